What follows belongs to an exercise in optimizing a design on an open flow for small area; a production flow would make more cautious choices. RTL that was checked went through simulation tests only; none was proved equivalent to the original. Order is by start time. A run may have started before the one above it ended, and the first run may already hold edits. Not every run is shown, and edits may drop behaviour that the tests do not exercise. No functional check of the RTL was part of run 3. In runs 5 to 9, 11 and 13 to 15 the design's own scripts or RTL, not TritonCTS, make the clock network. The flow treats the clock pin as an ideal source. Dropping or thinning the clock tree relies on that and would not hold on a real chip. Power figures rest on the tool's default switching activity, not on a simulated workload.

==> design.v <==
`timescale 1ns / 1ps
module vending_machine(
input			CLK,
input			RESET,
input			RELOAD,
input			CARD_IN,
input	[2:0]	ITEM_CODE,
input			KEY_PRESS,
input			VALID_TRN,
output	reg		VEND,
output	reg		INVALID_SEL,
output	reg[2:0]	COST,
output	reg		FALID_TRAN
);
parameter IDEL = 4'b0000,
		RELOADING = 4'b0001,
		AWAIT_KEY1 = 4'B0010,	
		AWAIT_KEY2 = 4'b0011, 
		INVALID_SELECTION = 4'b0100,
		AWAIT_VALID_TRAN = 4'b0101,
		FAILURE = 4'b0110,
		VENDING = 4'b0111;
reg [3:0] current_state;
reg [3:0] code1;
reg [3:0] code2;
reg	[2:0]	time_cnt;
reg	[3:0]	stored_10_left;
reg	[3:0]	stored_11_left;
reg	[3:0]	stored_12_left;
reg	[3:0]	stored_13_left;
reg	[3:0]	stored_14_left;
reg	[3:0]	stored_20_left;
reg	[3:0]	stored_21_left;
reg	[3:0]	stored_22_left;
reg	[3:0]	stored_23_left;
reg	[3:0]	stored_24_left;
always@(posedge CLK)
	begin
		if(RESET)
			begin
				stored_10_left <=0;
				stored_11_left <=0;
				stored_12_left <=0;
				stored_13_left <=0;
				stored_14_left <=0;
				stored_20_left <=0;
				stored_21_left <=0;
				stored_22_left <=0;
				stored_23_left <=0;
				stored_24_left <=0;
				code1 <=0;
				code2 <=0;
				VEND <= 0;
				INVALID_SEL<=0;
				COST <= 0;
				FALID_TRAN <=0;
				time_cnt <= 0;
				current_state <= IDEL;
			end
else
case(current_state)
	IDEL :
		begin
			code1 <=0;
			code2 <=0;
			VEND <= 0;
			INVALID_SEL<=0;
			COST <= 0;
			FALID_TRAN <=0;
			time_cnt <= 0;
			if(CARD_IN)
				current_state <= AWAIT_KEY1;
			else if(RELOAD)
				begin
					current_state <= RELOADING;
				end
		end
	 RELOADING:
		begin
			current_state <= IDEL;
			stored_10_left <=10;
			stored_11_left <=10;
			stored_12_left <=10;
			stored_13_left <=10;
			stored_14_left <=10;
			stored_20_left <=10;
			stored_21_left <=10;
			stored_22_left <=10;
			stored_23_left <=10;
			stored_24_left <=10;
		end
	AWAIT_KEY1:
		begin
			if(time_cnt == 4)
				begin
					time_cnt <=0;
					current_state <= IDEL;
				end
			else if(KEY_PRESS)
				begin
					time_cnt <=0;
					code1 <= ITEM_CODE;
					current_state <= AWAIT_KEY2;
				end
			else
				time_cnt <= time_cnt + 1'b1;
		end
	AWAIT_KEY2:
		begin
		if(time_cnt == 4)
			begin
				time_cnt <=0;
				current_state <= IDEL;
				INVALID_SEL <=1;
			end
		else if(KEY_PRESS)
			begin
			time_cnt <=0;
			if(code1==4'd1 && ITEM_CODE == 4'd0 && (stored_10_left > 0))
				begin
					code2 <=ITEM_CODE;
					COST <= 2;
					current_state <= AWAIT_VALID_TRAN;
				end
			else if(code1==4'd1 && ITEM_CODE == 4'd1 && (stored_11_left > 0))
				begin
					code2 <=ITEM_CODE;
					COST <= 2;
					current_state <= AWAIT_VALID_TRAN;
				end
			else if(code1==4'd1 && ITEM_CODE == 4'd2 && (stored_12_left > 0))
				begin
					code2 <=ITEM_CODE;
					COST <= 2;
					current_state <= AWAIT_VALID_TRAN;
				end
			else if(code1==4'd1 && ITEM_CODE == 4'd3 && (stored_13_left > 0))
				begin
					code2 <=ITEM_CODE;
					COST <= 2;
					current_state <= AWAIT_VALID_TRAN;
				end
			else if(code1==4'd1 && ITEM_CODE == 4'd4 && (stored_14_left > 0))
				begin
					code2 <=ITEM_CODE;
					COST <= 2;
					current_state <= AWAIT_VALID_TRAN;
				end
			else if(code1==4'd2 && ITEM_CODE == 4'd0 && (stored_20_left > 0))
				begin
					code2 <=ITEM_CODE;
					COST <= 5;
					current_state <= AWAIT_VALID_TRAN;
				end
			else if(code1==4'd2 && ITEM_CODE == 4'd1 && (stored_21_left > 0))
				begin
					code2 <=ITEM_CODE;
					COST <= 5;
					current_state <= AWAIT_VALID_TRAN;
				end
			else if(code1==4'd2 && ITEM_CODE == 4'd2 && (stored_22_left > 0))
				begin
					code2 <=ITEM_CODE;
					COST <= 5;
					current_state <= AWAIT_VALID_TRAN;
				end
			else if(code1==4'd2 && ITEM_CODE == 4'd3 && (stored_23_left > 0))
				begin
					code2 <=ITEM_CODE;
					COST <= 5;
					current_state <= AWAIT_VALID_TRAN;
				end
			else if(code1==4'd2 && ITEM_CODE == 4'd4 && (stored_24_left > 0))
				begin
					code2 <=ITEM_CODE;
					COST <= 5;
					current_state <= AWAIT_VALID_TRAN;
				end
			else
				begin
				INVALID_SEL <=1;
				current_state <= INVALID_SELECTION;
				end
			end
		else
			time_cnt <= time_cnt + 1'b1;
		end
	INVALID_SELECTION:
		begin
			INVALID_SEL <=0;
			current_state <= IDEL;	
		end
	AWAIT_VALID_TRAN:
		begin
			if(time_cnt == 4)
				begin
					time_cnt <=0;
					current_state <= FAILURE;
					FALID_TRAN <=1;
				end
			else if(VALID_TRN)
				begin
					time_cnt <=0;
					current_state <= VENDING;
					VEND <= 1;
				end
			else
				time_cnt <= time_cnt + 1'b1;
		end
	FAILURE:
		begin
			FALID_TRAN <=0;
			current_state <= IDEL;
		end
	VENDING:
		begin
			VEND <= 0;
			current_state <= IDEL;
			if(code1==4'd1 && code2 == 4'd0 && (stored_10_left > 0))
				begin
					stored_10_left <= stored_10_left -1'b1;
				end
			else if(code1==4'd1 && code2 == 4'd1 && (stored_11_left > 0))
				begin
					stored_11_left <= stored_11_left -1'b1;
				end
			else if(code1==4'd1 && code2 == 4'd2 && (stored_12_left > 0))
				begin
					stored_12_left <= stored_12_left -1'b1;
				end
			else if(code1==4'd1 && code2 == 4'd3 && (stored_13_left > 0))
				begin
					stored_13_left <= stored_13_left -1'b1;
				end
			else if(code1==4'd1 && code2 == 4'd4 && (stored_14_left > 0))
				begin
					stored_14_left <= stored_14_left -1'b1;
				end
			else if(code1==4'd2 && code2 == 4'd0 && (stored_20_left > 0))
				begin
					stored_20_left <= stored_20_left -1'b1;
				end
			else if(code1==4'd2 && code2 == 4'd1 && (stored_21_left > 0))
				begin
					stored_21_left <= stored_21_left -1'b1;
				end
			else if(code1==4'd2 && code2 == 4'd2 && (stored_22_left > 0))
				begin
					stored_22_left <= stored_22_left -1'b1;
				end
			else if(code1==4'd2 && code2 == 4'd3 && (stored_23_left > 0))
				begin
					stored_23_left <= stored_23_left -1'b1;
				end
			else if(code1==4'd2 && code2 == 4'd4 && (stored_24_left > 0))
				begin
					stored_24_left <= stored_24_left -1'b1;
				end
		end
endcase
end	 
endmodule
==> config.mk <==
export PLATFORM = sky130hd
export DESIGN_NAME = vending_machine
export DESIGN_NICKNAME = vending_machine
export VERILOG_FILES = /design/flow/design.v
export SDC_FILE = /design/flow/constraint.sdc
export NUM_CORES = 4
export LEC_CHECK = 0
export CAP_MARGIN = 20
export CORE_MARGIN = 2
export CORE_UTILIZATION = 40
export SLEW_MARGIN = 20
==> run.sh <==
#!/bin/bash
# synth_recipe.tcl (not shown) runs the flow's synth.tcl, then flattens the netlist and writes it again
# the make line also repeats each setting of config.mk as NAME=value (left out here)
make -C /OpenROAD-flow-scripts/flow DESIGN_CONFIG=/design/flow/config.mk WORK_HOME=/design/flow/orfs CLKGATE_MAP_FILE= SYNTH_SCRIPT=/design/flow/synth_recipe.tcl finish
==> constraint.sdc <==
create_clock -name core_clock -period 8.0 [get_ports {CLK}]
set_input_delay 1.6000 -clock core_clock [delete_from_list [all_inputs] [get_ports {CLK}]]
set_output_delay 1.6000 -clock core_clock [all_outputs]
set_load 0.01 [all_outputs]
==> results.cfg, run 1 <==
[run_status]
status = finished clean

[timing]
period_needed_ps = 3420
hold_viol = 0
setup_tns_ps = 0
clock_skew_ps = 7.75
tightest_slew_ps = 841
setup_viol = 0
maxSlewViolCount = 0
worst_slew_margin_rel_pct = 43.8
hold_slack_ps = 458
finalCritPeriodShare_pct = 42.7
rsz0062_at_grt = no
fmax_mhz = 293

[setup_path]
crit_path_cell_trace = clkdlybuf4s50_1 > nand2b_1 > nor3b_1 > o31ai_1 > a31oi_1 > a211oi_1
crit_type = primary input to flop
arrival_ps = 3670
critPathRequiredTime_ps = 8250
max_stage_delay_ps = 710
worst_setup_path_start_kind = primary input
cp_max_fo = 9
end_kind = flop
rr_worst_depth = 5
rr_startpoint = current_state[1]$_SDFFE_PP0P_
crit_slowest_cell = o31ai_1
r2r-end = stored_13_left[2]$_SDFFE_PP0P_
reg2reg_slack_ps = 5300

[job]
drv_cap = 0

[cts]
root_buffer = clkbuf_8
cts_resized = 0
clk_latency_ps = 340
cts-buffers-inserted = 9
postCtsSetupRepairBufs = 0
cts_tree = done
ctsHoldBuffers = 0
clock_path_buffers = 2
cts.reportedPaths.clkPinSlew_ps = 70
htreeDepth = 3
clock_sinks = 57

[synth]
synth_top_family_by_area = simple AND/OR/NAND/NOR gates
synth_compound_area_share_pct = 21.7
syn_area_um2 = 3450
avgSynthCellArea_um2 = 8.29
synth_area_leaders = dfxtp_1 (33%), ha_1 (8.0%), nor2_1 (4.8%)
yosysTopAreaCellShare_pct = 33.1
ys_types = 57
synth-xor-area-share_pct = 3.05
ys.flop_type = dfxtp_1
synthTopCellsByCount = dfxtp_1 (57), nor2_1 (44), nand2_1 (30), inv_1 (25)
synth_top_cell_by_area = dfxtp_1
ys.warnings.count = 1
yosysMostFrequentCell = dfxtp_1
synthMuxAreaShare_pct = 1.45
synth_simple_gate_area_share_pct = 26.9
syn-instance-count = 416
synth_edf_count = 0
ys_ff_latch = 57
synth_fp_nets = 447
yosysSeqAreaShare_pct = 33.1
synthAdderAreaFrac_pct = 7.98
synthArstFlopShare_pct = 0

[floorplanning]
die_w_um = 96.9
io_pins = 15
die_area_um2 = 9380
die_y_um = 96.9
rows = 33
start_util_pct = 41.5
core_um2 = 8300

[routing]
vias = 3116
wire_per_inst_um = 16.0
ant_nets = 0
drc = 0
first_pass_iters = 5
drtIter0Drc = 169
routed_wl_um = 8480
via_per_inst = 5.88

[global_route]
grt_max_degree = 44
grt_usage_pct = 18.2
grt_first_pass_wirelength_um = 13900
globalRouteOverflowTotal = 0
grt_pass1_vias = 2837
grt_antenna_before_repair = 0

[finish]
antennaDiodeCount = 0
finish.instance_area_um2 = 3860
stdcell_count = 530
layout-drive-gt1-share_pct = 8.94
fin_nets = 451
syn_to_final_growth_pct = 12.0

[pwr]
peakVddDrop_mv = 0.0952
p_leak_nw = 1.40
p_per_area_nw_per_um2 = 248

[worst_hold_path]
hold_path_depth = 2
hold_path_class = flop to flop
min_to = COST[1]$_SDFFE_PP0P_
hold_start = COST[1]$_SDFFE_PP0P_

[placement]
dp_hpwl_um = 5770
portBuffers = 14
dpl.cell_count = 514
routabilityCongestion = 0.772
place_area_um2 = 3630
## state kept, by name, summed over array words and instances, names as in the netlist, 4 cells and up
signal / cells
stored_24_left: 4
stored_12_left: 4
stored_14_left: 4
stored_22_left: 4
stored_21_left: 4
stored_20_left: 4
stored_11_left: 4
stored_23_left: 4
stored_13_left: 4
stored_10_left: 4
## where the power goes
part	internal, mW	total, mW	switching (mW)
clock network	0.191	0.312	0.121
logic	0.116	0.272	0.156
registers	0.330	0.376	0.0456
total	0.637	0.960	0.323
## worst max-delay path by stage
stage / from / slack (ps) / endpoint
floorplan: ITEM_CODE[2] / 4890 / INVALID_SEL$_SDFFE_PP0P_
global placement: ITEM_CODE[2] / 4360 / COST[0]$_SDFFE_PP0P_
detailed placement: ITEM_CODE[2] / 4270 / INVALID_SEL$_SDFFE_PP0P_
CTS: ITEM_CODE[2] / 4620 / INVALID_SEL$_SDFFE_PP0P_
global route: ITEM_CODE[2] / 4480 / current_state[0]$_SDFFE_PP0P_
finish: ITEM_CODE[2] / 4580 / INVALID_SEL$_SDFFE_PP0P_
## worst max-delay path, delay by kind of cell
family	cells	cell delay, ps
simple gates	2	280
buf+inv	1	660
compound gates	3	1120
## cells in the final DEF (no fill, tap or decap), drive strengths merged, types with 3 or more instances in the layout
cell type / n
o31ai: 9
nor3: 13
a21oi: 23
dfxtp: 57
a31o: 7
buf: 3
a22oi: 4
or3: 5
o21ai: 11
xor2: 9
nand2: 30
or3b: 7
or4: 7
clkdlybuf4s50: 14
a311oi: 8
nor2b: 3
clkbuf: 11
nand4: 11
nor3b: 10
xnor2: 3
inv: 25
nand2b: 11
nor4: 4
nand3: 9
nand3b: 3
a221oi: 3
o21a: 3
a211oi: 5
mux2i: 5
nor2: 45
a2111oi: 3
a31oi: 15
ha: 22
## kinds of logic after synthesis
family | Yosys count
muxes | 5
xor gates and xnor gates | 12
buffers and inverters | 49
AOI/OAI and AO/OA | 103
DFF | 57
adders and majority gates | 22
and+or+nand+nor | 168
## layer usage
metal / vias up / wire, um / GRT usage (%)
met4: 0 / 94 / 5.31
met2: 60 / 3930 / 29.3
met3: 12 / 294 / 3.83
li1: 1536 / - / -
met5: - / 0 / 0
met1: 1508 / 4160 / 24.6
## area by class of cell
cell class,instances,area (um2)
fillers,825,4440
well taps,105,131
flip-flops and latches,57,1140
inverters,25,93.8
repair buffers,17,163
clock inverters,5,77.6
clock buffers,11,151
multi-input cells,310,2110
## per-stage QoR
stage          setup slack (ps)  power, mW  util (%)
6_report                   4580      0.960      46.6
3_5_place_dp               4270      0.651      43.8
2_1_floorplan              4890      0.586         -
4_1_cts                    4620      0.967      46.6
3_3_place_gp               4360      0.645      43.8
5_1_grt                    4480       1.03      46.6
==> run 2, diff against run 1 <==
==> design.v (replaced) <==
module vending_machine(
input			CLK,
input			RESET,
input			RELOAD,
input			CARD_IN,
input	[2:0]	ITEM_CODE,
input			KEY_PRESS,
input			VALID_TRN,
output	reg		VEND,
output	reg		INVALID_SEL,
output	[2:0]	COST,
output	reg		FALID_TRAN
);
reg [1:0] s;
reg [2:0] t;
reg [2:0] x;
reg cost2, cost5;
reg [3:0] stock [0:9];
assign COST = {cost5, cost2, cost5};
wire st_idle = (s == 2'b00);
wire idle_act = st_idle & ~t[0];
wire key1 = (s == 2'b01);
wire key2 = (s == 2'b11);
wire pay  = (s == 2'b10);
wire t4 = t[2] & ~t[0];
wire [2:0] t_step = {t[1], t[0], ~t[2]};
wire load = idle_act & ~CARD_IN & RELOAD;
wire c1 = (x == 3'd1);
wire c2 = (x == 3'd2);
wire [9:0] nz;
genvar gi;
generate for (gi = 0; gi < 10; gi = gi + 1) begin : g_nz
	assign nz[gi] = stock[gi][0] | stock[gi][3];
end endgenerate
reg avail;
always @* begin
	case (ITEM_CODE)
		3'd0: avail = c1 ? nz[0] : nz[5];
		3'd1: avail = c1 ? nz[1] : nz[6];
		3'd2: avail = c1 ? nz[2] : nz[7];
		3'd3: avail = c1 ? nz[3] : nz[8];
		3'd4: avail = c1 ? nz[4] : nz[9];
		default: avail = 1'b0;
	endcase
end
wire valid = (c1 | c2) & avail;
wire key2_go = key2 & ~t4 & KEY_PRESS;
always @(posedge CLK) begin
	if (RESET) begin
		s <= 2'b00;
		t <= 3'b000;
		VEND <= 1'b0;
		FALID_TRAN <= 1'b0;
		INVALID_SEL <= 1'b0;
		cost2 <= 1'b0;
		cost5 <= 1'b0;
	end else begin
		VEND <= pay & ~t4 & VALID_TRN;
		FALID_TRAN <= pay & t4;
		INVALID_SEL <= key2 & (t4 | (KEY_PRESS & ~valid));
		cost2 <= (key2_go & valid & c1) | (cost2 & ~idle_act);
		cost5 <= (key2_go & valid & c2) | (cost5 & ~idle_act);
		case (s)
			2'b00: begin
				if (~t[0] & CARD_IN) s <= 2'b01;
				t <= {2'b00, load};
			end
			2'b01: begin
				if (t4) begin s <= 2'b00; t <= 3'b000; end
				else if (KEY_PRESS) begin s <= 2'b11; t <= 3'b000; end
				else t <= t_step;
			end
			2'b11: begin
				if (t4) begin s <= 2'b00; t <= 3'b000; end
				else if (KEY_PRESS) begin
					if (valid) begin s <= 2'b10; t <= 3'b000; end
					else begin s <= 2'b00; t <= 3'b001; end
				end
				else t <= t_step;
			end
			2'b10: begin
				if (t4 | VALID_TRN) begin s <= 2'b00; t <= 3'b001; end
				else t <= t_step;
			end
		endcase
	end
end
always @(posedge CLK)
	if (KEY_PRESS & ~pay)
		x <= ITEM_CODE;
wire dec_any = VEND & ~RESET;
wire lr = load | RESET;
wire load_n = load & ~RESET;
generate for (gi = 0; gi < 10; gi = gi + 1) begin : g_stock
	wire d = dec_any & (cost5 == (gi >= 5)) & (x == (gi % 5));
	wire h = ~(d | lr);
	wire [3:0] q = stock[gi];
	wire n0 = ~(q[0] & q[3]);
	wire [3:0] nx;
	vm_ao22  u0 (.a(h), .b(q[0]), .c(d), .e(n0),   .y(nx[0]));
	vm_ao221 u1 (.a(h), .b(q[1]), .c(d), .e(q[0]), .k(RESET),  .y(nx[1]));
	vm_ao221 u2 (.a(h), .b(q[2]), .c(d), .e(q[1]), .k(RESET),  .y(nx[2]));
	vm_ao221 u3 (.a(h), .b(q[3]), .c(d), .e(q[2]), .k(load_n), .y(nx[3]));
	always @(posedge CLK)
		stock[gi] <= nx;
end endgenerate
endmodule
module vm_ao22(input a, input b, input c, input e, output y);
	assign y = (a & b) | (c & e);
endmodule
module vm_ao221(input a, input b, input c, input e, input k, output y);
	assign y = (a & b) | (c & e) | k;
endmodule
--- a/config.mk
+++ b/config.mk
@@ -10,2 +10,3 @@
 export CORE_UTILIZATION = 40
 export SLEW_MARGIN = 20
+export SYNTH_HIERARCHICAL = 1
==> run 2 against run 1 <==
Global-route usage down 1.7 points. Area after synthesis down 38%. Final cell count down 45%. Power down 40%. Register-to-register slack better by 620 ps. Die area down 37%. Clock skew down 2.4 ps. Via count down 46%. Worst setup slack worse by 300 ps.
==> results.cfg, run 2 <==
[job]
drv_cap = 0

[setup_path]
reg2reg_slack_ps = 5920
arrival_ps = 3910
crit_type = primary input to flop
critPathRequiredTime_ps = 8200
end_kind = flop
worst_setup_path_start_kind = primary input
rr_worst_depth = 4
r2r-end = stock[0][2]$_DFF_P_
cp_max_fo = 36
worstSetupEndpoint = stock[0][2]$_DFF_P_
critical_path.startpoint = RESET
rr_startpoint = VEND$_SDFF_PP0_

[finish]
fin_nets = 236
stdcell_count = 293
syn_to_final_growth_pct = 13.6
largest-register = stock
antennaDiodeCount = 0
final_common_cell = dfxtp_1
fillers = 520
final_cell_mix = dfxtp_1 (50), a221o_1 (31), nor2_1 (29)
layout-drive-gt1-share_pct = 6.28
final_util_pct = 47.2
reg_top3 = stock: 40 flops, t: 3 flops, x: 3 flops
largest_register_ffs = 40

[pwr]
p_total_uw = 577
peakVddDrop_mv = 0.107
p_leak_nw = 0.870
p_per_area_nw_per_um2 = 238

[cts]
cts_resized = 0
cts-buffers-inserted = 5
cts.reportedPaths.clkPinSlew_ps = 90
clk_latency_ps = 310
root_buffer = clkbuf_8
ctsHoldBuffers = 0
clock_sinks = 53
htreeDepth = 2
postCtsSetupRepairBufs = 0
clock_path_buffers = 2
cts_tree = done

[synth]
ys_ff_latch = 53
ys_types = 37
synthTopCellsByCount = dfxtp_1 (50), a221o_1 (31), nor2_1 (29), nand2_1 (16), a22o_1 (10)
syn-instance-count = 207
synth_area_leaders = dfxtp_1 (47%), a221o_1 (15%), nor2_1 (5.1%)
ys.flop_type = dfxtp_1
avgSynthCellArea_um2 = 10.3
yosysSeqAreaShare_pct = 51.1
syn_area_um2 = 2140
ys.warnings.count = 8
synthArstFlopShare_pct = 0
synth_edf_count = 3
synth_top_cell_by_area = dfxtp_1
synth_fp_nets = 220
yosysMostFrequentCell = dfxtp_1
yosysTopAreaCellShare_pct = 46.8

[placement]
dp_hpwl_um = 3090
routabilityCongestion = 0.789
portBuffers = 14
dpl.cell_count = 286

[timing]
rsz0062_at_grt = no
finalCritPeriodShare_pct = 46.4
setup_viol = 0
tightest_slew_ps = 749
clock_skew_ps = 5.36
fmax_mhz = 269
hold_viol = 0
period_needed_ps = 3710
setup_tns_ps = 0
maxSlewViolCount = 0
worst_slew_margin_rel_pct = 49.6

[routing]
drtIter0Drc = 90
ant_nets = 0
vias = 1673
first_pass_iters = 4
wire_per_inst_um = 15.2
drc = 0
routed_wl_um = 4460
via_per_inst = 5.71

[floorplanning]
die_y_um = 77.1
die_w_um = 77.1
rows = 26
io_pins = 15
core_um2 = 5140
start_util_pct = 41.6
die_area_um2 = 5940

[run_status]
status = finished clean

[global_route]
grt_first_pass_wirelength_um = 7710
grt_usage_pct = 16.5
grt_antenna_before_repair = 0
globalRouteOverflowTotal = 0
grt_max_degree = 37
grt_pass1_vias = 1575

[worst_hold_path]
hold_path_class = flop to flop
-- run 2: changes by cell type in the layout (fill, tap and decap cells not counted), sizes merged, moves of 10 or more --
| cell | previous run | this run |
|---|---|---|
| a221o | 0 | 32 |
| a21oi | 23 | 4 |
| ha | 22 | 4 |
| inv | 25 | 7 |
| nor2 | 45 | 29 |
| a31oi | 15 | 0 |
| nand2 | 30 | 16 |
| nand4 | 11 | 0 |
| nor3 | 13 | 2 |
| a22o | 0 | 10 |
| nor3b | 10 | 0 |
-- run 2: worst max-delay path: stages --
cell             delay (ps)
clkdlybuf4s50_1         400
buf_4                   240
or3b_2                  560
nor4_1                  530
nor2_1                  190
a221o_1                 380
-- run 2: kinds of logic (layout without fill, tap and decap cells) --
kind of cell               Yosys count  in the layout  synth area share (%)
AOI/OAI and AO/OA                   68             68                  27.9
buffers and inverters               14             30                  3.34
DFF                                 53             53                  51.1
and+or+nand+nor                     68             68                  15.4
adders and majority gates            4              4                  2.34
-- run 2: worst min path at each step --
stage                    start               to  slack (ps)  cells past startpoint
2_1_floorplan  t[1]$_SDFF_PP0_  t[2]$_SDFF_PP0_         430                      1
3_3_place_gp   t[1]$_SDFF_PP0_  t[2]$_SDFF_PP0_         440                      1
3_5_place_dp   t[1]$_SDFF_PP0_  t[2]$_SDFF_PP0_         440                      1
4_1_cts        t[1]$_SDFF_PP0_  t[2]$_SDFF_PP0_         470                      1
5_1_grt        t[1]$_SDFF_PP0_  t[2]$_SDFF_PP0_         470                      1
6_report       t[1]$_SDFF_PP0_  t[2]$_SDFF_PP0_         460                      1
-- run 2: per-module statistics from Yosys (local to each module, per instance) --
| module | area, um2 | flip-flops and latches |
|---|---|---|
| vending_machine | 1750 | 53 |
| vm_ao22 | 8.76 | 0 |
| vm_ao221 | 10.0 | 0 |
-- run 2: routing by layer --
metal	track usage (%)	vias to the layer above	share of wire, %
met5	0	-	0
met3	3.88	7	3.6
met1	22.7	798	50
met4	7.50	0	1.7
met2	24.4	26	45
li1	-	842	-
-- run 2: cell type report --
| type | count | area (um2) | area share, % |
|---|---|---|---|
| timing repair buffer | 16 | 155 | 6.39 |
| multi-input combinational | 140 | 981 | 40.4 |
| tap | 70 | 87.6 | 3.61 |
| sequential | 53 | 1090 | 44.9 |
| inverter | 7 | 26.3 | 1.08 |
| clock buffer | 7 | 86.3 | 3.56 |
-- run 2: report_power, final --
| part | leakage (nW) | total, mW | internal, mW | switching, mW |
|---|---|---|---|---|
| clock network | 0.0443 | 0.152 | 0.0688 | 0.0827 |
| logic | 0.384 | 0.111 | 0.0474 | 0.0631 |
| registers | 0.441 | 0.315 | 0.295 | 0.0199 |
-- run 2: stage by stage --
| step | worst slack (ps) | hold slack (ps) | cell area, um2 |
|---|---|---|---|
| floorplan | 4800 | 429 | 2140 |
| global placement | 3990 | 438 | 2340 |
| detailed placement | 3960 | 443 | 2340 |
| CTS | 4280 | 466 | 2430 |
| global route | 4070 | 469 | 2430 |
| finish | 4290 | 462 | 2430 |
==> run 3, diff against run 2 <==
==> design.v (replaced) <==
module vending_machine(
input			CLK,
input			RESET,
input			RELOAD,
input			CARD_IN,
input	[2:0]	ITEM_CODE,
input			KEY_PRESS,
input			VALID_TRN,
output	reg		VEND,
output	reg		INVALID_SEL,
output	[2:0]	COST,
output	reg		FALID_TRAN
);
reg k1, k2, pay;
reg [2:0] t;
reg [2:0] x;
reg cost2, cost5;
assign COST = {cost5, cost2, cost5};
wire idle_act = ~(k1 | k2 | pay | t[0]);
wire t4 = t[2] & ~t[0];
wire nt4 = ~t4;
wire load = idle_act & ~CARD_IN & RELOAD;
wire c1 = ~x[2] & ~x[1] & x[0];
wire c2 = ~x[2] & x[1] & ~x[0];
wire [9:0] z;
wire [4:0] a;
genvar gi;
generate for (gi = 0; gi < 5; gi = gi + 1) begin : g_av
	assign a[gi] = (c1 & ~z[gi]) | (c2 & ~z[gi + 5]);
end endgenerate
wire avail = ITEM_CODE[2] ? (~ITEM_CODE[1] & ~ITEM_CODE[0] & a[4]) : a[ITEM_CODE[1:0]];
wire key2_go = k2 & nt4 & KEY_PRESS;
wire sel_ok = key2_go & avail;
wire stay = ~RESET & nt4 & (((k1 | k2) & ~KEY_PRESS) | (pay & ~VALID_TRN));
always @(posedge CLK) begin
	VEND <= ~RESET & pay & nt4 & VALID_TRN;
	FALID_TRAN <= ~RESET & pay & t4;
	INVALID_SEL <= ~RESET & k2 & (t4 | (KEY_PRESS & ~avail));
	cost2 <= ~RESET & ((sel_ok & c1) | (cost2 & ~idle_act));
	cost5 <= ~RESET & ((sel_ok & c2) | (cost5 & ~idle_act));
	k1 <= ~RESET & ((idle_act & CARD_IN) | (k1 & nt4 & ~KEY_PRESS));
	k2 <= ~RESET & ((k1 & nt4 & KEY_PRESS) | (k2 & nt4 & ~KEY_PRESS));
	pay <= ~RESET & (sel_ok | (pay & nt4 & ~VALID_TRN));
	t[2] <= stay & t[1];
	t[1] <= stay & t[0];
	t[0] <= (stay & ~t[2]) | (~RESET & (load | (pay & (t4 | VALID_TRN)) | (key2_go & ~avail)));
end
always @(posedge CLK)
	if (KEY_PRESS & ~pay)
		x <= ITEM_CODE;
wire [4:0] sel;
assign sel[0] = ~x[2] & ~x[1] & ~x[0];
assign sel[1] = ~x[1] & x[0];
assign sel[2] = x[1] & ~x[0];
assign sel[3] = x[1] & x[0];
assign sel[4] = x[2];
wire v_lo = VEND & cost2 & ~RESET;
wire v_hi = VEND & cost5 & ~RESET;
wire lr = load | RESET;
wire load_n = load & ~RESET;
generate for (gi = 0; gi < 10; gi = gi + 1) begin : g_stock
	reg [3:0] q;
	wire d = (gi < 5 ? v_lo : v_hi) & sel[gi % 5];
	wire h = ~(d | lr);
	wire n0 = ~(q[0] & q[3]);
	wire [3:0] nx;
	assign z[gi] = ~(q[0] | q[3]);
	vm_ao22  u0 (.a(h), .b(q[0]), .c(d), .e(n0),   .y(nx[0]));
	vm_ao221 u1 (.a(h), .b(q[1]), .c(d), .e(q[0]), .k(RESET),  .y(nx[1]));
	vm_ao221 u2 (.a(h), .b(q[2]), .c(d), .e(q[1]), .k(RESET),  .y(nx[2]));
	vm_ao221 u3 (.a(h), .b(q[3]), .c(d), .e(q[2]), .k(load_n), .y(nx[3]));
	always @(posedge CLK)
		q <= nx;
end endgenerate
endmodule
module vm_ao22(input a, input b, input c, input e, output y);
	assign y = (a & b) | (c & e);
endmodule
module vm_ao221(input a, input b, input c, input e, input k, output y);
	assign y = (a & b) | (c & e) | k;
endmodule
==> run 3 against run 2 <==
Critical path depth unchanged. Routed wire length is 9.6% lower. Register-to-register slack got worse by 190 ps. Still clean on timing, DRC and antenna. First-iteration DRC count increased by 49%. Clock-buffer cell count fell by 2. Maximum frequency is 5.4% higher. Worst hold slack lost 40 ps.
==> results.cfg, run 3 <==
[floorplanning]
core_um2 = 5040
die_area_um2 = 5740
die_w_um = 75.8
io_pins = 15
start_util_pct = 40.9
rows = 26
die_y_um = 75.8

[pwr]
peakVddDrop_mv = 0.0976
p_switching_uw = 121
p_leak_nw = 0.872
power.internal_uw = 369
power_frac_comb_pct = 8.6
switching_share_pct = 24.8
p_clk_share_pct = 30.9
power.share.sequential_pct = 60.5
p_per_area_nw_per_um2 = 209

[global_route]
globalRouteOverflowTotal = 0
grt_pass1_vias = 1445
grt_usage_pct = 15.8
grt_first_pass_wirelength_um = 6840
grt_antenna_before_repair = 0
grt_max_degree = 34

[synth]
ys.flop_type = dfxtp_1
synth_edf_count = 3
yosysSeqAreaShare_pct = 53.9
syn_area_um2 = 2060
ys_ff_latch = 54
yosysTopAreaCellShare_pct = 49.5
synthArstFlopShare_pct = 0
avgSynthCellArea_um2 = 10.3
synthTopCellsByCount = dfxtp_1 (51), nor2_1 (39), a221o_1 (30), nand2_1 (14), a22o_1 (10)
synth_fp_nets = 210
ys.warnings.count = 7
synth_area_leaders = dfxtp_1 (50%), a221o_1 (15%), nor2_1 (7.1%)
ys_types = 35
syn-instance-count = 201
yosysMostFrequentCell = dfxtp_1
synth_top_cell_by_area = dfxtp_1

[cts]
ctsHoldBuffers = 0
htreeDepth = 2
clock_sinks = 54
postCtsSetupRepairBufs = 0
root_buffer = clkbuf_8
clk_latency_ps = 310
cts_resized = 0
cts.reportedPaths.clkPinSlew_ps = 100
cts_tree = done
cts-buffers-inserted = 5
clock_path_buffers = 2

[setup_path]
worst_setup_path_start_kind = primary input
critPathRequiredTime_ps = 8200
end_kind = flop
cp_max_fo = 33
reg2reg_slack_ps = 5730
r2r-end = g_stock[5].q[3]$_DFF_P_
rr_startpoint = pay$_DFF_P_
rr_worst_depth = 5
worstSetupEndpoint = g_stock[0].q[1]$_DFF_P_
crit_type = primary input to flop
critical_path.startpoint = RESET
arrival_ps = 3730

[timing]
finalCritPeriodShare_pct = 44.0
fmax_mhz = 284
setup_tns_ps = 0
setup_viol = 0
layout_setup_ws_ps = 4480
tightest_slew_ps = 888
maxSlewViolCount = 0
worst_slew_margin_rel_pct = 40.6
clock_skew_ps = 9.62
rsz0062_at_grt = no
hold_viol = 0
period_needed_ps = 3520

[finish]
final_cell_mix = dfxtp_1 (51), nor2_1 (39), a221o_1 (30)
seq_area_um2 = 1110
antennaDiodeCount = 0
multiInputGateArea_um2 = 893
finish.instance_area_um2 = 2340
layout-drive-gt1-share_pct = 4.61
final_common_cell = dfxtp_1
fin_nets = 225
reg_top3 = g_stock.q: 40 flops, t: 3 flops, x: 3 flops
fillers = 485
largest_register_ffs = 40
largest-register = g_stock.q
syn_to_final_growth_pct = 13.7

[placement]
routabilityCongestion = 0.755
dp_hpwl_um = 2840
post-place-ws_ps = 4140
portBuffers = 14
place_area_um2 = 2250

[routing]
routed_wl_um = 4030
ant_nets = 0
first_pass_iters = 4
drc = 0
wire_per_inst_um = 14.0
via_per_inst = 5.49
vias = 1575
drtIter0Drc = 134

[job]
drv_cap = 0

[worst_hold_path]
hold_path_class = flop to flop

[run_status]
status = finished clean
run 3: cell count changes in the layout (fill, tap and decap cells not counted), sizes merged, moves of 3 or more:
cell / previous run / this run
o21ai: 7 / 1
a211oi: 3 / 0
nor2: 29 / 39
o32ai: 4 / 1
a21oi: 4 / 1
ha: 4 / 0
nor3b: 0 / 3
run 3: area by class of cell:
class	instances	area share, %
Clock buffer	5	2.94
Sequential cell	54	47.4
Clock inverter	3	0.854
Timing Repair Buffer	15	6.30
Inverter	4	0.641
Tap cell	70	3.74
Multi-Input combinational cell	136	38.1
run 3: modules after synthesis (local to each module, per instance):
module / area (um2) / cells inside
vm_ao22: 8.76 / 1
vm_ao221: 10.0 / 1
vending_machine: 1670 / 161
run 3: stage by stage:
stage	total power [mW]	hold WS (ps)	util [%]	std cells
6_report	0.490	422	46.5	287
5_1_grt	0.510	451	46.5	287
4_1_cts	0.492	422	46.5	287
3_5_place_dp	0.345	409	44.7	279
3_3_place_gp	0.345	409	44.7	279
2_1_floorplan	0.329	395	-	201
run 3: worst max-delay path: stages:
cell and delay, ps:
clkdlybuf4s50_1 390, buf_4 240, nand3b_1 290, nor4_1 590, nor2_1 210, a221o_1 390
run 3: worst min-delay path by stage:
stage                  from      endpoint  slack, ps  cells after the start
6_report       t[1]$_DFF_P_  t[2]$_DFF_P_        420                      2
3_5_place_dp   t[1]$_DFF_P_  t[2]$_DFF_P_        410                      2
3_3_place_gp   t[1]$_DFF_P_  t[2]$_DFF_P_        410                      2
4_1_cts        t[1]$_DFF_P_  t[2]$_DFF_P_        420                      2
5_1_grt        t[1]$_DFF_P_  t[2]$_DFF_P_        450                      2
2_1_floorplan  t[1]$_DFF_P_  t[2]$_DFF_P_        400                      2
run 3: logic make-up after synthesis:
group	synth area share, %
multiplexers	0.486
AND/OR/NAND/NOR	18.3
flip-flops	53.9
buffers and inverters	2.73
AO/OA/AOI/OAI	24.5
run 3: metal layers:
layer / vias up / GRT usage, % / part of all wire, %
met4: 0 / 4.68 / 1.2
met3: 7 / 4.37 / 3.6
met1: 750 / 21.4 / 51
met2: 20 / 24.7 / 44
li1: 798 / - / -
met5: - / 0 / 0
run 3: power by group through the flow:
stage / Sequential [mW] / Combinational, mW / Clock (mW)
4_1_cts: 0.297 / 0.0425 / 0.153
5_1_grt: 0.299 / 0.0470 / 0.164
6_report: 0.297 / 0.0421 / 0.151
3_5_place_dp: 0.303 / 0.0424 / 0
3_3_place_gp: 0.303 / 0.0424 / 0
2_1_floorplan: 0.300 / 0.0292 / 0
==> run 4, diff against run 3 <==
==> design.v (replaced) <==
module vending_machine(
input			CLK,
input			RESET,
input			RELOAD,
input			CARD_IN,
input	[2:0]	ITEM_CODE,
input			KEY_PRESS,
input			VALID_TRN,
output			VEND,
output			INVALID_SEL,
output	[2:0]	COST,
output			FALID_TRAN
);
reg k1, k2, pay;
reg [2:0] t;
reg [2:0] x;
reg cost2, cost5;
assign COST = {cost5, cost2, cost5};
wire k1_d, k2_d, pay_d, cost2_d, cost5_d, x_en;
wire [2:0] t_d;
wire [9:0] z;             
wire nc1, nc2;            
wire [4:0] a;             
wire m4, p4, navail;
vm_or3b  u_nc1 (.a(x[2]), .b(x[1]), .cn(x[0]), .y(nc1));
vm_or3b  u_nc2 (.a(x[2]), .b(x[0]), .cn(x[1]), .y(nc2));
genvar gi;
generate for (gi = 0; gi < 5; gi = gi + 1) begin : g_av
	vm_o22ai u_a (.a1(nc1), .a2(z[gi]), .b1(nc2), .b2(z[gi + 5]), .y(a[gi]));
end endgenerate
vm_mux4  u_m4 (.a0(a[0]), .a1(a[1]), .a2(a[2]), .a3(a[3]), .s0(ITEM_CODE[0]), .s1(ITEM_CODE[1]), .y(m4));
vm_nor3b u_p4 (.a(ITEM_CODE[1]), .b(ITEM_CODE[0]), .cn(a[4]), .y(p4));
vm_mux2i u_na (.a0(m4), .a1(p4), .s(ITEM_CODE[2]), .y(navail));
wire w, idle_act, nr, t4, g, ev, ge, gn, stay;
vm_or3   u_w   (.a(k1), .b(k2), .c(pay), .y(w));
vm_nor2  u_ia  (.a(w), .b(t[0]), .y(idle_act));
vm_inv   u_nr  (.a(RESET), .y(nr));
vm_and2b u_t4  (.an(t[0]), .b(t[2]), .y(t4));
vm_nor2  u_g   (.a(RESET), .b(t4), .y(g));
vm_mux2  u_ev  (.a0(KEY_PRESS), .a1(VALID_TRN), .s(pay), .y(ev));
vm_and2  u_ge  (.a(g), .b(ev), .y(ge));
vm_nor2b u_gn  (.a(ev), .bn(g), .y(gn));
vm_and2  u_st  (.a(gn), .b(w), .y(stay));
vm_a32o  u_k1  (.a1(nr), .a2(idle_act), .a3(CARD_IN), .b1(gn), .b2(k1), .y(k1_d));
vm_a22o  u_k2  (.a(ge), .b(k1), .c(gn), .e(k2), .y(k2_d));
wire sel_n, pay_h_n;
vm_nand3b u_sel (.an(navail), .b(ge), .c(k2), .y(sel_n));
vm_nand2 u_ph  (.a(gn), .b(pay), .y(pay_h_n));
vm_nand2 u_pay (.a(pay_h_n), .b(sel_n), .y(pay_d));
wire to2, q_ev, evd, fe, st2n, load, load_n, lr;
vm_and3  u_to2 (.a(nr), .b(k2), .c(t4), .y(to2));
vm_a21o  u_qev (.a1(k2), .a2(navail), .b(pay), .y(q_ev));
vm_and2  u_evd (.a(ge), .b(q_ev), .y(evd));
vm_a211o u_t2  (.a1(stay), .a2(t[1]), .b(to2), .c(evd), .y(t_d[2]));
vm_and2  u_t1  (.a(stay), .b(t[0]), .y(t_d[1]));
vm_and3  u_fe  (.a(nr), .b(pay), .c(t4), .y(fe));
vm_and2b u_s2n (.an(t[2]), .b(stay), .y(st2n));
vm_or4   u_t0  (.a(st2n), .b(load_n), .c(fe), .d(evd), .y(t_d[0]));
vm_and3b u_ld  (.an(CARD_IN), .b(idle_act), .c(RELOAD), .y(load));
vm_or2   u_lr  (.a(load), .b(RESET), .y(lr));
vm_and2  u_ldn (.a(load), .b(nr), .y(load_n));
wire keep;
vm_nor2  u_kp  (.a(RESET), .b(idle_act), .y(keep));
vm_a2bb2o u_c2 (.a1n(sel_n), .a2n(nc1), .b1(keep), .b2(cost2), .y(cost2_d));
vm_a2bb2o u_c5 (.a1n(sel_n), .a2n(nc2), .b1(keep), .b2(cost5), .y(cost5_d));
wire p;
vm_or2   u_p   (.a(cost2), .b(cost5), .y(p));
vm_and4b u_vend (.an(w), .b(t[0]), .c(t[2]), .d(p), .y(VEND));
vm_and4bb u_fail (.an(w), .bn(t[2]), .c(t[0]), .d(p), .y(FALID_TRAN));
vm_nor3b u_inv (.a(w), .b(p), .cn(t[2]), .y(INVALID_SEL));
vm_nor2b u_xen (.a(pay), .bn(KEY_PRESS), .y(x_en));
always @(posedge CLK) begin
	k1 <= k1_d;
	k2 <= k2_d;
	pay <= pay_d;
	t <= t_d;
	cost2 <= cost2_d;
	cost5 <= cost5_d;
end
always @(posedge CLK)
	if (x_en)
		x <= ITEM_CODE;
wire vlo_n, vhi_n;
wire [4:0] sel_x_n;       
vm_nand3 u_vlo (.a(VEND), .b(cost2), .c(nr), .y(vlo_n));
vm_nand3 u_vhi (.a(VEND), .b(cost5), .c(nr), .y(vhi_n));
vm_or3   u_s0  (.a(x[2]), .b(x[1]), .c(x[0]), .y(sel_x_n[0]));
vm_nand2b u_s1 (.an(x[1]), .b(x[0]), .y(sel_x_n[1]));
vm_nand2b u_s2 (.an(x[0]), .b(x[1]), .y(sel_x_n[2]));
vm_nand2 u_s3  (.a(x[1]), .b(x[0]), .y(sel_x_n[3]));
vm_inv   u_s4  (.a(x[2]), .y(sel_x_n[4]));
generate for (gi = 0; gi < 10; gi = gi + 1) begin : g_stock
	reg [3:0] q;
	wire [3:0] nx;
	wire d, h, n0;
	vm_nor2  u_d  (.a(gi < 5 ? vlo_n : vhi_n), .b(sel_x_n[gi % 5]), .y(d));
	vm_nor2  u_h  (.a(d), .b(lr), .y(h));
	vm_nand2 u_n0 (.a(q[0]), .b(q[3]), .y(n0));
	vm_nor2  u_z  (.a(q[0]), .b(q[3]), .y(z[gi]));
	vm_a22o  u0 (.a(h), .b(q[0]), .c(d), .e(n0),   .y(nx[0]));
	vm_a221o u1 (.a(h), .b(q[1]), .c(d), .e(q[0]), .k(RESET),  .y(nx[1]));
	vm_a221o u2 (.a(h), .b(q[2]), .c(d), .e(q[1]), .k(RESET),  .y(nx[2]));
	vm_a221o u3 (.a(h), .b(q[3]), .c(d), .e(q[2]), .k(load_n), .y(nx[3]));
	always @(posedge CLK)
		q <= nx;
end endgenerate
endmodule
module vm_inv(input a, output y); assign y = ~a; endmodule
module vm_nor2(input a, input b, output y); assign y = ~(a | b); endmodule
module vm_nand2(input a, input b, output y); assign y = ~(a & b); endmodule
module vm_and2(input a, input b, output y); assign y = a & b; endmodule
module vm_or2(input a, input b, output y); assign y = a | b; endmodule
module vm_and2b(input an, input b, output y); assign y = ~an & b; endmodule
module vm_nor2b(input a, input bn, output y); assign y = ~a & bn; endmodule
module vm_nand2b(input an, input b, output y); assign y = an | ~b; endmodule
module vm_and3(input a, input b, input c, output y); assign y = a & b & c; endmodule
module vm_nand3(input a, input b, input c, output y); assign y = ~(a & b & c); endmodule
module vm_or3(input a, input b, input c, output y); assign y = a | b | c; endmodule
module vm_or3b(input a, input b, input cn, output y); assign y = a | b | ~cn; endmodule
module vm_nor3b(input a, input b, input cn, output y); assign y = ~a & ~b & cn; endmodule
module vm_and3b(input an, input b, input c, output y); assign y = ~an & b & c; endmodule
module vm_nand3b(input an, input b, input c, output y); assign y = an | ~b | ~c; endmodule
module vm_or4(input a, input b, input c, input d, output y); assign y = a | b | c | d; endmodule
module vm_and4b(input an, input b, input c, input d, output y); assign y = ~an & b & c & d; endmodule
module vm_and4bb(input an, input bn, input c, input d, output y); assign y = ~an & ~bn & c & d; endmodule
module vm_a21o(input a1, input a2, input b, output y); assign y = (a1 & a2) | b; endmodule
module vm_a22o(input a, input b, input c, input e, output y); assign y = (a & b) | (c & e); endmodule
module vm_a221o(input a, input b, input c, input e, input k, output y); assign y = (a & b) | (c & e) | k; endmodule
module vm_a32o(input a1, input a2, input a3, input b1, input b2, output y); assign y = (a1 & a2 & a3) | (b1 & b2); endmodule
module vm_a211o(input a1, input a2, input b, input c, output y); assign y = (a1 & a2) | b | c; endmodule
module vm_a2bb2o(input a1n, input a2n, input b1, input b2, output y); assign y = (~a1n & ~a2n) | (b1 & b2); endmodule
module vm_o22ai(input a1, input a2, input b1, input b2, output y); assign y = ~((a1 | a2) & (b1 | b2)); endmodule
module vm_mux2(input a0, input a1, input s, output y); assign y = s ? a1 : a0; endmodule
module vm_mux2i(input a0, input a1, input s, output y); assign y = ~(s ? a1 : a0); endmodule
module vm_mux4(input a0, input a1, input a2, input a3, input s0, input s1, output y);
	assign y = s1 ? (s0 ? a3 : a2) : (s0 ? a1 : a0);
endmodule
==> run 4 against run 3 <==
Still clean. Worst hold slack better by 19 ps. Core utilization up 1.7 points. Clock power down 5%. Synthesized cell count down 8.5%. Non-clock buffer count down 1. Critical path depth unchanged. Worst setup slack worse by 230 ps. Clock-buffer cell count unchanged. Register-to-register slack worse by 230 ps. Global-route usage up 1.5 points. Die area down 1.8%. Critical path type unchanged. Largest cell class unchanged. Highest routed layer unchanged.
==> results.cfg, run 4 <==
[run_status]
status = finished clean

[timing]
finalCritPeriodShare_pct = 46.9
setup_tns_ps = 0
worst_slew_margin_rel_pct = 39.1
rsz0062_at_grt = no
period_needed_ps = 3750
fmax_mhz = 266
maxSlewViolCount = 0
setup_viol = 0
layout_setup_ws_ps = 4250
hold_viol = 0
clock_skew_ps = 7.76
tightest_slew_ps = 911

[cts]
cts_tree = done
cts_resized = 0
clock_sinks = 51
htreeDepth = 2
cts-buffers-inserted = 5
clock_path_buffers = 2
cts.reportedPaths.clkPinSlew_ps = 90
root_buffer = clkbuf_8
ctsHoldBuffers = 0
postCtsSetupRepairBufs = 0
clk_latency_ps = 310

[pwr]
peakVddDrop_mv = 0.109
p_leak_nw = 0.872
p_per_area_nw_per_um2 = 206

[finish]
antennaDiodeCount = 0
fillers = 436
fin_nets = 211
final_util_pct = 48.2
largest_register_ffs = 40
seq_area_um2 = 1050
final_cell_mix = dfxtp_1 (48), nor2_1 (33), a221o_1 (30)
reg_top3 = g_stock.q: 40 flops, t: 3 flops, x: 3 flops
multiInputGateArea_um2 = 940
layout-drive-gt1-share_pct = 8.37
syn_to_final_growth_pct = 14.1
largest-register = g_stock.q
final_common_cell = dfxtp_1

[routing]
wire_per_inst_um = 16.0
ant_nets = 0
first_pass_iters = 4
routed_wl_um = 4330
drc = 0
drtIter0Drc = 150
via_per_inst = 5.71
vias = 1542

[synth]
synth_area_leaders = dfxtp_1 (48%), a221o_1 (15%), nor2_1 (6.1%)
yosysMostFrequentCell = dfxtp_1
syn_area_um2 = 2020
synthArstFlopShare_pct = 0
avgSynthCellArea_um2 = 11.0
synthTopCellsByCount = dfxtp_1 (48), nor2_1 (33), a221o_1 (30), nand2_1 (13), a22o_1 (11)
synth_fp_nets = 193
syn-instance-count = 184
ys_types = 30
ys.flop_type = dfxtp_1
synth_edf_count = 3
ys_ff_latch = 51
ys.warnings.count = 7
synth_top_cell_by_area = dfxtp_1
yosysTopAreaCellShare_pct = 47.6
yosysSeqAreaShare_pct = 52.0

[worst_hold_path]
hold_path_class = flop to flop

[setup_path]
worst_setup_path_start_kind = primary input
cp_max_fo = 24
arrival_ps = 3950
end_kind = flop
critPathRequiredTime_ps = 8190
crit_type = primary input to flop

[floorplanning]
die_w_um = 75.1
rows = 25
start_util_pct = 42.2
io_pins = 15
core_um2 = 4790
die_area_um2 = 5640
die_y_um = 75.1

[placement]
post-place-ws_ps = 3930
dp_hpwl_um = 3070
portBuffers = 14
routabilityCongestion = 0.797

[job]
drv_cap = 0

[global_route]
globalRouteOverflowTotal = 0
grt_pass1_vias = 1454
grt_antenna_before_repair = 0
grt_max_degree = 25
grt_usage_pct = 17.3
grt_first_pass_wirelength_um = 7150
==> run 4: cell types whose count changed in the layout (fill, tap and decap cells not counted), moves of 3 or more <==
cell	delta
nor2_1	-6
and2_1	+4
nor2b_4	+4
nor3_1	-4
dfxtp_1	-3
nor3b_1	-3
nor4_1	-3
==> run 4: critical path: stages <==
cell and delay (ps):
clkdlybuf4s50_1 870, inv_1 350, nand3_1 230, nor2_1 360, nor2_1 150, a221o_1 390
==> run 4: logic make-up (layout without fill, tap and decap cells) <==
family                 Yosys count  after routing  synth area share, %
AOI/OAI and AO/OA               51             51                 24.0
buffers and inverters            5             24                 1.49
DFF                             51             51                 52.0
muxes                            3              3                 2.35
and+or+nand+nor                 74             74                 20.2
==> run 4: area by class of cell <==
type	instances	share of cell area [%]
Clock buffer	5	2.98
Clock inverter	3	0.651
Inverter	2	0.326
Multi-Input combinational cell	128	40.7
Sequential cell	51	45.6
Tap cell	67	3.64
Timing Repair Buffer	14	6.08
==> run 4: where the power goes <==
part / internal, mW / switching, mW / total [mW]
registers: 0.273 / 0.0120 / 0.285
clock network: 0.0596 / 0.0846 / 0.144
logic: 0.0234 / 0.0227 / 0.0462
total: 0.356 / 0.119 / 0.475
==> run 4: path summary, 6_finish.rpt <==
kind	startpoint	end	slack [ps]	cells past startpoint
hold reg to reg	t[1]$_DFF_P_	t[2]$_DFF_P_	440	1
setup / recovery	RESET	g_stock[2].q[1]$_DFF_P_	4250	6
hold / removal	t[1]$_DFF_P_	t[2]$_DFF_P_	440	1
setup reg to reg	x[1]$_DFFE_PP_	t[0]$_DFF_P_	5500	7
==> run 4: layer usage <==
metal / share of wire, % / GRT usage [%] / routed length [um]
met2: 48 / 28.5 / 2080
met3: 5.8 / 3.08 / 252
met5: 0 / 0 / 0
met4: 1.8 / 10.5 / 80
met1: 44 / 21.0 / 1910
==> run 4: per-stage QoR <==
stage / power, mW / hold WS (ps) / std cells / area, um2
finish: 0.475 / 441 / 270 / 2310
global route: 0.495 / 461 / 270 / 2310
CTS: 0.478 / 446 / 270 / 2310
detailed placement: 0.336 / 425 / 262 / 2220
global placement: 0.332 / 422 / 262 / 2220
floorplan: 0.318 / 412 / 184 / 2020
==> run 4: modules after synthesis (local to each module, per instance), excerpt <==
module	cell area, um2	cells
vm_mux4	22.5	1
vm_nand3	5.00	1
vm_mux2i	10.0	1
vm_and2	6.26	1
vm_a32o	10.0	1
vm_or3b	8.76	1
vm_a22o	8.76	1
vm_and4bb	12.5	1
vm_inv	3.75	1
vm_a211o	8.76	1
vm_nand2b	6.26	1
vm_o22ai	6.26	1
vm_nor2b	13.8	1
vm_and2b	13.8	1
vm_mux2	15.0	1
vm_a221o	10.0	1
==> run 5, diff against run 4 <==
==> flow/run.sh (new file) <==
#!/bin/bash
# The standard ORFS layout (standard.sh, unchanged synthesis) with:
#  - the smallest buffer (buf_1) on every input and output port;
#  - combinational cells downsized to their smallest drive strength after
#    floorplanning (flow/downsize.tcl); later repairs upsize where needed;
#  - a clock tree of VM_CLK_GROUPS buffers, each driving the register clock
#    pins of one placement cluster (flow/cts.tcl), in place of TritonCTS.
set -euo pipefail
here=$(pwd)
export BUFFER_PORTS_ARGS="-buffer_cell sky130_fd_sc_hd__buf_1"
export POST_FLOORPLAN_TCL=$here/flow/downsize.tcl
export PRE_CTS_TCL=$here/flow/cts.tcl
export VM_CLK_GROUPS=3
export VM_CLK_BUF=sky130_fd_sc_hd__clkbuf_8
bash standard.sh > standard.log 2>&1
==> flow/cts.tcl (new file) <==
# Sourced by ORFS's cts.tcl before clock_tree_synthesis: in place of the tree
# TritonCTS would build, split the register clock pins into VM_CLK_GROUPS
# groups by placement (k-means) and drive each group from one clock buffer
# placed at its centre; the clock port drives only those buffers. Every
# register is one buffer away from the clock port.
rename clock_tree_synthesis __tritoncts
proc clock_tree_synthesis { args } {
  set k 3
  if { [info exists ::env(VM_CLK_GROUPS)] } { set k $::env(VM_CLK_GROUPS) }
  set bufcell sky130_fd_sc_hd__clkbuf_8
  if { [info exists ::env(VM_CLK_BUF)] } { set bufcell $::env(VM_CLK_BUF) }
  set block [ord::get_db_block]
  set dbu [$block getDbUnitsPerMicron]
  set pins {}
  set xs {}
  set ys {}
  foreach pin [get_pins -of_objects [get_nets CLK]] {
    set it [sta::sta_to_db_pin $pin]
    set bb [[$it getInst] getBBox]
    lappend pins $pin
    lappend xs [expr { ([$bb xMin] + [$bb xMax]) / 2.0 / $dbu }]
    lappend ys [expr { ([$bb yMin] + [$bb yMax]) / 2.0 / $dbu }]
  }
  set n [llength $pins]
  # initial centres: points spread along the sorted x coordinate
  set order [lsort -real -indices $xs]
  set cx {}
  set cy {}
  for { set c 0 } { $c < $k } { incr c } {
    set i [lindex $order [expr { int(($c + 0.5) * $n / $k) }]]
    lappend cx [lindex $xs $i]
    lappend cy [lindex $ys $i]
  }
  for { set iter 0 } { $iter < 50 } { incr iter } {
    set assign {}
    for { set i 0 } { $i < $n } { incr i } {
      set best 0
      set bd 1e30
      for { set c 0 } { $c < $k } { incr c } {
        set dx [expr { [lindex $xs $i] - [lindex $cx $c] }]
        set dy [expr { [lindex $ys $i] - [lindex $cy $c] }]
        set d [expr { $dx * $dx + $dy * $dy }]
        if { $d < $bd } { set bd $d; set best $c }
      }
      lappend assign $best
    }
    set ncx {}
    set ncy {}
    for { set c 0 } { $c < $k } { incr c } {
      set sx 0.0
      set sy 0.0
      set m 0
      for { set i 0 } { $i < $n } { incr i } {
        if { [lindex $assign $i] == $c } {
          set sx [expr { $sx + [lindex $xs $i] }]
          set sy [expr { $sy + [lindex $ys $i] }]
          incr m
        }
      }
      if { $m > 0 } {
        lappend ncx [expr { $sx / $m }]
        lappend ncy [expr { $sy / $m }]
      } else {
        lappend ncx [lindex $cx $c]
        lappend ncy [lindex $cy $c]
      }
    }
    set cx $ncx
    set cy $ncy
  }
  for { set c 0 } { $c < $k } { incr c } {
    set group {}
    for { set i 0 } { $i < $n } { incr i } {
      if { [lindex $assign $i] == $c } { lappend group [lindex $pins $i] }
    }
    if { [llength $group] == 0 } { continue }
    puts "clock group $c: [llength $group] pins, buffer at ([lindex $cx $c], [lindex $cy $c])"
    insert_buffer -net CLK -load_pins $group -buffer_cell $bufcell \
      -location [list [lindex $cx $c] [lindex $cy $c]] \
      -buffer_name clkbuf_$c -net_name clknet_$c
  }
  set_propagated_clock [all_clocks]
}
==> flow/downsize.tcl (new file) <==
# Downsize every combinational cell that synthesis gave a drive strength
# above the smallest to the smallest-area cell of the same function (same
# cell family, other drive strength). Registers keep their cells; later
# repair steps upsize again wherever slew, capacitance or timing need it.
proc vm_downsize { } {
  set dont_use [list]
  if { [info exists ::env(DONT_USE_CELLS)] } { set dont_use $::env(DONT_USE_CELLS) }
  set n 0
  foreach inst [get_cells *] {
    set lc [get_lib_cells -of_objects $inst]
    set name [get_name $lc]
    if { ![regexp {^(sky130_fd_sc_hd__[a-z0-9]+)_([0-9]+)$} $name -> base sz] } { continue }
    if { [regexp {__(df|edf|sdf|dl|clk|buf|inv|tap|fill|decap|conb)} $base] } { continue }
    set best $name
    set best_area [get_property $lc area]
    foreach c [get_lib_cells ${base}_*] {
      set cn [get_name $c]
      if { ![regexp "^${base}_\[0-9\]+\$" $cn] } { continue }
      if { [lsearch -exact $dont_use $cn] >= 0 } { continue }
      set a [get_property $c area]
      if { $a < $best_area } { set best $cn; set best_area $a }
    }
    if { $best ne $name } {
      replace_cell $inst [get_lib_cells $best]
      incr n
    }
  }
  puts "vm_downsize: $n cells downsized"
}
vm_downsize
==> standard.sh (new file) <==
#!/bin/bash
# synth_recipe.tcl (not shown) runs the flow's synth.tcl, then flattens the netlist and writes it again
# the make line also repeats each setting of config.mk as NAME=value (left out here)
make -C /OpenROAD-flow-scripts/flow DESIGN_CONFIG=/design/flow/config.mk WORK_HOME=/design/flow/orfs CLKGATE_MAP_FILE= SYNTH_SCRIPT=/design/flow/synth_recipe.tcl "${@:-finish}"
removed: run.sh
==> run 5 against run 4 <==
Still clean on timing, DRC and antenna. Synthesized cell count stayed put. First-iteration DRC count is 48% lower. Flip-flop and latch count unchanged. Via count shrank 2.8%.
==> results.cfg, run 5 <==
[timing]
setup_tns_ps = 0
setup_viol = 0
worst_slew_margin_rel_pct = 25.1
period_needed_ps = 3610
maxSlewViolCount = 0
hold_slack_ps = 477
finalCritPeriodShare_pct = 45.1
tightest_slew_ps = 1120
clock_skew_ps = 34.4
rsz0062_at_grt = no
fmax_mhz = 277
hold_viol = 0

[floorplanning]
rows = 25
core_um2 = 4790
die_y_um = 75.1
die_area_um2 = 5640
start_util_pct = 42.2
die_w_um = 75.1
io_pins = 15

[finish]
largest-register = g_stock.q
final_common_cell = dfxtp_1
final_util_pct = 44.3
reg_top3 = g_stock.q: 40 flops, t: 3 flops, x: 3 flops
layout-drive-gt1-share_pct = 2.53
finish.instance_area_um2 = 2120
fin_nets = 209
antennaDiodeCount = 0
syn_to_final_growth_pct = 4.89
final_cell_mix = dfxtp_1 (48), nor2_1 (33), a221o_1 (30)
largest_register_ffs = 40

[placement]
portBuffers = 14
place_area_um2 = 2080
dp_hpwl_um = 2840
routabilityCongestion = 0.744

[setup_path]
arrival_ps = 3640
critPathRequiredTime_ps = 8040
r2r-end = t[0]$_DFF_P_
reg2reg_slack_ps = 5510
rr_worst_depth = 7
crit_slowest_cell = buf_1
max_stage_delay_ps = 810
cp_max_fo = 24
rr_startpoint = x[1]$_DFFE_PP_
crit_buf_inv = 2
end_kind = flop
worst_setup_path_start_kind = primary input
crit_family = buffers and inverters
crit_path_cell_trace = buf_1 > inv_1 > and2_1 > or4_1
crit_type = primary input to flop

[cts]
ctsHoldBuffers = 0
clk_latency_ps = 170
postCtsSetupRepairBufs = 0
cts_resized = 0
cts.reportedPaths.clkPinSlew_ps = 100

[pwr]
p_leak_nw = 0.795
power.internal_uw = 327
switching_share_pct = 22.3
power.share.sequential_pct = 67.5
p_per_area_nw_per_um2 = 199
peakVddDrop_mv = 0.115
p_clk_share_pct = 22.8
p_switching_uw = 93.8
power_frac_comb_pct = 9.7

[routing]
drtIter0Drc = 78
route.met2.wl_um = 1860
wire_per_inst_um = 15.0
routed_wl_um = 3970
dr_wl_met3_um = 192
vias = 1499
drc = 0
first_pass_iters = 5
via_per_inst = 5.66
wl_met1_um = 1870
ant_nets = 0
top_layer = met4

[worst_hold_path]
hold_path_class = flop to flop
hold_path_depth = 1
min_to = t[2]$_DFF_P_
hold_start = t[1]$_DFF_P_

[synth]
synth_edf_count = 3
synth_top_cell_by_area = dfxtp_1
synth_area_leaders = dfxtp_1 (48%), a221o_1 (15%), nor2_1 (6.1%)
avgSynthCellArea_um2 = 11.0
ys_ff_latch = 51
ys.flop_type = dfxtp_1
yosysSeqAreaShare_pct = 52.0
synth_fp_nets = 193
syn_area_um2 = 2020
yosysMostFrequentCell = dfxtp_1
synthArstFlopShare_pct = 0
synthTopCellsByCount = dfxtp_1 (48), nor2_1 (33), a221o_1 (30), nand2_1 (13), a22o_1 (11)
ys_types = 30
syn-instance-count = 184
ys.warnings.count = 7
yosysTopAreaCellShare_pct = 47.6

[global_route]
grt_max_degree = 25
grt_first_pass_wirelength_um = 6800
grt_pass1_vias = 1479
grt_usage_pct = 15.0
globalRouteOverflowTotal = 0
grt_antenna_before_repair = 0

[run_status]
status = finished clean

[job]
drv_cap = 0
## run 5: per-stage QoR
step / worst slack, ps / instances / power [mW]
final: 4390 / 265 / 0.421
after global routing: 4320 / 265 / 0.440
after CTS: 4420 / 265 / 0.423
after detailed placement: 4270 / 262 / 0.330
after global placement: 4350 / 262 / 0.327
after floorplan: 5180 / 184 / 0.318
## run 5: power groups by stage
stage          logic, mW  clock network (mW)  registers, mW
6_report          0.0408              0.0959          0.284
4_1_cts           0.0410              0.0981          0.284
2_1_floorplan     0.0319                   0          0.286
3_3_place_gp      0.0391                   0          0.288
5_1_grt           0.0453               0.109          0.286
3_5_place_dp      0.0409                   0          0.289
## run 5: cells by family after synthesis
group / Yosys count / share of synthesized area (%)
and+or+nand+nor: 74 / 20.2
AOI/OAI and AO/OA: 51 / 24.0
DFF: 51 / 52.0
buffers and inverters: 5 / 1.49
muxes: 3 / 2.35
## run 5: layer usage
| metal | up-vias | track usage (%) |
|---|---|---|
| li1 | 741 | - |
| met1 | 721 | 21.6 |
| met2 | 33 | 25.2 |
| met3 | 4 | 1.61 |
| met4 | 0 | 1.59 |
| met5 | - | 0 |
## run 5: how the worst max path moves through the flow
| stage | end | slack, ps | cells after the start | from |
|---|---|---|---|---|
| floorplan | t[0]$_DFF_P_ | 5180 | 5 | ITEM_CODE[0] |
| global placement | t[0]$_DFF_P_ | 4350 | 4 | RESET |
| detailed placement | t[0]$_DFF_P_ | 4270 | 4 | RESET |
| CTS | t[0]$_DFF_P_ | 4420 | 4 | RESET |
| global route | g_stock[1].q[3]$_DFF_P_ | 4320 | 6 | RESET |
| finish | t[0]$_DFF_P_ | 4390 | 4 | RESET |
## run 5: layout make-up, without the clock buffers
cell class	instances	area, um2
repair buffers	14	52.6
fillers	449	2670
flip-flops and latches	51	1050
inverters	2	7.51
well taps	67	83.8
multi-input cells	128	883
## run 5: per-module statistics from Yosys (local to each module, per instance), a selection
module / cells / times used
vending_machine: 54 / 1
vm_a221o: 1 / 30
vm_a32o: 1 / 1
vm_and2: 1 / 5
vm_and4b: 1 / 1
vm_and4bb: 1 / 1
vm_mux2: 1 / 1
vm_mux4: 1 / 1
vm_nand2: 1 / 13
vm_nand2b: 1 / 2
vm_nand3b: 1 / 1
vm_nor3b: 1 / 2
vm_or2: 1 / 2
vm_or3: 1 / 2
vm_or3b: 1 / 2
vm_or4: 1 / 1
==> run 6, diff against run 5 <==
--- a/flow/run.sh
+++ b/flow/run.sh
@@ -11,5 +11,5 @@
 export POST_FLOORPLAN_TCL=$here/flow/downsize.tcl
 export PRE_CTS_TCL=$here/flow/cts.tcl
-export VM_CLK_GROUPS=3
-export VM_CLK_BUF=sky130_fd_sc_hd__clkbuf_8
+export VM_CLK_GROUPS=2
+export VM_CLK_BUF=sky130_fd_sc_hd__clkbuf_16
 bash standard.sh > standard.log 2>&1
==> run 6 against run 5 <==
Core utilization up 0.18 points. Die area unchanged. Combinational power about the same. Sequential share of layout area down 0.20 points. Via count down 1.3%. Global-route usage down 0.14 points. Critical endpoint unchanged. Highest routed layer unchanged.
==> results.cfg, run 6 <==
[setup_path]
crit_type = primary input to flop
critPathRequiredTime_ps = 8040
arrival_ps = 3620
max_stage_delay_ps = 790
r2r-end = t[0]$_DFF_P_
worst_setup_path_start_kind = primary input
crit_slowest_cell = buf_1
rr_worst_depth = 7
crit_path_cell_trace = buf_1 > inv_1 > and2_1 > or4_1
end_kind = flop
crit_buf_inv = 2
rr_startpoint = x[1]$_DFFE_PP_
reg2reg_slack_ps = 5510
crit_family = buffers and inverters
cp_max_fo = 24

[timing]
worst_slew_margin_rel_pct = 26.4
rsz0062_at_grt = no
maxSlewViolCount = 0
finalCritPeriodShare_pct = 44.8
setup_viol = 0
period_needed_ps = 3590
clock_skew_ps = 4.95
fmax_mhz = 279
setup_tns_ps = 0
hold_viol = 0
tightest_slew_ps = 1100

[cts]
postCtsSetupRepairBufs = 0
ctsHoldBuffers = 0
clk_latency_ps = 160
cts_resized = 0
cts.reportedPaths.clkPinSlew_ps = 90

[finish]
final_util_pct = 44.5
reg_top3 = g_stock.q: 40 flops, t: 3 flops, x: 3 flops
layout-drive-gt1-share_pct = 2.03
syn_to_final_growth_pct = 5.33
antennaDiodeCount = 0
final_common_cell = dfxtp_1
fin_nets = 208
final_cell_mix = dfxtp_1 (48), nor2_1 (33), a221o_1 (30)
largest-register = g_stock.q
finish.instance_area_um2 = 2130
largest_register_ffs = 40

[placement]
dp_hpwl_um = 2840
routabilityCongestion = 0.744
place_area_um2 = 2080
portBuffers = 14

[synth]
yosysTopAreaCellShare_pct = 47.6
synthTopCellsByCount = dfxtp_1 (48), nor2_1 (33), a221o_1 (30), nand2_1 (13), a22o_1 (11)
ys_types = 30
synth_area_leaders = dfxtp_1 (48%), a221o_1 (15%), nor2_1 (6.1%)
yosysMostFrequentCell = dfxtp_1
synth_top_cell_by_area = dfxtp_1
ys_ff_latch = 51
ys.warnings.count = 7
synth_edf_count = 3
avgSynthCellArea_um2 = 11.0
syn-instance-count = 184
synth_fp_nets = 193
syn_area_um2 = 2020
yosysSeqAreaShare_pct = 52.0
synthArstFlopShare_pct = 0
ys.flop_type = dfxtp_1

[floorplanning]
start_util_pct = 42.2
io_pins = 15
die_y_um = 75.1
rows = 25
die_w_um = 75.1
die_area_um2 = 5640
core_um2 = 4790

[routing]
vias = 1479
routed_wl_um = 3950
wire_per_inst_um = 15.0
via_per_inst = 5.60
drtIter0Drc = 99
drc = 0
first_pass_iters = 4
ant_nets = 0

[worst_hold_path]
hold_start = t[1]$_DFF_P_
min_to = t[2]$_DFF_P_
hold_path_class = flop to flop
hold_path_depth = 1

[pwr]
p_per_area_nw_per_um2 = 203
p_leak_nw = 0.798
peakVddDrop_mv = 0.107

[job]
drv_cap = 0

[global_route]
grt_antenna_before_repair = 0
grt_usage_pct = 14.9
grt_pass1_vias = 1464
grt_first_pass_wirelength_um = 6740
grt_max_degree = 27
globalRouteOverflowTotal = 0

[run_status]
status = finished clean
## run 6: cell counts after synthesis
Identical to the previous run, type by type.
## run 6: worst max path at each step
stage                 startpoint           end  slack [ps]  cells after the start
detailed placement         RESET  t[0]$_DFF_P_        4270                      4
finish                     RESET  t[0]$_DFF_P_        4410                      4
global route               RESET  t[0]$_DFF_P_        4330                      4
global placement           RESET  t[0]$_DFF_P_        4350                      4
floorplan           ITEM_CODE[0]  t[0]$_DFF_P_        5180                      5
CTS                        RESET  t[0]$_DFF_P_        4420                      4
## run 6: per-stage QoR
step | instances | hold WS [ps] | power (mW) | setup WS (ps)
2_1_floorplan | 184 | 412 | 0.318 | 5180
3_3_place_gp | 262 | 427 | 0.327 | 4350
3_5_place_dp | 262 | 453 | 0.330 | 4270
4_1_cts | 264 | 480 | 0.434 | 4420
5_1_grt | 264 | 491 | 0.452 | 4330
6_report | 264 | 475 | 0.432 | 4410
## run 6: area by class of cell, without the clock buffers
type | instances | area (um2)
Tap cell | 67 | 83.8
Fill cell | 446 | 2660
Sequential cell | 51 | 1050
Timing Repair Buffer | 14 | 52.6
Inverter | 2 | 7.51
Multi-Input combinational cell | 128 | 883
## run 6: layer usage
layer | wire length, um | up-vias | GRT usage, %
met5 | 0 | - | 0
met4 | 33 | 0 | 1.19
met3 | 155 | 4 | 1.20
met2 | 1850 | 30 | 24.9
met1 | 1910 | 704 | 21.9
li1 | - | 741 | -
## run 6: cell families (layout without fill, tap and decap cells)
logic type	count (synthesis)	after routing	synth area share [%]
mux	3	3	2.35
flops	51	51	52.0
simple gates	74	74	20.2
buf+inv	5	18	1.49
compound gates	51	51	24.0
## run 6: worst register-to-register path: cells and delay by family, from the launching register on
kind,cells,cell delay (ps)
AOI/OAI and AO/OA,2,420
DFF,1,450
muxes,2,350
and+or+nand+nor,3,1150
## run 6: power breakdown
| part | switching [mW] | internal, mW | leakage, nW | total (mW) |
|---|---|---|---|---|
| Sequential | 0.0114 | 0.273 | 0.425 | 0.284 |
| Combinational | 0.0214 | 0.0195 | 0.348 | 0.0410 |
| Clock | 0.0610 | 0.0459 | 0.0246 | 0.107 |
## run 6: Yosys stat by module, one instance, submodules excluded, excerpt
module	cells inside	times used
vm_a22o	1	11
vm_nor2b	1	2
vm_mux2	1	1
vm_inv	1	2
vm_a2bb2o	1	2
vm_and4bb	1	1
vm_a221o	1	30
vm_and2b	1	2
vm_a21o	1	1
==> run 7, diff against run 6 <==
--- a/flow/run.sh
+++ b/flow/run.sh
@@ -11,5 +11,5 @@
 export POST_FLOORPLAN_TCL=$here/flow/downsize.tcl
 export PRE_CTS_TCL=$here/flow/cts.tcl
-export VM_CLK_GROUPS=2
-export VM_CLK_BUF=sky130_fd_sc_hd__clkbuf_16
+export VM_CLK_GROUPS=3
+export VM_CLK_BUF=sky130_fd_sc_hd__clkbuf_8
 bash standard.sh > standard.log 2>&1
--- a/config.mk
+++ b/config.mk
@@ -8,5 +8,5 @@
 export CAP_MARGIN = 20
 export CORE_MARGIN = 2
-export CORE_UTILIZATION = 40
+export CORE_UTILIZATION = 65
 export SLEW_MARGIN = 20
 export SYNTH_HIERARCHICAL = 1
==> run 7 against run 6 <==
Still clean on timing, DRC and antenna. First-iteration DRC count increased by 7.1%. Routed wire length decreased by 6.0%. Area after synthesis unchanged. Worst hold slack got worse by 17 ps. Core utilization increased by 25 points. Maximum frequency increased by 1.8%. Critical path depth unchanged. Clock skew increased by 11 ps. Clock power decreased by 12%. Global-route usage increased by 6.8 points. Flip-flop and latch count unchanged. Critical path type unchanged. Highest routed layer unchanged.
==> results.cfg, run 7 <==
[finish]
fin_nets = 209
fillers = 249
largest_register_ffs = 40
antennaDiodeCount = 0
syn_to_final_growth_pct = 2.79
seq_area_um2 = 1050
final_cell_mix = dfxtp_1 (48), nor2_1 (33), a221o_1 (30)
final_common_cell = dfxtp_1
reg_top3 = g_stock.q: 40 flops, t: 3 flops, x: 3 flops
layout-drive-gt1-share_pct = 2.53
largest-register = g_stock.q
multiInputGateArea_um2 = 883
stdcell_count = 231

[timing]
clock_skew_ps = 16.3
finalCritPeriodShare_pct = 44.1
fmax_mhz = 284
rsz0062_at_grt = no
setup_viol = 0
hold_viol = 0
setup_tns_ps = 0
worst_slew_margin_rel_pct = 28.4
tightest_slew_ps = 1070
hold_slack_ps = 458
maxSlewViolCount = 0
period_needed_ps = 3530

[synth]
synth_top_cell_by_area = dfxtp_1
synth_area_leaders = dfxtp_1 (48%), a221o_1 (15%), nor2_1 (6.1%)
yosysTopAreaCellShare_pct = 47.6
ys.warnings.count = 7
avgSynthCellArea_um2 = 11.0
syn-instance-count = 184
synthTopCellsByCount = dfxtp_1 (48), nor2_1 (33), a221o_1 (30), nand2_1 (13), a22o_1 (11)
synth_edf_count = 3
syn_area_um2 = 2020
synth_fp_nets = 193
ys.flop_type = dfxtp_1
yosysSeqAreaShare_pct = 52.0
yosysMostFrequentCell = dfxtp_1
ys_types = 30
synthArstFlopShare_pct = 0
ys_ff_latch = 51

[global_route]
grt_antenna_before_repair = 0
grt_max_degree = 25
grt_first_pass_wirelength_um = 6200
grt_pass1_vias = 1408
globalRouteOverflowTotal = 0
grt_usage_pct = 21.6

[routing]
ant_nets = 0
first_pass_iters = 4
routed_wl_um = 3710
drtIter0Drc = 106
drc = 0
via_per_inst = 6.53
wire_per_inst_um = 16.1
vias = 1508

[floorplanning]
start_util_pct = 67.3
die_y_um = 59.8
die_area_um2 = 3570
core_um2 = 3000
die_w_um = 59.8
io_pins = 15
rows = 20

[job]
drv_cap = 0

[setup_path]
crit_type = primary input to flop
critPathRequiredTime_ps = 8050
end_kind = flop
arrival_ps = 3570
cp_max_fo = 24
worst_setup_path_start_kind = primary input

[pwr]
switching_share_pct = 21.8
p_clk_share_pct = 22.5
p_leak_nw = 0.795
peakVddDrop_mv = 0.152
power.internal_uw = 327
power.share.sequential_pct = 67.9
power_frac_comb_pct = 9.6
p_per_area_nw_per_um2 = 201
p_switching_uw = 91.1

[placement]
portBuffers = 14
routabilityCongestion = 0.798
dpl.cell_count = 228
dp_hpwl_um = 2610

[cts]
clk_latency_ps = 160
cts_resized = 0
postCtsSetupRepairBufs = 0
ctsHoldBuffers = 0
cts.reportedPaths.clkPinSlew_ps = 100

[worst_hold_path]
hold_path_class = flop to flop

[run_status]
status = finished clean
run 7: cell counts after synthesis:
No cell type changed its count.
run 7: layout make-up, without the clock buffers:
class	instances	area share, %
Timing Repair Buffer	14	2.53
Multi-Input combinational cell	128	42.5
Sequential cell	51	50.6
Inverter	2	0.361
Tap cell	33	1.99
run 7: kinds of logic after synthesis:
| kind of cell | synth area share, % |
|---|---|
| AO/OA/AOI/OAI | 24.0 |
| buffers and inverters | 1.49 |
| flip-flops | 52.0 |
| multiplexers | 2.35 |
| AND/OR/NAND/NOR | 20.2 |
run 7: routing by layer:
| metal | vias up | wire [um] | track usage [%] |
|---|---|---|---|
| met4 | 0 | 89 | 5.71 |
| li1 | 744 | - | - |
| met3 | 8 | 156 | 1.52 |
| met5 | - | 0 | 0 |
| met1 | 723 | 1640 | 30.0 |
| met2 | 33 | 1820 | 36.3 |
run 7: final timing paths:
kind,start,to,slack [ps],depth (start not counted)
hold reg to reg,t[1]$_DFF_P_,t[2]$_DFF_P_,460,1
hold / removal,t[1]$_DFF_P_,t[2]$_DFF_P_,460,1
setup reg to reg,x[1]$_DFFE_PP_,t[0]$_DFF_P_,5560,7
setup / recovery,RESET,t[0]$_DFF_P_,4470,4
run 7: power groups by stage:
stage | clock [mW] | sequential, mW | combinational, mW
6_report | 0.0939 | 0.284 | 0.0400
5_1_grt | 0.106 | 0.286 | 0.0450
4_1_cts | 0.0951 | 0.284 | 0.0401
3_5_place_dp | 0 | 0.289 | 0.0401
3_3_place_gp | 0 | 0.288 | 0.0385
2_1_floorplan | 0 | 0.286 | 0.0319
run 7: Yosys stat by module, one instance, submodules excluded, a selection:
module,cell area (um2),cells,copies in the design
vm_and2b,13.8,1,2
vm_nand3b,7.51,1,1
vm_and2,6.26,1,5
vm_a21o,7.51,1,1
vm_mux4,22.5,1,1
vm_nor2,3.75,1,33
vm_nor3b,12.5,1,2
vm_and3b,8.76,1,1
vm_nor2b,13.8,1,2
vm_or3b,8.76,1,2
run 7: critical path, cell delays in order:
cell    delay, ps
buf_1         770
inv_1         270
and2_1        370
or4_1         560
run 7: metrics by stage:
stage,power (mW),area (um2),utilization [%],setup WS [ps]
after detailed placement,0.329,2040,67.8,4300
final,0.418,2080,69.2,4470
after global placement,0.327,2040,67.8,4380
after CTS,0.419,2080,69.2,4480
after floorplan,0.318,2020,-,5180
after global routing,0.438,2080,69.2,4360
==> run 8, diff against run 7 <==
--- a/design.v
+++ b/design.v
@@ -12,10 +12,11 @@
 output			FALID_TRAN
 );
-reg k1, k2, pay;
+reg [1:0] s;
 reg [2:0] t;
 reg [2:0] x;
 reg cost2, cost5;
 assign COST = {cost5, cost2, cost5};
-wire k1_d, k2_d, pay_d, cost2_d, cost5_d, x_en;
+wire [1:0] s_d;
+wire cost2_d, cost5_d, x_en;
 wire [2:0] t_d;
 wire [9:0] z;             
@@ -32,32 +33,32 @@
 vm_nor3b u_p4 (.a(ITEM_CODE[1]), .b(ITEM_CODE[0]), .cn(a[4]), .y(p4));
 vm_mux2i u_na (.a0(m4), .a1(p4), .s(ITEM_CODE[2]), .y(navail));
-wire w, idle_act, nr, t4, g, ev, ge, gn, stay;
-vm_or3   u_w   (.a(k1), .b(k2), .c(pay), .y(w));
+wire w, idle_act, nr, t4, ng, ev, ge, gn, stay;
+vm_or2   u_w   (.a(s[1]), .b(s[0]), .y(w));
 vm_nor2  u_ia  (.a(w), .b(t[0]), .y(idle_act));
 vm_inv   u_nr  (.a(RESET), .y(nr));
 vm_and2b u_t4  (.an(t[0]), .b(t[2]), .y(t4));
-vm_nor2  u_g   (.a(RESET), .b(t4), .y(g));
-vm_mux2  u_ev  (.a0(KEY_PRESS), .a1(VALID_TRN), .s(pay), .y(ev));
-vm_and2  u_ge  (.a(g), .b(ev), .y(ge));
-vm_nor2b u_gn  (.a(ev), .bn(g), .y(gn));
+vm_or2   u_ng  (.a(RESET), .b(t4), .y(ng));
+vm_mux2  u_ev  (.a0(VALID_TRN), .a1(KEY_PRESS), .s(s[0]), .y(ev));
+vm_nor2b u_ge  (.a(ng), .bn(ev), .y(ge));
+vm_nor2  u_gn  (.a(ng), .b(ev), .y(gn));
 vm_and2  u_st  (.a(gn), .b(w), .y(stay));
-vm_a32o  u_k1  (.a1(nr), .a2(idle_act), .a3(CARD_IN), .b1(gn), .b2(k1), .y(k1_d));
-vm_a22o  u_k2  (.a(ge), .b(k1), .c(gn), .e(k2), .y(k2_d));
-wire sel_n, pay_h_n;
-vm_nand3b u_sel (.an(navail), .b(ge), .c(k2), .y(sel_n));
-vm_nand2 u_ph  (.a(gn), .b(pay), .y(pay_h_n));
-vm_nand2 u_pay (.a(pay_h_n), .b(sel_n), .y(pay_d));
-wire to2, q_ev, evd, fe, st2n, load, load_n, lr;
-vm_and3  u_to2 (.a(nr), .b(k2), .c(t4), .y(to2));
-vm_a21o  u_qev (.a1(k2), .a2(navail), .b(pay), .y(q_ev));
-vm_and2  u_evd (.a(ge), .b(q_ev), .y(evd));
+wire h0, y1, sel_n;
+vm_a21oi u_h0  (.a1(ev), .a2(s[1]), .b(ng), .y(h0));
+vm_a32o  u_sd0 (.a1(nr), .a2(idle_act), .a3(CARD_IN), .b1(s[0]), .b2(h0), .y(s_d[0]));
+vm_nand2 u_y1  (.a(s[1]), .b(navail), .y(y1));
+vm_a32o  u_sd1 (.a1(ge), .a2(s[0]), .a3(y1), .b1(gn), .b2(s[1]), .y(s_d[1]));
+vm_nand4b u_sel (.an(navail), .b(ge), .c(s[1]), .d(s[0]), .y(sel_n));
+wire to2, q_ev, evd, fe, st2n, nload, load_n, lr;
+vm_and4  u_to2 (.a(nr), .b(s[1]), .c(s[0]), .d(t4), .y(to2));
+vm_nand2b u_qev (.an(navail), .b(s[0]), .y(q_ev));
+vm_and3  u_evd (.a(ge), .b(s[1]), .c(q_ev), .y(evd));
 vm_a211o u_t2  (.a1(stay), .a2(t[1]), .b(to2), .c(evd), .y(t_d[2]));
-vm_and2  u_t1  (.a(stay), .b(t[0]), .y(t_d[1]));
-vm_and3  u_fe  (.a(nr), .b(pay), .c(t4), .y(fe));
+vm_a21o  u_t1  (.a1(stay), .a2(t[0]), .b(fe), .y(t_d[1]));
+vm_and4b u_fe  (.an(s[0]), .b(nr), .c(s[1]), .d(t4), .y(fe));
 vm_and2b u_s2n (.an(t[2]), .b(stay), .y(st2n));
 vm_or4   u_t0  (.a(st2n), .b(load_n), .c(fe), .d(evd), .y(t_d[0]));
-vm_and3b u_ld  (.an(CARD_IN), .b(idle_act), .c(RELOAD), .y(load));
-vm_or2   u_lr  (.a(load), .b(RESET), .y(lr));
-vm_and2  u_ldn (.a(load), .b(nr), .y(load_n));
+vm_nand3b u_ld (.an(CARD_IN), .b(idle_act), .c(RELOAD), .y(nload));
+vm_nand2b u_lr (.an(RESET), .b(nload), .y(lr));
+vm_nor2  u_ldn (.a(RESET), .b(nload), .y(load_n));
 wire keep;
 vm_nor2  u_kp  (.a(RESET), .b(idle_act), .y(keep));
@@ -66,12 +67,10 @@
 wire p;
 vm_or2   u_p   (.a(cost2), .b(cost5), .y(p));
-vm_and4b u_vend (.an(w), .b(t[0]), .c(t[2]), .d(p), .y(VEND));
-vm_and4bb u_fail (.an(w), .bn(t[2]), .c(t[0]), .d(p), .y(FALID_TRAN));
+vm_and3b u_vend (.an(w), .b(t[2]), .c(p), .y(VEND));
+vm_nor2b u_fail (.a(w), .bn(t[1]), .y(FALID_TRAN));
 vm_nor3b u_inv (.a(w), .b(p), .cn(t[2]), .y(INVALID_SEL));
-vm_nor2b u_xen (.a(pay), .bn(KEY_PRESS), .y(x_en));
+vm_and2  u_xen (.a(KEY_PRESS), .b(s[0]), .y(x_en));
 always @(posedge CLK) begin
-	k1 <= k1_d;
-	k2 <= k2_d;
-	pay <= pay_d;
+	s <= s_d;
 	t <= t_d;
 	cost2 <= cost2_d;
@@ -122,4 +121,7 @@
 module vm_nand3b(input an, input b, input c, output y); assign y = an | ~b | ~c; endmodule
 module vm_or4(input a, input b, input c, input d, output y); assign y = a | b | c | d; endmodule
+module vm_and4(input a, input b, input c, input d, output y); assign y = a & b & c & d; endmodule
+module vm_nand4b(input an, input b, input c, input d, output y); assign y = an | ~b | ~c | ~d; endmodule
+module vm_a21oi(input a1, input a2, input b, output y); assign y = ~((a1 & a2) | b); endmodule
 module vm_and4b(input an, input b, input c, input d, output y); assign y = ~an & b & c & d; endmodule
 module vm_and4bb(input an, input bn, input c, input d, output y); assign y = ~an & ~bn & c & d; endmodule
==> run 8 against run 7 <==
Still clean on timing, DRC and antenna. Worst setup slack improved by 44 ps. Maximum frequency rose by 1.3%. Combinational power up 32%. First-iteration DRC count is 25% higher. Die area fell by 0.80%. Sequential power about the same. Clock skew decreased by 3.8 ps. Final cell count fell by 0.43%. Synthesized cell count fell by 0.54%. Clock power about the same. Highest routed layer is now met3.
==> results.cfg, run 8 <==
[setup_path]
crit_slowest_cell = buf_1
reg2reg_slack_ps = 5530
crit_family = buffers and inverters
end_kind = flop
crit_path_cell_trace = buf_1 > inv_1 > nand3_1 > nor2_1 > nor2_1 > a221o_1
rr_startpoint = x[1]$_DFFE_PP_
arrival_ps = 3590
cp_max_fo = 25
crit_buf_inv = 2
rr_worst_depth = 7
r2r-end = t[0]$_DFF_P_
worst_setup_path_start_kind = primary input
path_common_cell = nor2_1
crit_type = primary input to flop
critPathRequiredTime_ps = 8110
max_stage_delay_ps = 800

[timing]
hold_viol = 0
layout_setup_ws_ps = 4520
clock_skew_ps = 12.5
period_needed_ps = 3480
tightest_slew_ps = 1120
setup_viol = 0
fmax_mhz = 287
finalCritPeriodShare_pct = 43.5
maxSlewViolCount = 0
rsz0062_at_grt = no
setup_tns_ps = 0
worst_slew_margin_rel_pct = 25.3

[worst_hold_path]
min_to = t[2]$_DFF_P_
hold_path_depth = 1
hold_path_class = flop to flop
hold_start = t[1]$_DFF_P_

[finish]
largest-register = g_stock.q
largest_register_ffs = 40
syn_to_final_growth_pct = 2.62
stdcell_count = 230
layout-drive-gt1-share_pct = 2.03
final_cell_mix = dfxtp_1 (47), nor2_1 (34), a221o_1 (30)
final_common_cell = dfxtp_1
reg_top3 = g_stock.q: 40 flops, t: 3 flops, x: 3 flops
fin_nets = 208
antennaDiodeCount = 0

[global_route]
grt_pass1_vias = 1383
globalRouteOverflowTotal = 0
grt_usage_pct = 22.2
grt_antenna_before_repair = 0
grt_max_degree = 26
grt_first_pass_wirelength_um = 6240

[synth]
ys_types = 32
synthTopCellsByCount = dfxtp_1 (47), nor2_1 (34), a221o_1 (30), nand2_1 (12), a22o_1 (10)
synth_area_leaders = dfxtp_1 (47%), a221o_1 (15%), nor2_1 (6.4%)
yosysSeqAreaShare_pct = 51.5
synthArstFlopShare_pct = 0
avgSynthCellArea_um2 = 10.9
synth_top_cell_by_area = dfxtp_1
ys.flop_type = dfxtp_1
syn_area_um2 = 2000
yosysTopAreaCellShare_pct = 47.0
synth_edf_count = 3
synth_fp_nets = 192
ys_ff_latch = 50
syn-instance-count = 183
ys.warnings.count = 7
yosysMostFrequentCell = dfxtp_1

[routing]
via_per_inst = 6.43
first_pass_iters = 4
wire_per_inst_um = 16.4
drc = 0
vias = 1479
drtIter0Drc = 133
routed_wl_um = 3760
ant_nets = 0

[cts]
cts.reportedPaths.clkPinSlew_ps = 100
ctsHoldBuffers = 0
postCtsSetupRepairBufs = 0
cts_resized = 0
clk_latency_ps = 160

[placement]
portBuffers = 14
dpl.cell_count = 227
routabilityCongestion = 0.734
post-place-ws_ps = 4350
dp_hpwl_um = 2700

[pwr]
p_per_area_nw_per_um2 = 211
p_leak_nw = 0.770
peakVddDrop_mv = 0.143
p_total_uw = 434

[floorplanning]
die_w_um = 59.5
io_pins = 15
core_um2 = 3000
rows = 20
start_util_pct = 66.7
die_y_um = 59.5
die_area_um2 = 3540

[run_status]
status = finished clean

[job]
drv_cap = 0
[run 8: kinds of logic (layout without fill, tap and decap cells)]
logic type	count (synthesis)	after routing	share of synthesized area [%]
DFF	50	50	51.5
muxes	3	3	2.37
and+or+nand+nor	73	73	20.0
buffers and inverters	5	19	1.50
AOI/OAI and AO/OA	52	52	24.7
[run 8: how the worst max path moves through the flow]
| stage | cells after the start | end | slack [ps] | from |
|---|---|---|---|---|
| final | 6 | g_stock[7].q[2]$_DFF_P_ | 4520 | RESET |
| after global routing | 6 | g_stock[4].q[2]$_DFF_P_ | 4370 | RESET |
| after CTS | 6 | g_stock[9].q[2]$_DFF_P_ | 4530 | RESET |
| after detailed placement | 6 | t[0]$_DFF_P_ | 4350 | RESET |
| after global placement | 3 | t[0]$_DFF_P_ | 4440 | RESET |
| after floorplan | 5 | t[0]$_DFF_P_ | 5130 | ITEM_CODE[0] |
[run 8: report_power, final]
part / internal, mW / switching [mW] / leakage [nW] / total (mW)
combinational: 0.0252 / 0.0277 / 0.333 / 0.0529
sequential: 0.271 / 0.0153 / 0.415 / 0.287
clock: 0.0348 / 0.0595 / 0.0216 / 0.0942
[run 8: per-layer routing]
layer,global-route usage (%),up-vias,share of wire [%],wire length (um)
met1,31.8,720,47,1780
met3,1.31,0,2.9,109
met5,0,-,0,0
met2,37.7,21,50,1870
li1,-,738,-,-
met4,3.49,0,0,0
[run 8: metrics by stage]
stage               utilization (%)  area, um2  hold WS (ps)
floorplan                         -       2000           436
global placement               67.1       2010           442
detailed placement             67.1       2010           444
CTS                            68.5       2060           469
global route                   68.5       2060           483
finish                         68.5       2060           464
[run 8: final cells by class, without the clock buffers]
| cell class | instances | area, um2 |
|---|---|---|
| timing repair buffer | 14 | 52.6 |
| tap | 33 | 41.3 |
| fill | 259 | 947 |
| inverter | 2 | 7.51 |
| multi-input combinational | 128 | 882 |
| sequential | 50 | 1030 |
[run 8: modules after synthesis (local to each module, per instance), a selection]
module / flip-flops and latches / cells
vm_or3b: 0 / 1
vm_nand4b: 0 / 1
vm_a21oi: 0 / 1
vm_nor3b: 0 / 1
vm_and4: 0 / 1
vm_mux4: 0 / 1
vm_and2: 0 / 1
vm_a32o: 0 / 1
vm_nand3b: 0 / 1
vending_machine: 50 / 53
vm_a22o: 0 / 1
vm_and3: 0 / 1
vm_or4: 0 / 1
==> run 9, diff against run 8 <==
--- a/design.v
+++ b/design.v
@@ -7,8 +7,8 @@
 input			KEY_PRESS,
 input			VALID_TRN,
-output			VEND,
-output			INVALID_SEL,
+output	reg		VEND,
+output	reg		INVALID_SEL,
 output	[2:0]	COST,
-output			FALID_TRAN
+output	reg		FALID_TRAN
 );
 reg [1:0] s;
@@ -53,6 +53,6 @@
 vm_nand2b u_qev (.an(navail), .b(s[0]), .y(q_ev));
 vm_and3  u_evd (.a(ge), .b(s[1]), .c(q_ev), .y(evd));
-vm_a211o u_t2  (.a1(stay), .a2(t[1]), .b(to2), .c(evd), .y(t_d[2]));
-vm_a21o  u_t1  (.a1(stay), .a2(t[0]), .b(fe), .y(t_d[1]));
+vm_and2  u_t2  (.a(stay), .b(t[1]), .y(t_d[2]));
+vm_and2  u_t1  (.a(stay), .b(t[0]), .y(t_d[1]));
 vm_and4b u_fe  (.an(s[0]), .b(nr), .c(s[1]), .d(t4), .y(fe));
 vm_and2b u_s2n (.an(t[2]), .b(stay), .y(st2n));
@@ -65,12 +65,13 @@
 vm_a2bb2o u_c2 (.a1n(sel_n), .a2n(nc1), .b1(keep), .b2(cost2), .y(cost2_d));
 vm_a2bb2o u_c5 (.a1n(sel_n), .a2n(nc2), .b1(keep), .b2(cost5), .y(cost5_d));
-wire p;
-vm_or2   u_p   (.a(cost2), .b(cost5), .y(p));
-vm_and3b u_vend (.an(w), .b(t[2]), .c(p), .y(VEND));
-vm_nor2b u_fail (.a(w), .bn(t[1]), .y(FALID_TRAN));
-vm_nor3b u_inv (.a(w), .b(p), .cn(t[2]), .y(INVALID_SEL));
+wire vend_d, inv_d;
+vm_and3b u_vend (.an(s[0]), .b(ge), .c(s[1]), .y(vend_d));
+vm_a41o  u_inv (.a1(ge), .a2(s[1]), .a3(s[0]), .a4(navail), .b(to2), .y(inv_d));
 vm_and2  u_xen (.a(KEY_PRESS), .b(s[0]), .y(x_en));
 always @(posedge CLK) begin
 	s <= s_d;
+	VEND <= vend_d;
+	FALID_TRAN <= fe;
+	INVALID_SEL <= inv_d;
 	t <= t_d;
 	cost2 <= cost2_d;
@@ -121,4 +122,5 @@
 module vm_nand3b(input an, input b, input c, output y); assign y = an | ~b | ~c; endmodule
 module vm_or4(input a, input b, input c, input d, output y); assign y = a | b | c | d; endmodule
+module vm_a41o(input a1, input a2, input a3, input a4, input b, output y); assign y = (a1 & a2 & a3 & a4) | b; endmodule
 module vm_and4(input a, input b, input c, input d, output y); assign y = a & b & c & d; endmodule
 module vm_nand4b(input an, input b, input c, input d, output y); assign y = an | ~b | ~c | ~d; endmodule
==> run 9 against run 8 <==
Combinational power is 5.3% lower. Core utilization is 1.4 points higher. Clock skew decreased by 6.2 ps. Clock power is 2.8% higher. Worst setup slack gained 77 ps. Power grew 3.3%. Routed wire length increased by 1.0%. Critical endpoint is now g_stock[7].q[1]$_DFF_P_. Largest cell class unchanged. Highest routed layer is now met4.
==> results.cfg, run 9 <==
[setup_path]
arrival_ps = 3510
rr_startpoint = x[1]$_DFFE_PP_
end_kind = flop
reg2reg_slack_ps = 5520
critPathRequiredTime_ps = 8100
worst_setup_path_start_kind = primary input
path_common_cell = nor2_1
critical_path.startpoint = RESET
crit_path_cell_trace = buf_1 > inv_1 > nand3_1 > nor2_1 > nor2_1 > a221o_1
crit_slowest_cell = buf_1
crit_family = buffers and inverters
max_stage_delay_ps = 740
crit_type = primary input to flop
cp_max_fo = 25
crit_buf_inv = 2

[timing]
rsz0062_at_grt = no
worst_slew_margin_rel_pct = 32.1
maxSlewViolCount = 0
period_needed_ps = 3410
tightest_slew_ps = 1020
clock_skew_ps = 6.40
setup_viol = 0
layout_setup_ws_ps = 4590
hold_viol = 0
setup_tns_ps = 0
finalCritPeriodShare_pct = 42.6
fmax_mhz = 294
hold_slack_ps = 455

[pwr]
p_total_uw = 448
p_per_area_nw_per_um2 = 212
peakVddDrop_mv = 0.183
p_leak_nw = 0.780

[cts]
cts.reportedPaths.clkPinSlew_ps = 100
ctsHoldBuffers = 0
postCtsSetupRepairBufs = 0
clk_latency_ps = 160
cts_resized = 0

[floorplanning]
die_area_um2 = 3600
core_um2 = 3030
die_w_um = 60.0
io_pins = 15
rows = 20
die_y_um = 60.0
start_util_pct = 67.3

[synth]
syn_area_um2 = 2040
ys_types = 31
avgSynthCellArea_um2 = 11.1
yosysTopAreaCellShare_pct = 49.1
synth_edf_count = 3
synthTopCellsByCount = dfxtp_1 (50), nor2_1 (34), a221o_1 (30), nand2_1 (12), a22o_1 (10)
syn-instance-count = 184
ys.flop_type = dfxtp_1
ys.warnings.count = 7
ys_ff_latch = 53
synth_area_leaders = dfxtp_1 (49%), a221o_1 (15%), nor2_1 (6.3%)
yosysSeqAreaShare_pct = 53.6
synth_fp_nets = 193
synthArstFlopShare_pct = 0
yosysMostFrequentCell = dfxtp_1
synth_top_cell_by_area = dfxtp_1

[placement]
routabilityCongestion = 0.840
dp_hpwl_um = 2760
portBuffers = 14
post-place-ws_ps = 4400
dpl.cell_count = 239

[worst_hold_path]
hold_path_class = flop to flop
hold_start = t[1]$_DFF_P_

[routing]
routed_wl_um = 3800
route.met2.wl_um = 1900
first_pass_iters = 5
vias = 1541
via_per_inst = 6.37
wl_met1_um = 1640
drtIter0Drc = 140
wire_per_inst_um = 15.7
dr_wl_met3_um = 177
ant_nets = 0
drc = 0
top_layer = met4

[global_route]
grt_first_pass_wirelength_um = 6420
grt_antenna_before_repair = 0
grt_max_degree = 26
globalRouteOverflowTotal = 0
grt_usage_pct = 22.5
grt_pass1_vias = 1452

[finish]
multiInputGateArea_um2 = 868
final_common_cell = dfxtp_1
final_cell_mix = dfxtp_1 (50), nor2_1 (34), a221o_1 (30)
fillers = 236
seq_area_um2 = 1090
antennaDiodeCount = 0
layout-drive-gt1-share_pct = 2.02
largest_register_ffs = 40
reg_top3 = g_stock.q: 40 flops, t: 3 flops, x: 3 flops
stdcell_count = 242
largest-register = g_stock.q
fin_nets = 209
syn_to_final_growth_pct = 3.87

[job]
drv_cap = 0

[run_status]
status = finished clean
-- run 9: cell count changes in the layout (fill, tap and decap cells not counted), sizes merged --
cell,before,now
dfxtp,47,50
or2,3,2
nor3b,2,1
a41o,0,1
nor2b,4,3
a211o,1,0
a21o,1,0
and2,2,4
-- run 9: routing by layer --
layer / global-route usage (%) / vias up
met5: 0 / -
met4: 4.76 / 0
met3: 1.95 / 7
met2: 39.6 / 48
met1: 30.2 / 741
li1: - / 745
-- run 9: kinds of logic after synthesis --
kind of cell | share of synthesized area [%]
and+or+nand+nor | 18.7
DFF | 53.6
muxes | 2.33
AOI/OAI and AO/OA | 24.0
buffers and inverters | 1.47
-- run 9: Yosys stat by module, one instance, submodules excluded, a selection --
| module | flops+latches | copies in the design | cell area [um2] | cells inside |
|---|---|---|---|---|
| vm_and4 | 0 | 1 | 8.76 | 1 |
| vm_inv | 0 | 2 | 3.75 | 1 |
| vm_a41o | 0 | 1 | 10.0 | 1 |
| vm_nand4b | 0 | 1 | 8.76 | 1 |
| vm_and3b | 0 | 1 | 8.76 | 1 |
| vm_and2b | 0 | 2 | 13.8 | 1 |
| vm_a221o | 0 | 30 | 10.0 | 1 |
| vm_a21oi | 0 | 1 | 8.76 | 1 |
-- run 9: final timing paths --
check                                  to  cells past startpoint
setup / recovery  g_stock[7].q[1]$_DFF_P_                      6
setup reg to reg             t[0]$_DFF_P_                      7
hold reg to reg              t[2]$_DFF_P_                      1
hold / removal               t[2]$_DFF_P_                      1
-- run 9: worst register-to-register path, cell delays in order, from the launching register on --
cell,delay (ps)
edfxtp_1,450
or3b_1,510
o22ai_1,210
mux4_2,250
mux2i_1,130
nand2b_1,170
and3_1,180
or4_1,470
-- run 9: stage by stage --
stage	cell area, um2	util, %
floorplan	2040	-
global placement	2070	68.5
detailed placement	2070	68.5
CTS	2120	69.9
global route	2120	69.9
finish	2120	69.9
-- run 9: power by group --
group | total, mW | internal (mW) | switching [mW]
combinational | 0.0501 | 0.0239 | 0.0262
sequential | 0.301 | 0.286 | 0.0154
clock | 0.0968 | 0.0349 | 0.0620
-- run 9: area by class of cell, without the clock buffers --
| class | instances | share of cell area [%] |
|---|---|---|
| Sequential cell | 53 | 51.6 |
| Inverter | 2 | 0.355 |
| Tap cell | 44 | 2.60 |
| Timing Repair Buffer | 14 | 2.48 |
| Multi-Input combinational cell | 126 | 41.0 |
==> run 10, diff against run 9 <==
--- a/design.v
+++ b/design.v
@@ -7,8 +7,8 @@
 input			KEY_PRESS,
 input			VALID_TRN,
-output	reg		VEND,
-output	reg		INVALID_SEL,
+output			VEND,
+output			INVALID_SEL,
 output	[2:0]	COST,
-output	reg		FALID_TRAN
+output			FALID_TRAN
 );
 reg [1:0] s;
@@ -53,6 +53,6 @@
 vm_nand2b u_qev (.an(navail), .b(s[0]), .y(q_ev));
 vm_and3  u_evd (.a(ge), .b(s[1]), .c(q_ev), .y(evd));
-vm_and2  u_t2  (.a(stay), .b(t[1]), .y(t_d[2]));
-vm_and2  u_t1  (.a(stay), .b(t[0]), .y(t_d[1]));
+vm_a211o u_t2  (.a1(stay), .a2(t[1]), .b(to2), .c(evd), .y(t_d[2]));
+vm_a21o  u_t1  (.a1(stay), .a2(t[0]), .b(fe), .y(t_d[1]));
 vm_and4b u_fe  (.an(s[0]), .b(nr), .c(s[1]), .d(t4), .y(fe));
 vm_and2b u_s2n (.an(t[2]), .b(stay), .y(st2n));
@@ -65,13 +65,12 @@
 vm_a2bb2o u_c2 (.a1n(sel_n), .a2n(nc1), .b1(keep), .b2(cost2), .y(cost2_d));
 vm_a2bb2o u_c5 (.a1n(sel_n), .a2n(nc2), .b1(keep), .b2(cost5), .y(cost5_d));
-wire vend_d, inv_d;
-vm_and3b u_vend (.an(s[0]), .b(ge), .c(s[1]), .y(vend_d));
-vm_a41o  u_inv (.a1(ge), .a2(s[1]), .a3(s[0]), .a4(navail), .b(to2), .y(inv_d));
+wire p;
+vm_or2   u_p   (.a(cost2), .b(cost5), .y(p));
+vm_and3b u_vend (.an(w), .b(t[2]), .c(p), .y(VEND));
+vm_nor2b u_fail (.a(w), .bn(t[1]), .y(FALID_TRAN));
+vm_nor3b u_inv (.a(w), .b(p), .cn(t[2]), .y(INVALID_SEL));
 vm_and2  u_xen (.a(KEY_PRESS), .b(s[0]), .y(x_en));
 always @(posedge CLK) begin
 	s <= s_d;
-	VEND <= vend_d;
-	FALID_TRAN <= fe;
-	INVALID_SEL <= inv_d;
 	t <= t_d;
 	cost2 <= cost2_d;
@@ -122,5 +121,4 @@
 module vm_nand3b(input an, input b, input c, output y); assign y = an | ~b | ~c; endmodule
 module vm_or4(input a, input b, input c, input d, output y); assign y = a | b | c | d; endmodule
-module vm_a41o(input a1, input a2, input a3, input a4, input b, output y); assign y = (a1 & a2 & a3 & a4) | b; endmodule
 module vm_and4(input a, input b, input c, input d, output y); assign y = a & b & c & d; endmodule
 module vm_nand4b(input an, input b, input c, input d, output y); assign y = an | ~b | ~c | ~d; endmodule
--- a/flow/run.sh
+++ b/flow/run.sh
@@ -11,5 +11,5 @@
 export POST_FLOORPLAN_TCL=$here/flow/downsize.tcl
 export PRE_CTS_TCL=$here/flow/cts.tcl
-export VM_CLK_GROUPS=3
-export VM_CLK_BUF=sky130_fd_sc_hd__clkbuf_8
+export VM_CLK_GROUPS=4
+export VM_CLK_BUF=sky130_fd_sc_hd__clkbuf_4
 bash standard.sh > standard.log 2>&1
--- a/config.mk
+++ b/config.mk
@@ -8,5 +8,5 @@
 export CAP_MARGIN = 20
 export CORE_MARGIN = 2
-export CORE_UTILIZATION = 65
+export CORE_UTILIZATION = 90
 export SLEW_MARGIN = 20
 export SYNTH_HIERARCHICAL = 1
==> run 10 against run 9 <==
The flow now stops in global placement without I/O. Synthesized cell count decreased by 0.54%. Area after synthesis is 1.7% lower.
==> results.cfg, run 10 <==
[synth]
yosysTopAreaCellShare_pct = 47.0
ys_types = 32
ys_ff_latch = 50
synth_edf_count = 3
syn-instance-count = 183
synth_area_leaders = dfxtp_1 (47%), a221o_1 (15%), nor2_1 (6.4%)
synthArstFlopShare_pct = 0
ys.flop_type = dfxtp_1
synth_top_cell_by_area = dfxtp_1
syn_area_um2 = 2000
yosysMostFrequentCell = dfxtp_1
synthTopCellsByCount = dfxtp_1 (47), nor2_1 (34), a221o_1 (30), nand2_1 (12), a22o_1 (10)
synth_fp_nets = 192
avgSynthCellArea_um2 = 10.9
yosysSeqAreaShare_pct = 51.5
ys.warnings.count = 7

[floorplanning]
rows = 17
die_y_um = 51.2
start_util_pct = 93.2
die_w_um = 51.2

[run_status]
firstError = [ERROR GPL-0301] Utilization 103.863 % exceeds 100%.
status = aborted with a tool error
stop_stage = global placement without I/O
==> run 10: cell types whose count changed after synthesis, sizes merged <==
cell / previous run / this run
a41o: 1 / 0
nor2b: 3 / 4
or2: 2 / 3
a211o: 0 / 1
a21o: 0 / 1
dfxtp: 50 / 47
nor3b: 1 / 2
and2: 4 / 2
==> run 10: Yosys stat by module (local to each module, per instance), excerpt <==
| module | flip-flops and latches | copies in the design | cells inside |
|---|---|---|---|
| vm_mux2 | 0 | 1 | 1 |
| vm_and4b | 0 | 1 | 1 |
| vm_mux2i | 0 | 1 | 1 |
| vm_and4 | 0 | 1 | 1 |
| vm_or3b | 0 | 2 | 1 |
| vm_or4 | 0 | 1 | 1 |
| vm_nand2b | 0 | 4 | 1 |
| vm_nand3 | 0 | 2 | 1 |
| vm_inv | 0 | 2 | 1 |
==> run 10: logic make-up after synthesis <==
| logic type | Yosys count | synth area share, % |
|---|---|---|
| AND/OR/NAND/NOR | 73 | 20.0 |
| AO/OA/AOI/OAI | 52 | 24.7 |
| flip-flops | 50 | 51.5 |
| buffers and inverters | 5 | 1.50 |
| multiplexers | 3 | 2.37 |
==> run 11, diff against run 10 <==
--- a/design.v
+++ b/design.v
@@ -24,6 +24,7 @@
 wire [4:0] a;             
 wire m4, p4, navail;
-vm_or3b  u_nc1 (.a(x[2]), .b(x[1]), .cn(x[0]), .y(nc1));
-vm_or3b  u_nc2 (.a(x[2]), .b(x[0]), .cn(x[1]), .y(nc2));
+wire [4:0] sel_x_n;       
+vm_or2   u_nc1 (.a(x[2]), .b(sel_x_n[1]), .y(nc1));
+vm_or2   u_nc2 (.a(x[2]), .b(sel_x_n[2]), .y(nc2));
 genvar gi;
 generate for (gi = 0; gi < 5; gi = gi + 1) begin : g_av
@@ -49,13 +50,13 @@
 vm_a32o  u_sd1 (.a1(ge), .a2(s[0]), .a3(y1), .b1(gn), .b2(s[1]), .y(s_d[1]));
 vm_nand4b u_sel (.an(navail), .b(ge), .c(s[1]), .d(s[0]), .y(sel_n));
-wire to2, q_ev, evd, fe, st2n, nload, load_n, lr;
+wire to2, q_ev, evd, pay_exit, st2n, nload, load_n, lr;
 vm_and4  u_to2 (.a(nr), .b(s[1]), .c(s[0]), .d(t4), .y(to2));
 vm_nand2b u_qev (.an(navail), .b(s[0]), .y(q_ev));
 vm_and3  u_evd (.a(ge), .b(s[1]), .c(q_ev), .y(evd));
 vm_a211o u_t2  (.a1(stay), .a2(t[1]), .b(to2), .c(evd), .y(t_d[2]));
-vm_a21o  u_t1  (.a1(stay), .a2(t[0]), .b(fe), .y(t_d[1]));
-vm_and4b u_fe  (.an(s[0]), .b(nr), .c(s[1]), .d(t4), .y(fe));
+vm_a21o  u_t1  (.a1(stay), .a2(t[0]), .b(pay_exit), .y(t_d[1]));
+vm_and4bb u_pe (.an(s[0]), .bn(gn), .c(s[1]), .d(nr), .y(pay_exit));
 vm_and2b u_s2n (.an(t[2]), .b(stay), .y(st2n));
-vm_or4   u_t0  (.a(st2n), .b(load_n), .c(fe), .d(evd), .y(t_d[0]));
+vm_or4   u_t0  (.a(st2n), .b(load_n), .c(pay_exit), .d(evd), .y(t_d[0]));
 vm_nand3b u_ld (.an(CARD_IN), .b(idle_act), .c(RELOAD), .y(nload));
 vm_nand2b u_lr (.an(RESET), .b(nload), .y(lr));
@@ -65,9 +66,7 @@
 vm_a2bb2o u_c2 (.a1n(sel_n), .a2n(nc1), .b1(keep), .b2(cost2), .y(cost2_d));
 vm_a2bb2o u_c5 (.a1n(sel_n), .a2n(nc2), .b1(keep), .b2(cost5), .y(cost5_d));
-wire p;
-vm_or2   u_p   (.a(cost2), .b(cost5), .y(p));
-vm_and3b u_vend (.an(w), .b(t[2]), .c(p), .y(VEND));
-vm_nor2b u_fail (.a(w), .bn(t[1]), .y(FALID_TRAN));
-vm_nor3b u_inv (.a(w), .b(p), .cn(t[2]), .y(INVALID_SEL));
+vm_and3b u_vend (.an(w), .b(t[2]), .c(t[1]), .y(VEND));
+vm_nor3b u_fail (.a(w), .b(t[2]), .cn(t[1]), .y(FALID_TRAN));
+vm_nor3b u_inv (.a(w), .b(t[1]), .cn(t[2]), .y(INVALID_SEL));
 vm_and2  u_xen (.a(KEY_PRESS), .b(s[0]), .y(x_en));
 always @(posedge CLK) begin
@@ -81,5 +80,4 @@
 		x <= ITEM_CODE;
 wire vlo_n, vhi_n;
-wire [4:0] sel_x_n;       
 vm_nand3 u_vlo (.a(VEND), .b(cost2), .c(nr), .y(vlo_n));
 vm_nand3 u_vhi (.a(VEND), .b(cost5), .c(nr), .y(vhi_n));
--- a/flow/run.sh
+++ b/flow/run.sh
@@ -11,5 +11,5 @@
 export POST_FLOORPLAN_TCL=$here/flow/downsize.tcl
 export PRE_CTS_TCL=$here/flow/cts.tcl
-export VM_CLK_GROUPS=4
-export VM_CLK_BUF=sky130_fd_sc_hd__clkbuf_4
+export VM_CLK_GROUPS=3
+export VM_CLK_BUF=sky130_fd_sc_hd__clkbuf_8
 bash standard.sh > standard.log 2>&1
--- a/config.mk
+++ b/config.mk
@@ -8,5 +8,5 @@
 export CAP_MARGIN = 20
 export CORE_MARGIN = 2
-export CORE_UTILIZATION = 90
+export CORE_UTILIZATION = 65
 export SLEW_MARGIN = 20
 export SYNTH_HIERARCHICAL = 1
==> run 11 against run 10 <==
The run now finishes clean. Area after synthesis fell by 0.50%. Synthesized cell count fell by 0.55%.
==> results.cfg, run 11 <==
[setup_path]
crit_slowest_cell = buf_1
crit_buf_inv = 2
cp_max_fo = 25
rr_startpoint = x[1]$_DFFE_PP_
rr_worst_depth = 8
r2r-end = t[0]$_DFF_P_
crit_type = primary input to flop
crit_path_cell_trace = buf_1 > inv_1 > nand3_1 > nor2_1 > nor2_1 > a221o_1
path_depth = 6
end_kind = flop
worst_setup_path_start_kind = primary input
crit_family = buffers and inverters
reg2reg_slack_ps = 5520
arrival_ps = 3600
critical_path.startpoint = RESET
worstSetupEndpoint = g_stock[2].q[2]$_DFF_P_
critPathRequiredTime_ps = 8100
max_stage_delay_ps = 800
path_common_cell = nor2_1

[job]
drv_cap = 0

[floorplanning]
die_w_um = 59.4
start_util_pct = 66.9
die_area_um2 = 3530
io_pins = 15
core_um2 = 2980
rows = 20
die_y_um = 59.4

[pwr]
switching_share_pct = 23.7
peakVddDrop_mv = 0.165
power.share.sequential_pct = 65.9
p_clk_share_pct = 20.9
p_switching_uw = 104
power_frac_comb_pct = 13.1
power.internal_uw = 335
p_leak_nw = 0.759
p_per_area_nw_per_um2 = 214

[finish]
multiInputGateArea_um2 = 875
reg_top3 = g_stock.q: 40 flops, t: 3 flops, x: 3 flops
final_common_cell = dfxtp_1
syn_to_final_growth_pct = 2.76
fillers = 244
layout-drive-gt1-share_pct = 2.55
antennaDiodeCount = 0
fin_nets = 207
final_cell_mix = dfxtp_1 (47), nor2_1 (34), a221o_1 (30)
largest_register_ffs = 40
largest-register = g_stock.q
seq_area_um2 = 1030

[synth]
synth_fp_nets = 191
syn-instance-count = 182
ys.warnings.count = 7
yosysSeqAreaShare_pct = 51.7
avgSynthCellArea_um2 = 11.0
synthTopCellsByCount = dfxtp_1 (47), nor2_1 (34), a221o_1 (30), nand2_1 (12), a22o_1 (10)
synth_compound_area_share_pct = 24.8
ys_types = 31
synth_top_cell_by_area = dfxtp_1
yosysTopAreaCellShare_pct = 47.2
synth_edf_count = 3
synthAdderAreaFrac_pct = 0
synth_area_leaders = dfxtp_1 (47%), a221o_1 (15%), nor2_1 (6.4%)
synthMuxAreaShare_pct = 2.39
synth_top_family_by_area = compound AO/OA/AOI/OAI gates
syn_area_um2 = 1990
ys_ff_latch = 50
synthArstFlopShare_pct = 0
ys.flop_type = dfxtp_1
yosysMostFrequentCell = dfxtp_1
synth_simple_gate_area_share_pct = 19.6
synth-xor-area-share_pct = 0

[cts]
cts.reportedPaths.clkPinSlew_ps = 110
postCtsSetupRepairBufs = 0
clk_latency_ps = 160
ctsHoldBuffers = 0
cts_resized = 0

[worst_hold_path]
hold_path_class = flop to flop

[timing]
rsz0062_at_grt = no
hold_slack_ps = 459
tightest_slew_ps = 1110
maxSlewViolCount = 0
fmax_mhz = 286
finalCritPeriodShare_pct = 43.8
hold_viol = 0
setup_tns_ps = 0
worst_slew_margin_rel_pct = 26.3
clock_skew_ps = 30.3
period_needed_ps = 3500
setup_viol = 0

[global_route]
grt_antenna_before_repair = 0
grt_first_pass_wirelength_um = 6370
grt_pass1_vias = 1391
grt_usage_pct = 22.7
globalRouteOverflowTotal = 0
grt_max_degree = 26

[placement]
routabilityCongestion = 0.786
dp_hpwl_um = 2750
portBuffers = 14

[routing]
drtIter0Drc = 134
routed_wl_um = 3810
via_per_inst = 6.41
vias = 1468
drc = 0
ant_nets = 0
wire_per_inst_um = 16.6
first_pass_iters = 4

[run_status]
status = finished clean
-- run 11: cell types whose count changed after synthesis, sizes merged --
| cell | previous run | this run |
|---|---|---|
| nor2b | 4 | 3 |
| or2 | 3 | 4 |
| and4bb | 0 | 1 |
| nor3b | 2 | 3 |
| or3b | 2 | 0 |
| and4b | 1 | 0 |
-- run 11: cell families after synthesis --
group,after synthesis
simple gates,72
compound gates,52
flops,50
buf+inv,5
mux,3
-- run 11: Yosys stat by module, one instance, submodules excluded, a selection --
module | flip-flops and latches | cells inside
vm_o22ai | 0 | 1
vm_a32o | 0 | 1
vm_and3b | 0 | 1
vm_a21o | 0 | 1
vm_a2bb2o | 0 | 1
vm_mux2 | 0 | 1
vm_a221o | 0 | 1
vm_nor2 | 0 | 1
vm_and2b | 0 | 1
vm_or4 | 0 | 1
vm_or2 | 0 | 1
vm_and4bb | 0 | 1
vm_and2 | 0 | 1
vm_nand3b | 0 | 1
vm_a22o | 0 | 1
vm_or3 | 0 | 1
-- run 11: worst min path at each step --
stage | start | to | slack [ps] | cells after the start
2_1_floorplan | g_stock[0].q[1]$_DFF_P_ | g_stock[0].q[2]$_DFF_P_ | 450 | 1
3_3_place_gp | g_stock[5].q[1]$_DFF_P_ | g_stock[5].q[2]$_DFF_P_ | 460 | 1
3_5_place_dp | g_stock[6].q[2]$_DFF_P_ | g_stock[6].q[3]$_DFF_P_ | 470 | 1
4_1_cts | g_stock[0].q[1]$_DFF_P_ | g_stock[0].q[2]$_DFF_P_ | 470 | 1
5_1_grt | g_stock[0].q[1]$_DFF_P_ | g_stock[0].q[2]$_DFF_P_ | 490 | 1
6_report | g_stock[0].q[1]$_DFF_P_ | g_stock[0].q[2]$_DFF_P_ | 460 | 1
-- run 11: power by group through the flow --
stage               Sequential (mW)  Clock [mW]  Combinational (mW)
floorplan                     0.291           0              0.0479
global placement              0.293           0              0.0546
detailed placement            0.295           0              0.0574
CTS                           0.289      0.0948              0.0576
global route                  0.293       0.104              0.0637
finish                        0.290      0.0920              0.0576
-- run 11: area by class of cell, without the clock buffers --
type,instances,share of cell area [%]
repair buffers,14,2.57
well taps,33,2.02
multi-input cells,127,42.7
flip-flops and latches,50,50.3
inverters,2,0.367
-- run 11: stage by stage --
stage	setup slack [ps]	area [um2]	util, %	power (mW)	instances
2_1_floorplan	5130	1990	-	0.339	182
3_5_place_dp	4340	2010	67.4	0.352	226
3_3_place_gp	4460	2010	67.4	0.348	226
5_1_grt	4360	2050	68.8	0.461	229
4_1_cts	4520	2050	68.8	0.442	229
6_report	4500	2050	68.8	0.439	229
-- run 11: routing by layer --
layer	vias to the layer above	track usage [%]	wire (um)
li1	738	-	-
met1	701	31.3	1760
met2	22	38.9	1890
met3	7	1.53	94
met4	0	5.52	73
met5	-	0	0
==> run 12, diff against run 11 <==
==> run.sh (new file) <==
#!/bin/bash
# synth_recipe.tcl (not shown) runs the flow's synth.tcl, then flattens the netlist and writes it again
# the make line also repeats each setting of config.mk as NAME=value (left out here)
make -C /OpenROAD-flow-scripts/flow DESIGN_CONFIG=/design/flow/config.mk WORK_HOME=/design/flow/orfs CLKGATE_MAP_FILE= SYNTH_SCRIPT=/design/flow/synth_recipe.tcl finish
--- a/config.mk
+++ b/config.mk
@@ -8,5 +8,5 @@
 export CAP_MARGIN = 20
 export CORE_MARGIN = 2
-export CORE_UTILIZATION = 65
+export CORE_UTILIZATION = 40
 export SLEW_MARGIN = 20
 export SYNTH_HIERARCHICAL = 1
removed: flow/run.sh
removed: flow/cts.tcl
removed: flow/downsize.tcl
removed: standard.sh
==> run 12 against run 11 <==
Clock skew fell by 23 ps. Routed wire length rose by 15%. Critical endpoint is now g_stock[2].q[3]$_DFF_P_. Flip-flop and latch count did not move. Via count rose by 6.1%. Worst setup slack got worse by 240 ps. Register-to-register slack got worse by 100 ps. Critical path type unchanged. Critical path depth did not move. Maximum frequency fell by 6.4%. Still clean.
==> results.cfg, run 12 <==
[finish]
layout-drive-gt1-share_pct = 9.95
reg_top3 = g_stock.q: 40 flops, t: 3 flops, x: 3 flops
stdcell_count = 268
antennaDiodeCount = 0
syn_to_final_growth_pct = 14.8
final_common_cell = dfxtp_1
largest_register_ffs = 40
final_cell_mix = dfxtp_1 (47), nor2_1 (34), a221o_1 (30)
final_util_pct = 48.1
fin_nets = 209
largest-register = g_stock.q

[synth]
synthTopCellsByCount = dfxtp_1 (47), nor2_1 (34), a221o_1 (30), nand2_1 (12), a22o_1 (10)
synth_area_leaders = dfxtp_1 (47%), a221o_1 (15%), nor2_1 (6.4%)
synthArstFlopShare_pct = 0
syn-instance-count = 182
yosysMostFrequentCell = dfxtp_1
ys.flop_type = dfxtp_1
syn_area_um2 = 1990
synth_edf_count = 3
avgSynthCellArea_um2 = 11.0
ys_types = 31
ys.warnings.count = 7
yosysSeqAreaShare_pct = 51.7
synth_top_cell_by_area = dfxtp_1
synth_fp_nets = 191
ys_ff_latch = 50
yosysTopAreaCellShare_pct = 47.2

[floorplanning]
rows = 25
die_area_um2 = 5560
die_y_um = 74.6
io_pins = 15
die_w_um = 74.6
core_um2 = 4750
start_util_pct = 41.9

[timing]
setup_tns_ps = 0
tightest_slew_ps = 966
hold_viol = 0
setup_viol = 0
period_needed_ps = 3740
finalCritPeriodShare_pct = 46.8
clock_skew_ps = 7.53
hold_slack_ps = 489
fmax_mhz = 267
worst_slew_margin_rel_pct = 35.4
maxSlewViolCount = 0
rsz0062_at_grt = no

[setup_path]
crit_type = primary input to flop
worst_setup_path_start_kind = primary input
end_kind = flop
cp_max_fo = 25
critPathRequiredTime_ps = 8200
arrival_ps = 3940

[cts]
clock_path_buffers = 2
cts_resized = 0
cts_tree = done
cts-buffers-inserted = 5
root_buffer = clkbuf_8
htreeDepth = 2
clock_sinks = 50
postCtsSetupRepairBufs = 0
cts.reportedPaths.clkPinSlew_ps = 100
ctsHoldBuffers = 0
clk_latency_ps = 300

[pwr]
p_per_area_nw_per_um2 = 222
power.share.sequential_pct = 57.3
power_frac_comb_pct = 13.1
p_leak_nw = 0.843
power.internal_uw = 370
switching_share_pct = 27.2
peakVddDrop_mv = 0.0933
p_total_uw = 508
p_clk_share_pct = 29.6
p_switching_uw = 138

[placement]
dpl.cell_count = 260
portBuffers = 14
dp_hpwl_um = 3100
routabilityCongestion = 0.850

[global_route]
grt_usage_pct = 17.7
grt_max_degree = 26
met3_usage_pct = 4.34
globalRouteOverflowTotal = 0
grt_first_pass_wirelength_um = 7360
grt_use_met2_pct = 28.7
grt.busiest_layer = met2
met1_usage_pct = 22.0
grt_antenna_before_repair = 0
grt_pass1_vias = 1566

[run_status]
status = finished clean

[routing]
via_per_inst = 5.81
vias = 1558
drc = 0
first_pass_iters = 4
wire_per_inst_um = 16.3
ant_nets = 0
routed_wl_um = 4370
drtIter0Drc = 64

[worst_hold_path]
hold_path_class = flop to flop

[job]
drv_cap = 0
run 12: cell counts after synthesis:
Identical to the previous run, type by type.
run 12: path summary, 6_finish.rpt:
kind	depth (start not counted)	to	slack (ps)	start
setup reg to reg	8	t[0]$_DFF_P_	5420	x[1]$_DFFE_PP_
hold reg to reg	1	g_stock[1].q[3]$_DFF_P_	490	g_stock[1].q[2]$_DFF_P_
setup / recovery	6	g_stock[2].q[3]$_DFF_P_	4260	RESET
hold / removal	1	g_stock[1].q[3]$_DFF_P_	490	g_stock[1].q[2]$_DFF_P_
run 12: logic make-up (layout without fill, tap and decap cells):
logic type | Yosys count | count (layout) | synth area share [%]
AOI/OAI and AO/OA | 52 | 52 | 24.8
and+or+nand+nor | 72 | 72 | 19.6
muxes | 3 | 3 | 2.39
buffers and inverters | 5 | 24 | 1.51
DFF | 50 | 50 | 51.7
run 12: layer usage:
metal	up-vias	share of wire, %
met2	38	50
met5	-	0
li1	747	-
met4	0	1.3
met3	10	4.7
met1	763	44
run 12: critical path, cell delays in order:
cell and delay, ps:
clkdlybuf4s50_1 870, inv_1 350, nand3_1 240, nor2_1 350, nor2_1 150, a221o_1 380
run 12: layout make-up:
cell class                 count  area, um2
tap                           67       83.8
multi-input combinational    127        932
timing repair buffer          14        140
clock inverter                 3       23.8
fill                         449       2470
clock buffer                   5       68.8
sequential                    50       1030
inverter                       2       7.51
run 12: per-stage QoR:
step	area (um2)	setup WS, ps
floorplan	1990	5130
global placement	2190	4050
detailed placement	2190	3970
CTS	2290	4280
global route	2290	4080
finish	2290	4260
run 12: power by group through the flow:
stage,Sequential [mW],Clock [mW],Combinational (mW)
5_1_grt,0.294,0.168,0.0737
3_5_place_dp,0.296,0,0.0664
2_1_floorplan,0.291,0,0.0479
6_report,0.291,0.150,0.0665
3_3_place_gp,0.294,0,0.0640
4_1_cts,0.291,0.155,0.0666
run 12: modules after synthesis, one instance, submodules excluded, excerpt:
| module | copies in the design | cells inside |
|---|---|---|
| vm_nand2b | 4 | 1 |
| vm_and3 | 1 | 1 |
| vm_or4 | 1 | 1 |
| vm_nand4b | 1 | 1 |
| vm_or2 | 4 | 1 |
| vm_a21o | 1 | 1 |
| vm_and2 | 2 | 1 |
| vm_a221o | 30 | 1 |
| vm_or3 | 1 | 1 |
| vm_a21oi | 1 | 1 |
| vm_nand2 | 12 | 1 |
| vm_mux2i | 1 | 1 |
| vm_mux4 | 1 | 1 |
==> run 13, diff against run 12 <==
--- a/design.v
+++ b/design.v
@@ -13,5 +13,6 @@
 );
 reg [1:0] s;
-reg [2:0] t;
+reg [1:0] t;
+reg t2n;
 reg [2:0] x;
 reg cost2, cost5;
@@ -19,5 +20,6 @@
 wire [1:0] s_d;
 wire cost2_d, cost5_d, x_en;
-wire [2:0] t_d;
+wire [1:0] t_d;
+wire t2n_d;
 wire [9:0] z;             
 wire nc1, nc2;            
@@ -38,5 +40,5 @@
 vm_nor2  u_ia  (.a(w), .b(t[0]), .y(idle_act));
 vm_inv   u_nr  (.a(RESET), .y(nr));
-vm_and2b u_t4  (.an(t[0]), .b(t[2]), .y(t4));
+vm_nor2  u_t4  (.a(t2n), .b(t[0]), .y(t4));
 vm_or2   u_ng  (.a(RESET), .b(t4), .y(ng));
 vm_mux2  u_ev  (.a0(VALID_TRN), .a1(KEY_PRESS), .s(s[0]), .y(ev));
@@ -54,8 +56,8 @@
 vm_nand2b u_qev (.an(navail), .b(s[0]), .y(q_ev));
 vm_and3  u_evd (.a(ge), .b(s[1]), .c(q_ev), .y(evd));
-vm_a211o u_t2  (.a1(stay), .a2(t[1]), .b(to2), .c(evd), .y(t_d[2]));
+vm_a211oi u_t2 (.a1(stay), .a2(t[1]), .b(to2), .c(evd), .y(t2n_d));
 vm_a21o  u_t1  (.a1(stay), .a2(t[0]), .b(pay_exit), .y(t_d[1]));
 vm_and4bb u_pe (.an(s[0]), .bn(gn), .c(s[1]), .d(nr), .y(pay_exit));
-vm_and2b u_s2n (.an(t[2]), .b(stay), .y(st2n));
+vm_and2  u_s2n (.a(t2n), .b(stay), .y(st2n));
 vm_or4   u_t0  (.a(st2n), .b(load_n), .c(pay_exit), .d(evd), .y(t_d[0]));
 vm_nand3b u_ld (.an(CARD_IN), .b(idle_act), .c(RELOAD), .y(nload));
@@ -66,11 +68,12 @@
 vm_a2bb2o u_c2 (.a1n(sel_n), .a2n(nc1), .b1(keep), .b2(cost2), .y(cost2_d));
 vm_a2bb2o u_c5 (.a1n(sel_n), .a2n(nc2), .b1(keep), .b2(cost5), .y(cost5_d));
-vm_and3b u_vend (.an(w), .b(t[2]), .c(t[1]), .y(VEND));
-vm_nor3b u_fail (.a(w), .b(t[2]), .cn(t[1]), .y(FALID_TRAN));
-vm_nor3b u_inv (.a(w), .b(t[1]), .cn(t[2]), .y(INVALID_SEL));
+vm_nor3b u_vend (.a(w), .b(t2n), .cn(t[1]), .y(VEND));
+vm_and3b u_fail (.an(w), .b(t2n), .c(t[1]), .y(FALID_TRAN));
+vm_nor3  u_inv (.a(w), .b(t2n), .c(t[1]), .y(INVALID_SEL));
 vm_and2  u_xen (.a(KEY_PRESS), .b(s[0]), .y(x_en));
 always @(posedge CLK) begin
 	s <= s_d;
 	t <= t_d;
+	t2n <= t2n_d;
 	cost2 <= cost2_d;
 	cost5 <= cost5_d;
@@ -121,4 +124,6 @@
 module vm_and4(input a, input b, input c, input d, output y); assign y = a & b & c & d; endmodule
 module vm_nand4b(input an, input b, input c, input d, output y); assign y = an | ~b | ~c | ~d; endmodule
+module vm_a211oi(input a1, input a2, input b, input c, output y); assign y = ~((a1 & a2) | b | c); endmodule
+module vm_nor3(input a, input b, input c, output y); assign y = ~(a | b | c); endmodule
 module vm_a21oi(input a1, input a2, input b, output y); assign y = ~((a1 & a2) | b); endmodule
 module vm_and4b(input an, input b, input c, input d, output y); assign y = ~an & b & c & d; endmodule
==> flow/run.sh (new file) <==
#!/bin/bash
# The standard ORFS layout (standard.sh, unchanged synthesis) with:
#  - the smallest buffer (buf_1) on every input and output port;
#  - combinational cells downsized to their smallest drive strength after
#    floorplanning (flow/downsize.tcl); later repairs upsize where needed;
#  - a clock tree of VM_CLK_GROUPS buffers, each driving the register clock
#    pins of one placement cluster (flow/cts.tcl), in place of TritonCTS.
set -euo pipefail
here=$(pwd)
export BUFFER_PORTS_ARGS="-buffer_cell sky130_fd_sc_hd__buf_1"
export POST_FLOORPLAN_TCL=$here/flow/downsize.tcl
export PRE_CTS_TCL=$here/flow/cts.tcl
export VM_CLK_GROUPS=3
export VM_CLK_BUF=sky130_fd_sc_hd__clkbuf_8
bash standard.sh > standard.log 2>&1
==> flow/cts.tcl: back to that of run 5 <==
==> flow/downsize.tcl (new file) <==
# Downsize every combinational cell that synthesis gave a drive strength
# above the smallest to the smallest-area cell of the same function (same
# cell family, other drive strength). Registers keep their cells; later
# repair steps upsize again wherever slew, capacitance or timing need it.
proc vm_downsize { } {
  set dont_use [list]
  if { [info exists ::env(DONT_USE_CELLS)] } { set dont_use $::env(DONT_USE_CELLS) }
  set n 0
  foreach inst [get_cells *] {
    set lc [get_lib_cells -of_objects $inst]
    set name [get_name $lc]
    if { ![regexp {^(sky130_fd_sc_hd__[a-z0-9]+)_([0-9]+)$} $name -> base sz] } { continue }
    if { [regexp {__(df|edf|sdf|dl|clk|buf|inv|tap|fill|decap|conb)} $base] } { continue }
    set best $name
    set best_area [get_property $lc area]
    foreach c [get_lib_cells ${base}_*] {
      set cn [get_name $c]
      if { ![regexp "^${base}_\[0-9\]+\$" $cn] } { continue }
      if { [lsearch -exact $dont_use $cn] >= 0 } { continue }
      set a [get_property $c area]
      if { $a < $best_area } { set best $cn; set best_area $a }
    }
    if { $best ne $name } {
      replace_cell $inst [get_lib_cells $best]
      incr n
    }
  }
  puts "vm_downsize: $n cells downsized"
}
vm_downsize
==> standard.sh (new file) <==
#!/bin/bash
# synth_recipe.tcl (not shown) runs the flow's synth.tcl, then flattens the netlist and writes it again
# the make line also repeats each setting of config.mk as NAME=value (left out here)
make -C /OpenROAD-flow-scripts/flow DESIGN_CONFIG=/design/flow/config.mk WORK_HOME=/design/flow/orfs CLKGATE_MAP_FILE= SYNTH_SCRIPT=/design/flow/synth_recipe.tcl "${@:-finish}"
--- a/config.mk
+++ b/config.mk
@@ -8,5 +8,5 @@
 export CAP_MARGIN = 20
 export CORE_MARGIN = 2
-export CORE_UTILIZATION = 40
+export CORE_UTILIZATION = 65
 export SLEW_MARGIN = 20
 export SYNTH_HIERARCHICAL = 1
removed: run.sh
==> run 13 against run 12 <==
Routed wire length shrank 12%. Area after synthesis fell by 0.82%. Register-to-register slack gained 150 ps. Maximum frequency rose by 8.5%. Still clean on timing, DRC and antenna. Design area fell by 11%. Largest cell class unchanged. Via count decreased by 2.4%. Final cell count fell by 15%. Core utilization grew 20 points. Clock skew grew 3.8 ps.
==> results.cfg, run 13 <==
[worst_hold_path]
hold_path_depth = 1
min_to = g_stock[7].q[2]$_DFF_P_
hold_path_class = flop to flop
hold_start = g_stock[7].q[1]$_DFF_P_

[finish]
stdcell_count = 229
layout-drive-gt1-share_pct = 2.55
reg_top3 = g_stock.q: 40 flops, x: 3 flops
seq_area_um2 = 1030
antennaDiodeCount = 0
multiInputGateArea_um2 = 868
final_cell_mix = dfxtp_1 (47), nor2_1 (35), a221o_1 (30)
syn_to_final_growth_pct = 3.29
final_common_cell = dfxtp_1
fillers = 244
final_util_pct = 68.6
largest-register = g_stock.q
fin_nets = 207
largest_register_ffs = 40

[pwr]
power.share.sequential_pct = 65.4
power_frac_comb_pct = 13.1
power.internal_uw = 335
p_per_area_nw_per_um2 = 217
p_switching_uw = 108
switching_share_pct = 24.4
p_leak_nw = 0.747
peakVddDrop_mv = 0.124
p_total_uw = 443
p_clk_share_pct = 21.5

[synth]
yosysTopAreaCellShare_pct = 47.6
synth_compound_area_share_pct = 25.2
ys.warnings.count = 7
avgSynthCellArea_um2 = 10.9
synthMuxAreaShare_pct = 2.41
synth_simple_gate_area_share_pct = 18.7
synth_top_family_by_area = compound AO/OA/AOI/OAI gates
synthArstFlopShare_pct = 0
synthAdderAreaFrac_pct = 0
yosysSeqAreaShare_pct = 52.2
synthTopCellsByCount = dfxtp_1 (47), nor2_1 (35), a221o_1 (30), nand2_1 (12), a22o_1 (10)
synth_top_cell_by_area = dfxtp_1
synth_edf_count = 3
synth_fp_nets = 191
syn_area_um2 = 1980
ys.flop_type = dfxtp_1
ys_ff_latch = 50
syn-instance-count = 182
ys_types = 32
synth-xor-area-share_pct = 0
yosysMostFrequentCell = dfxtp_1
synth_area_leaders = dfxtp_1 (48%), a221o_1 (15%), nor2_1 (6.6%)

[floorplanning]
start_util_pct = 66.4
core_um2 = 2980
die_w_um = 59.2
io_pins = 15
die_area_um2 = 3500
die_y_um = 59.2
rows = 20

[cts]
clk_latency_ps = 160
cts.reportedPaths.clkPinSlew_ps = 110
cts_resized = 0
postCtsSetupRepairBufs = 0
ctsHoldBuffers = 0

[global_route]
grt_first_pass_wirelength_um = 6340
grt_pass1_vias = 1426
grt_usage_pct = 22.5
globalRouteOverflowTotal = 0
grt_antenna_before_repair = 0
grt_max_degree = 26

[placement]
portBuffers = 14
routabilityCongestion = 0.841
dpl.cell_count = 226
dp_hpwl_um = 2740

[routing]
drc = 0
first_pass_iters = 4
wire_per_inst_um = 16.7
drtIter0Drc = 170
vias = 1520
ant_nets = 0
routed_wl_um = 3830
via_per_inst = 6.64

[timing]
clock_skew_ps = 11.3
hold_viol = 0
setup_tns_ps = 0
fmax_mhz = 290
tightest_slew_ps = 1050
period_needed_ps = 3450
setup_viol = 0
maxSlewViolCount = 0
rsz0062_at_grt = no
finalCritPeriodShare_pct = 43.1
worst_slew_margin_rel_pct = 30.0

[setup_path]
crit_type = primary input to flop
worst_setup_path_start_kind = primary input
arrival_ps = 3500
critPathRequiredTime_ps = 8050
end_kind = flop
rr_startpoint = x[1]$_DFFE_PP_
rr_worst_depth = 8
reg2reg_slack_ps = 5570
cp_max_fo = 25
r2r-end = t[0]$_DFF_P_

[job]
drv_cap = 0

[run_status]
status = finished clean
[run 13: modules after synthesis, one instance, submodules excluded, a selection]
module | area, um2 | copies in the design
vm_a2bb2o | 15.0 | 2
vm_nor2 | 3.75 | 35
vm_nor3 | 10.0 | 1
vm_or2 | 6.26 | 4
vm_o22ai | 6.26 | 5
vending_machine | 1050 | 1
vm_and4 | 8.76 | 1
vm_a211oi | 12.5 | 1
vm_mux4 | 22.5 | 1
vm_and2 | 6.26 | 3
vm_a22o | 8.76 | 10
vm_nand4b | 8.76 | 1
[run 13: through the flow]
step           hold WS (ps)  instance area, um2  setup slack [ps]
3_3_place_gp            458                2000              4470
3_5_place_dp            467                2000              4370
4_1_cts                 491                2040              4560
6_report                491                2040              4550
5_1_grt                 512                2040              4370
2_1_floorplan           450                1980              5120
[run 13: cell families after synthesis]
logic type	Yosys count
and+or+nand+nor	72
AOI/OAI and AO/OA	52
DFF	50
buffers and inverters	5
muxes	3
[run 13: worst max-delay path by stage]
stage | endpoint | depth (start not counted) | slack [ps] | from
6_report | t[0]$_DFF_P_ | 6 | 4550 | RESET
5_1_grt | g_stock[3].q[3]$_DFF_P_ | 6 | 4370 | RESET
4_1_cts | t[0]$_DFF_P_ | 6 | 4560 | RESET
3_5_place_dp | t[0]$_DFF_P_ | 6 | 4370 | RESET
3_3_place_gp | t[0]$_DFF_P_ | 6 | 4470 | RESET
2_1_floorplan | t[0]$_DFF_P_ | 5 | 5120 | ITEM_CODE[0]
[run 13: power groups by stage]
stage               sequential, mW  combinational, mW  clock (mW)
floorplan                    0.291             0.0472           0
global placement             0.293             0.0548           0
detailed placement           0.295             0.0577           0
CTS                          0.289             0.0577      0.0962
global route                 0.293             0.0641       0.105
finish                       0.290             0.0582      0.0952
[run 13: per-layer routing]
layer | global-route usage, % | vias up | routed length, um
li1 | - | 733 | -
met1 | 30.4 | 745 | 1730
met2 | 39.8 | 37 | 1890
met3 | 2.18 | 5 | 165
met4 | 3.25 | 0 | 46
met5 | 0 | - | 0
[run 13: final cells by class, without the clock buffers]
type	instances	area share [%]
inverter	2	0.368
sequential	50	50.5
tap	33	2.02
timing repair buffer	14	2.57
multi-input combinational	127	42.5
[run 13: critical path, cell delays in order]
cell,delay (ps)
buf_1,760
or2_1,250
nor2_1,70
and2_1,180
and2_1,140
or4_1,500
==> run 14, diff against run 13 <==
--- a/design.v
+++ b/design.v
@@ -52,5 +52,5 @@
 vm_a32o  u_sd1 (.a1(ge), .a2(s[0]), .a3(y1), .b1(gn), .b2(s[1]), .y(s_d[1]));
 vm_nand4b u_sel (.an(navail), .b(ge), .c(s[1]), .d(s[0]), .y(sel_n));
-wire to2, q_ev, evd, pay_exit, st2n, nload, load_n, lr;
+wire to2, q_ev, evd, pay_exit, st2n, nload, load_n, lr, nlr;
 vm_and4  u_to2 (.a(nr), .b(s[1]), .c(s[0]), .d(t4), .y(to2));
 vm_nand2b u_qev (.an(navail), .b(s[0]), .y(q_ev));
@@ -63,4 +63,5 @@
 vm_nand3b u_ld (.an(CARD_IN), .b(idle_act), .c(RELOAD), .y(nload));
 vm_nand2b u_lr (.an(RESET), .b(nload), .y(lr));
+vm_nor2b u_nlr (.a(RESET), .bn(nload), .y(nlr));
 vm_nor2  u_ldn (.a(RESET), .b(nload), .y(load_n));
 wire keep;
@@ -93,10 +94,10 @@
 	reg [3:0] q;
 	wire [3:0] nx;
-	wire d, h, n0;
+	wire d, h, k0;
 	vm_nor2  u_d  (.a(gi < 5 ? vlo_n : vhi_n), .b(sel_x_n[gi % 5]), .y(d));
 	vm_nor2  u_h  (.a(d), .b(lr), .y(h));
-	vm_nand2 u_n0 (.a(q[0]), .b(q[3]), .y(n0));
 	vm_nor2  u_z  (.a(q[0]), .b(q[3]), .y(z[gi]));
-	vm_a22o  u0 (.a(h), .b(q[0]), .c(d), .e(n0),   .y(nx[0]));
+	vm_a21oi u_k0 (.a1(q[0]), .a2(nlr), .b(d), .y(k0));
+	vm_a31oi u0 (.a1(q[3]), .a2(q[0]), .a3(d), .b(k0), .y(nx[0]));
 	vm_a221o u1 (.a(h), .b(q[1]), .c(d), .e(q[0]), .k(RESET),  .y(nx[1]));
 	vm_a221o u2 (.a(h), .b(q[2]), .c(d), .e(q[1]), .k(RESET),  .y(nx[2]));
@@ -126,4 +127,5 @@
 module vm_a211oi(input a1, input a2, input b, input c, output y); assign y = ~((a1 & a2) | b | c); endmodule
 module vm_nor3(input a, input b, input c, output y); assign y = ~(a | b | c); endmodule
+module vm_a31oi(input a1, input a2, input a3, input b, output y); assign y = ~((a1 & a2 & a3) | b); endmodule
 module vm_a21oi(input a1, input a2, input b, output y); assign y = ~((a1 & a2) | b); endmodule
 module vm_and4b(input an, input b, input c, input d, output y); assign y = ~an & b & c & d; endmodule
==> run 14 against run 13 <==
Clock power is 2% lower. First-iteration DRC count fell by 27%. Sequential power about the same. Clock skew fell by 4.1 ps. Still clean. Core utilization decreased by 0.78 points. Critical endpoint unchanged. Synthesized cell count grew 0.55%. Design area is 0.31% lower. Power shrank 0.41%. Combinational power is 0.7% higher. Worst hold slack worse by 3.0 ps.
==> results.cfg, run 14 <==
[run_status]
status = finished clean

[worst_hold_path]
hold_path_depth = 1
hold_path_class = flop to flop
min_to = g_stock[1].q[0]$_DFF_P_
hold_start = g_stock[1].q[3]$_DFF_P_

[routing]
via_per_inst = 6.63
drtIter0Drc = 124
drc = 0
vias = 1524
first_pass_iters = 4
wire_per_inst_um = 16.6
ant_nets = 0
routed_wl_um = 3820

[finish]
layout-drive-gt1-share_pct = 2.54
fillers = 258
final_common_cell = dfxtp_1
largest-register = g_stock.q
antennaDiodeCount = 0
fin_nets = 208
reg_top3 = g_stock.q: 40 flops, x: 3 flops
finish.instance_area_um2 = 2040
final_cell_mix = dfxtp_1 (47), nor2_1 (35), a221o_1 (30)
largest_register_ffs = 40
syn_to_final_growth_pct = 0.993

[synth]
synthArstFlopShare_pct = 0
avgSynthCellArea_um2 = 11.0
synth_fp_nets = 192
ys.warnings.count = 7
ys.flop_type = dfxtp_1
syn-instance-count = 183
yosysTopAreaCellShare_pct = 46.7
synth_edf_count = 3
synthTopCellsByCount = dfxtp_1 (47), nor2_1 (35), a221o_1 (30), a21oi_2 (11), a31oi_1 (10)
yosysMostFrequentCell = dfxtp_1
synth_top_cell_by_area = dfxtp_1
yosysSeqAreaShare_pct = 51.1
ys_ff_latch = 50
ys_types = 32
synth_area_leaders = dfxtp_1 (47%), a221o_1 (15%), nor2_1 (6.5%)
syn_area_um2 = 2020

[setup_path]
r2r-end = t[0]$_DFF_P_
arrival_ps = 3510
crit_slowest_cell = buf_1
crit_path_cell_trace = buf_1 > or2_1 > nor2_1 > and2_1 > and2_1 > or4_1
rr_worst_depth = 8
worst_setup_path_start_kind = primary input
path_common_cell = and2_1
reg2reg_slack_ps = 5570
crit_type = primary input to flop
max_stage_delay_ps = 790
end_kind = flop
critPathRequiredTime_ps = 8040
rr_startpoint = x[0]$_DFFE_PP_
cp_max_fo = 26

[placement]
dp_hpwl_um = 2730
portBuffers = 14
post-place-ws_ps = 4380
place_area_um2 = 1990
routabilityCongestion = 0.755

[global_route]
grt_antenna_before_repair = 0
globalRouteOverflowTotal = 0
grt_first_pass_wirelength_um = 6280
grt_usage_pct = 22.1
grt_pass1_vias = 1433
grt_max_degree = 27

[timing]
clock_skew_ps = 7.27
hold_viol = 0
worst_slew_margin_rel_pct = 27.1
finalCritPeriodShare_pct = 43.3
period_needed_ps = 3460
fmax_mhz = 289
tightest_slew_ps = 1090
layout_setup_ws_ps = 4540
rsz0062_at_grt = no
setup_tns_ps = 0
maxSlewViolCount = 0
setup_viol = 0

[pwr]
p_per_area_nw_per_um2 = 217
p_total_uw = 441
p_leak_nw = 0.744
peakVddDrop_mv = 0.130

[cts]
postCtsSetupRepairBufs = 0
clk_latency_ps = 160
cts.reportedPaths.clkPinSlew_ps = 100
cts_resized = 0
ctsHoldBuffers = 0

[floorplanning]
start_util_pct = 67.1
rows = 20
core_um2 = 3000
die_w_um = 59.7
io_pins = 15
die_area_um2 = 3560
die_y_um = 59.7

[job]
drv_cap = 0
==> run 14: kinds of logic (layout without fill, tap and decap cells) <==
| kind of cell | after synthesis | after routing | share of synthesized area, % |
|---|---|---|---|
| mux | 3 | 3 | 2.36 |
| buf+inv | 5 | 19 | 1.49 |
| compound gates | 62 | 62 | 27.8 |
| simple gates | 63 | 63 | 17.2 |
| flops | 50 | 50 | 51.1 |
==> run 14: area by class of cell, without the clock buffers <==
cell class	instances	area, um2	area share, %
Inverter	2	7.51	0.369
Tap cell	33	41.3	2.03
Multi-Input combinational cell	128	862	42.3
Timing Repair Buffer	14	52.6	2.58
Sequential cell	50	1030	50.6
==> run 14: worst max path at each step <==
stage                              end    startpoint  depth (start not counted)
2_1_floorplan             t[0]$_DFF_P_  ITEM_CODE[0]                          5
3_3_place_gp              t[0]$_DFF_P_         RESET                          6
3_5_place_dp              t[0]$_DFF_P_         RESET                          6
4_1_cts                   t[0]$_DFF_P_         RESET                          6
5_1_grt        g_stock[2].q[1]$_DFF_P_         RESET                          6
6_report                  t[0]$_DFF_P_         RESET                          6
==> run 14: routing by layer <==
metal	wire length, um	track usage [%]	vias to the layer above
met5	0	0	-
met4	30	3.17	0
met3	139	1.30	4
met2	1940	41.8	36
met1	1710	28.0	733
li1	-	-	751
==> run 14: where the power goes <==
group	internal (mW)	leakage [nW]	switching [mW]
registers	0.273	0.416	0.0164
logic	0.0276	0.307	0.0310
clock network	0.0348	0.0216	0.0587
total	0.335	0.744	0.106
==> run 14: stage by stage <==
step | utilization (%) | hold WS [ps] | cells
finish | 67.8 | 488 | 230
global route | 67.8 | 512 | 230
CTS | 67.8 | 488 | 230
detailed placement | 66.4 | 466 | 227
global placement | 66.4 | 461 | 227
floorplan | - | 446 | 183
==> run 14: per-module statistics from Yosys (local to each module, per instance), excerpt <==
module,copies in the design,flip-flops and latches,cells inside,area [um2]
vm_or3,1,0,1,6.26
vm_and4,1,0,1,8.76
vm_a32o,2,0,1,10.0
vm_or4,1,0,1,7.51
vm_or2,4,0,1,6.26
vm_nand2,2,0,1,3.75
vm_a21oi,11,0,1,8.76
vm_a221o,30,0,1,10.0
vm_nor2b,2,0,1,13.8
vm_nand2b,4,0,1,6.26
vm_mux2,1,0,1,15.0
vm_and3b,1,0,1,8.76
==> run 14: worst max-delay path, delay by kind of cell <==
family	cells	cell delay (ps)
buffers and inverters	1	790
AND/OR/NAND/NOR	5	1110
==> run 15, diff against run 14 <==
--- a/design.v
+++ b/design.v
@@ -22,18 +22,25 @@
 wire [1:0] t_d;
 wire t2n_d;
-wire [9:0] z;             
-wire nc1, nc2;            
-wire [4:0] a;             
-wire m4, p4, navail;
+wire c1, c2;              
+wire [4:0] u, v;          
+wire a1, a2, ic2n, r0, r4, r3, lo_n, hi_n, avail;
 wire [4:0] sel_x_n;       
-vm_or2   u_nc1 (.a(x[2]), .b(sel_x_n[1]), .y(nc1));
-vm_or2   u_nc2 (.a(x[2]), .b(sel_x_n[2]), .y(nc2));
+wire [39:0] stock;        
+vm_nor2  u_cl1 (.a(x[2]), .b(sel_x_n[1]), .y(c1));
+vm_nor2  u_cl2 (.a(x[2]), .b(sel_x_n[2]), .y(c2));
 genvar gi;
 generate for (gi = 0; gi < 5; gi = gi + 1) begin : g_av
-	vm_o22ai u_a (.a1(nc1), .a2(z[gi]), .b1(nc2), .b2(z[gi + 5]), .y(a[gi]));
+	vm_o21ai u_u (.a1(stock[4 * gi]), .a2(stock[4 * gi + 3]), .b(c1), .y(u[gi]));
+	vm_o21ai u_v (.a1(stock[4 * gi + 20]), .a2(stock[4 * gi + 23]), .b(c2), .y(v[gi]));
 end endgenerate
-vm_mux4  u_m4 (.a0(a[0]), .a1(a[1]), .a2(a[2]), .a3(a[3]), .s0(ITEM_CODE[0]), .s1(ITEM_CODE[1]), .y(m4));
-vm_nor3b u_p4 (.a(ITEM_CODE[1]), .b(ITEM_CODE[0]), .cn(a[4]), .y(p4));
-vm_mux2i u_na (.a0(m4), .a1(p4), .s(ITEM_CODE[2]), .y(navail));
+vm_inv   u_ic2 (.a(ITEM_CODE[2]), .y(ic2n));
+vm_nand2 u_a1  (.a(u[1]), .b(v[1]), .y(a1));
+vm_nand2 u_a2  (.a(u[2]), .b(v[2]), .y(a2));
+vm_a31oi u_r0  (.a1(ic2n), .a2(u[0]), .a3(v[0]), .b(ITEM_CODE[0]), .y(r0));    
+vm_nand3 u_r4  (.a(ITEM_CODE[2]), .b(u[4]), .c(v[4]), .y(r4));                 
+vm_a32oi u_lo  (.a1(ITEM_CODE[0]), .a2(ic2n), .a3(a1), .b1(r0), .b2(r4), .y(lo_n));  
+vm_nand3 u_r3  (.a(ITEM_CODE[0]), .b(u[3]), .c(v[3]), .y(r3));                 
+vm_o211ai u_hi (.a1(ITEM_CODE[0]), .a2(a2), .b(r3), .c(ITEM_CODE[1]), .y(hi_n));  
+vm_o22ai u_av  (.a1(ITEM_CODE[1]), .a2(lo_n), .b1(hi_n), .b2(ITEM_CODE[2]), .y(avail));
 wire w, idle_act, nr, t4, ng, ev, ge, gn, stay;
 vm_or2   u_w   (.a(s[1]), .b(s[0]), .y(w));
@@ -46,13 +53,13 @@
 vm_nor2  u_gn  (.a(ng), .b(ev), .y(gn));
 vm_and2  u_st  (.a(gn), .b(w), .y(stay));
-wire h0, y1, sel_n;
+wire h0, y1, sel;
 vm_a21oi u_h0  (.a1(ev), .a2(s[1]), .b(ng), .y(h0));
 vm_a32o  u_sd0 (.a1(nr), .a2(idle_act), .a3(CARD_IN), .b1(s[0]), .b2(h0), .y(s_d[0]));
-vm_nand2 u_y1  (.a(s[1]), .b(navail), .y(y1));
+vm_nand2b u_y1 (.an(avail), .b(s[1]), .y(y1));
 vm_a32o  u_sd1 (.a1(ge), .a2(s[0]), .a3(y1), .b1(gn), .b2(s[1]), .y(s_d[1]));
-vm_nand4b u_sel (.an(navail), .b(ge), .c(s[1]), .d(s[0]), .y(sel_n));
+vm_and4  u_sel (.a(avail), .b(ge), .c(s[1]), .d(s[0]), .y(sel));
 wire to2, q_ev, evd, pay_exit, st2n, nload, load_n, lr, nlr;
 vm_and4  u_to2 (.a(nr), .b(s[1]), .c(s[0]), .d(t4), .y(to2));
-vm_nand2b u_qev (.an(navail), .b(s[0]), .y(q_ev));
+vm_nand2 u_qev (.a(avail), .b(s[0]), .y(q_ev));
 vm_and3  u_evd (.a(ge), .b(s[1]), .c(q_ev), .y(evd));
 vm_a211oi u_t2 (.a1(stay), .a2(t[1]), .b(to2), .c(evd), .y(t2n_d));
@@ -67,6 +74,6 @@
 wire keep;
 vm_nor2  u_kp  (.a(RESET), .b(idle_act), .y(keep));
-vm_a2bb2o u_c2 (.a1n(sel_n), .a2n(nc1), .b1(keep), .b2(cost2), .y(cost2_d));
-vm_a2bb2o u_c5 (.a1n(sel_n), .a2n(nc2), .b1(keep), .b2(cost5), .y(cost5_d));
+vm_a22o  u_c2  (.a(sel), .b(c1), .c(keep), .e(cost2), .y(cost2_d));
+vm_a22o  u_c5  (.a(sel), .b(c2), .c(keep), .e(cost5), .y(cost5_d));
 vm_nor3b u_vend (.a(w), .b(t2n), .cn(t[1]), .y(VEND));
 vm_and3b u_fail (.an(w), .b(t2n), .c(t[1]), .y(FALID_TRAN));
@@ -94,8 +101,8 @@
 	reg [3:0] q;
 	wire [3:0] nx;
+	assign stock[4 * gi + 3 : 4 * gi] = q;
 	wire d, h, k0;
 	vm_nor2  u_d  (.a(gi < 5 ? vlo_n : vhi_n), .b(sel_x_n[gi % 5]), .y(d));
 	vm_nor2  u_h  (.a(d), .b(lr), .y(h));
-	vm_nor2  u_z  (.a(q[0]), .b(q[3]), .y(z[gi]));
 	vm_a21oi u_k0 (.a1(q[0]), .a2(nlr), .b(d), .y(k0));
 	vm_a31oi u0 (.a1(q[3]), .a2(q[0]), .a3(d), .b(k0), .y(nx[0]));
@@ -112,5 +119,4 @@
 module vm_and2(input a, input b, output y); assign y = a & b; endmodule
 module vm_or2(input a, input b, output y); assign y = a | b; endmodule
-module vm_and2b(input an, input b, output y); assign y = ~an & b; endmodule
 module vm_nor2b(input a, input bn, output y); assign y = ~a & bn; endmodule
 module vm_nand2b(input an, input b, output y); assign y = an | ~b; endmodule
@@ -118,5 +124,4 @@
 module vm_nand3(input a, input b, input c, output y); assign y = ~(a & b & c); endmodule
 module vm_or3(input a, input b, input c, output y); assign y = a | b | c; endmodule
-module vm_or3b(input a, input b, input cn, output y); assign y = a | b | ~cn; endmodule
 module vm_nor3b(input a, input b, input cn, output y); assign y = ~a & ~b & cn; endmodule
 module vm_and3b(input an, input b, input c, output y); assign y = ~an & b & c; endmodule
@@ -124,10 +129,11 @@
 module vm_or4(input a, input b, input c, input d, output y); assign y = a | b | c | d; endmodule
 module vm_and4(input a, input b, input c, input d, output y); assign y = a & b & c & d; endmodule
-module vm_nand4b(input an, input b, input c, input d, output y); assign y = an | ~b | ~c | ~d; endmodule
 module vm_a211oi(input a1, input a2, input b, input c, output y); assign y = ~((a1 & a2) | b | c); endmodule
 module vm_nor3(input a, input b, input c, output y); assign y = ~(a | b | c); endmodule
 module vm_a31oi(input a1, input a2, input a3, input b, output y); assign y = ~((a1 & a2 & a3) | b); endmodule
+module vm_o21ai(input a1, input a2, input b, output y); assign y = ~((a1 | a2) & b); endmodule
+module vm_a32oi(input a1, input a2, input a3, input b1, input b2, output y); assign y = ~((a1 & a2 & a3) | (b1 & b2)); endmodule
+module vm_o211ai(input a1, input a2, input b, input c, output y); assign y = ~((a1 | a2) & b & c); endmodule
 module vm_a21oi(input a1, input a2, input b, output y); assign y = ~((a1 & a2) | b); endmodule
-module vm_and4b(input an, input b, input c, input d, output y); assign y = ~an & b & c & d; endmodule
 module vm_and4bb(input an, input bn, input c, input d, output y); assign y = ~an & ~bn & c & d; endmodule
 module vm_a21o(input a1, input a2, input b, output y); assign y = (a1 & a2) | b; endmodule
@@ -135,10 +141,4 @@
 module vm_a221o(input a, input b, input c, input e, input k, output y); assign y = (a & b) | (c & e) | k; endmodule
 module vm_a32o(input a1, input a2, input a3, input b1, input b2, output y); assign y = (a1 & a2 & a3) | (b1 & b2); endmodule
-module vm_a211o(input a1, input a2, input b, input c, output y); assign y = (a1 & a2) | b | c; endmodule
-module vm_a2bb2o(input a1n, input a2n, input b1, input b2, output y); assign y = (~a1n & ~a2n) | (b1 & b2); endmodule
 module vm_o22ai(input a1, input a2, input b1, input b2, output y); assign y = ~((a1 | a2) & (b1 | b2)); endmodule
 module vm_mux2(input a0, input a1, input s, output y); assign y = s ? a1 : a0; endmodule
-module vm_mux2i(input a0, input a1, input s, output y); assign y = ~(s ? a1 : a0); endmodule
-module vm_mux4(input a0, input a1, input a2, input a3, input s0, input s1, output y);
-	assign y = s1 ? (s0 ? a3 : a2) : (s0 ? a1 : a0);
-endmodule
==> run 15 against run 14 <==
Design area fell by 0.61%. Final cell count up 0.43%. Combinational power down 4.1%. Die area decreased by 1.2%. Critical path depth is the same. Via count increased by 1.0%. Flip-flop and latch count did not move. Power rose by 0.14%. Global-route usage up 1.4 points. Synthesized cell count rose by 0.55%. Largest cell class unchanged. First-iteration DRC count up 2.4%. Maximum frequency rose by 6.2%.
==> results.cfg, run 15 <==
[finish]
reg_top3 = g_stock.q: 40 flops, x: 3 flops
multiInputGateArea_um2 = 845
final_cell_mix = dfxtp_1 (47), a221o_1 (30), nor2_1 (27)
largest_register_ffs = 40
layout-drive-gt1-share_pct = 2.53
final_common_cell = dfxtp_1
antennaDiodeCount = 0
final_util_pct = 67.9
syn_to_final_growth_pct = 1.70
largest-register = g_stock.q
fillers = 251
fin_nets = 209
seq_area_um2 = 1030

[timing]
maxSlewViolCount = 0
tightest_slew_ps = 931
setup_viol = 0
finalCritPeriodShare_pct = 40.7
period_needed_ps = 3260
hold_viol = 0
clock_skew_ps = 8.22
setup_tns_ps = 0
worst_slew_margin_rel_pct = 37.8
fmax_mhz = 307
rsz0062_at_grt = no

[setup_path]
rr_worst_depth = 9
worst_setup_path_start_kind = primary input
crit_path_cell_trace = clkbuf_2 > inv_1 > nand3_1 > nor2_1 > nor2_1 > a221o_1
path_depth = 6
arrival_ps = 3310
crit_slowest_cell = nor2_1
crit_family = simple AND/OR/NAND/NOR gates
end_kind = flop
cp_max_fo = 26
crit_buf_inv = 2
critPathRequiredTime_ps = 8050
max_stage_delay_ps = 380
path_common_cell = nor2_1
crit_type = primary input to flop

[cts]
cts_resized = 0
cts.reportedPaths.clkPinSlew_ps = 100
ctsHoldBuffers = 0
postCtsSetupRepairBufs = 0
clk_latency_ps = 160

[placement]
routabilityCongestion = 0.770
portBuffers = 14
dp_hpwl_um = 2790

[global_route]
grt_antenna_before_repair = 0
met3_usage_pct = 1.31
grt_first_pass_wirelength_um = 6580
met1_usage_pct = 33.6
grt_usage_pct = 23.5
grt_pass1_vias = 1439
grt_max_degree = 27
grt_use_met2_pct = 39.7
grt.busiest_layer = met2
globalRouteOverflowTotal = 0

[routing]
routed_wl_um = 4080
via_per_inst = 6.67
wire_per_inst_um = 17.6
drc = 0
vias = 1540
drtIter0Drc = 127
ant_nets = 0
first_pass_iters = 4

[floorplanning]
die_area_um2 = 3520
start_util_pct = 66.8
die_w_um = 59.3
io_pins = 15
rows = 20
core_um2 = 2980
die_y_um = 59.3

[synth]
yosysTopAreaCellShare_pct = 47.3
synth_top_cell_by_area = dfxtp_1
synthArstFlopShare_pct = 0
yosysMostFrequentCell = dfxtp_1
synthTopCellsByCount = dfxtp_1 (47), a221o_1 (30), nor2_1 (27), a21oi_2 (11), a31oi_1 (11)
synth_fp_nets = 193
ys.flop_type = dfxtp_1
syn_area_um2 = 1990
avgSynthCellArea_um2 = 10.8
yosysSeqAreaShare_pct = 51.8
synth_edf_count = 3
synth_area_leaders = dfxtp_1 (47%), a221o_1 (15%), nor2_1 (5.1%)
ys.warnings.count = 7
ys_types = 32
syn-instance-count = 184
ys_ff_latch = 50

[pwr]
p_per_area_nw_per_um2 = 218
p_leak_nw = 0.764
peakVddDrop_mv = 0.136

[worst_hold_path]
hold_path_class = flop to flop
hold_path_depth = 1

[run_status]
status = finished clean

[job]
drv_cap = 0
## run 15: cell types whose count changed in the layout (fill, tap and decap cells not counted), moves of 2 or more
| cell | change |
|---|---|
| o21ai_1 | +10 |
| nor2_1 | -8 |
| o22ai_1 | -4 |
| a22o_1 | +2 |
| nand2_1 | +2 |
| nand3_1 | +2 |
| o2bb2ai_1 | -2 |
| or2_1 | -2 |
## run 15: final cells by class, without the clock buffers
cell class / count / share of cell area, %
inverter: 3 / 0.557
timing repair buffer: 14 / 2.66
sequential: 50 / 51.0
multi-input combinational: 128 / 41.7
tap: 33 / 2.04
## run 15: worst reg2reg max path: stages (launching register included)
cell and delay [ps]:
edfxtp_1 430, nand2b_1 210, nor2_1 420, o21ai_1 160, a31oi_1 220, a32oi_1 80
o22ai_1 290, nand2_1 80, and3_1 190, or4_1 450
## run 15: final timing paths
check | slack, ps | startpoint | endpoint
setup / recovery | 4740 | RESET | g_stock[1].q[1]$_DFF_P_
hold / removal | 490 | g_stock[1].q[3]$_DFF_P_ | g_stock[1].q[0]$_DFF_P_
setup reg to reg | 5360 | x[0]$_DFFE_PP_ | t[0]$_DFF_P_
hold reg to reg | 490 | g_stock[1].q[3]$_DFF_P_ | g_stock[1].q[0]$_DFF_P_
## run 15: power by group
part	leakage [nW]	internal (mW)	switching, mW
logic	0.327	0.0255	0.0307
clock network	0.0216	0.0348	0.0612
registers	0.416	0.273	0.0167
## run 15: routing by layer
metal | vias up | part of all wire (%)
li1 | 758 | -
met1 | 736 | 46
met2 | 42 | 49
met3 | 4 | 4.3
met4 | 0 | 1.0
met5 | - | 0
## run 15: kinds of logic (layout without fill, tap and decap cells)
| kind of cell | Yosys count | after routing | synth area share [%] |
|---|---|---|---|
| mux | 1 | 1 | 0.754 |
| buf+inv | 6 | 20 | 1.70 |
| flops | 50 | 50 | 51.8 |
| simple gates | 56 | 56 | 15.5 |
| compound gates | 71 | 71 | 30.2 |
## run 15: modules after synthesis (local to each module, per instance), excerpt
module / cells / flops+latches
vm_nor3: 1 / 0
vm_or2: 1 / 0
vm_nand2b: 1 / 0
vm_and3b: 1 / 0
vm_nand3b: 1 / 0
vm_nand3: 1 / 0
vm_a32oi: 1 / 0
vm_a22o: 1 / 0
vm_a211oi: 1 / 0
vm_a32o: 1 / 0
vm_o22ai: 1 / 0
vm_nand2: 1 / 0
vm_inv: 1 / 0
vm_or3: 1 / 0
vm_and4: 1 / 0
vm_o21ai: 1 / 0
## run 15: stage by stage
step	cells	setup WS, ps	hold slack (ps)	instance area [um2]	power (mW)
after global placement	228	4440	458	1980	0.346
after global routing	231	4600	510	2020	0.461
after floorplan	184	5140	446	1990	0.337
after CTS	231	4540	487	2020	0.441
final	231	4740	486	2020	0.442
after detailed placement	228	4350	462	1980	0.350

==> port drivers added, routing unchanged <==
How much do the figures lean on ideal ports? The routed layouts below were timed once more, with nothing changed but the port constraints. Step 1 assumes that a clkbuf_16 drives the clock port and a buf_2 every other input. Step 2 adds t to the input delays and takes it off the output delays; t is the mean of the earliest and latest rising clock arrival at the registers after step 1. Input paths then give back, and output paths get back, about the clock's delay inside the block. Three values: ideal, step 1, step 2; two values: the first two.
run	t (ns)	slack for setup (ns)	worst data-port slew with drivers (ns)
run 1	0.365	4.584 / 4.594 / 4.229	0.04
run 2	0.332	4.288 / 4.297 / 3.965	0.03
run 3	0.327	4.479 / 4.483 / 4.156	0.03
run 4	0.336	4.245 / 4.254 / 3.918	0.03
run 5	0.201	4.393 / 4.409 / 4.209	0.04
run 6	0.197	4.412 / 4.427 / 4.231	0.04
run 7	0.197	4.474 / 4.492 / 4.295	0.03
run 8	0.200	4.518 / 4.537 / 4.337	0.03
run 9	0.207	4.595 / 4.619 / 4.412	0.03
run 11	0.197	4.498 / 4.518 / 4.322	0.03
run 12	0.327	4.257 / 4.261 / 3.934	0.03
run 13	0.202	4.551 / 4.568 / 4.366	0.03
run 14	0.199	4.539 / 4.555 / 4.356	0.03
run 15	0.202	4.742 / 4.768 / 4.566	0.03
After both steps setup and hold are still met in every run listed. For run 1, which loses most, drivers alone change the setup slack by +0.010 ns; drivers and shift together by -0.355 ns.
